Source: an optimization exercise on an open RTL-to-GDS flow (aim: small area). Production flows keep margins and buffers that such runs may drop. Function was checked by simulation only, so behaviour that the tests miss may differ from the original. Runs are listed by start time; runs that overlapped did not see each other's results, and the first one shown may already differ from the original design. Some runs may be left out. An edit can pass the tests and still lose a function that they never use. No activity file was given, so power comes from the tool's default toggle rates.

==> flow/design.v <==
`timescale 1ns / 1ps
module Word(
	output reg	[679:0]	word	,
	input			[5:0]		choose
    );
always @(*) begin
	Word_Choose(choose);
	end
task Word_Choose;
	input	[5:0] d;
	begin
		word = 680'h0;
		case (d)
			0: word = 680'h00000000000000000000000000000000000000000000000000000000000000000000000000000000000000000000000000000000000000000000000000000000000000000000000000000000000000000000000000;
			1: word = 680'h00080000000000000000000000000000000000000000000000000000000000000000000000000000000000000000000000000000000000000000000000100000000000000000000060000000000040000000000000;
			2: word = 680'h001C1800000000600000003000000000070180000000400C00000001000000000000000000000000000000000000000000000000000000000000000000180000000020000000000030000000000060000000600000;
			3: word = 680'h001C0C000000003000000038000030000300E0000040600F00000000C000000000000000000000000000000000000000000000000000000000000000001E000030003800006000001C000000040070000000380000;
			4: word = 680'h00180E000000003800000031FFFFF8000300C0200060300E000C0C00E0000000000000000000000000000000000000000000000000000000000000000038000030001C0001F000001C0000000E00E00000001C0000;
			5: word = 680'h003806000000001C00000030C06000000300C0700030381C000FFE006000000000000000000003000000000000000000000000000000000000000000003F000030001C218FE000000E00001FFE00D00000001C0000;
			6: word = 680'h00300400C000001C000000300060003FFFFFFFF800383818000C1C406020000007F0FC003000FF000030000000000000000001F8801F807FF8000F880071C00030000871F00000000C0000000C01D0000200080020;
			7: word = 680'h007FFFFFE000001800000C300060001C0300C000001C1C18000C18404070000001C030007800070000780000000000000000060F8030C01C0E0038780070E000301FFFF9C00002000C0020000C0188000200000060;
			8: word = 680'h00E00C000002000000600F30006000000300C000001C1830000C18FFFFF0000001C0200078000700007800000000000000000C0380E0701C030060180060780030080080C0000200000070020C038C0003FFFFFFF0;
			9: word = 680'h00E00C000003FFFFFFF00E30006000000300C000001C1820000C10C00040000000E0600030000700003000000000000000001C0180C0301C0380C01800C03C20300101C0C00003FFFFFFF8078C03040006000000E0;
			10:word = 680'h01E00C000002000000780E30006000000300C00002080040100C31C00080000000E04000000007000000000000000000000038018180181C01C1C00C00C01C38300181C0C0000600000070060C0606000600000080;
			11:word = 680'h03600C030006000000C00E30806020000300800002000040300C21C00080000000704000000007000000000000000000000038008380181C01C1800401800C303000C180C00006080600C0060C0603000E00000500;
			12:word = 680'h067FFFFF8006000001800630FFFFF8018000000007FFFFFFF80C200000000000007080000000070000000000000000000000380083801C1C01C38004030000303000E300C0000E06078080060C0C03800E00000E00;
			13:word = 680'h0C600C00000E000001000630C0603000E000020006000000700C400006000000003080000000070000000000000000000000380003000C1C01C38000030000303000E200C0000E07870100061C1801C001FFFFFF00;
			14:word = 680'h08600C00000C000002000630C06030007030078006000000600C403FFF0000000039800030000700003000400000000000003C0003000C1C01C300000700403030004218C0300C0387000006181000F00000700000;
			15:word = 680'h10600C020000000000C00630C0603000313FFF800E000000800C4000000000000039000FF00007000FF007C7C03F9F8000001E0007000E1C01C7000005FFE0303000043CC0780001C70000061820037C0000E00000;
			16:word = 680'h207FFFFF0000000001E00630C0603000323003000E000019000C200000000000001F000070000700007001C8E00F060000001F0007000E1C0387000009807030301FFFFEFFFC000187000006185FFFB00001802000;
			17:word = 680'h00600C00000FFFFFFFF00630C0603010023003001CFFFFF8000C100000000000001E000070000700007001D06007040000000FC007000E1C030700001980603030000C00C18000808700000E188E00000003001800;
			18:word = 680'h00600C000000001800000630C060300C023003000040003C000C180000400000000E000070000700007001E070070C00000003F007000E1C0E0700002180E03030000C00C18000600700000C190000000006001C00;
			19:word = 680'h00600C008000001800000630C06030060430030000000070000C0C0000E00000000E000070000700007001C070039800000000FC07000E1FFC0700000180E03030000C00C18000780600000C1B0000000018000E00;
			20:word = 680'h00600C01C000001800000630C060300704300700000000C0000C0CFFFFF07FFFC00F000070000700007001C0700390000000003F07000E1C000700000180E03030000C00C180003C0600000FFF8100C000F0000700;
			21:word = 680'h007FFFFFE000001800000630C06030038830070000000300000C060630000000000F000070000700007001C07001F0000000000F87000E1C000700000180E03030000C31C180001C06000004032180E0007FFFFF00;
			22:word = 680'h006010000000001800000630C06030030830070000001600000C060630000000000B800070000700007001C07001E0000000000787000E1C000700000180C030300FFFF9C180001C06000000031080E0007E000300;
			23:word = 680'h00601C000000001800000E30C06030001830060000001C00200C0606300000000013800070000700007001C07000E00000000003C7000E1C000700000180C03030000C01818000080E0030000310C0C00000180300;
			24:word = 680'h000018001000001800000E30C06030001030060000001C00700C0606300000000013C00070000700007001C07000F00000000001C3000C1C000700000180C03030000C01818000000E0078000318E1C000001C0000;
			25:word = 680'h000018003800001800000E60C0603000303086003FFFFFFFF80D0E06300000000021C00070000700007001C07000F00000002001C3800C1C00038004018FC03030010D0181801FFFFFFFFC000F1861800000180000;
			26:word = 680'h3FFFFFFFFC00001800000860C060300020307E0018001C00000CFC0E300000000021E00070000700007001C07001380000002001C3801C1C00038004018784203003CC81818000000C000001F60C71800000180600;
			27:word = 680'h0000F9000000001800000060C060300060301C2000001C00000C380C301000000060E00070000700007001C07003380000003001C1801C1C000380080183040030038CE1818000001C00003F060C71000000180F00;
			28:word = 680'h0001D98000000018000000C0C063F007E030081000001C00000C200C301000000040E00070000700007001C070021C0000001001C180181C000180080180040030030C73018000001C000038060C730000FFFFFF80;
			29:word = 680'h000398C000000018000000C0C060E001C030001000001C00000C001C3010000000C0700070000700007001C070041E000000180380C0301C0001C0100180040030060C33018000003B800010060C62000000180000;
			30:word = 680'h0006186000000018000001808060C000C030003000001C00000C0018301000000080700070000700007001C0700C0E0000001C030060701C0000E0300180040030060C320180000070F00000060C02000000180000;
			31:word = 680'h001C1838000000180000018000600000C030003000001C00000C0038301000000180780070000700007001C0701C0F0000001E0E0030C01C0000704001800400300C0C2601800000E03E0000060C06000000180000;
			32:word = 680'h0038181C000000180000030000600000C030003800001C00000C00703010000007E0FE0FFF80FFF80FFF87F1FC7E3FC0000011FC001F807F00001F800180060030080C0C01800001C01F80000E0004000000180000;
			33:word = 680'h00E0180F80000E380000020000600000C038007800001C00000C00E0383800000000000000000000000000000000000000000000000000000000000001800F0070101C08018000038007C0039C0004100000180030;
			34:word = 680'h01801803FC0003F80000040000600000C01FFFF00003FC00000C01801FF800000000000000000000000000000000000000000000000000000000000001FFFE0FF020FC100180000E0003C000FC0008380000180078;
			35:word = 680'h06001800F80000F00000080000600000C00000000000F800000C03001FF0000000000000000000000000000000000000000000000000000000000000007FF803E0003820018000780001C00078FFFFFC1FFFFFFFFC;
			36:word = 680'h18001800300000700000100000600000C000000000007000000C1C00000000000000000000000000000000000000000000000000000000000000000000000000C0003040038003C00000C000200000000000000000;
			37:word = 680'h200010000000004000002000004000000000000000002000000800000000000000000000000000000000000000000000000000000000000000000000000000000000008002001C0000000000000000000000000000;
			38:word = 680'h00000000000000000000000000000000000000000000000000000000000000000000000000000000000000000000000000000000000000000000000000000000000000000000000000000000000000000000000000;
			39:word = 680'h00000000000000000000000000000000000000000000000000000000000000000000000000000000000000000000000000000000000000000000000000000000000000000000000000000000000000000000000000;
			endcase
		end
	endtask
endmodule
`timescale 1ns / 1ps
module Debouncer(
    input 	  		Raw		,
    input 	  		Clk		,
    input 	  		Rst		,
    output wire 	Enabled
    );
reg 			Debouncer		;
reg 			Debouncer_Prev	;
reg [7:0] 	Counter			;
always @ (posedge Clk) begin
	if (Rst) begin
		Counter <= 0;
		Debouncer <= 0;
		Debouncer_Prev <= 0;
		end
	else begin
		if (Counter == 130) begin
			Counter <= 0;
			Debouncer <= Raw;
			end
		else begin
			Counter <= Counter + 1;
			end
		Debouncer_Prev <= Debouncer;
		end
   end
assign Enabled = Debouncer && !Debouncer_Prev;
endmodule
`timescale 1ns / 1ps
module Game_Clock(
    input wire Clk		,
	 input wire	Rst		,
    input wire Pause		,
    output reg Game_Clk
    );
reg [14:0] Counter;
always @ (posedge Clk) begin
	if (Rst) begin
		Counter <= 0;
		Game_Clk <= 0;
		end
	else if (!Pause) begin
		if (Counter == 32500) begin
			Counter <= 0;
			Game_Clk <= 1;
			end
		else begin
			Counter <= Counter + 1;
			Game_Clk <= 0;
			end
		end
	else begin
		Game_Clk <= 0;
		end
  end
endmodule
`timescale 1ns / 1ps
module Cur_Type(
    input		[2:0] 		Type		,
    input 		[3:0] 		Pos_X		,
    input		[4:0] 		Pos_Y		,
    input 		[1:0] 		Cur_Rot	,
    output reg [7:0] 		Cur_1		,
    output reg [7:0] 		Cur_2		,
    output reg [7:0] 		Cur_3		,
    output reg [7:0] 		Cur_4		,
    output reg [2:0] 		Width		,
    output reg [2:0] 		Height
    );
parameter					BLOCKS_WIDE = 14			;
always @ (*) begin
	case (Type)
		3'b000: begin
			Cur_1 = 8'b11111111;
         Cur_2 = 8'b11111111;
         Cur_3 = 8'b11111111;
         Cur_4 = 8'b11111111;
         Width = 0;
         Height = 0;
         end
      3'b001: begin
         if (Cur_Rot == 0 || Cur_Rot == 2) begin
				Cur_1 = (Pos_Y * BLOCKS_WIDE) + Pos_X;
            Cur_2 = ((Pos_Y + 1) * BLOCKS_WIDE) + Pos_X;
            Cur_3 = ((Pos_Y + 2) * BLOCKS_WIDE) + Pos_X;
            Cur_4 = ((Pos_Y + 3) * BLOCKS_WIDE) + Pos_X;
            Width = 1;
            Height = 4;
            end
			else begin
            Cur_1 = (Pos_Y * BLOCKS_WIDE) + Pos_X;
            Cur_2 = (Pos_Y * BLOCKS_WIDE) + Pos_X + 1;
            Cur_3 = (Pos_Y * BLOCKS_WIDE) + Pos_X + 2;
            Cur_4 = (Pos_Y * BLOCKS_WIDE) + Pos_X + 3;
            Width = 4;
            Height = 1;
            end
         end
      3'b010: begin
         Cur_1 = (Pos_Y * BLOCKS_WIDE) + Pos_X;
         Cur_2 = (Pos_Y * BLOCKS_WIDE) + Pos_X + 1;
         Cur_3 = ((Pos_Y + 1) * BLOCKS_WIDE) + Pos_X;
         Cur_4 = ((Pos_Y + 1) * BLOCKS_WIDE) + Pos_X + 1;
         Width = 2;
         Height = 2;
         end
      3'b011: begin
         case (Cur_Rot)
				0: begin
					Cur_1 = (Pos_Y * BLOCKS_WIDE) + Pos_X + 1;
               Cur_2 = ((Pos_Y + 1) * BLOCKS_WIDE) + Pos_X;
               Cur_3 = ((Pos_Y + 1) * BLOCKS_WIDE) + Pos_X + 1;
               Cur_4 = ((Pos_Y + 1) * BLOCKS_WIDE) + Pos_X + 2;
               Width = 3;
               Height = 2;
               end
            1: begin
               Cur_1 = (Pos_Y * BLOCKS_WIDE) + Pos_X;
               Cur_2 = ((Pos_Y + 1) * BLOCKS_WIDE) + Pos_X;
               Cur_3 = ((Pos_Y + 2) * BLOCKS_WIDE) + Pos_X;
               Cur_4 = ((Pos_Y + 1) * BLOCKS_WIDE) + Pos_X + 1;
               Width = 2;
               Height = 3;
               end
            2: begin
               Cur_1 = (Pos_Y * BLOCKS_WIDE) + Pos_X;
               Cur_2 = (Pos_Y * BLOCKS_WIDE) + Pos_X + 1;
               Cur_3 = (Pos_Y * BLOCKS_WIDE) + Pos_X + 2;
               Cur_4 = ((Pos_Y + 1) * BLOCKS_WIDE) + Pos_X + 1;
               Width = 3;
               Height = 2;
               end
            3: begin
               Cur_1 = (Pos_Y * BLOCKS_WIDE) + Pos_X + 1;
               Cur_2 = ((Pos_Y + 1) * BLOCKS_WIDE) + Pos_X + 1;
               Cur_3 = ((Pos_Y + 2) * BLOCKS_WIDE) + Pos_X + 1;
               Cur_4 = ((Pos_Y + 1) * BLOCKS_WIDE) + Pos_X;
               Width = 2;
               Height = 3;
               end
            endcase
         end
		3'b100: begin
			if (Cur_Rot == 0 || Cur_Rot == 2) begin
				Cur_1 = (Pos_Y * BLOCKS_WIDE) + Pos_X + 1;
            Cur_2 = (Pos_Y * BLOCKS_WIDE) + Pos_X + 2;
            Cur_3 = ((Pos_Y + 1) * BLOCKS_WIDE) + Pos_X;
            Cur_4 = ((Pos_Y + 1) * BLOCKS_WIDE) + Pos_X + 1;
            Width = 3;
            Height = 2;
				end
			else begin
            Cur_1 = (Pos_Y * BLOCKS_WIDE) + Pos_X;
            Cur_2 = ((Pos_Y + 1) * BLOCKS_WIDE) + Pos_X;
            Cur_3 = ((Pos_Y + 1) * BLOCKS_WIDE) + Pos_X + 1;
            Cur_4 = ((Pos_Y + 2) * BLOCKS_WIDE) + Pos_X + 1;
            Width = 2;
            Height = 3;
            end
			end
      3'b101: begin
			if (Cur_Rot == 0 || Cur_Rot == 2) begin
				Cur_1 = (Pos_Y * BLOCKS_WIDE) + Pos_X;
            Cur_2 = (Pos_Y * BLOCKS_WIDE) + Pos_X + 1;
            Cur_3 = ((Pos_Y + 1) * BLOCKS_WIDE) + Pos_X + 1;
            Cur_4 = ((Pos_Y + 1) * BLOCKS_WIDE) + Pos_X + 2;
            Width = 3;
            Height = 2;
            end
			else begin
            Cur_1 = (Pos_Y * BLOCKS_WIDE) + Pos_X + 1;
            Cur_2 = ((Pos_Y + 1) * BLOCKS_WIDE) + Pos_X;
            Cur_3 = ((Pos_Y + 2) * BLOCKS_WIDE) + Pos_X;
            Cur_4 = ((Pos_Y + 1) * BLOCKS_WIDE) + Pos_X + 1;
            Width = 2;
            Height = 3;
            end
         end
      3'b110: begin
			case (Cur_Rot)
				0: begin
						Cur_1 = (Pos_Y * BLOCKS_WIDE) + Pos_X + 1;
						Cur_2 = ((Pos_Y + 1) * BLOCKS_WIDE) + Pos_X + 1;
						Cur_3 = ((Pos_Y + 2) * BLOCKS_WIDE) + Pos_X + 1;
						Cur_4 = ((Pos_Y + 2) * BLOCKS_WIDE) + Pos_X;
						Width = 2;
						Height = 3;
						end
            1: begin
						Cur_1 = (Pos_Y * BLOCKS_WIDE) + Pos_X;
						Cur_2 = ((Pos_Y + 1) * BLOCKS_WIDE) + Pos_X;
						Cur_3 = ((Pos_Y + 1) * BLOCKS_WIDE) + Pos_X + 1;
						Cur_4 = ((Pos_Y + 1) * BLOCKS_WIDE) + Pos_X + 2;
						Width = 3;
						Height = 2;
						end
            2: begin
                  Cur_1 = (Pos_Y * BLOCKS_WIDE) + Pos_X;
                  Cur_2 = ((Pos_Y + 1) * BLOCKS_WIDE) + Pos_X;
                  Cur_3 = ((Pos_Y + 2) * BLOCKS_WIDE) + Pos_X;
                  Cur_4 = (Pos_Y * BLOCKS_WIDE) + Pos_X + 1;
                  Width = 2;
                  Height = 3;
                  end
            3: begin
                  Cur_1 = (Pos_Y * BLOCKS_WIDE) + Pos_X;
                  Cur_2 = (Pos_Y * BLOCKS_WIDE) + Pos_X + 1;
                  Cur_3 = (Pos_Y * BLOCKS_WIDE) + Pos_X + 2;
                  Cur_4 = ((Pos_Y + 1) * BLOCKS_WIDE) + Pos_X + 2;
                  Width = 3;
                  Height = 2;
                  end
             endcase
          end
		3'b111: begin
			case (Cur_Rot)
				0: begin
						Cur_1 = (Pos_Y * BLOCKS_WIDE) + Pos_X;
                  Cur_2 = ((Pos_Y + 1) * BLOCKS_WIDE) + Pos_X;
                  Cur_3 = ((Pos_Y + 2) * BLOCKS_WIDE) + Pos_X;
                  Cur_4 = ((Pos_Y + 2) * BLOCKS_WIDE) + Pos_X + 1;
                  Width = 2;
                  Height = 3;
                  end
            1: begin
                  Cur_1 = ((Pos_Y + 1) * BLOCKS_WIDE) + Pos_X;
                  Cur_2 = (Pos_Y * BLOCKS_WIDE) + Pos_X;
                  Cur_3 = (Pos_Y * BLOCKS_WIDE) + Pos_X + 1;
                  Cur_4 = (Pos_Y * BLOCKS_WIDE) + Pos_X + 2;
                  Width = 3;
                  Height = 2;
                  end
            2: begin
                  Cur_1 = (Pos_Y * BLOCKS_WIDE) + Pos_X + 1;
                  Cur_2 = ((Pos_Y + 1) * BLOCKS_WIDE) + Pos_X + 1;
                  Cur_3 = ((Pos_Y + 2) * BLOCKS_WIDE) + Pos_X + 1;
                  Cur_4 = (Pos_Y * BLOCKS_WIDE) + Pos_X;
                  Width = 2;
                  Height = 3;
                  end
            3: begin
                  Cur_1 = ((Pos_Y + 1) * BLOCKS_WIDE) + Pos_X;
                  Cur_2 = ((Pos_Y + 1) * BLOCKS_WIDE) + Pos_X + 1;
                  Cur_3 = ((Pos_Y + 1) * BLOCKS_WIDE) + Pos_X + 2;
                  Cur_4 = (Pos_Y * BLOCKS_WIDE) + Pos_X + 2;
                  Width = 3;
                  Height = 2;
                  end
					endcase
				end
			endcase
		end
endmodule
`timescale 1ns / 1ps
module Cur_Control(
	 input					Clk			,
    input 	            Rst			,
    input	            Game_Clk		,
    input 	            Left_en		,
    input 	            Right_en		,
    input 	            Rotate_en	,
    input 	            Down_en		,
	 input 		[7:0] 	Cur_1			,
	 input 		[7:0] 	Cur_2			,
	 input 		[7:0] 	Cur_3			,
	 input 		[7:0] 	Cur_4			,
	 input 		[2:0] 	Cur_Width	,
	 input 		[2:0] 	Cur_Height	,
	 output reg	[251:0] 	Game			,
	 output reg  [3:0] 	Pos_X			,
    output reg  [4:0] 	Pos_Y			,
	 output reg 	[1:0]   	Cur_Rot		,
	 output reg	[2:0]		Type
    );
reg 		[2:0] 	Random				;
always @ (posedge Clk) begin
	if (Rst) begin
		Random <= 1;
		end
	else if (Random == 7) begin
		Random <= 1;
      end
	else begin
      Random <= Random + 1;
      end
   end
reg		[3:0]		Test_Pos_X			;
reg		[4:0]		Test_Pos_Y			;
reg		[1:0] 	Test_Cur_Rot		;
reg		[31:0]	New_Cur				;
reg 		[2:0] 	New_Width			;
reg		[2:0] 	New_Height			;
reg					Over					;
reg		[251:0]	g						;
reg		[255:0]	gx						;
reg		[3:0]		px						;
reg		[4:0]		py						;
reg		[1:0]		rot					;
reg		[2:0]		typ					;
always @ (posedge Clk) begin
	g = Game;
	px = Pos_X;
	py = Pos_Y;
	rot = Cur_Rot;
	typ = Type;
	if(Rst) begin
		px = 6;
		py = 0;
		rot = 0;
		g = 0;
		typ = 0;
		end
	else begin
		if(&g[251:238]) begin
			g = {g[237:0],14'b0};
			end
		if(&g[237:224]) begin
			g = {g[251:238],g[223:0],14'b0};
			end
		if(&g[223:210]) begin
			g = {g[251:224],g[209:0],14'b0};
			end
		if(&g[209:196]) begin
			g = {g[251:210],g[195:0],14'b0};
			end
		if(&g[195:182]) begin
			g = {g[251:196],g[181:0],14'b0};
			end
		if(&g[181:168]) begin
			g = {g[251:182],g[167:0],14'b0};
			end
		if(&g[167:154]) begin
			g = {g[251:168],g[153:0],14'b0};
			end
		if(&g[153:140]) begin
			g = {g[251:154],g[139:0],14'b0};
			end
		if(&g[139:126]) begin
			g = {g[251:140],g[125:0],14'b0};
			end
		if(&g[125: 112]) begin
			g = {g[251:126],g[111:0],14'b0};
			end
		if(&g[111: 98]) begin
			g = {g[251:112],g[97:0],14'b0};
			end
		if(&g[97 : 84]) begin
			g = {g[251:98],g[83:0],14'b0};
			end
		if(&g[83:70]) begin
			g = {g[251:84],g[69:0],14'b0};
			end
		if(&g[69:56]) begin
			g = {g[251:70],g[55:0],14'b0};
			end
		if(&g[55:42]) begin
			g = {g[251:56],g[41:0],14'b0};
			end
		if(&g[41:28]) begin
			g = {g[251:42],g[27:0],14'b0};
			end
		if(&g[27:14]) begin
			g = {g[251:28],g[13:0],14'b0};
			end
		if(&g[13:0]) begin
			g = {g[251:14],14'b0};
			end
		Over = |g[13:0];
		gx = {4'b0000, g};
		if(Over) begin
			g = { 14'b011111_11_111110,
						14'b000000_00_000000, 
						14'b000000_00_000000, 
						14'b011001_00_111110, 
						14'b000101_00_000010, 
						14'b001111_00_011110, 
						14'b010001_00_000010, 
						14'b001111_00_111110, 
						14'b000000_00_000000, 
						14'b000000_00_000000, 
						14'b000100_00_011100, 
						14'b001010_00_100010, 
						14'b001010_00_100010, 
						14'b010001_00_100010, 
						14'b010001_00_011100, 
						14'b000000_00_000000, 
						14'b000000_00_000000, 
						14'b011111_11_111110	 
						};
			typ = 0;
			end
		else begin
			if(Game_Clk || Down_en) begin
				Test_Pos_X = px;
				Test_Pos_Y = py + 1;
				Test_Cur_Rot = rot;
				Test_Cur(Test_Pos_X, Test_Pos_Y, Test_Cur_Rot, typ);
				if(py + New_Height < 18 &&
						!(gx[New_Cur[7:0]] || gx[New_Cur[15:8]] ||
							gx[New_Cur[23:16]]|| gx[New_Cur[31:24]])) begin
					py = Test_Pos_Y;
					end
				else begin
					g[Cur_1] = 1;
					g[Cur_2] = 1;
					g[Cur_3] = 1;
					g[Cur_4] = 1;
					typ = Random;
					px = 6;
					py = 0;
					rot = 0;
					end
				end
			else if (Left_en) begin
				Test_Pos_X = px - 1;
				Test_Pos_Y = py;
				Test_Cur_Rot = rot;
				Test_Cur(Test_Pos_X, Test_Pos_Y, Test_Cur_Rot, typ);
				if(px > 0 &&
						!(gx[New_Cur[7:0]] || gx[New_Cur[15:8]] ||
							gx[New_Cur[23:16]]|| gx[New_Cur[31:24]])) begin
					px = Test_Pos_X;
					end
				end
			else if (Right_en) begin
				Test_Pos_X = px + 1;
				Test_Pos_Y = py;
				Test_Cur_Rot = rot;
				Test_Cur(Test_Pos_X, Test_Pos_Y, Test_Cur_Rot, typ);
				if(px + New_Width < 14 &&
						!(gx[New_Cur[7:0]] || gx[New_Cur[15:8]] ||
							gx[New_Cur[23:16]]|| gx[New_Cur[31:24]])) begin
					px = Test_Pos_X;
					end
				end
			else if (Rotate_en) begin
				Test_Pos_X = px;
				Test_Pos_Y = py;
				Test_Cur_Rot = rot + 1;
				Test_Cur(Test_Pos_X, Test_Pos_Y, Test_Cur_Rot, typ);
				if (px + New_Width <= 14 &&
						py + New_Height <= 18 &&
							 !(gx[New_Cur[7:0]] || gx[New_Cur[15:8]] ||
									gx[New_Cur[23:16]]|| gx[New_Cur[31:24]])) begin
					rot = Test_Cur_Rot;
					end
				end
			end
		end
	Game <= g;
	Pos_X <= px;
	Pos_Y <= py;
	Cur_Rot <= rot;
	Type <= typ;
   end
task	Test_Cur;														 
	input 	[3:0] 	Test_Pos_X			;
   input	   [4:0] 	Test_Pos_Y			;
	input		[1:0]		Test_Cur_Rot		;
	input		[2:0]		Test_Type			;
   begin
		case (Test_Type)
		3'b000: begin
			New_Cur[7:0] = 8'b11111111;
         New_Cur[15:8] = 8'b11111111;
         New_Cur[23:16] = 8'b11111111;
         New_Cur[31:24] = 8'b11111111;
         New_Width = 0;
         New_Height = 0;
			end
      3'b001: begin
         if (Test_Cur_Rot == 0 || Test_Cur_Rot == 2) begin
				New_Cur[7:0] = (Test_Pos_Y * 14) + Test_Pos_X;
            New_Cur[15:8] = ((Test_Pos_Y + 1) * 14) + Test_Pos_X;
            New_Cur[23:16] = ((Test_Pos_Y + 2) * 14) + Test_Pos_X;
            New_Cur[31:24] = ((Test_Pos_Y + 3) * 14) + Test_Pos_X;
            New_Width = 1;
            New_Height = 4;
            end
			else begin
            New_Cur[7:0] = (Test_Pos_Y * 14) + Test_Pos_X;
            New_Cur[15:8] = (Test_Pos_Y * 14) + Test_Pos_X + 1;
            New_Cur[23:16] = (Test_Pos_Y * 14) + Test_Pos_X + 2;
            New_Cur[31:24] = (Test_Pos_Y * 14) + Test_Pos_X + 3;
            New_Width = 4;
            New_Height = 1;
            end
         end
      3'b010: begin
         New_Cur[7:0] = (Test_Pos_Y * 14) + Test_Pos_X;
         New_Cur[15:8] = (Test_Pos_Y * 14) + Test_Pos_X + 1;
         New_Cur[23:16] = ((Test_Pos_Y + 1) * 14) + Test_Pos_X;
         New_Cur[31:24] = ((Test_Pos_Y + 1) * 14) + Test_Pos_X + 1;
         New_Width = 2;
         New_Height = 2;
         end
      3'b011: begin
         case (Test_Cur_Rot)
				0: begin
					New_Cur[7:0] = (Test_Pos_Y * 14) + Test_Pos_X + 1;
               New_Cur[15:8] = ((Test_Pos_Y + 1) * 14) + Test_Pos_X;
               New_Cur[23:16] = ((Test_Pos_Y + 1) * 14) + Test_Pos_X + 1;
               New_Cur[31:24] = ((Test_Pos_Y + 1) * 14) + Test_Pos_X + 2;
               New_Width = 3;
               New_Height = 2;
               end
            1: begin
               New_Cur[7:0] = (Test_Pos_Y * 14) + Test_Pos_X;
               New_Cur[15:8] = ((Test_Pos_Y + 1) * 14) + Test_Pos_X;
               New_Cur[23:16] = ((Test_Pos_Y + 2) * 14) + Test_Pos_X;
               New_Cur[31:24] = ((Test_Pos_Y + 1) * 14) + Test_Pos_X + 1;
               New_Width = 2;
               New_Height = 3;
               end
            2: begin
               New_Cur[7:0] = (Test_Pos_Y * 14) + Test_Pos_X;
               New_Cur[15:8] = (Test_Pos_Y * 14) + Test_Pos_X + 1;
               New_Cur[23:16] = (Test_Pos_Y * 14) + Test_Pos_X + 2;
               New_Cur[31:24] = ((Test_Pos_Y + 1) * 14) + Test_Pos_X + 1;
               New_Width = 3;
               New_Height = 2;
               end
            3: begin
               New_Cur[7:0] = (Test_Pos_Y * 14) + Test_Pos_X + 1;
               New_Cur[15:8] = ((Test_Pos_Y + 1) * 14) + Test_Pos_X + 1;
               New_Cur[23:16] = ((Test_Pos_Y + 2) * 14) + Test_Pos_X + 1;
               New_Cur[31:24] = ((Test_Pos_Y + 1) * 14) + Test_Pos_X;
               New_Width = 2;
               New_Height = 3;
               end
            endcase
         end
		3'b100: begin
			if (Test_Cur_Rot == 0 || Test_Cur_Rot == 2) begin
				New_Cur[7:0] = (Test_Pos_Y * 14) + Test_Pos_X + 1;
            New_Cur[15:8] = (Test_Pos_Y * 14) + Test_Pos_X + 2;
            New_Cur[23:16] = ((Test_Pos_Y + 1) * 14) + Test_Pos_X;
            New_Cur[31:24] = ((Test_Pos_Y + 1) * 14) + Test_Pos_X + 1;
            New_Width = 3;
            New_Height = 2;
				end
			else begin
            New_Cur[7:0] = (Test_Pos_Y * 14) + Test_Pos_X;
            New_Cur[15:8] = ((Test_Pos_Y + 1) * 14) + Test_Pos_X;
            New_Cur[23:16] = ((Test_Pos_Y + 1) * 14) + Test_Pos_X + 1;
            New_Cur[31:24] = ((Test_Pos_Y + 2) * 14) + Test_Pos_X + 1;
            New_Width = 2;
            New_Height = 3;
            end
			end
      3'b101: begin
			if (Test_Cur_Rot == 0 || Test_Cur_Rot == 2) begin
				New_Cur[7:0] = (Test_Pos_Y * 14) + Test_Pos_X;
            New_Cur[15:8] = (Test_Pos_Y * 14) + Test_Pos_X + 1;
            New_Cur[23:16] = ((Test_Pos_Y + 1) * 14) + Test_Pos_X + 1;
            New_Cur[31:24] = ((Test_Pos_Y + 1) * 14) + Test_Pos_X + 2;
            New_Width = 3;
            New_Height = 2;
            end
			else begin
            New_Cur[7:0] = (Test_Pos_Y * 14) + Test_Pos_X + 1;
            New_Cur[15:8] = ((Test_Pos_Y + 1) * 14) + Test_Pos_X;
            New_Cur[23:16] = ((Test_Pos_Y + 2) * 14) + Test_Pos_X;
            New_Cur[31:24] = ((Test_Pos_Y + 1) * 14) + Test_Pos_X + 1;
            New_Width = 2;
            New_Height = 3;
            end
         end
      3'b110: begin			 
			case (Test_Cur_Rot)
				0: begin
						New_Cur[7:0] = (Test_Pos_Y * 14) + Test_Pos_X + 1;
						New_Cur[15:8] = ((Test_Pos_Y + 1) * 14) + Test_Pos_X + 1;
						New_Cur[23:16] = ((Test_Pos_Y + 2) * 14) + Test_Pos_X + 1;
						New_Cur[31:24] = ((Test_Pos_Y + 2) * 14) + Test_Pos_X;
						New_Width = 2;
						New_Height = 3;
						end
            1: begin
						New_Cur[7:0] = (Test_Pos_Y * 14) + Test_Pos_X;
						New_Cur[15:8] = ((Test_Pos_Y + 1) * 14) + Test_Pos_X;
						New_Cur[23:16] = ((Test_Pos_Y + 1) * 14) + Test_Pos_X + 1;
						New_Cur[31:24] = ((Test_Pos_Y + 1) * 14) + Test_Pos_X + 2;
						New_Width = 3;
						New_Height = 2;
						end
            2: begin
                  New_Cur[7:0] = (Test_Pos_Y * 14) + Test_Pos_X;
                  New_Cur[15:8] = ((Test_Pos_Y + 1) * 14) + Test_Pos_X;
                  New_Cur[23:16] = ((Test_Pos_Y + 2) * 14) + Test_Pos_X;
                  New_Cur[31:24] = (Test_Pos_Y * 14) + Test_Pos_X + 1;
                  New_Width = 2;
                  New_Height = 3;
                  end
            3: begin
                  New_Cur[7:0] = (Test_Pos_Y * 14) + Test_Pos_X;
                  New_Cur[15:8] = (Test_Pos_Y * 14) + Test_Pos_X + 1;
                  New_Cur[23:16] = (Test_Pos_Y * 14) + Test_Pos_X + 2;
                  New_Cur[31:24] = ((Test_Pos_Y + 1) * 14) + Test_Pos_X + 2;
                  New_Width = 3;
                  New_Height = 2;
                  end
             endcase
          end
		3'b111: begin
			case (Test_Cur_Rot)
				0: begin
						New_Cur[7:0] = (Test_Pos_Y * 14) + Test_Pos_X;
                  New_Cur[15:8] = ((Test_Pos_Y + 1) * 14) + Test_Pos_X;
                  New_Cur[23:16] = ((Test_Pos_Y + 2) * 14) + Test_Pos_X;
                  New_Cur[31:24] = ((Test_Pos_Y + 2) * 14) + Test_Pos_X + 1;
                  New_Width = 2;
                  New_Height = 3;
                  end
            1: begin
                  New_Cur[7:0] = ((Test_Pos_Y + 1) * 14) + Test_Pos_X;
                  New_Cur[15:8] = (Test_Pos_Y * 14) + Test_Pos_X;
                  New_Cur[23:16] = (Test_Pos_Y * 14) + Test_Pos_X + 1;
                  New_Cur[31:24] = (Test_Pos_Y * 14) + Test_Pos_X + 2;
                  New_Width = 3;
                  New_Height = 2;
                  end
            2: begin
                  New_Cur[7:0] = (Test_Pos_Y * 14) + Test_Pos_X + 1;
                  New_Cur[15:8] = ((Test_Pos_Y + 1) * 14) + Test_Pos_X + 1;
                  New_Cur[23:16] = ((Test_Pos_Y + 2) * 14) + Test_Pos_X + 1;
                  New_Cur[31:24] = (Test_Pos_Y * 14) + Test_Pos_X;
                  New_Width = 2;
                  New_Height = 3;
                  end
            3: begin
                  New_Cur[7:0] = ((Test_Pos_Y + 1) * 14) + Test_Pos_X;
                  New_Cur[15:8] = ((Test_Pos_Y + 1) * 14) + Test_Pos_X + 1;
                  New_Cur[23:16] = ((Test_Pos_Y + 1) * 14) + Test_Pos_X + 2;
                  New_Cur[31:24] = (Test_Pos_Y * 14) + Test_Pos_X + 2;
                  New_Width = 3;
                  New_Height = 2;
                  end
					endcase
				end
			endcase
      end
	endtask
endmodule
`timescale 1ns / 1ps
module Vga_Display(
    input 		                  Clk		,
    input 		                  Rst		,
    input [2:0]               	Type		,
    input [7:0]    					Cur_1		,
    input [7:0]               	Cur_2		,
    input [7:0]               	Cur_3		,
    input [7:0]               	Cur_4		,
    input [251:0]						Game		,
    output reg [7:0]             RGB		,
    output wire                  Hsync		,
    output wire                  Vsync
    );
reg [10:0] H_Cnt;
reg [9:0] V_Cnt;
parameter 		WINDOW_WIDTH = 1024;
parameter 		WINDOW_HEIGHT = 768;
parameter 		HSYNC_PULSE_WIDTH = 136;
parameter 		HSYNC_BACK_PORCH = 160;
parameter 		HSYNC_FRONT_PORCH = 24;
parameter 		VSYNC_PULSE_WIDTH = 6;
parameter 		VSYNC_BACK_PORCH = 29;
parameter 		VSYNC_FRONT_PORCH = 3;
parameter		GREEN  = 8'b00_111_000;
parameter		WHITE  = 8'b11_111_111;
parameter		BLACK  = 8'b00_000_000;
parameter		BROWN  = 8'b01_000_010;
parameter		YELLOW = 8'b10_111_111;
parameter		PINK   = 8'b10_001_111;
parameter		BULE   = 8'b11_110_000;
parameter		RED    = 8'b00_000_111;
parameter		GREY   = 8'b11_101_101;
parameter		ORANGE = 8'b00_101_111;
parameter		D_BLUE = 8'b11_000_000;
parameter		BLOCK  = 8'b00_101_111;
parameter		BLOCK_X_SIZE = 32;
parameter		BLOCK_Y_SIZE = 40;
parameter		BLOCKS_WIDE  = 14;
parameter		BLOCKS_HIGH  = 18;
parameter		BOARD_WIDTH  = (BLOCKS_WIDE * BLOCK_X_SIZE);
parameter		BOARD_HEIGHT = (BLOCKS_HIGH * BLOCK_Y_SIZE);
parameter		BOARD_X = (((WINDOW_WIDTH - BOARD_WIDTH) / 2) - 1);
parameter		BOARD_Y = (((WINDOW_HEIGHT - BOARD_HEIGHT) / 2) - 1);
parameter		H_BACK  = HSYNC_PULSE_WIDTH + HSYNC_BACK_PORCH;
parameter		V_BACK  = VSYNC_PULSE_WIDTH + VSYNC_BACK_PORCH;
parameter		H_TOTAL = H_BACK + WINDOW_WIDTH + HSYNC_FRONT_PORCH;
parameter		V_TOTAL = V_BACK + WINDOW_HEIGHT + VSYNC_FRONT_PORCH;
assign Hsync = ~(H_Cnt >= (WINDOW_WIDTH + HSYNC_FRONT_PORCH) &&
                     H_Cnt < (WINDOW_WIDTH + HSYNC_FRONT_PORCH + HSYNC_PULSE_WIDTH));
assign Vsync = ~(V_Cnt >= (WINDOW_HEIGHT + VSYNC_FRONT_PORCH) &&
                     V_Cnt < (WINDOW_HEIGHT + VSYNC_FRONT_PORCH + VSYNC_PULSE_WIDTH));
wire [9:0] Cur_Index = ((H_Cnt-BOARD_X)/BLOCK_X_SIZE) +
							(((V_Cnt-BOARD_Y)/BLOCK_Y_SIZE)*BLOCKS_WIDE);
wire		[679:0]	word_ji;
Word	ji		(	.word(word_ji)				,
					.choose(V_Cnt-25)
					);
reg [7:0] Pix;
always @ (posedge Clk) begin
	if (H_Cnt >= BOARD_X && V_Cnt >= BOARD_Y &&
			H_Cnt <= BOARD_X + BOARD_WIDTH && V_Cnt <= BOARD_Y + BOARD_HEIGHT) begin
		if (H_Cnt == BOARD_X || H_Cnt == BOARD_X + BOARD_WIDTH ||
				V_Cnt == BOARD_Y || V_Cnt == BOARD_Y + BOARD_HEIGHT) begin
			Pix = WHITE;
			end
		else begin
			if (Cur_Index == Cur_1 ||
					Cur_Index == Cur_2 ||
						Cur_Index == Cur_3 ||
							Cur_Index == Cur_4) begin
				case (Type)
					3'b000: Pix = BLOCK;
               3'b001: Pix = BROWN;
               3'b010: Pix = PINK;
               3'b011: Pix = BULE;
               3'b100: Pix = RED;
               3'b101: Pix = GREEN;
               3'b110: Pix = D_BLUE;
               3'b111: Pix = GREEN;
               endcase
				end
			else begin
				if(Game[Cur_Index] == 1) begin
					Pix = ORANGE;
					end
				else begin
					Pix = GREY;
					end
				end
			end
		if((H_Cnt-BOARD_X)%BLOCK_X_SIZE == 0 ||
				(V_Cnt-BOARD_Y)%BLOCK_Y_SIZE == 0) begin
			Pix = WHITE;
			end
		end
	else begin
      Pix = BLACK;
		end
	if(H_Cnt >= 172 && H_Cnt <= 679+172 &&
			V_Cnt >= 25 && V_Cnt <= 39+25 ) begin
		if(word_ji[679 - H_Cnt + 172] == 1) begin
			Pix = RED;
			end
		end
	RGB <= Pix;
   end
always@(posedge Clk)begin
   if (Rst) begin
      H_Cnt<=11'b0;
      end
   else if (H_Cnt==H_TOTAL-1) begin
      H_Cnt<=11'b0;
      end
   else begin
      H_Cnt<=H_Cnt+1'b1;
      end
   end
always@(posedge Clk)begin
   if (Rst) begin
      V_Cnt<=10'b0;
      end
   else if(H_Cnt==H_TOTAL-1) begin
      if(V_Cnt==V_TOTAL-1) begin
			V_Cnt<=10'b0;
         end
      else begin
         V_Cnt<=V_Cnt+1'b1;
         end
      end
	else begin
      V_Cnt<=V_Cnt;
      end
   end
endmodule
`timescale 1ns / 1ps
module Tetris(
    input wire        		Clk_In	,
    input wire        		Rotate	,
    input wire        		Left		,
    input wire        		Right		,
    input wire        		Down		,
    input wire        		Pause		,
    input wire        		Rst		,
    output wire [7:0] 		RGB		,
    output wire       		Hsync		,
    output wire       		Vsync
    );
wire		 	Clk	= Clk_In;
wire 		Rotate_En		;
wire 		Left_En			;
wire 		Right_En			;
wire 		Down_En			;
wire 		Count				;
Debouncer De_Rotate (.Raw(Rotate)			,
						   .Rst(Rst)				,
						   .Clk(Clk)				,
						   .Enabled(Rotate_En)
								);
Debouncer De_Left   (.Raw(Left)				,
						   .Rst(Rst)				,
					      .Clk(Clk)				,
					      .Enabled(Left_En)
								);
Debouncer De_Right  (.Raw(Right)				,
						   .Rst(Rst)				,
						   .Clk(Clk)				,
							.Enabled(Right_En)
								);
Debouncer De_Down  ( .Raw(Down)				,
						   .Rst(Rst)				,
						   .Clk(Clk)				,
						   .Enabled(Down_En)
								);
wire [7:0] 		Cur_1			;
wire [7:0] 		Cur_2			;
wire [7:0] 		Cur_3			;
wire [7:0] 		Cur_4			;
wire [2:0] 		Cur_Width	;
wire [2:0] 		Cur_Height	;
wire [3:0] 		Pos_X			;
wire [4:0] 		Pos_Y			;
wire [1:0] 		Cur_Rot		;
wire [2:0] 		Type			;
wire [251:0]	Game;
Cur_Type	   c1 ( .Type(Type)			,
					  .Pos_X(Pos_X)		,
					  .Pos_Y(Pos_Y)		,
					  .Cur_Rot(Cur_Rot)	,
					  .Cur_1(Cur_1)		,
					  .Cur_2(Cur_2)		,
					  .Cur_3(Cur_3)		,
					  .Cur_4(Cur_4)		,
					  .Width(Cur_Width)	,
					  .Height(Cur_Height)
						);
wire 		 Game_Clk	;
Game_Clock 	g1  (.Clk(Clk)				,
					  .Pause(Pause)		,
					  .Rst(Rst)				,
					  .Game_Clk(Game_Clk)
						);
Cur_Control c2 (.Game_Clk(Game_Clk)				,
					 .Clk(Clk)							,
					 .Rst(Rst)							,
					 .Left_en(Left_En)				,
					 .Right_en(Right_En)				,
					 .Rotate_en(Rotate_En)			,
					 .Down_en(Down_En)				,
					 .Cur_1(Cur_1)						,
					 .Cur_2(Cur_2)						,
					 .Cur_3(Cur_3)						,
					 .Cur_4(Cur_4)						,
					 .Cur_Rot(Cur_Rot)				,
					 .Pos_X(Pos_X)						,
					 .Game(Game)						,
					 .Pos_Y(Pos_Y)						,
					 .Type(Type)
						);
Vga_Display d1 ( .Clk(Clk)				,
					  .Rst(Rst)			,
					  .Type(Type)			,
					  .Cur_1(Cur_1)		,
					  .Cur_2(Cur_2)		,
					  .Cur_3(Cur_3)		,
					  .Cur_4(Cur_4)		,
					  .Game(Game)			,
					  .RGB(RGB)				,
					  .Hsync(Hsync)		,
					  .Vsync(Vsync)
						);
endmodule
==> flow/run.sh <==
#!/bin/bash
# synth_recipe.tcl (not shown) runs the flow's synth.tcl, then flattens the netlist and writes it again
# the make line also repeats each setting of config.mk as NAME=value (left out here)
make -C /OpenROAD-flow-scripts/flow DESIGN_CONFIG=/design/flow/config.mk WORK_HOME=/design/flow/orfs CLKGATE_MAP_FILE= SYNTH_SCRIPT=/design/flow/synth_recipe.tcl finish
==> flow/config.mk <==
export PLATFORM = sky130hd
export DESIGN_NAME = Tetris
export DESIGN_NICKNAME = Tetris
export VERILOG_FILES = /design/flow/design.v
export SDC_FILE = /design/flow/constraint.sdc
export NUM_CORES = 8
export LEC_CHECK = 0
export CAP_MARGIN = 20
export CELL_PAD_IN_SITES_DETAIL_PLACEMENT = 1
export CELL_PAD_IN_SITES_GLOBAL_PLACEMENT = 2
export CORE_MARGIN = 2
export CORE_UTILIZATION = 20
export PLACE_DENSITY = 0.3
export SLEW_MARGIN = 20
export SYNTH_MEMORY_MAX_BITS = 65536
==> flow/constraint.sdc <==
create_clock -name core_clock -period 20.0 [get_ports {Clk_In}]
set_input_delay 4.0000 -clock core_clock [delete_from_list [all_inputs] [get_ports {Clk_In}]]
set_output_delay 4.0000 -clock core_clock [all_outputs]
set_load 0.01 [all_outputs]
==> results of run 1 <==
-- layer usage --
| layer | vias to the layer above | part of all wire, % | wire, um | track usage (%) |
|---|---|---|---|---|
| met2 | 9271 | 43 | 577000 | 61.6 |
| li1 | 74627 | - | - | - |
| met1 | 95322 | 44 | 597000 | 55.1 |
| met4 | 74 | 5.7 | 77100 | 19.4 |
| met3 | 1991 | 7.3 | 98700 | 6.95 |
| met5 | - | 0.037 | 503 | 0 |
-- final timing paths --
| kind | endpoint | start | slack [ns] |
|---|---|---|---|
| max | c2.Cur_Rot[0] | c2.Game[240] | 0.49 |
| max reg2reg | c2.Cur_Rot[0] | c2.Game[240] | 0.49 |
| min reg2reg | d1.RGB[5] | flop | 0.46 |
| min | d1.RGB[5] | flop | 0.46 |
-- final cells by class --
cell class / instances / area (sq um)
repair buffers: 1425 / 11300
diodes: 60 / 150
flip-flops and latches: 360 / 7250
clock buffers: 68 / 1480
fillers: 77397 / 484000
clock inverters: 23 / 332
inverters: 257 / 980
well taps: 8350 / 10400
multi-input cells: 17495 / 112000
-- what timing repair did --
| action | CTS | global route |
|---|---|---|
| resized for setup | 1 | 6 |
| pin swaps | 0 | 3 |
| setup endpoints to repair | 93 | 273 |
| cloned | 0 | 1 |
| endpoints found under the hold margin | 0 | 0 |
| buffers inserted | 0 | 8 |
-- placed cells by master (no fill, tap or decap), types with 275 or more instances in the layout --
| master | Yosys | final |
|---|---|---|
| a211oi_1 | 644 | 630 |
| xnor2_1 | 353 | 337 |
| nor2_1 | 2540 | 2485 |
| a21oi_1 | 2328 | 2277 |
| nand3_1 | 492 | 481 |
| o211ai_1 | 635 | 635 |
| a221oi_1 | 294 | 281 |
| dfxtp_1 | 360 | 339 |
| nor3_1 | 416 | 398 |
| nand2_1 | 2637 | 2611 |
| a31oi_1 | 281 | 275 |
| mux2i_1 | 1048 | 1038 |
| o21ai_0 | 1887 | 1792 |
| buf_4 | 28 | 1363 |
-- power by group through the flow --
stage | registers [W] | clock network, W | logic (W)
after floorplan | 0.000755 | 0 | 0.000344
after global placement | 0.000779 | 0 | 0.000691
after detailed placement | 0.000779 | 0 | 0.000688
after CTS | 0.000763 | 0.00106 | 0.000690
after global routing | 0.000764 | 0.00108 | 0.000732
final | 0.000764 | 0.00103 | 0.000719
-- metrics by stage --
| stage | power [W] | TNS, ns | setup slack (ns) |
|---|---|---|---|
| floorplan | 0.00110 | 0 | 6.42 |
| global placement | 0.00147 | 0 | 0.107 |
| detailed placement | 0.00147 | -1.54 | -0.122 |
| CTS | 0.00252 | 0 | 0.0518 |
| global route | 0.00258 | 0 | 0.0119 |
| finish | 0.00252 | 0 | 0.492 |
-- kinds of logic (layout without fill, tap and decap cells) --
family                   Yosys count  count (layout)  share of synthesized area, %
AO/OA/AOI/OAI                   8129            8129                          41.6
AND/OR/NAND/NOR                 7133            7134                          24.6
buffers and inverters           2530            1773                          7.88
multiplexers                    1454            1454                          13.7
XOR/XNOR                         524             524                          3.65
flip-flops                       360             360                          5.74
adder cells (fa/ha/maj)          253             253                          2.82
other                              1              61                       0.00299
-- registers in the layout (all words and copies together) (netlist names), 2 cells and up, named ones only --
register / flops
De_Down.Counter: 8
De_Left.Counter: 8
De_Right.Counter: 8
De_Rotate.Counter: 8
c2.Cur_Rot: 2
c2.Game: 252
c2.Pos_X: 4
c2.Pos_Y: 5
c2.Random: 3
c2.Type: 3
d1.H_Cnt: 11
d1.RGB: 7
d1.V_Cnt: 10
g1.Counter: 15
==> summary.txt, run 1 <==
Clocking
  • H-tree depth: 2
  • Clock-pin transition on the worst setup and hold timing paths: 0.08 ns
  • Clock Path Buffers: 3
  • Hold buffers post-CTS: 0
  • CTS tree: yes
  • Clock insertion delay at the later pin of the skew report: 0.78 ns
  • TritonCTS Buffers: 50
  • CTS root buffer: clkbuf_16
  • Clk sink count: 360

Synth
  • Synth cell types: 129
  • Gate Count Post-Synth: 20384
  • Syn avg cell area: 6.16 sq um
  • Synth Flop Type: dfxtp_1
  • EDFF count, synth: 0
  • Synth Cell Area: 126000 sq um
  • Yosys top cell area share: 9.28%
  • Syn nets: 20642
  • Top cells by area, synth: a21oi_1 (9.3%), mux2i_1 (8.4%), nand2_1 (7.9%)
  • Post-synth ARST share: 0%
  • Most common cell in the synthesized netlist: nand2_1
  • Seq/Total Area, Yosys: 5.74%
  • Yosys reg bits: 360
  • Commonest cells in the netlist: nand2_1 (2637), nor2_1 (2540), a21oi_1 (2328), o21ai_0 (1887), clkbuf_1 (1758)
  • Yosys warns: 7
  • Synth area leader: a21oi_1

Detailed routing
  • DR vias/cell: 6.47
  • DRT iter0 DRCs: 22876
  • Number of iterations in the first detailed-routing pass: 7
  • WL/cell: 48.2 um
  • DRC Markers: 0
  • Via count: 181285
  • Remaining antenna violation count: 0
  • Final WL: 1350 mm

Floorplan
  • Die height: 797 um
  • Die Wd: 797 um
  • Core area: 627000 sq um
  • Number of I/O pins: 17
  • Initial core utilization: 20.0%
  • Num rows: 291
  • Die area: 634000 sq um

Timing
  • Crit share post-route: 97.5%
  • Clock Skews: 0.0833 ns
  • Final Critical Period: 19.51 ns
  • Final Max Slew Viols: 0
  • Least-Margin Pin Slew: 1.35 ns
  • Final setup viols: 0
  • Slew headroom: 9.93%
  • RSZ-0062 raised after global routing: false
  • Hold Worst Slack: 0.459 ns
  • Final Hold Viols: 0
  • Fmax achieved: 51.3 MHz

Placement
  • Placer's final routability congestion estimate: 0.995
  • Area after DPL: 141000 sq um
  • Number of port buffers: 16
  • HPWL Detailed: 1020 mm
  • Cells after DPL: 27873

Finish
  • Finished Cell Area: 143000 sq um
  • Layout Cells excl Fill: 28038
  • Synth-to-layout area growth: 14.2%
  • Final Util: 22.9%
  • Share of layout cells above drive strength 1: 13.0%
  • NumNets Final: 19847

Pwr
  • Sequential share of power: 30.4%
  • Leak: 48.0 nW
  • PD cells: 17.5 nW/um^2
  • Cell Int Power: 0.00149 W
  • Clock share of power: 41.1%
  • Gate power share: 28.6%
  • IR drop worst, VDD: 0.0511 mV
  • Psw: 0.00102 W
  • Net switching share of the total power: 40.6%

Critical path
  • Startpoint Class: flop
  • Req. time, crit path: 20.69 ns
  • Max FO, Critical Path: 41
  • Crit path largest cell delay: 0.97 ns
  • Cell mode on critical path: buf_4
  • CP Depth: 49
  • Worst r2r path cells: 49
  • Largest delay share family, worst path: simple AND/OR/NAND/NOR gates
  • Kind of critical path: flop to flop
  • Critical path arrival: 20.20 ns
  • CP max-delay cell: or4_2
  • Crit path buf inv count: 8
  • CP endpoint kind: flop

Flow run
  • Max-Cap Viols: 0

Global routing
  • GRT Overall Usage: 40.4%
  • Vias in the first global route: 173079
  • First-pass GRT wire length: 1760 mm
  • Pin count of the biggest net entering global routing: 152
  • GRT overflow: 0
  • Initial antenna violation count: 213

Min path
  • Worst Hold Class: flop to flop
  • WHS Path Cells: 1

Status
  • Status: finished clean
==> run 2: changes to the inputs <==
==> flow/design.v (replaced) <==
`timescale 1ns / 1ps
module Word(
	output reg	[679:0]	word	,
	input			[5:0]		choose
    );
always @(*) begin
	Word_Choose(choose);
	end
task Word_Choose;
	input	[5:0] d;
	begin
		word = 680'h0;
		case (d)
			0: word = 680'h00000000000000000000000000000000000000000000000000000000000000000000000000000000000000000000000000000000000000000000000000000000000000000000000000000000000000000000000000;
			1: word = 680'h00080000000000000000000000000000000000000000000000000000000000000000000000000000000000000000000000000000000000000000000000100000000000000000000060000000000040000000000000;
			2: word = 680'h001C1800000000600000003000000000070180000000400C00000001000000000000000000000000000000000000000000000000000000000000000000180000000020000000000030000000000060000000600000;
			3: word = 680'h001C0C000000003000000038000030000300E0000040600F00000000C000000000000000000000000000000000000000000000000000000000000000001E000030003800006000001C000000040070000000380000;
			4: word = 680'h00180E000000003800000031FFFFF8000300C0200060300E000C0C00E0000000000000000000000000000000000000000000000000000000000000000038000030001C0001F000001C0000000E00E00000001C0000;
			5: word = 680'h003806000000001C00000030C06000000300C0700030381C000FFE006000000000000000000003000000000000000000000000000000000000000000003F000030001C218FE000000E00001FFE00D00000001C0000;
			6: word = 680'h00300400C000001C000000300060003FFFFFFFF800383818000C1C406020000007F0FC003000FF000030000000000000000001F8801F807FF8000F880071C00030000871F00000000C0000000C01D0000200080020;
			7: word = 680'h007FFFFFE000001800000C300060001C0300C000001C1C18000C18404070000001C030007800070000780000000000000000060F8030C01C0E0038780070E000301FFFF9C00002000C0020000C0188000200000060;
			8: word = 680'h00E00C000002000000600F30006000000300C000001C1830000C18FFFFF0000001C0200078000700007800000000000000000C0380E0701C030060180060780030080080C0000200000070020C038C0003FFFFFFF0;
			9: word = 680'h00E00C000003FFFFFFF00E30006000000300C000001C1820000C10C00040000000E0600030000700003000000000000000001C0180C0301C0380C01800C03C20300101C0C00003FFFFFFF8078C03040006000000E0;
			10:word = 680'h01E00C000002000000780E30006000000300C00002080040100C31C00080000000E04000000007000000000000000000000038018180181C01C1C00C00C01C38300181C0C0000600000070060C0606000600000080;
			11:word = 680'h03600C030006000000C00E30806020000300800002000040300C21C00080000000704000000007000000000000000000000038008380181C01C1800401800C303000C180C00006080600C0060C0603000E00000500;
			12:word = 680'h067FFFFF8006000001800630FFFFF8018000000007FFFFFFF80C200000000000007080000000070000000000000000000000380083801C1C01C38004030000303000E300C0000E06078080060C0C03800E00000E00;
			13:word = 680'h0C600C00000E000001000630C0603000E000020006000000700C400006000000003080000000070000000000000000000000380003000C1C01C38000030000303000E200C0000E07870100061C1801C001FFFFFF00;
			14:word = 680'h08600C00000C000002000630C06030007030078006000000600C403FFF0000000039800030000700003000400000000000003C0003000C1C01C300000700403030004218C0300C0387000006181000F00000700000;
			15:word = 680'h10600C020000000000C00630C0603000313FFF800E000000800C4000000000000039000FF00007000FF007C7C03F9F8000001E0007000E1C01C7000005FFE0303000043CC0780001C70000061820037C0000E00000;
			16:word = 680'h207FFFFF0000000001E00630C0603000323003000E000019000C200000000000001F000070000700007001C8E00F060000001F0007000E1C0387000009807030301FFFFEFFFC000187000006185FFFB00001802000;
			17:word = 680'h00600C00000FFFFFFFF00630C0603010023003001CFFFFF8000C100000000000001E000070000700007001D06007040000000FC007000E1C030700001980603030000C00C18000808700000E188E00000003001800;
			18:word = 680'h00600C000000001800000630C060300C023003000040003C000C180000400000000E000070000700007001E070070C00000003F007000E1C0E0700002180E03030000C00C18000600700000C190000000006001C00;
			19:word = 680'h00600C008000001800000630C06030060430030000000070000C0C0000E00000000E000070000700007001C070039800000000FC07000E1FFC0700000180E03030000C00C18000780600000C1B0000000018000E00;
			20:word = 680'h00600C01C000001800000630C060300704300700000000C0000C0CFFFFF07FFFC00F000070000700007001C0700390000000003F07000E1C000700000180E03030000C00C180003C0600000FFF8100C000F0000700;
			21:word = 680'h007FFFFFE000001800000630C06030038830070000000300000C060630000000000F000070000700007001C07001F0000000000F87000E1C000700000180E03030000C31C180001C06000004032180E0007FFFFF00;
			22:word = 680'h006010000000001800000630C06030030830070000001600000C060630000000000B800070000700007001C07001E0000000000787000E1C000700000180C030300FFFF9C180001C06000000031080E0007E000300;
			23:word = 680'h00601C000000001800000E30C06030001830060000001C00200C0606300000000013800070000700007001C07000E00000000003C7000E1C000700000180C03030000C01818000080E0030000310C0C00000180300;
			24:word = 680'h000018001000001800000E30C06030001030060000001C00700C0606300000000013C00070000700007001C07000F00000000001C3000C1C000700000180C03030000C01818000000E0078000318E1C000001C0000;
			25:word = 680'h000018003800001800000E60C0603000303086003FFFFFFFF80D0E06300000000021C00070000700007001C07000F00000002001C3800C1C00038004018FC03030010D0181801FFFFFFFFC000F1861800000180000;
			26:word = 680'h3FFFFFFFFC00001800000860C060300020307E0018001C00000CFC0E300000000021E00070000700007001C07001380000002001C3801C1C00038004018784203003CC81818000000C000001F60C71800000180600;
			27:word = 680'h0000F9000000001800000060C060300060301C2000001C00000C380C301000000060E00070000700007001C07003380000003001C1801C1C000380080183040030038CE1818000001C00003F060C71000000180F00;
			28:word = 680'h0001D98000000018000000C0C063F007E030081000001C00000C200C301000000040E00070000700007001C070021C0000001001C180181C000180080180040030030C73018000001C000038060C730000FFFFFF80;
			29:word = 680'h000398C000000018000000C0C060E001C030001000001C00000C001C3010000000C0700070000700007001C070041E000000180380C0301C0001C0100180040030060C33018000003B800010060C62000000180000;
			30:word = 680'h0006186000000018000001808060C000C030003000001C00000C0018301000000080700070000700007001C0700C0E0000001C030060701C0000E0300180040030060C320180000070F00000060C02000000180000;
			31:word = 680'h001C1838000000180000018000600000C030003000001C00000C0038301000000180780070000700007001C0701C0F0000001E0E0030C01C0000704001800400300C0C2601800000E03E0000060C06000000180000;
			32:word = 680'h0038181C000000180000030000600000C030003800001C00000C00703010000007E0FE0FFF80FFF80FFF87F1FC7E3FC0000011FC001F807F00001F800180060030080C0C01800001C01F80000E0004000000180000;
			33:word = 680'h00E0180F80000E380000020000600000C038007800001C00000C00E0383800000000000000000000000000000000000000000000000000000000000001800F0070101C08018000038007C0039C0004100000180030;
			34:word = 680'h01801803FC0003F80000040000600000C01FFFF00003FC00000C01801FF800000000000000000000000000000000000000000000000000000000000001FFFE0FF020FC100180000E0003C000FC0008380000180078;
			35:word = 680'h06001800F80000F00000080000600000C00000000000F800000C03001FF0000000000000000000000000000000000000000000000000000000000000007FF803E0003820018000780001C00078FFFFFC1FFFFFFFFC;
			36:word = 680'h18001800300000700000100000600000C000000000007000000C1C00000000000000000000000000000000000000000000000000000000000000000000000000C0003040038003C00000C000200000000000000000;
			37:word = 680'h200010000000004000002000004000000000000000002000000800000000000000000000000000000000000000000000000000000000000000000000000000000000008002001C0000000000000000000000000000;
			38:word = 680'h00000000000000000000000000000000000000000000000000000000000000000000000000000000000000000000000000000000000000000000000000000000000000000000000000000000000000000000000000;
			39:word = 680'h00000000000000000000000000000000000000000000000000000000000000000000000000000000000000000000000000000000000000000000000000000000000000000000000000000000000000000000000000;
			endcase
		end
	endtask
endmodule
`timescale 1ns / 1ps
module Cur_Control(
    input  wire         Clk,
    input  wire         Rst,
    input  wire         Game_Clk,
    input  wire         Down_en,
    input  wire         Left_en,
    input  wire         Right_en,
    input  wire         Rotate_en,
    input  wire [2:0]   rnd,
    output reg  [251:0] G,
    output reg  [3:0]   px,
    output reg  [4:0]   py,
    output reg  [1:0]   rot,
    output reg  [2:0]   typ,
    output reg          over
    );
function [15:0] shape;
    input [2:0] t;
    input [1:0] r;
    begin
        case ({t, r})
            5'b00100, 5'b00110: shape = 16'h1111;
            5'b00101, 5'b00111: shape = 16'h000f;
            5'b01000, 5'b01001, 5'b01010, 5'b01011: shape = 16'h0033;
            5'b01100: shape = 16'h0072;
            5'b01101: shape = 16'h0131;
            5'b01110: shape = 16'h0027;
            5'b01111: shape = 16'h0232;
            5'b10000, 5'b10010: shape = 16'h0036;
            5'b10001, 5'b10011: shape = 16'h0231;
            5'b10100, 5'b10110: shape = 16'h0063;
            5'b10101, 5'b10111: shape = 16'h0132;
            5'b11000: shape = 16'h0322;
            5'b11001: shape = 16'h0071;
            5'b11010: shape = 16'h0113;
            5'b11011: shape = 16'h0047;
            5'b11100: shape = 16'h0311;
            5'b11101: shape = 16'h0017;
            5'b11110: shape = 16'h0223;
            5'b11111: shape = 16'h0074;
            default:  shape = 16'h0000;
        endcase
    end
endfunction
function [5:0] wh;
    input [2:0] t;
    input [1:0] r;
    begin
        case (t)
            3'd0: wh = {3'd0, 3'd0};
            3'd1: wh = r[0] ? {3'd4, 3'd1} : {3'd1, 3'd4};
            3'd2: wh = {3'd2, 3'd2};
            3'd3, 3'd4, 3'd5: wh = r[0] ? {3'd2, 3'd3} : {3'd3, 3'd2};
            default: wh = r[0] ? {3'd3, 3'd2} : {3'd2, 3'd3};
        endcase
    end
endfunction
wire [17:0] full;
wire [2:0]  sel [0:18];
wire [17:0] rem;
wire [13:0] g1 [0:17];
assign sel[18] = {2'b00, ~Rst};
genvar k;
generate
    for (k = 0; k < 18; k = k + 1) begin : rows
        assign full[k] = &G[14*k +: 14];
        wire [2:0] fr;
        assign fr[0] = full[k];
        if (k >= 1) assign fr[1] = full[k-1]; else assign fr[1] = 1'b0;
        if (k >= 2) assign fr[2] = full[k-2]; else assign fr[2] = 1'b0;
        assign rem[k] = |(sel[k+1] & fr);
        assign sel[k] = rem[k] ? {sel[k+1][1:0], 1'b0} : sel[k+1];
        wire [13:0] r0 = G[14*k +: 14];
        wire [13:0] r1, r2;
        if (k >= 1) assign r1 = G[14*(k-1) +: 14]; else assign r1 = 14'd0;
        if (k >= 2) assign r2 = G[14*(k-2) +: 14]; else assign r2 = 14'd0;
        assign g1[k] = ({14{sel[k][0]}} & r0) | ({14{sel[k][1]}} & r1) |
                       ({14{sel[k][2]}} & r2);
    end
endgenerate
wire over_now = ~over & (|g1[0]);
wire act      = ~Rst & ~over & ~over_now;
wire drop     = Game_Clk | Down_en;
wire a_drop   = act & drop;
wire a_left   = act & ~drop & Left_en;
wire a_right  = act & ~drop & ~Left_en & Right_en;
wire a_rot    = act & ~drop & ~Left_en & ~Right_en & Rotate_en;
wire [3:0] tx   = px + {{3{a_left}}, a_left | a_right};
wire [4:0] ty   = py + {4'd0, a_drop};
wire [1:0] trot = rot + {1'b0, a_rot};
wire [5:0] twh  = wh(typ, trot);
wire [4:0] txw  = {1'b0, tx} + {2'b00, twh[5:3]};
wire [4:0] tyh  = ty + {2'b00, twh[2:0]};
wire bound_ok   = (txw <= 5'd14) && (tyh <= 5'd18);
wire [15:0] tshape = shape(typ, trot);
wire [13:0] srow [0:3];
wire [13:0] slot [0:3];
genvar i;
generate
    for (i = 0; i < 4; i = i + 1) begin : srows
        wire [17:0] sh = {14'd0, tshape[4*i +: 4]} << tx;
        assign srow[i] = sh[13:0];
    end
    for (i = 0; i < 4; i = i + 1) begin : slots
        wire [1:0] idx = i - ty[1:0];
        assign slot[i] = srow[idx];
    end
endgenerate
wire [18:0] inr;
wire [17:0] hitrow;
generate
    for (k = 0; k < 19; k = k + 1) begin : inrows
        wire [4:0] d = k - ty;
        assign inr[k] = (d < 5'd4);
    end
    for (k = 0; k < 18; k = k + 1) begin : hits
        assign hitrow[k] = inr[k] & (|(g1[k] & slot[k % 4]));
    end
endgenerate
wire coll = |hitrow;
wire ok   = bound_ok & ~coll;
wire lock = a_drop & ~ok;
wire move = (a_drop | a_left | a_right | a_rot) & ok;
wire [251:0] gnext;
generate
    for (k = 0; k < 18; k = k + 1) begin : nxt
        assign gnext[14*k +: 14] = g1[k] | ({14{lock & inr[k+1]}} & slot[(k+1) % 4]);
    end
endgenerate
always @(posedge Clk) begin
    G <= gnext;
    if (Rst) begin
        px   <= 4'd6;
        py   <= 5'd0;
        rot  <= 2'd0;
        typ  <= 3'd0;
        over <= 1'b0;
    end
    else begin
        if (over_now) begin
            over <= 1'b1;
            typ  <= 3'd0;
        end
        if (move) begin
            px  <= tx;
            py  <= ty;
            rot <= trot;
        end
        if (lock) begin
            px  <= 4'd6;
            py  <= 5'd0;
            rot <= 2'd0;
            typ <= rnd;
        end
    end
end
endmodule
`timescale 1ns / 1ps
module Tetris(
    input wire        Clk_In,
    input wire        Rotate,
    input wire        Left,
    input wire        Right,
    input wire        Down,
    input wire        Pause,
    input wire        Rst,
    output wire [7:0] RGB,
    output wire       Hsync,
    output wire       Vsync
    );
wire Clk = Clk_In;
function [15:0] shape;
    input [2:0] t;
    input [1:0] r;
    begin
        case ({t, r})
            5'b00100, 5'b00110: shape = 16'h1111;
            5'b00101, 5'b00111: shape = 16'h000f;
            5'b01000, 5'b01001, 5'b01010, 5'b01011: shape = 16'h0033;
            5'b01100: shape = 16'h0072;
            5'b01101: shape = 16'h0131;
            5'b01110: shape = 16'h0027;
            5'b01111: shape = 16'h0232;
            5'b10000, 5'b10010: shape = 16'h0036;
            5'b10001, 5'b10011: shape = 16'h0231;
            5'b10100, 5'b10110: shape = 16'h0063;
            5'b10101, 5'b10111: shape = 16'h0132;
            5'b11000: shape = 16'h0322;
            5'b11001: shape = 16'h0071;
            5'b11010: shape = 16'h0113;
            5'b11011: shape = 16'h0047;
            5'b11100: shape = 16'h0311;
            5'b11101: shape = 16'h0017;
            5'b11110: shape = 16'h0223;
            5'b11111: shape = 16'h0074;
            default:  shape = 16'h0000;
        endcase
    end
endfunction
reg  [7:0] dcnt;
reg  [3:0] bd;
reg  [3:0] be;
wire       samp = (dcnt == 8'd130);
wire [3:0] raw  = {Rotate, Left, Right, Down};
always @(posedge Clk) begin
    if (Rst) begin
        dcnt <= 8'd0;
        bd   <= 4'd0;
        be   <= 4'd0;
    end
    else begin
        dcnt <= samp ? 8'd0 : dcnt + 8'd1;
        be   <= samp ? (raw & ~bd) : 4'd0;
        if (samp)
            bd <= raw;
    end
end
wire down_en   = be[0];
wire right_en  = be[1];
wire left_en   = be[2];
wire rotate_en = be[3];
reg [14:0] gcnt;
reg        gclk;
always @(posedge Clk) begin
    if (Rst) begin
        gcnt <= 15'd0;
        gclk <= 1'b0;
    end
    else if (!Pause) begin
        if (gcnt == 15'd32500) begin
            gcnt <= 15'd0;
            gclk <= 1'b1;
        end
        else begin
            gcnt <= gcnt + 15'd1;
            gclk <= 1'b0;
        end
    end
    else
        gclk <= 1'b0;
end
reg [2:0] rnd;
always @(posedge Clk) begin
    if (Rst || rnd == 3'd7)
        rnd <= 3'd1;
    else
        rnd <= rnd + 3'd1;
end
wire [251:0] G;
wire [3:0]   px;
wire [4:0]   py;
wire [1:0]   rot;
wire [2:0]   typ;
wire         over;
Cur_Control c2 (.Clk(Clk), .Rst(Rst), .Game_Clk(gclk), .Down_en(down_en),
                .Left_en(left_en), .Right_en(right_en), .Rotate_en(rotate_en),
                .rnd(rnd), .G(G), .px(px), .py(py), .rot(rot), .typ(typ),
                .over(over));
reg [10:0] hc;
reg [4:0]  vr;
reg [5:0]  vs;
wire hend = (hc == 11'd1343);
always @(posedge Clk) begin
    if (Rst) begin
        hc <= 11'd0;
        vr <= 5'd31;
        vs <= 6'd17;
    end
    else begin
        hc <= hend ? 11'd0 : hc + 11'd1;
        if (hend) begin
            if (vr == 5'd19 && vs == 6'd22) begin
                vr <= 5'd31;
                vs <= 6'd17;
            end
            else if (vs == 6'd39) begin
                vr <= vr + 5'd1;
                vs <= 6'd0;
            end
            else
                vs <= vs + 6'd1;
        end
    end
end
assign Hsync = ~(hc >= 11'd1048 && hc < 11'd1184);
assign Vsync = ~(vr == 5'd18 && vs >= 6'd28 && vs <= 6'd33);
wire in_v     = (vr <= 5'd17) || (vr == 5'd18 && vs == 6'd0);
wire in_h     = (hc >= 11'd287) && (hc <= 11'd735);
wire grid     = (hc[4:0] == 5'd31) || (vs == 6'd0);
wire [3:0] col = hc[8:5] - 4'd9;
wire [4:0] row = vr;
localparam [251:0] OVER_PAT = 252'h7ff8000000193e1408f1e4408f3e00000001070a22288912244700000001ffe;
reg [13:0] grow;
integer rr;
always @(*) begin
    grow = 14'd0;
    for (rr = 0; rr < 18; rr = rr + 1)
        if (row == rr)
            grow = over ? OVER_PAT[14*rr +: 14] : G[14*rr +: 14];
end
wire bcell = grow[col];
wire [4:0]  dy = row - py;
wire [4:0]  dx = {1'b0, col} - {1'b0, px};
wire [15:0] cshape = shape(typ, rot);
wire piece = (dy < 5'd4) && (dx < 5'd4) && cshape[{dy[1:0], dx[1:0]}];
reg [7:0] pcol;
always @(*) begin
    case (typ)
        3'd1: pcol = 8'b01_000_010;
        3'd2: pcol = 8'b10_001_111;
        3'd3: pcol = 8'b11_110_000;
        3'd4: pcol = 8'b00_000_111;
        3'd5: pcol = 8'b00_111_000;
        3'd6: pcol = 8'b11_000_000;
        3'd7: pcol = 8'b00_111_000;
        default: pcol = 8'b00_101_111;
    endcase
end
wire [679:0] word_row;
Word ji (.word(word_row), .choose(vs - 6'd2));
wire in_text = (vr == 5'd0) && (vs >= 6'd2) && (hc >= 11'd172) && (hc <= 11'd851);
wire [9:0] widx = 10'd851 - hc[9:0];
wire text = in_text && word_row[widx];
reg [7:0] pix;
always @(*) begin
    if (in_v && in_h) begin
        if (grid)
            pix = 8'hFF;
        else if (piece)
            pix = pcol;
        else if (bcell)
            pix = 8'b00_101_111;
        else
            pix = 8'b11_101_101;
    end
    else
        pix = 8'h00;
    if (text)
        pix = 8'b00_000_111;
end
reg [7:0] rgb_r;
always @(posedge Clk) rgb_r <= pix;
assign RGB = rgb_r;
endmodule
==> summary.txt, run 2 <==
Pwr
  • PD cells: 41.1 nW/um^2 (+130%)
  • IR drop worst, VDD: 0.0597 mV (+17%)
  • Leak: 14.8 nW (-69%)
  • Overall Power: 0.00184 W (-27%)

Detailed routing
  • Final WL: 387 mm (-71%)
  • DR vias/cell: 6.63 (+2.5%)
  • Via count: 53309 (-71%)
  • Met3 WL: 39.7 mm (-60%)
  • DRC Markers: 0 (unchanged)
  • Remaining antenna violation count: 0 (unchanged)
  • DRT iter0 DRCs: 7653 (-67%)
  • Met1 wire length: 178 mm (-70%)
  • Met2 WL: 154 mm (-73%)
  • Top sig layer: met5
  • WL/cell: 48.1 um (-0.15%)
  • Number of iterations in the first detailed-routing pass: 8 (+1)

Synth
  • EDFF count, synth: 0 (unchanged)
  • Seq/Total Area, Yosys: 17.1% (+11 points)
  • Synth Flop Type: dfxtp_1
  • Most common cell in the synthesized netlist: nand2_1
  • Yosys top cell area share: 17.1% (+7.9 points)
  • Yosys warns: 3 (-4)
  • Commonest cells in the netlist: nand2_1 (641), a21oi_1 (520), nor2_1 (464), clkbuf_1 (408), o21ai_0 (374)
  • Post-synth ARST share: 0% (unchanged)
  • Top cells by area, synth: dfxtp_1 (17%), a21oi_1 (6.7%), nand2_1 (6.2%)
  • Synth Cell Area: 38600 sq um (-69%)
  • Synth cell types: 125 (-3.1%)
  • Syn nets: 5682 (-72%)
  • Syn avg cell area: 6.94 sq um (+13%)
  • Synth area leader: dfxtp_1
  • Yosys reg bits: 331 (-8.1%)
  • Gate Count Post-Synth: 5569 (-73%)

Critical path
  • CP startpoint: Rst
  • Req. time, crit path: 20.52 ns (-0.17 ns)
  • CP endpoint kind: flop
  • Crit path largest cell delay: 1.00 ns (+0.03 ns)
  • Reg2reg start: c2.G[144]
  • CP max-delay cell: o41ai_1
  • Max FO, Critical Path: 45 (+9.8%)
  • Capture point of the worst reg-to-reg path: c2.G[46]
  • Kind of critical path: input pin to flop
  • Worst r2r path cells: 30 (-39%)
  • Startpoint Class: input pin
  • Cell mode on critical path: buf_4
  • Worst Setup EP: c2.G[46]
  • Critical path arrival: 15.31 ns (-4.89 ns)
  • R2r setup slk: 6.98 ns (+6.49 ns)

Timing
  • PnR worst setup slack: 5.21 ns (+4.72 ns)
  • Hold Worst Slack: 0.415 ns (-0.0442 ns)
  • Slew headroom: 12.4% (+2.4 points)
  • Setup TNS: 0 ns (unchanged)
  • Final Hold Viols: 0 (unchanged)
  • Crit share post-route: 74.0% (-24 points)
  • RSZ-0062 raised after global routing: false
  • Clock Skews: 0.0792 ns (-0.00414 ns)
  • Fmax achieved: 67.6 MHz (+32%)
  • Final Critical Period: 14.79 ns (-4.72 ns)
  • Final setup viols: 0 (unchanged)
  • Final Max Slew Viols: 0 (unchanged)
  • Least-Margin Pin Slew: 1.31 ns (-0.0367 ns)

Floorplan
  • Die height: 444 um (-44%)
  • Initial core utilization: 20.1% (+0.072 points)
  • Die area: 197000 sq um (-69%)
  • Number of I/O pins: 17 (unchanged)
  • Num rows: 161 (-45%)
  • Die Wd: 444 um (-44%)
  • Core area: 192000 sq um (-69%)

Clocking
  • CTS tree: yes
  • Clk sink count: 331 (-8.1%)
  • H-tree depth: 2 (unchanged)
  • Hold buffers post-CTS: 0 (unchanged)
  • Clock-pin transition on the worst setup and hold timing paths: 0.06 ns (-0.02 ns)
  • TritonCTS Buffers: 47 (-6.0%)
  • Clock Path Buffers: 3 (unchanged)
  • CTS root buffer: clkbuf_16
  • Post-CTS Resized: 0 (-1)
  • Clock insertion delay at the later pin of the skew report: 0.72 ns (-0.06 ns)
  • Post-CTS Setup Inserts: 0 (unchanged)

Status
  • Status: finished clean

Finish
  • Area of the multi-input gates: 29900 sq um (-73%)
  • NumNets Final: 5588 (-72%)
  • Most frequent cells in the layout: nand2_1 (639), a21oi_1 (517), nor2_1 (449)
  • Filler Cell Count: 23287 (-70%)
  • Synth-to-layout area growth: 15.9%
  • Layout Cells excl Fill: 8043 (-71%)
  • Max reg flops: 252 (unchanged)
  • Share of layout cells above drive strength 1: 13.9% (+0.92 points)
  • Sequential cell area: 6640 sq um (-8.4%)
  • Most common cell after layout, fill and taps aside: nand2_1
  • Biggest regs: c2.G x252, gcnt x15, hc x11
  • Top reg by flops: c2.G

Global routing
  • Vias in the first global route: 50784 (-71%)
  • Pin count of the biggest net entering global routing: 122 (-20%)
  • Initial antenna violation count: 30 (-86%)
  • First-pass GRT wire length: 507 mm (-71%)
  • GRT Overall Usage: 37.6% (-2.8 points)
  • GRT overflow: 0 (unchanged)

Placement
  • Placer's final routability congestion estimate: 0.992 (-0.32%)
  • Post-Place Worst Slack: 4.78 ns (+4.91 ns)
  • HPWL Detailed: 290 mm (-72%)
  • Number of port buffers: 16 (unchanged)
  • Cells after DPL: 7952 (-71%)

Flow run
  • Max-Cap Viols: 0 (unchanged)

Min path
  • Worst Hold Class: flop to flop
  • WHS Path Cells: 1 (unchanged)
==> run 2: changes by cell type in the layout (fill, tap and decap cells not counted), sizes merged, moves of 304 or more <==
cell / delta
nor2: -2075
nand2: -1997
a21oi: -1812
o21ai: -1550
buf: -1033
mux2i: -1012
a211oi: -564
o211ai: -548
nand3: -319
xnor2: -304
==> run 2: worst max-delay path, delay by kind of cell <==
kind            cells  cell delay [ns]
buf+inv             7             2.37
simple gates        7             3.57
compound gates     11             4.55
fa+ha+maj           2             0.72
==> run 2: logic make-up after synthesis <==
group | synth area share, %
compound gates | 45.0
xor+xnor | 1.69
fa+ha+maj | 3.56
buf+inv | 6.67
flops | 17.1
mux | 2.13
simple gates | 23.8
==> run 2: area by class of cell <==
class / count / area share [%]
Antenna cell: 5 / 0.0279
Clock buffer: 64 / 3.04
Clock inverter: 22 / 0.673
Inverter: 96 / 0.805
Multi-Input combinational cell: 4609 / 66.9
Sequential cell: 331 / 14.8
Tap cell: 2526 / 7.06
Timing Repair Buffer: 390 / 6.71
==> run 2: layer usage <==
| metal | GRT usage [%] | vias up |
|---|---|---|
| met5 | 0 | - |
| met4 | 12.9 | 10 |
| met3 | 10.0 | 581 |
| met2 | 52.6 | 3206 |
| met1 | 54.6 | 27981 |
| li1 | - | 21531 |
==> run 2: metrics by stage <==
stage	utilization, %	cell area [sq um]
floorplan	-	38600
global placement	22.4	43000
detailed placement	22.4	43100
CTS	23.3	44800
global route	23.3	44800
finish	23.3	44800
==> run 2: worst min path at each step <==
stage	start	end	slack, ns
floorplan	rnd[0]	rnd[0]	0.38
global placement	rnd[0]	rnd[0]	0.40
detailed placement	rnd[0]	rnd[0]	0.41
CTS	rnd[0]	rnd[0]	0.42
global route	rnd[0]	rnd[0]	0.44
finish	rnd[0]	rnd[0]	0.42
==> run 2: power by group <==
part	switching, W	leakage [nW]	total (W)	internal, W
Combinational	0.000172	11.3	0.000224	0.0000517
Sequential	0.00000513	2.67	0.000667	0.000662
Clock	0.000416	0.814	0.000950	0.000534
Total	0.000594	14.8	0.00184	0.00125
## Run 3: large edit since run 2, in outline
flow/design.v: 402 -> 2514 lines; modules unchanged: 0
  Word: edited, 56 -> 2157 lines, shown in part
  Cur_Control: edited, 157 -> 166 lines
  Tetris: edited, 186 -> 188 lines
==> module Word as of run 3, first 27 of 2157 lines <==
module Word(
    input  wire [5:0]  vs,
    input  wire [10:0] hx,
    output wire        text
    );
  wire new_n19, new_n20, new_n21, new_n22, new_n23, new_n24, new_n25,
    new_n26, new_n27, new_n28, new_n29, new_n30, new_n31, new_n32, new_n33,
    new_n34, new_n35, new_n36, new_n37, new_n38, new_n39, new_n40, new_n41,
    new_n42, new_n43, new_n44, new_n45, new_n46, new_n47, new_n48, new_n49,
    new_n50, new_n51, new_n52, new_n53, new_n54, new_n55, new_n56, new_n57,
    new_n58, new_n59, new_n60, new_n61, new_n62, new_n63, new_n64, new_n65,
    new_n66, new_n67, new_n68, new_n69, new_n70, new_n71, new_n72, new_n73,
    new_n74, new_n75, new_n76, new_n77, new_n78, new_n79, new_n80, new_n81,
    new_n82, new_n83, new_n84, new_n85, new_n86, new_n87, new_n88, new_n89,
    new_n90, new_n91, new_n92, new_n93, new_n94, new_n95, new_n96, new_n97,
    new_n98, new_n99, new_n100, new_n101, new_n102, new_n103, new_n104,
    new_n105, new_n106, new_n107, new_n108, new_n109, new_n110, new_n111,
    new_n112, new_n113, new_n114, new_n115, new_n116, new_n117, new_n118,
    new_n119, new_n120, new_n121, new_n122, new_n123, new_n124, new_n125,
    new_n126, new_n127, new_n128, new_n129, new_n130, new_n131, new_n132,
    new_n133, new_n134, new_n135, new_n136, new_n137, new_n138, new_n139,
    new_n140, new_n141, new_n142, new_n143, new_n144, new_n145, new_n146,
    new_n147, new_n148, new_n149, new_n150, new_n151, new_n152, new_n153,
    new_n154, new_n155, new_n156, new_n157, new_n158, new_n159, new_n160,
    new_n161, new_n162, new_n163, new_n164, new_n165, new_n166, new_n167,
    new_n168, new_n169, new_n170, new_n171, new_n172, new_n173, new_n174,
    new_n175, new_n176, new_n177, new_n178, new_n179, new_n180, new_n181,
==> module Cur_Control, changes in run 3 <==
@@ -92,26 +92,35 @@
 wire [4:0] txw  = {1'b0, tx} + {2'b00, twh[5:3]};
 wire [4:0] tyh  = ty + {2'b00, twh[2:0]};
 wire bound_ok   = (txw <= 5'd14) && (tyh <= 5'd18);
+wire [15:0] txo = 16'd1 << tx;
+wire [19:0] tyo = 20'd1 << ty;
 wire [15:0] tshape = shape(typ, trot);
-wire [13:0] srow [0:3];
 wire [13:0] slot [0:3];
-genvar i;
+genvar i, c;
 generate
-    for (i = 0; i < 4; i = i + 1) begin : srows
-        wire [17:0] sh = {14'd0, tshape[4*i +: 4]} << tx;
-        assign srow[i] = sh[13:0];
-    end
     for (i = 0; i < 4; i = i + 1) begin : slots
         wire [1:0] idx = i - ty[1:0];
-        assign slot[i] = srow[idx];
+        wire [3:0] srow = tshape[4*idx +: 4];
+        for (c = 0; c < 14; c = c + 1) begin : cols
+            wire [3:0] t;
+            assign t[0] = txo[c] & srow[0];
+            if (c >= 1) assign t[1] = txo[c-1] & srow[1]; else assign t[1] = 1'b0;
+            if (c >= 2) assign t[2] = txo[c-2] & srow[2]; else assign t[2] = 1'b0;
+            if (c >= 3) assign t[3] = txo[c-3] & srow[3]; else assign t[3] = 1'b0;
+            assign slot[i][c] = |t;
+        end
     end
 endgenerate
 wire [18:0] inr;
 wire [17:0] hitrow;
 generate
     for (k = 0; k < 19; k = k + 1) begin : inrows
-        wire [4:0] d = k - ty;
-        assign inr[k] = (d < 5'd4);
+        wire [3:0] t;
+        assign t[0] = tyo[k];
+        if (k >= 1) assign t[1] = tyo[k-1]; else assign t[1] = 1'b0;
+        if (k >= 2) assign t[2] = tyo[k-2]; else assign t[2] = 1'b0;
+        if (k >= 3) assign t[3] = tyo[k-3]; else assign t[3] = 1'b0;
+        assign inr[k] = |t;
     end
     for (k = 0; k < 18; k = k + 1) begin : hits
         assign hitrow[k] = inr[k] & (|(g1[k] & slot[k % 4]));
==> module Tetris, changes in run 3 <==
@@ -133,14 +133,18 @@
 wire [4:0] row = vr;
 localparam [251:0] OVER_PAT = 252'h7ff8000000193e1408f1e4408f3e00000001070a22288912244700000001ffe;
 reg [13:0] grow;
+reg [13:0] prow;
 integer rr;
 always @(*) begin
     grow = 14'd0;
+    prow = 14'd0;
     for (rr = 0; rr < 18; rr = rr + 1)
-        if (row == rr)
-            grow = over ? OVER_PAT[14*rr +: 14] : G[14*rr +: 14];
+        if (row == rr) begin
+            grow = G[14*rr +: 14];
+            prow = OVER_PAT[14*rr +: 14];
+        end
 end
-wire bcell = grow[col];
+wire bcell = over ? prow[col] : grow[col];
 wire [4:0]  dy = row - py;
 wire [4:0]  dx = {1'b0, col} - {1'b0, px};
 wire [15:0] cshape = shape(typ, rot);
@@ -158,11 +162,9 @@
         default: pcol = 8'b00_101_111;
     endcase
 end
-wire [679:0] word_row;
-Word ji (.word(word_row), .choose(vs - 6'd2));
-wire in_text = (vr == 5'd0) && (vs >= 6'd2) && (hc >= 11'd172) && (hc <= 11'd851);
-wire [9:0] widx = 10'd851 - hc[9:0];
-wire text = in_text && word_row[widx];
+wire wbit;
+Word ji (.vs(vs), .hx(hc), .text(wbit));
+wire text = (vr == 5'd0) && wbit;
 reg [7:0] pix;
 always @(*) begin
     if (in_v && in_h) begin
==> flow/config.mk (replaced) <==
export PLATFORM = sky130hd
export DESIGN_NAME = Tetris
export DESIGN_NICKNAME = Tetris
export VERILOG_FILES = /design/flow/design.v
export SDC_FILE = /design/flow/constraint.sdc
export NUM_CORES = 8
export LEC_CHECK = 0
export ABC_AREA = 1
export CAP_MARGIN = 20
export CELL_PAD_IN_SITES_DETAIL_PLACEMENT = 0
export CELL_PAD_IN_SITES_GLOBAL_PLACEMENT = 0
export CORE_MARGIN = 2
export CORE_UTILIZATION = 65
export PLACE_DENSITY = 0.75
export SLEW_MARGIN = 20
export SYNTH_MEMORY_MAX_BITS = 65536
==> summary.txt, run 3 <==
Status
  • Status: did not finish
  • Failing step: global routing
  • Error: [ERROR GRT-0116] Global routing finished with congestion. Check the congestion regions in the DRC Viewer.

Clocking
  • Clk sink count: 331 (unchanged)
  • H-tree depth: 2 (unchanged)
  • TritonCTS Buffers: 40 (-15%)
  • Post-CTS Setup Inserts: 0 (unchanged)
  • CTS root buffer: clkbuf_16
  • Clock Path Buffers: 3 (unchanged)
  • Hold buffers post-CTS: 0 (unchanged)
  • Post-CTS Resized: 0 (unchanged)

Synth
  • Synth Cell Area: 33400 sq um (-13%)
  • Most common cell in the synthesized netlist: nand2_1
  • Commonest cells in the netlist: nand2_1 (1031), inv_1 (846), nor2_1 (697), nand3_1 (442), o21ai_0 (368)
  • Syn nets: 5800 (+2.1%)
  • Yosys top cell area share: 19.8% (+2.7 points)
  • EDFF count, synth: 0 (unchanged)
  • Yosys reg bits: 331 (unchanged)
  • Syn avg cell area: 5.85 sq um (-16%)
  • Synth Flop Type: dfxtp_1
  • Synth area leader: dfxtp_1
  • Yosys warns: 2 (-1)
  • Top cells by area, synth: dfxtp_1 (20%), nand2_1 (12%), inv_1 (9.5%)
  • Seq/Total Area, Yosys: 19.8% (+2.7 points)
  • Synth cell types: 75 (-40%)
  • Post-synth ARST share: 0% (unchanged)
  • Gate Count Post-Synth: 5712 (+2.6%)

Floorplan
  • Num rows: 83 (-48%)
  • Number of I/O pins: 17 (unchanged)
  • Die Wd: 231 um (-48%)
  • Initial core utilization: 65.5% (+45 points)
  • Die height: 231 um (-48%)

Placement
  • HPWL Detailed: 155 mm (-47%)
  • Cells after DPL: 6288 (-21%)
  • Number of port buffers: 16 (unchanged)
  • Placer's final routability congestion estimate: 1.71 (+72%)

Global routing
  • GRT Overall Usage: 82.0%
  • Vias in the first global route: 49340
  • First-pass GRT wire length: 327 mm
  • Pin count of the biggest net entering global routing: 118
  • GRT overflow: 128
## run 3: changes by cell type after synthesis, sizes merged, moves of 173 or more
cell and change:
nand2 +410, nand3 +294, nor2 +257, a21oi -196, inv +831, o31ai -173, o21ai +215, clkbuf -265
## run 3: power groups by stage
stage	combinational (W)	clock (W)	sequential (W)
CTS	0.0000357	0.000781	0.000664
detailed placement	0.0000346	0	0.000679
global placement	0.0000340	0	0.000679
floorplan	0.0000237	0	0.000678
## run 3: metal layers
| layer | GRT overflow | track usage (%) |
|---|---|---|
| met5 | 5 | 55.5 |
| met4 | 34 | 69.6 |
| met3 | 39 | 74.0 |
| met2 | 36 | 91.8 |
| met1 | 14 | 85.8 |
## run 3: worst max path at each step
stage               from        end
floorplan            Rst   c2.G[21]
global placement     Rst  c2.G[142]
detailed placement   Rst   c2.G[30]
CTS                  Rst   c2.G[31]
## run 3: stage by stage
stage / power, W / hold slack [ns] / instance area [sq um] / util, % / worst slack, ns
after floorplan: 0.000701 / 0.383 / 33400 / - / 6.56
after global placement: 0.000713 / 0.400 / 34100 / 66.7 / 1.64
after detailed placement: 0.000713 / 0.410 / 34100 / 66.7 / 1.22
after CTS: 0.00148 / 0.430 / 35500 / 69.5 / 1.52
## run 3: logic make-up after synthesis
family / after synthesis / synth area share (%)
AND/OR/NAND/NOR: 2581 / 34.3
AO/OA/AOI/OAI: 1552 / 28.5
buffers and inverters: 1144 / 13.6
flip-flops: 331 / 19.8
adder cells (fa/ha/maj): 81 / 3.14
XOR/XNOR: 23 / 0.602
==> run 4: changes to the inputs <==
==> flow/config.mk (replaced) <==
export PLATFORM = sky130hd
export DESIGN_NAME = Tetris
export DESIGN_NICKNAME = Tetris
export VERILOG_FILES = /design/flow/design.v
export SDC_FILE = /design/flow/constraint.sdc
export NUM_CORES = 8
export LEC_CHECK = 0
export ABC_AREA = 1
export CAP_MARGIN = 20
export CELL_PAD_IN_SITES_DETAIL_PLACEMENT = 1
export CELL_PAD_IN_SITES_GLOBAL_PLACEMENT = 2
export CORE_MARGIN = 2
export CORE_UTILIZATION = 30
export PLACE_DENSITY = 0.45
export SLEW_MARGIN = 20
export SYNTH_MEMORY_MAX_BITS = 65536
==> summary.txt, run 4 <==
Timing
  • Final Critical Period: 19.19 ns
  • Final setup viols: 0
  • Final Max Slew Viols: 0
  • Final Hold Viols: 0
  • Setup TNS: 0 ns
  • Crit share post-route: 96.0%
  • RSZ-0062 raised after global routing: false
  • Slew headroom: 9.78%
  • Clock Skews: 0.0520 ns
  • Fmax achieved: 52.1 MHz
  • Least-Margin Pin Slew: 1.35 ns

Clocking
  • Clock-pin transition on the worst setup and hold timing paths: 0.06 ns
  • CTS root buffer: clkbuf_16
  • Clock insertion delay at the later pin of the skew report: 0.65 ns
  • H-tree depth: 2 (unchanged)
  • Clock Path Buffers: 3 (unchanged)
  • CTS tree: yes
  • Hold buffers post-CTS: 0 (unchanged)
  • TritonCTS Buffers: 42 (+5.0%)
  • Clk sink count: 331 (unchanged)

Global routing
  • GRT overflow: 0
  • Initial antenna violation count: 43
  • Pin count of the biggest net entering global routing: 51
  • First-pass GRT wire length: 391 mm
  • GRT Overall Usage: 49.9%
  • Vias in the first global route: 45533

Detailed routing
  • Remaining antenna violation count: 0
  • DRT iter0 DRCs: 9144
  • DRC Markers: 0
  • WL/cell: 40.4 um
  • DR vias/cell: 6.76
  • Via count: 49433
  • Number of iterations in the first detailed-routing pass: 6
  • Final WL: 296 mm

Finish
  • Filler Cell Count: 14680
  • Top reg by flops: c2.G
  • NumNets Final: 5851
  • Share of layout cells above drive strength 1: 8.19%
  • Max reg flops: 252
  • Most frequent cells in the layout: nand2_1 (1031), inv_1 (846), nor2_1 (683)
  • Biggest regs: c2.G x252, gcnt x15, hc x11
  • Sequential cell area: 6630 sq um
  • Most common cell after layout, fill and taps aside: nand2_1
  • Synth-to-layout area growth: 12.5%
  • Area of the multi-input gates: 22400 sq um

Min path
  • Worst Hold Class: flop to flop
  • Hold wc startpoint: bd[1]

Floorplan
  • Die area: 114000 sq um
  • Num rows: 122 (+47%)
  • Die Wd: 338 um (+46%)
  • Core area: 111000 sq um
  • Die height: 338 um (+46%)
  • Number of I/O pins: 17 (unchanged)
  • Initial core utilization: 30.2% (-35 points)

Synth
  • Synth Flop Type: dfxtp_1
  • Most common cell in the synthesized netlist: nand2_1
  • Yosys warns: 2 (unchanged)
  • Top cells by area, synth: dfxtp_1 (20%), nand2_1 (12%), inv_1 (9.5%)
  • Seq/Total Area, Yosys: 19.8% (unchanged)
  • Gate Count Post-Synth: 5712 (unchanged)
  • Synth Cell Area: 33400 sq um (unchanged)
  • Yosys reg bits: 331 (unchanged)
  • EDFF count, synth: 0 (unchanged)
  • Syn nets: 5800 (unchanged)
  • Yosys top cell area share: 19.8% (unchanged)
  • Synth area leader: dfxtp_1
  • Syn avg cell area: 5.85 sq um (unchanged)
  • Commonest cells in the netlist: nand2_1 (1031), inv_1 (846), nor2_1 (697), nand3_1 (442), o21ai_0 (368)
  • Post-synth ARST share: 0% (unchanged)
  • Synth cell types: 75 (unchanged)

Critical path
  • CP endpoint kind: flop
  • Startpoint Class: input pin
  • CP startpoint: Rst
  • Critical path arrival: 19.71 ns
  • Kind of critical path: input pin to flop
  • Req. time, crit path: 20.52 ns
  • Crit path largest cell delay: 0.64 ns
  • Cell mode on critical path: nand2_1
  • CP max-delay cell: o21ai_0
  • Max FO, Critical Path: 18
  • Crit path buf inv count: 15
  • Largest delay share family, worst path: simple AND/OR/NAND/NOR gates
  • R2r setup slk: 3.86 ns
  • Reg2reg start: c2.G[250]

Placement
  • HPWL Detailed: 236 mm (+52%)
  • Placer's final routability congestion estimate: 1.17 (-31%)
  • Number of port buffers: 16 (unchanged)

Status
  • Status: finished clean

Flow run
  • Max-Cap Viols: 0
run 4: stage by stage:
stage / area, sq um / util, % / std cells / setup WS, ns / hold WS, ns
2_1_floorplan: 33400 / - / 5712 / 6.56 / 0.383
3_3_place_gp: 35900 / 32.5 / 7203 / 0.762 / 0.408
3_5_place_dp: 36000 / 32.5 / 7204 / 0.459 / 0.415
4_1_cts: 37500 / 33.9 / 7282 / 1.04 / 0.423
5_1_grt: 37600 / 33.9 / 7289 / 0.0501 / 0.431
6_report: 37600 / 34.0 / 7311 / 0.807 / 0.418
run 4: cell families (layout without fill, tap and decap cells):
logic type	count (synthesis)	after routing	share of synthesized area (%)
simple gates	2581	2581	34.3
buf+inv	1144	1229	13.6
compound gates	1552	1552	28.5
fa+ha+maj	81	81	3.14
flops	331	331	19.8
xor+xnor	23	23	0.602
other cells	0	26	0
run 4: final timing paths:
path         cells past startpoint   endpoint
max                             74  c2.G[166]
min                              1      be[1]
max reg2reg                     75  c2.G[166]
min reg2reg                      1      be[1]
run 4: cell type report:
cell class	count	area share (%)
Multi-Input combinational cell	4237	59.6
Antenna cell	26	0.173
Clock buffer	49	2.89
Timing Repair Buffer	205	4.18
Tap cell	1488	4.95
Inverter	946	9.45
Clock inverter	29	1.12
Sequential cell	331	17.6
run 4: repair_timing:
action,in CTS,in global routing
gates resized for setup,0,6
buffers inserted,0,0
setup endpoints to repair,0,258
run 4: layer usage:
layer | routed length [um] | track usage, %
met2 | 106000 | 62.4
met1 | 122000 | 66.9
met5 | 802 | 2.64
met3 | 50500 | 27.7
met4 | 16800 | 23.7
Power of run 4 is not shown: the default activity estimate is doubtful for this run.
==> run 5: changes to the inputs <==
--- a/flow/design.v
+++ b/flow/design.v
@@ -2215,20 +2215,24 @@
     end
 endfunction
 wire [17:0] full;
-wire [2:0]  sel [0:18];
-wire [17:0] rem;
+wire [19:0] below;       
+wire [17:0] second;      
+wire [18:0] two;         
+wire [2:0]  sel [0:17];  
 wire [13:0] g1 [0:17];
-assign sel[18] = {2'b00, ~Rst};
+assign below[19] = 1'b0;
+assign below[18] = 1'b0;
+assign two[18]   = 1'b0;
 genvar k;
 generate
-    for (k = 0; k < 18; k = k + 1) begin : rows
-        assign full[k] = &G[14*k +: 14];
-        wire [2:0] fr;
-        assign fr[0] = full[k];
-        if (k >= 1) assign fr[1] = full[k-1]; else assign fr[1] = 1'b0;
-        if (k >= 2) assign fr[2] = full[k-2]; else assign fr[2] = 1'b0;
-        assign rem[k] = |(sel[k+1] & fr);
-        assign sel[k] = rem[k] ? {sel[k+1][1:0], 1'b0} : sel[k+1];
+    for (k = 17; k >= 0; k = k - 1) begin : rows
+        if (k == 0) assign full[k] = 1'b0;
+        else        assign full[k] = &G[14*k +: 14];
+        assign below[k]  = below[k+1] | full[k];
+        assign second[k] = full[k] & below[k+2];
+        if (k >= 1) assign two[k] = two[k+1] | second[k-1];
+        else        assign two[k] = two[k+1];
+        assign sel[k] = {3{~Rst}} & {two[k], below[k] & ~two[k], ~below[k]};
         wire [13:0] r0 = G[14*k +: 14];
         wire [13:0] r1, r2;
         if (k >= 1) assign r1 = G[14*(k-1) +: 14]; else assign r1 = 14'd0;
@@ -2240,13 +2244,12 @@
 wire over_now = ~over & (|g1[0]);
 wire act      = ~Rst & ~over & ~over_now;
 wire drop     = Game_Clk | Down_en;
-wire a_drop   = act & drop;
-wire a_left   = act & ~drop & Left_en;
-wire a_right  = act & ~drop & ~Left_en & Right_en;
-wire a_rot    = act & ~drop & ~Left_en & ~Right_en & Rotate_en;
-wire [3:0] tx   = px + {{3{a_left}}, a_left | a_right};
-wire [4:0] ty   = py + {4'd0, a_drop};
-wire [1:0] trot = rot + {1'b0, a_rot};
+wire d_left   = ~drop & Left_en;
+wire d_right  = ~drop & ~Left_en & Right_en;
+wire d_rot    = ~drop & ~Left_en & ~Right_en & Rotate_en;
+wire [3:0] tx   = px + {{3{d_left}}, d_left | d_right};
+wire [4:0] ty   = py + {4'd0, drop};
+wire [1:0] trot = rot + {1'b0, d_rot};
 wire [5:0] twh  = wh(typ, trot);
 wire [4:0] txw  = {1'b0, tx} + {2'b00, twh[5:3]};
 wire [4:0] tyh  = ty + {2'b00, twh[2:0]};
@@ -2282,17 +2285,19 @@
         assign inr[k] = |t;
     end
     for (k = 0; k < 18; k = k + 1) begin : hits
-        assign hitrow[k] = inr[k] & (|(g1[k] & slot[k % 4]));
+        if (k == 0) assign hitrow[k] = 1'b0;
+        else        assign hitrow[k] = inr[k] & (|(g1[k] & slot[k % 4]));
     end
 endgenerate
 wire coll = |hitrow;
 wire ok   = bound_ok & ~coll;
-wire lock = a_drop & ~ok;
-wire move = (a_drop | a_left | a_right | a_rot) & ok;
+wire lock = act & drop & ~ok;
+wire move = act & (drop | d_left | d_right | d_rot) & ok;
 wire [251:0] gnext;
 generate
     for (k = 0; k < 18; k = k + 1) begin : nxt
-        assign gnext[14*k +: 14] = g1[k] | ({14{lock & inr[k+1]}} & slot[(k+1) % 4]);
+        if (k == 0) assign gnext[14*k +: 14] = {14{lock & inr[k+1]}} & slot[(k+1) % 4];
+        else        assign gnext[14*k +: 14] = g1[k] | ({14{lock & inr[k+1]}} & slot[(k+1) % 4]);
     end
 endgenerate
 always @(posedge Clk) begin
--- a/flow/config.mk
+++ b/flow/config.mk
@@ -11,6 +11,10 @@
 export CELL_PAD_IN_SITES_GLOBAL_PLACEMENT = 2
 export CORE_MARGIN = 2
 export CORE_UTILIZATION = 30
+export CTS_BUF_LIST = sky130_fd_sc_hd__clkbuf_8
+export CTS_CLUSTER_DIAMETER = 60
+export CTS_CLUSTER_SIZE = 20
+export GPL_TIMING_DRIVEN = 0
 export PLACE_DENSITY = 0.45
 export SLEW_MARGIN = 20
 export SYNTH_MEMORY_MAX_BITS = 65536
==> summary.txt, run 5 <==
Flow run
  • Max-Cap Viols: 1 (+1)

Floorplan
  • Number of I/O pins: 17 (unchanged)
  • Core area: 109000 sq um (-1.8%)
  • Die height: 335 um (-0.85%)
  • Die area: 112000 sq um (-1.7%)
  • Initial core utilization: 30.2% (about the same)
  • Die Wd: 335 um (-0.85%)
  • Num rows: 121 (-0.82%)

Critical path
  • Critical path arrival: 6.69 ns (-13.02 ns)
  • CP endpoint kind: primary output
  • Reg2reg start: vs[0]
  • Max FO, Critical Path: 11 (-7)
  • Capture point of the worst reg-to-reg path: rgb_r[5]
  • R2r setup slk: 9.34 ns (+5.48 ns)
  • CP startpoint: vs[0]
  • Worst r2r path cells: 23 (-69%)
  • Kind of critical path: flop to primary output
  • Startpoint Class: flop
  • Req. time, crit path: 16.00 ns (-4.52 ns)
  • Worst Setup EP: Vsync

Min path
  • Hold wc startpoint: bd[1]
  • Worst Hold Class: flop to flop

Timing
  • PnR worst setup slack: 9.31 ns (+8.50 ns)
  • Fmax achieved: 93.5 MHz (+79%)
  • Least-Margin Pin Slew: 1.51 ns (+0.154 ns)
  • Hold Worst Slack: 0.433 ns (+0.0154 ns)
  • Clock Skews: 0.145 ns (+0.0932 ns)
  • Final Max Slew Viols: 2 (+2)
  • Slew headroom: -1.58% (-11 points)
  • Final setup viols: 0 (unchanged)
  • Final Critical Period: 10.69 ns (-8.50 ns)
  • RSZ-0062 raised after global routing: false
  • Setup TNS: 0 ns (unchanged)
  • Crit share post-route: 53.5% (-42 points)
  • Final Hold Viols: 0 (unchanged)

Status
  • Violated checks: capacitance limit, slew limit
  • Status: failed layout checks

Finish
  • Most frequent cells in the layout: nand2_1 (1769), inv_1 (706), nor2_1 (669)
  • Synth-to-layout area growth: 12.2%
  • Final Util: 33.9% (-0.077 points)
  • Max reg flops: 252 (unchanged)
  • Top reg by flops: c2.G
  • Share of layout cells above drive strength 1: 6.88% (-1.3 points)
  • Biggest regs: c2.G x252, gcnt x15, hc x11
  • Most common cell after layout, fill and taps aside: nand2_1
  • NumNets Final: 6047 (+3.3%)

Detailed routing
  • WL/cell: 38.6 um (-4.6%)
  • Remaining antenna violation count: 0 (unchanged)
  • DR vias/cell: 6.51 (-3.7%)
  • Final WL: 287 mm (-2.9%)
  • Number of iterations in the first detailed-routing pass: 6 (unchanged)
  • Via count: 48507 (-1.9%)
  • DRT iter0 DRCs: 7089 (-22%)
  • DRC Markers: 0 (unchanged)

Placement
  • Placer's final routability congestion estimate: 1.14 (-2.6%)
  • Post-Place Worst Slack: 10.25 ns (+9.79 ns)
  • Number of port buffers: 15 (-1)
  • HPWL Detailed: 223 mm (-5.4%)

Global routing
  • First-pass GRT wire length: 380 mm (-2.7%)
  • GRT Overall Usage: 49.2% (-0.69 points)
  • GRT overflow: 0 (unchanged)
  • Initial antenna violation count: 38 (-12%)
  • Pin count of the biggest net entering global routing: 17 (-67%)
  • Vias in the first global route: 44913 (-1.4%)

Clocking
  • Clock-pin transition on the worst setup and hold timing paths: 0.10 ns (+0.04 ns)
  • Post-CTS Resized: 0 (unchanged)
  • TritonCTS Buffers: 49 (+17%)
  • Clock Path Buffers: 3 (unchanged)
  • H-tree depth: 2 (unchanged)
  • CTS tree: yes
  • Clk sink count: 331 (unchanged)
  • Clock insertion delay at the later pin of the skew report: 0.85 ns (+0.20 ns)
  • CTS root buffer: clkbuf_8
  • Post-CTS Setup Inserts: 0 (unchanged)
  • Hold buffers post-CTS: 0 (unchanged)

Synth
  • Yosys reg bits: 331 (unchanged)
  • Most common cell in the synthesized netlist: nand2_1
  • Yosys warns: 2 (unchanged)
  • Synth area leader: nand2_1
  • Synth Flop Type: dfxtp_1
  • Top cells by area, synth: nand2_1 (20%), dfxtp_1 (20%), nand3_1 (10%)
  • Seq/Total Area, Yosys: 20.2% (+0.34 points)
  • Synth Cell Area: 32900 sq um (-1.7%)
  • Syn avg cell area: 5.60 sq um (-4.3%)
  • Gate Count Post-Synth: 5866 (+2.7%)
  • Syn nets: 5952 (+2.6%)
  • Post-synth ARST share: 0% (unchanged)
  • EDFF count, synth: 0 (unchanged)
  • Commonest cells in the netlist: nand2_1 (1769), nor2_1 (704), inv_1 (703), nand3_1 (659), dfxtp_1 (331)
  • Yosys top cell area share: 20.2% (+0.39 points)
  • Synth cell types: 73 (-2.7%)
-- run 5: worst min path at each step --
stage / cells after the start / slack, ns / to
2_1_floorplan: 1 / 0.38 / rnd[0]
3_3_place_gp: 1 / 0.40 / rnd[0]
3_5_place_dp: 1 / 0.41 / be[1]
4_1_cts: 1 / 0.43 / be[1]
5_1_grt: 1 / 0.45 / be[1]
6_report: 1 / 0.43 / be[1]
-- run 5: final cells by class --
class                      instances  area (sq um)
tap                             1414          1770
inverter                         767          2880
buffer                           201           950
sequential                       331          6630
clock buffer                      52           716
clock inverter                    40           524
fill                           14835         71800
multi-input combinational       4567         22700
timing repair buffer              44           602
antenna                           31          77.6
-- run 5: metal layers --
metal | vias up | part of all wire [%] | global-route usage [%]
met1 | 23991 | 41 | 65.6
met3 | 896 | 15 | 21.9
met5 | - | 0.17 | 0.521
met2 | 3819 | 37 | 65.1
met4 | 48 | 6.5 | 26.1
li1 | 19753 | - | -
-- run 5: logic make-up (layout without fill, tap and decap cells) --
logic type / after synthesis / after routing / share of synthesized area [%]
other: 0 / 31 / 0
AO/OA/AOI/OAI: 933 / 933 / 17.9
XOR/XNOR: 20 / 20 / 0.556
flip-flops: 331 / 331 / 20.2
adder cells (fa/ha/maj): 79 / 79 / 3.12
buffers and inverters: 968 / 1104 / 11.6
AND/OR/NAND/NOR: 3534 / 3534 / 46.7
multiplexers: 1 / 1 / 0.0305
-- run 5: worst max-delay path, stage by stage, from the launching register on --
cell and delay (ns):
dfxtp_1 0.36, clkbuf_1 0.30, inv_1 0.28, clkbuf_1 1.03, clkbuf_1 0.72, buf_1 0.99, clkbuf_2 0.66, ha_1 0.46
o211ai_1 0.15, nor3_1 0.14, o21ai_0 0.22, clkdlybuf4s50_1 0.63
-- run 5: metrics by stage --
stage	cell area (sq um)	instances
6_report	36900	7447
5_1_grt	36800	7417
4_1_cts	36800	7414
2_1_floorplan	32900	5866
3_3_place_gp	34800	7295
3_5_place_dp	35500	7322
Power of run 5 is not shown: the default activity estimate is doubtful for this run.
==> run 6: changes to the inputs <==
==> flow/flow/run.sh (new file) <==
#!/bin/bash
# Own layout flow: the standard flow (standard.sh) with one change.  The
# ABC script that maps the synthesised logic to standard cells is replaced by
# an area-oriented one (flow/abc_area.script).  Everything else (synthesis
# passes, register names and cells, floorplan, power grid, placement, CTS,
# routing) is the standard flow's.  The make output goes to flow_make.log;
# ORFS keeps each step's log under orfs/logs/.
set -euo pipefail
W=$(pwd)
cat > "$W/own_synth.tcl" <<TCL
# The standard flow's synthesis script (synth_recipe.tcl), with ABC's -script replaced
proc abc {args} {
  set i [lsearch -exact \$args -script]
  if {\$i >= 0} { lset args [expr {\$i + 1}] {$W/flow/abc_area.script} }
  yosys abc {*}\$args
}
source {$W/synth_recipe.tcl}
TCL
sed "s#SYNTH_SCRIPT=[^ ]*#SYNTH_SCRIPT=$W/own_synth.tcl#" "$W/standard.sh" > "$W/own_standard.sh"
grep -q "SYNTH_SCRIPT=$W/own_synth.tcl" "$W/own_standard.sh"
bash "$W/own_standard.sh" > "$W/flow_make.log" 2>&1
==> flow/flow/abc_area.script (new file) <==
strash
dc2
balance
rewrite
refactor
balance
rewrite
rewrite -z
balance
refactor -z
rewrite -z
balance
dc2
amap
topo
==> flow/standard.sh (new file) <==
#!/bin/bash
# synth_recipe.tcl (not shown) runs the flow's synth.tcl, then flattens the netlist and writes it again
# the make line also repeats each setting of config.mk as NAME=value (left out here)
make -C /OpenROAD-flow-scripts/flow DESIGN_CONFIG=/design/flow/config.mk WORK_HOME=/design/flow/orfs CLKGATE_MAP_FILE= SYNTH_SCRIPT=/design/flow/synth_recipe.tcl "${@:-finish}"
==> flow/config.mk (replaced) <==
export PLATFORM = sky130hd
export DESIGN_NAME = Tetris
export DESIGN_NICKNAME = Tetris
export VERILOG_FILES = /design/flow/design.v
export SDC_FILE = /design/flow/constraint.sdc
export NUM_CORES = 8
export LEC_CHECK = 0
export ABC_AREA = 1
export CAP_MARGIN = 20
export CELL_PAD_IN_SITES_DETAIL_PLACEMENT = 1
export CELL_PAD_IN_SITES_GLOBAL_PLACEMENT = 2
export CORE_MARGIN = 2
export CORE_UTILIZATION = 28
export PLACE_DENSITY = 0.55
export SLEW_MARGIN = 20
export SYNTH_MEMORY_MAX_BITS = 65536
removed: flow/run.sh
==> summary.txt, run 6 <==
Synth
  • Syn nets: 3790 (-36%)
  • Top cells by area, synth: dfxtp_1 (25%), a222oi_1 (11%), nor2_1 (11%)
  • Synth Flop Type: dfxtp_1
  • Post-synth ARST share: 0% (unchanged)
  • Yosys top cell area share: 25.4% (+5.2 points)
  • Commonest cells in the netlist: nor2_1 (738), o21ai_0 (438), clkinv_1 (409), dfxtp_1 (331), a222oi_1 (279)
  • Synth Cell Area: 26000 sq um (-21%)
  • Yosys reg bits: 331 (unchanged)
  • Yosys warns: 2 (unchanged)
  • Syn avg cell area: 7.03 sq um (+25%)
  • Synth cell types: 58 (-21%)
  • Gate Count Post-Synth: 3704 (-37%)
  • Synth area leader: dfxtp_1
  • Most common cell in the synthesized netlist: nor2_1
  • EDFF count, synth: 0 (unchanged)
  • Seq/Total Area, Yosys: 25.4% (+5.3 points)

Critical path
  • Startpoint Class: flop
  • CP endpoint kind: flop
  • Kind of critical path: flop to flop
  • Cell mode on critical path: o21ai_0
  • R2r setup slk: 9.66 ns (+0.32 ns)
  • Largest delay share family, worst path: compound AO/OA/AOI/OAI gates
  • Req. time, crit path: 20.40 ns (+4.40 ns)
  • Crit path largest cell delay: 1.01 ns (-0.02 ns)
  • Critical path arrival: 10.74 ns (+4.05 ns)
  • Worst r2r path cells: 29 (+26%)
  • Reg2reg start: c2.typ[0]
  • CP Depth: 29 (+18)
  • Max FO, Critical Path: 14 (+3)
  • CP max-delay cell: o21a_1
  • Crit path buf inv count: 4 (-3)
  • Capture point of the worst reg-to-reg path: c2.G[220]

Global routing
  • First-pass GRT wire length: 342 mm (-10%)
  • GRT overflow: 0 (unchanged)
  • GRT Overall Usage: 51.4% (+2.2 points)
  • Pin count of the biggest net entering global routing: 60 (+43)
  • Initial antenna violation count: 55 (+45%)
  • Vias in the first global route: 39439 (-12%)

Placement
  • HPWL Detailed: 180 mm (-19%)
  • Cells after DPL: 5154 (-30%)
  • Placer's final routability congestion estimate: 1.21 (+5.6%)
  • Area after DPL: 29200 sq um (-18%)
  • Number of port buffers: 16 (+1)

Finish
  • Filler Cell Count: 11509 (-22%)
  • Layout Cells excl Fill: 5288 (-29%)
  • Top reg by flops: c2.G
  • NumNets Final: 4054 (-33%)
  • Most common cell after layout, fill and taps aside: nor2_1
  • Synth-to-layout area growth: 19.3%
  • Finished Cell Area: 31100 sq um (-16%)
  • Biggest regs: c2.G x252, gcnt x15, hc x11
  • Area of the multi-input gates: 18000 sq um (-21%)
  • Most frequent cells in the layout: nor2_1 (709), o21ai_0 (432), clkinv_1 (409)
  • Max reg flops: 252 (unchanged)
  • Share of layout cells above drive strength 1: 7.95% (+1.1 points)
  • Sequential cell area: 6630 sq um (about the same)

Clocking
  • Hold buffers post-CTS: 0 (unchanged)
  • TritonCTS Buffers: 43 (-12%)
  • Post-CTS Setup Inserts: 0 (unchanged)
  • Clk sink count: 331 (unchanged)
  • Clock-pin transition on the worst setup and hold timing paths: 0.06 ns (-0.04 ns)
  • Clock Path Buffers: 3 (unchanged)
  • Post-CTS Resized: 0 (unchanged)
  • CTS root buffer: clkbuf_16
  • H-tree depth: 2 (unchanged)
  • CTS tree: yes
  • Clock insertion delay at the later pin of the skew report: 0.64 ns (-0.21 ns)

Floorplan
  • Die height: 309 um (-7.8%)
  • Initial core utilization: 28.3% (-1.9 points)
  • Number of I/O pins: 17 (unchanged)
  • Core area: 91900 sq um (-15%)
  • Num rows: 111 (-8.3%)
  • Die area: 95500 sq um (-15%)
  • Die Wd: 309 um (-7.8%)

Timing
  • Crit share post-route: 51.7% (-1.8 points)
  • Clock Skews: 0.0667 ns (-0.0784 ns)
  • Setup TNS: 0 ns (unchanged)
  • Slew headroom: 10.9% (+12 points)
  • RSZ-0062 raised after global routing: false
  • Final Max Slew Viols: 0 (-2)
  • Final Hold Viols: 0 (unchanged)
  • Hold Worst Slack: 0.434 ns (+0.000549 ns)
  • Final setup viols: 0 (unchanged)
  • Fmax achieved: 96.7 MHz (+3.4%)
  • Final Critical Period: 10.34 ns (-0.353 ns)
  • Least-Margin Pin Slew: 1.33 ns (-0.176 ns)

Detailed routing
  • DRT iter0 DRCs: 7377 (+4.1%)
  • Final WL: 247 mm (-14%)
  • DRC Markers: 0 (unchanged)
  • DR vias/cell: 7.69 (+18%)
  • WL/cell: 46.7 um (+21%)
  • Remaining antenna violation count: 0 (unchanged)
  • Number of iterations in the first detailed-routing pass: 14 (+8)
  • Via count: 40655 (-16%)

Min path
  • Worst Hold Class: flop to flop
  • Hold wc startpoint: rnd[0]
  • Worst Hold End: rnd[0]
  • WHS Path Cells: 1 (unchanged)

Status
  • Status: finished clean

Flow run
  • Max-Cap Viols: 0 (-1)
## run 6: cell count changes after synthesis, sizes merged, moves of 50 or more
cell / change
a21oi: -103
a222oi: +279
buf: -80
clkbuf: -120
clkinv: +388
inv: -746
nand2: -1604
nand3: -625
nand4: -147
nor3: +62
o211ai: -64
o21a: +50
o21ai: +142
o22ai: +108
## run 6: cells by family (layout without fill, tap and decap cells)
family,Yosys count,in the layout,synth area share [%]
flip-flops,331,331,25.4
adder cells (fa/ha/maj),79,79,3.94
other,0,45,0
buffers and inverters,410,706,5.92
AND/OR/NAND/NOR,1366,1366,23.3
AO/OA/AOI/OAI,1518,1518,41.4
## run 6: routing by layer
metal  track usage, %  up-vias  wire length, um
met5            0.809        -              359
li1                 -    15213                -
met3             25.9     1683            33300
met4             49.3       36            30300
met1             53.6    19663            80400
met2             74.3     4060           102000
## run 6: area by class of cell
cell class	instances	area share, %
well taps	1243	5.01
clock buffers	57	3.86
multi-input cells	2963	58.0
clock inverters	20	0.902
repair buffers	220	5.55
flip-flops and latches	331	21.3
diodes	45	0.363
inverters	409	4.94
## run 6: worst max-delay path by stage
stage / slack [ns] / start / to
after floorplan: 11.42 / Rst / c2.G[20]
after global placement: 9.51 / Rst / c2.G[212]
after detailed placement: 9.51 / Rst / c2.G[163]
after CTS: 10.06 / Rst / c2.G[163]
after global routing: 9.29 / c2.G[242] / c2.G[215]
final: 9.66 / c2.typ[0] / c2.G[220]
## run 6: stage by stage
step	utilization (%)	setup WS, ns
finish	33.8	9.66
global route	33.7	9.29
CTS	33.4	10.06
detailed placement	31.8	9.51
global placement	31.8	9.51
floorplan	-	11.42
Power of run 6 is not shown: the default activity estimate is doubtful for this run.
==> run 7: changes to the inputs <==
--- a/flow/config.mk
+++ b/flow/config.mk
@@ -11,6 +11,10 @@
 export CELL_PAD_IN_SITES_GLOBAL_PLACEMENT = 2
 export CORE_MARGIN = 2
 export CORE_UTILIZATION = 28
+export CTS_BUF_LIST = sky130_fd_sc_hd__clkbuf_8
+export CTS_CLUSTER_DIAMETER = 50
+export CTS_CLUSTER_SIZE = 16
+export GPL_TIMING_DRIVEN = 0
 export PLACE_DENSITY = 0.55
 export SLEW_MARGIN = 20
 export SYNTH_MEMORY_MAX_BITS = 65536
==> summary.txt, run 7 <==
Placement
  • HPWL Detailed: 178 mm (-1.1%)
  • Placer's final routability congestion estimate: 1.11 (-8.3%)
  • Number of port buffers: 16 (unchanged)

Clocking
  • Clock-pin transition on the worst setup and hold timing paths: 0.09 ns (+0.03 ns)
  • Clk sink count: 331 (unchanged)
  • TritonCTS Buffers: 54 (+26%)
  • CTS tree: yes
  • Post-CTS Setup Inserts: 0 (unchanged)
  • CTS root buffer: clkbuf_8
  • Hold buffers post-CTS: 0 (unchanged)
  • Post-CTS Resized: 0 (unchanged)
  • H-tree depth: 2 (unchanged)
  • Clock Path Buffers: 3 (unchanged)
  • Clock insertion delay at the later pin of the skew report: 0.80 ns (+0.16 ns)

Detailed routing
  • Number of iterations in the first detailed-routing pass: 15 (+1)
  • DRT iter0 DRCs: 7003 (-5.1%)
  • WL/cell: 45.5 um (-2.5%)
  • Final WL: 233 mm (-5.4%)
  • Remaining antenna violation count: 0 (unchanged)
  • DR vias/cell: 7.46 (-2.9%)
  • Via count: 38274 (-5.9%)
  • DRC Markers: 0 (unchanged)

Finish
  • Biggest regs: c2.G x252, gcnt x15, hc x11
  • Share of layout cells above drive strength 1: 6.01% (-1.9 points)
  • Synth-to-layout area growth: 14.9%
  • Top reg by flops: c2.G
  • Most common cell after layout, fill and taps aside: nor2_1
  • NumNets Final: 3915 (-3.4%)
  • Max reg flops: 252 (unchanged)
  • Filler Cell Count: 11472 (-0.32%)
  • Most frequent cells in the layout: nor2_1 (691), o21ai_0 (426), clkinv_1 (406)

Timing
  • Hold Worst Slack: 0.433 ns (-0.000656 ns)
  • RSZ-0062 raised after global routing: false
  • Final Critical Period: 11.29 ns (+0.951 ns)
  • Slew headroom: 10.6% (-0.27 points)
  • Clock Skews: 0.0785 ns (+0.0118 ns)
  • Final Hold Viols: 0 (unchanged)
  • Final setup viols: 0 (unchanged)
  • Setup TNS: 0 ns (unchanged)
  • Final Max Slew Viols: 0 (unchanged)
  • Least-Margin Pin Slew: 1.34 ns (+0.00902 ns)
  • Fmax achieved: 88.6 MHz (-8.4%)
  • Crit share post-route: 56.5% (+4.8 points)

Synth
  • Seq/Total Area, Yosys: 25.4% (unchanged)
  • EDFF count, synth: 0 (unchanged)
  • Synth Flop Type: dfxtp_1
  • Synth cell types: 58 (unchanged)
  • Syn nets: 3790 (unchanged)
  • Syn avg cell area: 7.03 sq um (unchanged)
  • Most common cell in the synthesized netlist: nor2_1
  • Yosys top cell area share: 25.4% (unchanged)
  • Post-synth ARST share: 0% (unchanged)
  • Top cells by area, synth: dfxtp_1 (25%), a222oi_1 (11%), nor2_1 (11%)
  • Yosys reg bits: 331 (unchanged)
  • Yosys warns: 2 (unchanged)
  • Synth area leader: dfxtp_1
  • Synth Cell Area: 26000 sq um (unchanged)
  • Commonest cells in the netlist: nor2_1 (738), o21ai_0 (438), clkinv_1 (409), dfxtp_1 (331), a222oi_1 (279)
  • Gate Count Post-Synth: 3704 (unchanged)

Min path
  • Worst Hold End: be[3]
  • Hold wc startpoint: bd[3]
  • Worst Hold Class: flop to flop
  • WHS Path Cells: 1 (unchanged)

Critical path
  • CP endpoint kind: flop
  • Max FO, Critical Path: 15 (+1)
  • Reg2reg start: vs[4]
  • Worst r2r path cells: 26 (-10%)
  • R2r setup slk: 8.71 ns (-0.95 ns)
  • Startpoint Class: flop
  • Kind of critical path: flop to flop
  • Req. time, crit path: 20.59 ns (+0.19 ns)
  • Capture point of the worst reg-to-reg path: rgb_r[3]
  • Critical path arrival: 11.88 ns (+1.14 ns)

Floorplan
  • Die area: 95500 sq um (unchanged)
  • Die Wd: 309 um (unchanged)
  • Core area: 91900 sq um (unchanged)
  • Die height: 309 um (unchanged)
  • Initial core utilization: 28.3% (unchanged)
  • Number of I/O pins: 17 (unchanged)
  • Num rows: 111 (unchanged)

Global routing
  • Vias in the first global route: 37014 (-6.1%)
  • GRT overflow: 0 (unchanged)
  • First-pass GRT wire length: 315 mm (-8.0%)
  • Pin count of the biggest net entering global routing: 49 (-18%)
  • GRT Overall Usage: 47.4% (-4.0 points)
  • Initial antenna violation count: 24 (-56%)

Status
  • Status: finished clean

Flow run
  • Max-Cap Viols: 0 (unchanged)
==> run 7: cell count changes in the layout (fill, tap and decap cells not counted), sizes merged <==
cell	previous run	this run
clkdlybuf4s18	0	1
diode	45	11
clkinvlp	2	6
buf	203	51
clkinv	419	425
inv	4	18
bufinv	4	5
==> run 7: metal layers <==
metal | wire length [um] | up-vias | part of all wire, % | global-route usage [%]
li1 | - | 14904 | - | -
met1 | 82900 | 18727 | 36 | 54.5
met2 | 96300 | 3479 | 41 | 70.5
met3 | 27400 | 1144 | 12 | 14.4
met4 | 26500 | 20 | 11 | 43.0
met5 | 141 | - | 0.060 | 0
==> run 7: layout make-up <==
cell class	instances	area [sq um]	area share, %
plain buffers	1	7.51	0.0251
flip-flops and latches	331	6630	22.2
clock buffers	56	771	2.58
multi-input cells	2963	18100	60.6
diodes	11	27.5	0.0920
clock inverters	45	561	1.87
well taps	1243	1560	5.20
inverters	409	1540	5.16
repair buffers	69	681	2.27
==> run 7: metrics by stage <==
stage          cells  setup WS (ns)  util [%]  area (sq um)
4_1_cts         5113           9.26      32.4         29800
3_3_place_gp    4963           3.80      30.2         27800
6_report        5128           8.71      32.5         29900
2_1_floorplan   3704          11.42         -         26000
5_1_grt         5119           8.32      32.5         29900
3_5_place_dp    5012           9.31      31.0         28500
==> run 7: worst max-delay path: stages (launching register included) <==
cell	delay (ns)
dfxtp_1	0.38
clkinv_1	0.45
nor2_1	0.46
clkinv_1	0.40
nor2_1	0.76
clkinv_1	0.64
nor2_1	0.39
clkinv_1	0.65
nor2_4	0.93
clkinv_2	0.75
nor2_1	0.98
clkinv_1	0.89
nor3_1	0.63
a21oi_1	0.19
o211ai_1	0.26
a311oi_1	0.24
a31oi_1	0.22
or4_1	0.12
nor4_1	0.10
nand2b_1	0.26
o2111ai_1	0.07
or4_1	0.25
nand2_1	0.09
nand2_1	0.12
nand4_1	0.43
nand2_1	0.34
a31oi_1	0.10
==> run 7: how the worst max path moves through the flow <==
stage,to,slack (ns),startpoint
2_1_floorplan,c2.G[20],11.42,Rst
3_3_place_gp,c2.G[195],3.80,Rst
3_5_place_dp,c2.G[220],9.31,Rst
4_1_cts,c2.G[210],9.26,c2.G[243]
5_1_grt,c2.G[154],8.32,c2.G[243]
6_report,rgb_r[3],8.71,vs[4]
==> run 7: cell families (layout without fill, tap and decap cells) <==
logic type / after synthesis / count (layout) / share of synthesized area [%]
other cells: 0 / 11 / 0
flops: 331 / 331 / 25.4
buf+inv: 410 / 580 / 5.92
fa+ha+maj: 79 / 79 / 3.94
compound gates: 1518 / 1518 / 41.4
simple gates: 1366 / 1366 / 23.3
Power of run 7 is not shown: the default activity estimate is doubtful for this run.
==> run 8: changes to the inputs <==
--- a/flow/config.mk
+++ b/flow/config.mk
@@ -11,9 +11,9 @@
 export CELL_PAD_IN_SITES_GLOBAL_PLACEMENT = 2
 export CORE_MARGIN = 2
 export CORE_UTILIZATION = 28
-export CTS_BUF_LIST = sky130_fd_sc_hd__clkbuf_8
-export CTS_CLUSTER_DIAMETER = 50
-export CTS_CLUSTER_SIZE = 16
+export CTS_BUF_LIST = sky130_fd_sc_hd__clkbuf_16
+export CTS_CLUSTER_DIAMETER = 80
+export CTS_CLUSTER_SIZE = 30
 export GPL_TIMING_DRIVEN = 0
 export PLACE_DENSITY = 0.55
 export SLEW_MARGIN = 20
==> summary.txt, run 8 <==
Status
  • Status: finished clean

Floorplan
  • Die height: 309 um (unchanged)
  • Die area: 95500 sq um (unchanged)
  • Initial core utilization: 28.3% (unchanged)
  • Num rows: 111 (unchanged)
  • Die Wd: 309 um (unchanged)
  • Core area: 91900 sq um (unchanged)
  • Number of I/O pins: 17 (unchanged)

Critical path
  • Cell mode on critical path: clkinv_1
  • Startpoint Class: flop
  • Critical path arrival: 12.17 ns (+0.29 ns)
  • Crit path largest cell delay: 0.97 ns (about the same)
  • Kind of critical path: flop to flop
  • CP max-delay cell: nor2_1
  • Largest delay share family, worst path: simple AND/OR/NAND/NOR gates
  • Crit path buf inv count: 6 (unchanged)
  • Req. time, crit path: 20.48 ns (-0.11 ns)
  • Max FO, Critical Path: 15 (unchanged)
  • CP endpoint kind: flop

Detailed routing
  • DRC Markers: 0 (unchanged)
  • WL/cell: 45.7 um (+0.52%)
  • Via count: 38172 (-0.27%)
  • Remaining antenna violation count: 0 (unchanged)
  • Final WL: 233 mm (-0.36%)
  • DRT iter0 DRCs: 7454 (+6.4%)
  • Number of iterations in the first detailed-routing pass: 13 (-2)
  • DR vias/cell: 7.51 (+0.62%)

Synth
  • Top cells by area, synth: dfxtp_1 (25%), a222oi_1 (11%), nor2_1 (11%)
  • EDFF count, synth: 0 (unchanged)
  • Seq/Total Area, Yosys: 25.4% (unchanged)
  • Synth cell types: 58 (unchanged)
  • Yosys reg bits: 331 (unchanged)
  • Synth area leader: dfxtp_1
  • Commonest cells in the netlist: nor2_1 (738), o21ai_0 (438), clkinv_1 (409), dfxtp_1 (331), a222oi_1 (279)
  • Syn avg cell area: 7.03 sq um (unchanged)
  • Gate Count Post-Synth: 3704 (unchanged)
  • Yosys top cell area share: 25.4% (unchanged)
  • Post-synth ARST share: 0% (unchanged)
  • Most common cell in the synthesized netlist: nor2_1
  • Synth Cell Area: 26000 sq um (unchanged)
  • Syn nets: 3790 (unchanged)
  • Yosys warns: 2 (unchanged)
  • Synth Flop Type: dfxtp_1

Clocking
  • Clock insertion delay at the later pin of the skew report: 0.66 ns (-0.14 ns)
  • CTS tree: yes
  • Post-CTS Resized: 0 (unchanged)
  • Clock-pin transition on the worst setup and hold timing paths: 0.09 ns (about the same)
  • Post-CTS Setup Inserts: 0 (unchanged)
  • TritonCTS Buffers: 27 (-50%)
  • Hold buffers post-CTS: 0 (unchanged)
  • Clock Path Buffers: 3 (unchanged)
  • H-tree depth: 1 (-1)
  • Clk sink count: 331 (unchanged)
  • CTS root buffer: clkbuf_16

Global routing
  • Vias in the first global route: 36846 (-0.45%)
  • Initial antenna violation count: 23 (-4.2%)
  • First-pass GRT wire length: 314 mm (-0.20%)
  • Pin count of the biggest net entering global routing: 49 (unchanged)
  • GRT Overall Usage: 47.2% (-0.18 points)
  • GRT overflow: 0 (unchanged)

Flow run
  • Max-Cap Viols: 0 (unchanged)

Placement
  • HPWL Detailed: 178 mm (unchanged)
  • Number of port buffers: 16 (unchanged)
  • Placer's final routability congestion estimate: 1.11 (unchanged)

Timing
  • Least-Margin Pin Slew: 1.29 ns (-0.0458 ns)
  • Slew headroom: 13.7% (+3.1 points)
  • Setup TNS: 0 ns (unchanged)
  • Final setup viols: 0 (unchanged)
  • Clock Skews: 0.0666 ns (-0.0119 ns)
  • Final Max Slew Viols: 0 (unchanged)
  • Final Critical Period: 11.69 ns (+0.396 ns)
  • Crit share post-route: 58.4% (+2.0 points)
  • Fmax achieved: 85.6 MHz (-3.4%)
  • Hold Worst Slack: 0.437 ns (+0.00419 ns)
  • RSZ-0062 raised after global routing: false
  • Final Hold Viols: 0 (unchanged)

Finish
  • Share of layout cells above drive strength 1: 4.84% (-1.2 points)
  • Biggest regs: c2.G x252, gcnt x15, hc x11
  • Most frequent cells in the layout: nor2_1 (689), o21ai_0 (426), clkinv_1 (407)
  • Max reg flops: 252 (unchanged)
  • Synth-to-layout area growth: 13.6%
  • NumNets Final: 3889 (-0.66%)
  • Most common cell after layout, fill and taps aside: nor2_1
  • Top reg by flops: c2.G

Min path
  • Worst Hold Class: flop to flop
run 8: cell count changes in the layout (fill, tap and decap cells not counted), moves of 5 or more:
cell | before | now
diode_2 | 11 | 16
clkbuf_8 | 56 | 0
clkinvlp_4 | 6 | 0
clkinv_4 | 7 | 2
clkbuf_16 | 0 | 27
bufinv_16 | 5 | 0
run 8: final timing paths:
check	start	endpoint	slack, ns	depth (start not counted)
min reg2reg	bd[2]	be[2]	0.44	1
max	vs[4]	rgb_r[3]	8.31	26
min	bd[2]	be[2]	0.44	1
max reg2reg	vs[4]	rgb_r[3]	8.31	26
run 8: metrics by stage:
stage / util (%) / cell area, sq um / std cells / worst slack (ns)
2_1_floorplan: - / 26000 / 3704 / 11.42
3_3_place_gp: 30.2 / 27800 / 4963 / 3.80
3_5_place_dp: 31.0 / 28500 / 5012 / 9.31
4_1_cts: 32.0 / 29500 / 5062 / 9.21
5_1_grt: 32.1 / 29500 / 5067 / 8.43
6_report: 32.2 / 29600 / 5083 / 8.31
run 8: per-layer routing:
| metal | global-route usage [%] | wire [um] | vias up |
|---|---|---|---|
| met5 | 0 | 100 | - |
| met4 | 43.2 | 26800 | 12 |
| met3 | 14.6 | 27400 | 1118 |
| met2 | 70.1 | 95600 | 3433 |
| met1 | 54.1 | 82600 | 18762 |
| li1 | - | - | 14847 |
run 8: worst register-to-register path: cells and delay by family, from the launching register on:
family                 cells  cell delay (ns)
AO/OA/AOI/OAI              6             1.10
buffers and inverters      6             3.95
flip-flops                 1             0.37
AND/OR/NAND/NOR           14             6.14
run 8: cell families after synthesis:
kind of cell	after synthesis	synth area share, %
buffers and inverters	410	5.92
AND/OR/NAND/NOR	1366	23.3
adder cells (fa/ha/maj)	79	3.94
AO/OA/AOI/OAI	1518	41.4
flip-flops	331	25.4
run 8: area by class of cell:
type	instances	area, sq um
clock inverter	23	304
sequential	331	6630
buffer	1	7.51
antenna	16	40.0
tap	1243	1560
timing repair buffer	70	682
fill	11485	62400
clock buffer	27	676
multi-input combinational	2963	18100
inverter	409	1540
Power of run 8 is not shown: the default activity estimate is doubtful for this run.
--- run 9: outline of the changes from run 8 ---
flow/design.v: 2519 -> 2447 lines; modules unchanged: 1
  Word: edited, 2157 -> 2070 lines, shown in part
  Tetris: edited, 188 -> 203 lines
==> module Word as of run 9, first 27 of 2070 lines <==
module Word(
    input  wire [5:0]  vs,
    input  wire [10:0] hx,
    output wire        text
    );
  wire new_n19, new_n20, new_n21, new_n22, new_n23, new_n24, new_n25,
    new_n26, new_n27, new_n28, new_n29, new_n30, new_n31, new_n32, new_n33,
    new_n34, new_n35, new_n36, new_n37, new_n38, new_n39, new_n40, new_n41,
    new_n42, new_n43, new_n44, new_n45, new_n46, new_n47, new_n48, new_n49,
    new_n50, new_n51, new_n52, new_n53, new_n54, new_n55, new_n56, new_n57,
    new_n58, new_n59, new_n60, new_n61, new_n62, new_n63, new_n64, new_n65,
    new_n66, new_n67, new_n68, new_n69, new_n70, new_n71, new_n72, new_n73,
    new_n74, new_n75, new_n76, new_n77, new_n78, new_n79, new_n80, new_n81,
    new_n82, new_n83, new_n84, new_n85, new_n86, new_n87, new_n88, new_n89,
    new_n90, new_n91, new_n92, new_n93, new_n94, new_n95, new_n96, new_n97,
    new_n98, new_n99, new_n100, new_n101, new_n102, new_n103, new_n104,
    new_n105, new_n106, new_n107, new_n108, new_n109, new_n110, new_n111,
    new_n112, new_n113, new_n114, new_n115, new_n116, new_n117, new_n118,
    new_n119, new_n120, new_n121, new_n122, new_n123, new_n124, new_n125,
    new_n126, new_n127, new_n128, new_n129, new_n130, new_n131, new_n132,
    new_n133, new_n134, new_n135, new_n136, new_n137, new_n138, new_n139,
    new_n140, new_n141, new_n142, new_n143, new_n144, new_n145, new_n146,
    new_n147, new_n148, new_n149, new_n150, new_n151, new_n152, new_n153,
    new_n154, new_n155, new_n156, new_n157, new_n158, new_n159, new_n160,
    new_n161, new_n162, new_n163, new_n164, new_n165, new_n166, new_n167,
    new_n168, new_n169, new_n170, new_n171, new_n172, new_n173, new_n174,
    new_n175, new_n176, new_n177, new_n178, new_n179, new_n180, new_n181,
==> module Tetris, changes in run 9 <==
@@ -42,8 +42,9 @@
 reg  [7:0] dcnt;
 reg  [3:0] bd;
 reg  [3:0] be;
-wire       samp = (dcnt == 8'd130);
+wire       samp = (dcnt == 8'he4);
 wire [3:0] raw  = {Rotate, Left, Right, Down};
+wire       dfb  = ~(dcnt[7] ^ dcnt[5] ^ dcnt[4] ^ dcnt[3]);
 always @(posedge Clk) begin
     if (Rst) begin
         dcnt <= 8'd0;
@@ -51,7 +52,7 @@
         be   <= 4'd0;
     end
     else begin
-        dcnt <= samp ? 8'd0 : dcnt + 8'd1;
+        dcnt <= samp ? 8'd0 : {dcnt[6:0], dfb};
         be   <= samp ? (raw & ~bd) : 4'd0;
         if (samp)
             bd <= raw;
@@ -132,19 +133,33 @@
 wire [3:0] col = hc[8:5] - 4'd9;
 wire [4:0] row = vr;
 localparam [251:0] OVER_PAT = 252'h7ff8000000193e1408f1e4408f3e00000001070a22288912244700000001ffe;
-reg [13:0] grow;
+wire [17:0] rowoh;
+wire [13:0] coloh;
+wire [13:0] colbit;
+genvar gr, gc;
+generate
+    for (gr = 0; gr < 18; gr = gr + 1) begin : rsel
+        assign rowoh[gr] = (row == gr);
+    end
+    for (gc = 0; gc < 14; gc = gc + 1) begin : csel
+        assign coloh[gc] = (col == gc);
+        wire [17:0] colv;
+        for (gr = 0; gr < 18; gr = gr + 1) begin : cv
+            assign colv[gr] = G[14*gr + gc];
+        end
+        assign colbit[gc] = |(rowoh & colv);
+    end
+endgenerate
+wire gbit = |(coloh & colbit);
 reg [13:0] prow;
 integer rr;
 always @(*) begin
-    grow = 14'd0;
     prow = 14'd0;
     for (rr = 0; rr < 18; rr = rr + 1)
-        if (row == rr) begin
-            grow = G[14*rr +: 14];
+        if (row == rr)
             prow = OVER_PAT[14*rr +: 14];
-        end
-end
-wire bcell = over ? prow[col] : grow[col];
+end
+wire bcell = over ? prow[col] : gbit;
 wire [4:0]  dy = row - py;
 wire [4:0]  dx = {1'b0, col} - {1'b0, px};
 wire [15:0] cshape = shape(typ, rot);
==> flow/flow/run.sh (replaced) <==
#!/bin/bash
# Own layout flow: the standard flow (standard.sh) with three changes.
#  1. The ABC script that maps the synthesised logic to standard cells is an
#     area-oriented one (flow/abc_area.script) instead of ORFS's.
#  2. Clock tree synthesis builds fewer, larger sink clusters and inserts no
#     dummy loads (CTS_ARGS below).
#  3. The port buffers are buf_2 cells (BUFFER_PORTS_ARGS below).
# Everything else (synthesis passes, register names and cells, floorplan,
# power grid, placement, routing) is the standard flow's.  The make output
# goes to flow_make.log; ORFS keeps each step's log under orfs/logs/.
set -euo pipefail
W=$(pwd)
cat > "$W/own_synth.tcl" <<TCL
# The standard flow's synthesis script (synth_recipe.tcl), with ABC's -script replaced
proc abc {args} {
  set i [lsearch -exact \$args -script]
  if {\$i >= 0} { lset args [expr {\$i + 1}] {$W/flow/abc_area.script} }
  yosys abc {*}\$args
}
source {$W/synth_recipe.tcl}
TCL
sed "s#SYNTH_SCRIPT=[^ ]*#SYNTH_SCRIPT=$W/own_synth.tcl#" "$W/standard.sh" > "$W/own_standard.sh"
grep -q "SYNTH_SCRIPT=$W/own_synth.tcl" "$W/own_standard.sh"
CTS="-sink_clustering_enable -repair_clock_nets -sink_clustering_size 24"
CTS="$CTS -sink_clustering_max_diameter 70 -buf_list sky130_fd_sc_hd__clkbuf_16"
CTS="$CTS -dont_use_dummy_load"
PORTS="-inputs -outputs -buffer_cell sky130_fd_sc_hd__buf_2"
bash "$W/own_standard.sh" "CTS_ARGS=$CTS" "BUFFER_PORTS_ARGS=$PORTS" finish \
  > "$W/flow_make.log" 2>&1
==> flow/config.mk (replaced) <==
export PLATFORM = sky130hd
export DESIGN_NAME = Tetris
export DESIGN_NICKNAME = Tetris
export VERILOG_FILES = /design/flow/design.v
export SDC_FILE = /design/flow/constraint.sdc
export NUM_CORES = 8
export LEC_CHECK = 0
export ABC_AREA = 1
export CAP_MARGIN = 30
export CELL_PAD_IN_SITES_DETAIL_PLACEMENT = 1
export CELL_PAD_IN_SITES_GLOBAL_PLACEMENT = 2
export CORE_MARGIN = 2
export CORE_UTILIZATION = 28
export GPL_TIMING_DRIVEN = 0
export PLACE_DENSITY = 0.55
export SLEW_MARGIN = 30
export SYNTH_MEMORY_MAX_BITS = 65536
==> summary.txt, run 9 <==
Finish
  • Area of the multi-input gates: 17700 sq um (-2.2%)
  • Most frequent cells in the layout: nor2_1 (531), o21ai_0 (402), clkinv_1 (387)
  • Sequential cell area: 6630 sq um (about the same)
  • Top reg by flops: c2.G
  • Most common cell after layout, fill and taps aside: nor2_1
  • Filler Cell Count: 10857 (-5.5%)
  • Synth-to-layout area growth: 15.9%
  • Biggest regs: c2.G x252, gcnt x15, hc x11
  • Share of layout cells above drive strength 1: 7.93% (+3.1 points)
  • NumNets Final: 3644 (-6.3%)
  • Max reg flops: 252 (unchanged)

Synth
  • Post-Synth XOR/XNOR Area: 0% (unchanged)
  • Yosys warns: 2 (unchanged)
  • Top cells by area, synth: dfxtp_1 (27%), a222oi_1 (12%), nor2_1 (9.3%)
  • Yosys top cell area share: 26.6% (+1.1 points)
  • Synth Area in Compound Gates: 41.7% (+0.34 points)
  • Seq/Total Area, Yosys: 26.6% (+1.1 points)
  • Most common cell in the synthesized netlist: nor2_1
  • Post-synth ARST share: 0% (unchanged)
  • Largest family of logic cells by synthesized area: compound AO/OA/AOI/OAI gates
  • Synth area leader: dfxtp_1
  • Mux cell area share after synthesis: 0% (unchanged)
  • Gate Count Post-Synth: 3428 (-7.5%)
  • EDFF count, synth: 0 (unchanged)
  • Commonest cells in the netlist: nor2_1 (619), o21ai_0 (415), clkinv_1 (390), dfxtp_1 (331), a222oi_1 (304)
  • Synth cell types: 60 (+3.4%)
  • Synth Cell Area: 24900 sq um (-4.3%)
  • Synth Flop Type: dfxtp_1
  • Yosys reg bits: 331 (unchanged)
  • Synth Area in Simple Gates: 21.1% (-2.2 points)
  • Syn avg cell area: 7.27 sq um (+3.4%)
  • Syn nets: 3525 (-7.0%)
  • Adder-Cell Fraction of Synth Area: 4.67% (+0.73 points)

Floorplan
  • Num rows: 109 (-1.8%)
  • Die Wd: 302 um (-2.1%)
  • Die area: 91400 sq um (-4.2%)
  • Die height: 302 um (-2.1%)
  • Initial core utilization: 28.2% (-0.11 points)
  • Core area: 88400 sq um (-3.9%)
  • Number of I/O pins: 17 (unchanged)

Clocking
  • Post-CTS Resized: 0 (unchanged)
  • Hold buffers post-CTS: 0 (unchanged)
  • Clock insertion delay at the later pin of the skew report: 0.67 ns (about the same)
  • Post-CTS Setup Inserts: 0 (unchanged)
  • Clock-pin transition on the worst setup and hold timing paths: 0.07 ns (-0.02 ns)
  • CTS tree: yes
  • H-tree depth: 1 (unchanged)
  • TritonCTS Buffers: 29 (+7.4%)
  • Clk sink count: 331 (unchanged)
  • Clock Path Buffers: 3 (unchanged)
  • CTS root buffer: clkbuf_16

Critical path
  • Crit path buf inv count: 7 (+1)
  • Crit path largest cell delay: 1.02 ns (+0.05 ns)
  • Critical path arrival: 12.26 ns (+0.09 ns)
  • Largest delay share family, worst path: simple AND/OR/NAND/NOR gates
  • Startpoint Class: flop
  • CP endpoint kind: flop
  • Req. time, crit path: 20.49 ns (about the same)
  • Kind of critical path: flop to flop
  • Cell mode on critical path: clkinv_1
  • CP max-delay cell: clkinv_1
  • Max FO, Critical Path: 14 (-1)

Global routing
  • GRT overflow: 0 (unchanged)
  • Initial antenna violation count: 36 (+57%)
  • Pin count of the biggest net entering global routing: 61 (+24%)
  • First-pass GRT wire length: 325 mm (+3.4%)
  • GRT Overall Usage: 51.8% (+4.7 points)
  • Vias in the first global route: 36323 (-1.4%)

Timing
  • Least-Margin Pin Slew: 1.23 ns (-0.0599 ns)
  • Crit share post-route: 58.9% (+0.42 points)
  • Final setup viols: 0 (unchanged)
  • Final Max Slew Viols: 0 (unchanged)
  • Final Hold Viols: 0 (unchanged)
  • Slew headroom: 17.7% (+4.0 points)
  • Final Critical Period: 11.77 ns (+0.0835 ns)
  • Fmax achieved: 84.9 MHz (-0.71%)
  • Clock Skews: 0.133 ns (+0.0663 ns)
  • PnR worst setup slack: 8.23 ns (-0.0835 ns)
  • RSZ-0062 raised after global routing: false
  • Setup TNS: 0 ns (unchanged)

Detailed routing
  • Remaining antenna violation count: 0 (unchanged)
  • DRT iter0 DRCs: 7649 (+2.6%)
  • WL/cell: 51.4 um (+12%)
  • Final WL: 244 mm (+4.8%)
  • Number of iterations in the first detailed-routing pass: 17 (+4)
  • Via count: 37779 (-1.0%)
  • DRC Markers: 0 (unchanged)
  • DR vias/cell: 7.97 (+6.1%)

Min path
  • Worst Hold Class: flop to flop

Placement
  • Number of port buffers: 16 (unchanged)
  • Post-Place Worst Slack: 8.77 ns (-0.543 ns)
  • HPWL Detailed: 184 mm (+3.3%)
  • Placer's final routability congestion estimate: 1.16 (+5.2%)

Flow run
  • Max-Cap Viols: 0 (unchanged)

Status
  • Status: finished clean
run 9: changes by cell type in the layout (fill, tap and decap cells not counted), sizes merged, moves of 17 or more:
cell / before / now
diode: 16 / 33
clkinv: 417 / 390
o21ai: 438 / 415
a21oi: 143 / 119
nor2: 738 / 619
a221oi: 28 / 55
a222oi: 279 / 304
nor3: 150 / 90
buf: 54 / 83
o21a: 50 / 32
a211oi: 51 / 22
run 9: logic make-up (layout without fill, tap and decap cells):
logic type	Yosys count	in the layout
DFF	331	331
AOI/OAI and AO/OA	1445	1445
adders and majority gates	90	90
buffers and inverters	391	508
and+or+nand+nor	1171	1171
other	0	33
run 9: worst paths after layout:
kind              endpoint  cells after the start  startpoint  slack, ns
setup / recovery  rgb_r[3]                     28       vs[4]       8.23
hold / removal      rnd[0]                      1      rnd[0]       0.42
setup reg to reg  rgb_r[3]                     28       vs[4]       8.23
hold reg to reg     rnd[0]                      1      rnd[0]       0.42
run 9: through the flow:
| step | instances | hold slack [ns] | utilization, % | area (sq um) |
|---|---|---|---|---|
| global placement | 4609 | 0.405 | 30.0 | 26500 |
| floorplan | 3428 | 0.387 | - | 24900 |
| global route | 4715 | 0.431 | 32.6 | 28800 |
| detailed placement | 4676 | 0.412 | 31.6 | 27900 |
| CTS | 4705 | 0.426 | 32.4 | 28700 |
| finish | 4743 | 0.424 | 32.7 | 28900 |
run 9: area by class of cell:
type	instances	area share, %
inverter	390	5.08
tap	1165	5.04
clock buffer	29	2.51
timing repair buffer	88	2.73
buffer	1	0.0260
antenna	33	0.286
sequential	331	22.9
multi-input combinational	2706	61.4
run 9: worst reg2reg max path: cells and delay by family (launching register included):
| family | cells | cell delay, ns |
|---|---|---|
| buffers and inverters | 7 | 3.65 |
| AO/OA/AOI/OAI | 4 | 0.95 |
| flip-flops | 1 | 0.70 |
| AND/OR/NAND/NOR | 17 | 6.33 |
run 9: routing by layer:
metal  vias up  global-route usage, %  part of all wire (%)
li1      14016                      -                     -
met1     18344                   54.2                    32
met2      3852                   76.9                    42
met3      1549                   21.0                    13
met4        18                   53.9                    13
met5         -                  0.104                 0.050
Power of run 9 is not shown: the default activity estimate is doubtful for this run.
==> run 10: changes to the inputs <==
--- a/flow/config.mk
+++ b/flow/config.mk
@@ -10,8 +10,8 @@
 export CELL_PAD_IN_SITES_DETAIL_PLACEMENT = 1
 export CELL_PAD_IN_SITES_GLOBAL_PLACEMENT = 2
 export CORE_MARGIN = 2
-export CORE_UTILIZATION = 28
+export CORE_UTILIZATION = 32
 export GPL_TIMING_DRIVEN = 0
-export PLACE_DENSITY = 0.55
+export PLACE_DENSITY = 0.6
 export SLEW_MARGIN = 30
 export SYNTH_MEMORY_MAX_BITS = 65536
==> summary.txt, run 10 <==
Timing
  • Fmax achieved: 84.5 MHz (-0.50%)
  • Final Critical Period: 11.83 ns (+0.0586 ns)
  • Final Hold Viols: 0 (unchanged)
  • Slew headroom: 15.9% (-1.8 points)
  • Least-Margin Pin Slew: 1.26 ns (+0.0221 ns)
  • Final Max Slew Viols: 0 (unchanged)
  • Crit share post-route: 59.2% (+0.29 points)
  • Clock Skews: 0.0887 ns (-0.0442 ns)
  • RSZ-0062 raised after global routing: false
  • Hold Worst Slack: 0.423 ns (-0.000939 ns)
  • Setup TNS: 0 ns (unchanged)
  • Final setup viols: 0 (unchanged)

Finish
  • Most frequent cells in the layout: nor2_1 (545), o21ai_0 (403), clkinv_1 (388)
  • Synth-to-layout area growth: 15.5%
  • Top reg by flops: c2.G
  • Biggest regs: c2.G x252, gcnt x15, hc x11
  • Share of layout cells above drive strength 1: 7.80% (-0.13 points)
  • NumNets Final: 3650 (+0.16%)
  • Max reg flops: 252 (unchanged)
  • Most common cell after layout, fill and taps aside: nor2_1
  • Final Util: 37.2% (+4.5 points)
  • Filler Cell Count: 9597 (-12%)

Critical path
  • CP endpoint kind: flop
  • Worst r2r path cells: 30 (+7.1%)
  • Capture point of the worst reg-to-reg path: c2.G[135]
  • Critical path arrival: 12.26 ns (about the same)
  • Max FO, Critical Path: 16 (+2)
  • Startpoint Class: flop
  • Crit path largest cell delay: 1.12 ns (+0.10 ns)
  • R2r setup slk: 8.17 ns (-0.06 ns)
  • CP max-delay cell: a222oi_1
  • Reg2reg start: c2.typ[0]
  • Req. time, crit path: 20.43 ns (-0.06 ns)
  • Kind of critical path: flop to flop

Detailed routing
  • DR vias/cell: 8.27 (+3.8%)
  • WL/cell: 49.5 um (-3.7%)
  • Final WL: 229 mm (-6.0%)
  • Via count: 38274 (+1.3%)
  • DRC Markers: 0 (unchanged)
  • Remaining antenna violation count: 0 (unchanged)
  • Number of iterations in the first detailed-routing pass: 15 (-2)
  • DRT iter0 DRCs: 8928 (+17%)

Clocking
  • Clock-pin transition on the worst setup and hold timing paths: 0.07 ns (about the same)
  • Clock insertion delay at the later pin of the skew report: 0.66 ns (about the same)
  • Post-CTS Resized: 0 (unchanged)
  • CTS tree: yes
  • CTS root buffer: clkbuf_16
  • TritonCTS Buffers: 29 (unchanged)
  • Hold buffers post-CTS: 0 (unchanged)
  • Post-CTS Setup Inserts: 0 (unchanged)
  • H-tree depth: 1 (unchanged)
  • Clock Path Buffers: 3 (unchanged)
  • Clk sink count: 331 (unchanged)

Global routing
  • GRT Overall Usage: 54.8% (+2.9 points)
  • GRT overflow: 0 (unchanged)
  • Initial antenna violation count: 32 (-11%)
  • Pin count of the biggest net entering global routing: 61 (unchanged)
  • First-pass GRT wire length: 311 mm (-4.4%)
  • Vias in the first global route: 36265 (-0.16%)

Synth
  • Yosys warns: 2 (unchanged)
  • Commonest cells in the netlist: nor2_1 (619), o21ai_0 (415), clkinv_1 (390), dfxtp_1 (331), a222oi_1 (304)
  • Top cells by area, synth: dfxtp_1 (27%), a222oi_1 (12%), nor2_1 (9.3%)
  • EDFF count, synth: 0 (unchanged)
  • Gate Count Post-Synth: 3428 (unchanged)
  • Syn nets: 3525 (unchanged)
  • Synth Cell Area: 24900 sq um (unchanged)
  • Synth Flop Type: dfxtp_1
  • Yosys reg bits: 331 (unchanged)
  • Syn avg cell area: 7.27 sq um (unchanged)
  • Yosys top cell area share: 26.6% (unchanged)
  • Synth area leader: dfxtp_1
  • Most common cell in the synthesized netlist: nor2_1
  • Synth cell types: 60 (unchanged)
  • Seq/Total Area, Yosys: 26.6% (unchanged)
  • Post-synth ARST share: 0% (unchanged)

Floorplan
  • Core area: 77300 sq um (-12%)
  • Number of I/O pins: 17 (unchanged)
  • Initial core utilization: 32.2% (+4.0 points)
  • Die Wd: 283 um (-6.4%)
  • Die area: 80200 sq um (-12%)
  • Die height: 283 um (-6.4%)
  • Num rows: 102 (-6.4%)

Placement
  • Number of port buffers: 16 (unchanged)
  • HPWL Detailed: 171 mm (-7.3%)
  • Placer's final routability congestion estimate: 1.24 (+6.1%)

Min path
  • Worst Hold End: dcnt[3]
  • WHS Path Cells: 2 (+1)
  • Hold wc startpoint: dcnt[2]
  • Worst Hold Class: flop to flop

Flow run
  • Max-Cap Viols: 0 (unchanged)

Status
  • Status: finished clean
-- run 10: cell counts after synthesis --
No cell type changed its count.
-- run 10: logic make-up after synthesis --
kind of cell	after synthesis	share of synthesized area, %
and+or+nand+nor	1171	21.1
adders and majority gates	90	4.67
AOI/OAI and AO/OA	1445	41.7
buffers and inverters	391	5.90
DFF	331	26.6
-- run 10: worst max-delay path: cells and delay by family (launching register included) --
| kind | cells | cell delay, ns |
|---|---|---|
| DFF | 1 | 0.77 |
| buffers and inverters | 10 | 3.62 |
| AOI/OAI and AO/OA | 10 | 3.59 |
| and+or+nand+nor | 10 | 3.61 |
-- run 10: metrics by stage --
stage | instances | instance area, sq um | setup slack [ns]
floorplan | 3428 | 24900 | 11.62
global placement | 4484 | 26300 | 5.90
detailed placement | 4556 | 27800 | 9.04
CTS | 4585 | 28600 | 8.93
global route | 4595 | 28700 | 8.21
finish | 4628 | 28800 | 8.17
-- run 10: worst max path at each step --
stage | start | to | slack, ns | depth (start not counted)
after floorplan | Rst | c2.G[238] | 11.62 | 15
after global placement | c2.G[244] | c2.typ[1] | 5.90 | 49
after detailed placement | c2.typ[0] | c2.G[135] | 9.04 | 30
after CTS | be[0] | c2.G[135] | 8.93 | 33
after global routing | be[0] | c2.G[135] | 8.21 | 33
final | c2.typ[0] | c2.G[135] | 8.17 | 30
-- run 10: metal layers --
layer,vias to the layer above,GRT usage [%],part of all wire [%]
met2,4206,76.6,40
met5,-,2.14,0.069
met4,20,55.4,13
met1,18266,57.6,32
li1,14041,-,-
met3,1741,28.2,15
-- run 10: area by class of cell --
type                            count  area [sq um]  area share (%)
Buffer                              1          7.51          0.0261
Timing Repair Buffer               94           876            3.04
Inverter                          390          1470            5.09
Sequential cell                   331          6630            23.0
Tap cell                         1040          1300            4.52
Clock buffer                       29           726            2.52
Multi-Input combinational cell   2706         17700            61.5
Antenna cell                       37          92.6           0.321
Power of run 10 is not shown: the default activity estimate is doubtful for this run.
==> run 11: changes to the inputs <==
--- a/flow/design.v
+++ b/flow/design.v
@@ -2308,18 +2308,19 @@
 wire rotate_en = be[3];
 reg [14:0] gcnt;
 reg        gclk;
+wire       gfb = ~(gcnt[14] ^ gcnt[13]);
 always @(posedge Clk) begin
     if (Rst) begin
         gcnt <= 15'd0;
         gclk <= 1'b0;
     end
     else if (!Pause) begin
-        if (gcnt == 15'd32500) begin
+        if (gcnt == 15'h42f4) begin
             gcnt <= 15'd0;
             gclk <= 1'b1;
         end
         else begin
-            gcnt <= gcnt + 15'd1;
+            gcnt <= {gcnt[13:0], gfb};
             gclk <= 1'b0;
         end
     end
--- a/flow/flow/run.sh
+++ b/flow/flow/run.sh
@@ -1,10 +1,12 @@
 #!/bin/bash
-# Own layout flow: the standard flow (standard.sh) with three changes.
+# Own layout flow: the standard flow (standard.sh) with four changes.
 #  1. The ABC script that maps the synthesised logic to standard cells is an
 #     area-oriented one (flow/abc_area.script) instead of ORFS's.
 #  2. Clock tree synthesis builds fewer, larger sink clusters and inserts no
 #     dummy loads (CTS_ARGS below).
 #  3. The port buffers are buf_2 cells (BUFFER_PORTS_ARGS below).
+#  4. Synthesis does not map adders to half/full-adder cells
+#     (ADDER_MAP_FILE empty), so ABC optimises that logic with the rest.
 # Everything else (synthesis passes, register names and cells, floorplan,
 # power grid, placement, routing) is the standard flow's.  The make output
 # goes to flow_make.log; ORFS keeps each step's log under orfs/logs/.
@@ -25,5 +27,5 @@
 CTS="$CTS -sink_clustering_max_diameter 70 -buf_list sky130_fd_sc_hd__clkbuf_16"
 CTS="$CTS -dont_use_dummy_load"
 PORTS="-inputs -outputs -buffer_cell sky130_fd_sc_hd__buf_2"
-bash "$W/own_standard.sh" "CTS_ARGS=$CTS" "BUFFER_PORTS_ARGS=$PORTS" finish \
+bash "$W/own_standard.sh" "CTS_ARGS=$CTS" "BUFFER_PORTS_ARGS=$PORTS" ADDER_MAP_FILE= finish \
   > "$W/flow_make.log" 2>&1
--- a/flow/config.mk
+++ b/flow/config.mk
@@ -10,8 +10,8 @@
 export CELL_PAD_IN_SITES_DETAIL_PLACEMENT = 1
 export CELL_PAD_IN_SITES_GLOBAL_PLACEMENT = 2
 export CORE_MARGIN = 2
-export CORE_UTILIZATION = 32
+export CORE_UTILIZATION = 28
 export GPL_TIMING_DRIVEN = 0
-export PLACE_DENSITY = 0.6
+export PLACE_DENSITY = 0.55
 export SLEW_MARGIN = 30
 export SYNTH_MEMORY_MAX_BITS = 65536
==> summary.txt, run 11 <==
Status
  • Status: finished clean

Timing
  • Final setup viols: 0 (unchanged)
  • Final Critical Period: 12.02 ns (+0.192 ns)
  • Least-Margin Pin Slew: 1.21 ns (-0.0493 ns)
  • RSZ-0062 raised after global routing: false
  • Fmax achieved: 83.2 MHz (-1.6%)
  • Final Max Slew Viols: 0 (unchanged)
  • Hold Worst Slack: 0.421 ns (-0.00204 ns)
  • Final Hold Viols: 0 (unchanged)
  • Setup TNS: 0 ns (unchanged)
  • Clock Skews: 0.0631 ns (-0.0256 ns)
  • Crit share post-route: 60.1% (+0.96 points)
  • Slew headroom: 18.9% (+3.0 points)

Synth
  • Syn avg cell area: 7.02 sq um (-3.5%)
  • Synth cell types: 56 (-6.7%)
  • Yosys warns: 2 (unchanged)
  • Synth area leader: dfxtp_1
  • EDFF count, synth: 0 (unchanged)
  • Post-synth ARST share: 0% (unchanged)
  • Synth Flop Type: dfxtp_1
  • Seq/Total Area, Yosys: 27.9% (+1.3 points)
  • Synth Cell Area: 23800 sq um (-4.7%)
  • Yosys reg bits: 331 (unchanged)
  • Syn nets: 3393 (-3.7%)
  • Commonest cells in the netlist: nor2_1 (716), o21ai_0 (413), clkinv_1 (343), dfxtp_1 (331), a222oi_1 (277)
  • Most common cell in the synthesized netlist: nor2_1
  • Gate Count Post-Synth: 3386 (-1.2%)
  • Top cells by area, synth: dfxtp_1 (28%), a222oi_1 (12%), nor2_1 (11%)
  • Yosys top cell area share: 27.9% (+1.3 points)

Finish
  • Share of layout cells above drive strength 1: 10.5% (+2.7 points)
  • Final Util: 33.8% (-3.4 points)
  • Max reg flops: 252 (unchanged)
  • Synth-to-layout area growth: 19.3%
  • Biggest regs: c2.G x252, gcnt x15, hc x11
  • Top reg by flops: c2.G
  • Most frequent cells in the layout: nor2_1 (630), o21ai_0 (402), clkinv_1 (338)
  • NumNets Final: 3564 (-2.4%)
  • Most common cell after layout, fill and taps aside: nor2_1
  • Filler Cell Count: 10481 (+9.2%)
  • Finished Cell Area: 28400 sq um (-1.6%)

Detailed routing
  • DR vias/cell: 7.96 (-3.8%)
  • WL/cell: 50.0 um (+1.0%)
  • DRT iter0 DRCs: 7547 (-15%)
  • Via count: 37567 (-1.8%)
  • DRC Markers: 0 (unchanged)
  • Remaining antenna violation count: 0 (unchanged)
  • Final WL: 236 mm (+3.0%)
  • Number of iterations in the first detailed-routing pass: 14 (-1)

Critical path
  • Crit path largest cell delay: 0.81 ns (-0.31 ns)
  • Req. time, crit path: 20.52 ns (+0.09 ns)
  • Startpoint Class: flop
  • Max FO, Critical Path: 15 (-1)
  • Critical path arrival: 12.54 ns (+0.28 ns)
  • CP endpoint kind: flop
  • Kind of critical path: flop to flop
  • Cell mode on critical path: clkinv_1
  • CP max-delay cell: nor4_2

Global routing
  • GRT Overall Usage: 52.5% (-2.3 points)
  • Pin count of the biggest net entering global routing: 59 (-3.3%)
  • GRT overflow: 0 (unchanged)
  • Initial antenna violation count: 35 (+9.4%)
  • First-pass GRT wire length: 315 mm (+1.4%)
  • Vias in the first global route: 35543 (-2.0%)

Clocking
  • Post-CTS Setup Inserts: 0 (unchanged)
  • H-tree depth: 1 (unchanged)
  • Clk sink count: 331 (unchanged)
  • CTS tree: yes
  • Clock insertion delay at the later pin of the skew report: 0.64 ns (-0.02 ns)
  • TritonCTS Buffers: 30 (+3.4%)
  • CTS root buffer: clkbuf_16
  • Hold buffers post-CTS: 0 (unchanged)
  • Post-CTS Resized: 0 (unchanged)
  • Clock-pin transition on the worst setup and hold timing paths: 0.08 ns (about the same)
  • Clock Path Buffers: 3 (unchanged)

Placement
  • Number of port buffers: 16 (unchanged)
  • Placer's final routability congestion estimate: 1.14 (-7.8%)
  • HPWL Detailed: 180 mm (+5.5%)
  • Area after DPL: 27400 sq um (-1.5%)

Floorplan
  • Core area: 83800 sq um (+8.4%)
  • Number of I/O pins: 17 (unchanged)
  • Die area: 87200 sq um (+8.8%)
  • Die height: 295 um (+4.3%)
  • Die Wd: 295 um (+4.3%)
  • Num rows: 106 (+3.9%)
  • Initial core utilization: 28.4% (-3.9 points)

Flow run
  • Max-Cap Viols: 0 (unchanged)

Min path
  • Worst Hold Class: flop to flop
run 11: path summary, 6_finish.rpt:
check,from,end,slack (ns),cells past startpoint
worst max-delay path,c2.G[244],c2.G[166],7.98,38
worst min-delay path,rnd[0],rnd[0],0.42,1
worst max register to register,c2.G[244],c2.G[166],7.98,38
worst min register to register,rnd[0],rnd[0],0.42,1
run 11: layout make-up:
| class | instances | area (sq um) | area share [%] |
|---|---|---|---|
| antenna | 31 | 77.6 | 0.274 |
| inverter | 343 | 1290 | 4.56 |
| tap | 1134 | 1420 | 5.00 |
| timing repair buffer | 139 | 1260 | 4.45 |
| clock buffer | 30 | 751 | 2.65 |
| multi-input combinational | 2711 | 16900 | 59.7 |
| sequential | 331 | 6630 | 23.4 |
| buffer | 1 | 7.51 | 0.0265 |
run 11: kinds of logic (layout without fill, tap and decap cells):
kind of cell / after synthesis / after routing / share of synthesized area (%)
AOI/OAI and AO/OA: 1420 / 1420 / 42.4
buffers and inverters: 344 / 513 / 5.45
DFF: 331 / 331 / 27.9
other: 0 / 31 / 0
and+or+nand+nor: 1291 / 1291 / 24.2
run 11: metal layers:
layer	part of all wire, %	wire length (um)	track usage, %
met2	41	95700	76.0
met5	0.035	83	1.44
met4	14	32600	56.7
met3	13	30700	21.3
met1	33	76800	55.3
run 11: stage by stage:
step	cells	setup slack (ns)
5_1_grt	4696	7.74
6_report	4720	7.98
2_1_floorplan	3386	8.92
3_5_place_dp	4655	7.85
3_3_place_gp	4536	2.18
4_1_cts	4685	8.17
run 11: critical path: cells and delay by family, from the launching register on:
family	cells	cell delay, ns
DFF	1	0.38
AOI/OAI and AO/OA	10	2.78
buffers and inverters	11	2.45
and+or+nand+nor	17	6.27
Power of run 11 is not shown: the default activity estimate is doubtful for this run.
==> run 12: changes to the inputs <==
--- a/flow/config.mk
+++ b/flow/config.mk
@@ -6,12 +6,12 @@
 export NUM_CORES = 8
 export LEC_CHECK = 0
 export ABC_AREA = 1
-export CAP_MARGIN = 30
+export CAP_MARGIN = 15
 export CELL_PAD_IN_SITES_DETAIL_PLACEMENT = 1
 export CELL_PAD_IN_SITES_GLOBAL_PLACEMENT = 2
 export CORE_MARGIN = 2
 export CORE_UTILIZATION = 28
 export GPL_TIMING_DRIVEN = 0
 export PLACE_DENSITY = 0.55
-export SLEW_MARGIN = 30
+export SLEW_MARGIN = 15
 export SYNTH_MEMORY_MAX_BITS = 65536
==> summary.txt, run 12 <==
Status
  • Status: finished clean

Synth
  • Synth Flop Type: dfxtp_1
  • Most common cell in the synthesized netlist: nor2_1
  • Seq/Total Area, Yosys: 27.9% (unchanged)
  • Syn avg cell area: 7.02 sq um (unchanged)
  • Post-synth ARST share: 0% (unchanged)
  • Synth Cell Area: 23800 sq um (unchanged)
  • Yosys reg bits: 331 (unchanged)
  • Yosys top cell area share: 27.9% (unchanged)
  • Syn nets: 3393 (unchanged)
  • Yosys warns: 2 (unchanged)
  • EDFF count, synth: 0 (unchanged)
  • Gate Count Post-Synth: 3386 (unchanged)
  • Synth cell types: 56 (unchanged)
  • Synth area leader: dfxtp_1
  • Commonest cells in the netlist: nor2_1 (716), o21ai_0 (413), clkinv_1 (343), dfxtp_1 (331), a222oi_1 (277)
  • Top cells by area, synth: dfxtp_1 (28%), a222oi_1 (12%), nor2_1 (11%)

Critical path
  • Req. time, crit path: 20.53 ns (about the same)
  • CP startpoint: c2.G[244]
  • Reg2reg start: c2.G[244]
  • CP max-delay cell: nor2b_1
  • CP endpoint kind: flop
  • Startpoint Class: flop
  • Worst r2r path cells: 37 (-2.6%)
  • Cell mode on critical path: clkinv_1
  • Critical path arrival: 13.17 ns (+0.63 ns)
  • Kind of critical path: flop to flop
  • Crit path largest cell delay: 0.97 ns (+0.16 ns)
  • Max FO, Critical Path: 15 (unchanged)

Clocking
  • TritonCTS Buffers: 30 (unchanged)
  • CTS tree: yes
  • Post-CTS Setup Inserts: 0 (unchanged)
  • Clock insertion delay at the later pin of the skew report: 0.67 ns (+0.03 ns)
  • Post-CTS Resized: 0 (unchanged)
  • Clock Path Buffers: 3 (unchanged)
  • H-tree depth: 1 (unchanged)
  • Clk sink count: 331 (unchanged)
  • Hold buffers post-CTS: 0 (unchanged)
  • CTS root buffer: clkbuf_16
  • Clock-pin transition on the worst setup and hold timing paths: 0.07 ns (about the same)

Min path
  • WHS Path Cells: 1 (unchanged)
  • Worst Hold Class: flop to flop
  • Hold wc startpoint: rnd[0]

Timing
  • Hold Worst Slack: 0.416 ns (-0.00505 ns)
  • Clock Skews: 0.0764 ns (+0.0132 ns)
  • Final Critical Period: 12.65 ns (+0.623 ns)
  • Setup TNS: 0 ns (unchanged)
  • Fmax achieved: 79.1 MHz (-4.9%)
  • Final Hold Viols: 0 (unchanged)
  • Crit share post-route: 63.2% (+3.1 points)
  • Slew headroom: 3.98% (-15 points)
  • Least-Margin Pin Slew: 1.43 ns (+0.227 ns)
  • RSZ-0062 raised after global routing: false
  • Final setup viols: 0 (unchanged)
  • Final Max Slew Viols: 0 (unchanged)

Global routing
  • Vias in the first global route: 35369 (-0.49%)
  • Initial antenna violation count: 40 (+14%)
  • Pin count of the biggest net entering global routing: 59 (unchanged)
  • GRT Overall Usage: 52.5% (about the same)
  • First-pass GRT wire length: 315 mm (about the same)
  • GRT overflow: 0 (unchanged)

Detailed routing
  • Final WL: 237 mm (+0.28%)
  • Via count: 37373 (-0.52%)
  • DRT iter0 DRCs: 7685 (+1.8%)
  • Number of iterations in the first detailed-routing pass: 14 (unchanged)
  • DR vias/cell: 7.94 (-0.20%)
  • Remaining antenna violation count: 0 (unchanged)
  • WL/cell: 50.3 um (+0.60%)
  • DRC Markers: 0 (unchanged)

Floorplan
  • Die Wd: 295 um (unchanged)
  • Core area: 83800 sq um (unchanged)
  • Die height: 295 um (unchanged)
  • Initial core utilization: 28.4% (unchanged)
  • Number of I/O pins: 17 (unchanged)
  • Die area: 87200 sq um (unchanged)
  • Num rows: 106 (unchanged)

Finish
  • Synth-to-layout area growth: 18.6%
  • Max reg flops: 252 (unchanged)
  • Filler Cell Count: 10380 (-0.96%)
  • Share of layout cells above drive strength 1: 8.78% (-1.7 points)
  • Layout Cells excl Fill: 4705 (-0.32%)
  • Sequential cell area: 6630 sq um (about the same)
  • Area of the multi-input gates: 16700 sq um (-1.3%)
  • NumNets Final: 3553 (-0.31%)
  • Biggest regs: c2.G x252, gcnt x15, hc x11
  • Final Util: 33.6% (-0.21 points)
  • Top reg by flops: c2.G
  • Most common cell after layout, fill and taps aside: nor2_1
  • Most frequent cells in the layout: nor2_1 (659), o21ai_0 (403), clkinv_1 (341)

Placement
  • Number of port buffers: 16 (unchanged)
  • Placer's final routability congestion estimate: 1.14 (unchanged)
  • HPWL Detailed: 181 mm (+0.17%)
  • Cells after DPL: 4645 (-0.21%)

Flow run
  • Max-Cap Viols: 0 (unchanged)
## run 12: cell counts after synthesis
No cell type changed its count.
## run 12: cell type report
class	instances	share of cell area (%)
diodes	27	0.240
plain buffers	1	0.0266
clock buffers	30	2.66
inverters	343	4.58
multi-input cells	2711	59.2
flip-flops and latches	331	23.5
well taps	1134	5.04
repair buffers	128	4.69
## run 12: worst paths after layout
kind                            slack (ns)   endpoint
worst max-delay path                  7.35  c2.G[131]
worst min-delay path                  0.42     rnd[0]
worst max register to register        7.35  c2.G[131]
worst min register to register        0.42     rnd[0]
## run 12: logic make-up after synthesis
kind of cell,share of synthesized area (%)
AOI/OAI and AO/OA,42.4
and+or+nand+nor,24.2
buffers and inverters,5.45
DFF,27.9
## run 12: through the flow
| step | setup WS (ns) | area [sq um] |
|---|---|---|
| floorplan | 8.92 | 23800 |
| global placement | 2.18 | 25300 |
| detailed placement | 7.41 | 27200 |
| CTS | 7.81 | 28000 |
| global route | 7.15 | 28100 |
| finish | 7.35 | 28200 |
## run 12: layer usage
metal | vias to the layer above | track usage, % | part of all wire, %
met3 | 1453 | 21.0 | 13
li1 | 13887 | - | -
met4 | 14 | 57.0 | 13
met1 | 18172 | 55.4 | 32
met2 | 3847 | 76.2 | 41
met5 | - | 1.50 | 0.079
## run 12: worst max-delay path, delay by kind of cell (launching register included)
family	cells	cell delay (ns)
and+or+nand+nor	20	8.11
buffers and inverters	10	2.32
AOI/OAI and AO/OA	7	1.69
DFF	1	0.38
Power of run 12 is not shown: the default activity estimate is doubtful for this run.
==> run 13: changes to the inputs <==
--- a/flow/flow/run.sh
+++ b/flow/flow/run.sh
@@ -1,7 +1,8 @@
 #!/bin/bash
 # Own layout flow: the standard flow (standard.sh) with four changes.
 #  1. The ABC script that maps the synthesised logic to standard cells is an
-#     area-oriented one (flow/abc_area.script) instead of ORFS's.
+#     area-oriented one (flow/abc_area.script) instead of ORFS's, and does not
+#     use the weakest (_0) cells.
 #  2. Clock tree synthesis builds fewer, larger sink clusters and inserts no
 #     dummy loads (CTS_ARGS below).
 #  3. The port buffers are buf_2 cells (BUFFER_PORTS_ARGS below).
@@ -17,6 +18,9 @@
 proc abc {args} {
   set i [lsearch -exact \$args -script]
   if {\$i >= 0} { lset args [expr {\$i + 1}] {$W/flow/abc_area.script} }
+  foreach c {a2111oi_0 a21boi_0 and2_0 o21ai_0 o311ai_0 or2_0} {
+    lappend args -dont_use sky130_fd_sc_hd__\$c
+  }
   yosys abc {*}\$args
 }
 source {$W/synth_recipe.tcl}
--- a/flow/config.mk
+++ b/flow/config.mk
@@ -6,12 +6,12 @@
 export NUM_CORES = 8
 export LEC_CHECK = 0
 export ABC_AREA = 1
-export CAP_MARGIN = 15
+export CAP_MARGIN = 30
 export CELL_PAD_IN_SITES_DETAIL_PLACEMENT = 1
 export CELL_PAD_IN_SITES_GLOBAL_PLACEMENT = 2
 export CORE_MARGIN = 2
 export CORE_UTILIZATION = 28
 export GPL_TIMING_DRIVEN = 0
 export PLACE_DENSITY = 0.55
-export SLEW_MARGIN = 15
+export SLEW_MARGIN = 30
 export SYNTH_MEMORY_MAX_BITS = 65536
==> summary.txt, run 13 <==
Timing
  • Final Hold Viols: 0 (unchanged)
  • Least-Margin Pin Slew: 1.18 ns (-0.259 ns)
  • Crit share post-route: 59.9% (-3.3 points)
  • Final Critical Period: 11.98 ns (-0.667 ns)
  • RSZ-0062 raised after global routing: false
  • Setup TNS: 0 ns (unchanged)
  • Final setup viols: 0 (unchanged)
  • Slew headroom: 21.2% (+17 points)
  • Final Max Slew Viols: 0 (unchanged)
  • Clock Skews: 0.0707 ns (-0.00561 ns)
  • Fmax achieved: 83.5 MHz (+5.6%)

Detailed routing
  • DR vias/cell: 7.94 (about the same)
  • DRT iter0 DRCs: 7883 (+2.6%)
  • Number of iterations in the first detailed-routing pass: 11 (-3)
  • Final WL: 236 mm (-0.13%)
  • DRC Markers: 0 (unchanged)
  • WL/cell: 50.2 um (-0.22%)
  • Remaining antenna violation count: 0 (unchanged)
  • Via count: 37375 (+0.0054%)

Finish
  • Most common cell after layout, fill and taps aside: nor2_1
  • Share of layout cells above drive strength 1: 10.9% (+2.1 points)
  • Filler Cell Count: 10300 (-0.77%)
  • Max reg flops: 252 (unchanged)
  • Top reg by flops: c2.G
  • Biggest regs: c2.G x252, gcnt x15, hc x11
  • Synth-to-layout area growth: 19.0%
  • NumNets Final: 3568 (+0.42%)
  • Most frequent cells in the layout: nor2_1 (622), o21ai_1 (402), clkinv_1 (344)

Clocking
  • Clock-pin transition on the worst setup and hold timing paths: 0.09 ns (+0.02 ns)
  • Clk sink count: 331 (unchanged)
  • H-tree depth: 1 (unchanged)
  • TritonCTS Buffers: 29 (-3.3%)
  • CTS tree: yes
  • CTS root buffer: clkbuf_16
  • Post-CTS Resized: 0 (unchanged)
  • Clock insertion delay at the later pin of the skew report: 0.65 ns (-0.02 ns)
  • Clock Path Buffers: 3 (unchanged)
  • Hold buffers post-CTS: 0 (unchanged)
  • Post-CTS Setup Inserts: 0 (unchanged)

Placement
  • Placer's final routability congestion estimate: 1.14 (+0.45%)
  • HPWL Detailed: 181 mm (+0.55%)
  • Number of port buffers: 16 (unchanged)

Synth
  • Gate Count Post-Synth: 3390 (+0.12%)
  • Top cells by area, synth: dfxtp_1 (28%), a222oi_1 (12%), nor2_1 (11%)
  • Syn avg cell area: 7.02 sq um (about the same)
  • Synth cell types: 56 (unchanged)
  • Post-synth ARST share: 0% (unchanged)
  • Synth Cell Area: 23800 sq um (+0.11%)
  • Seq/Total Area, Yosys: 27.9% (-0.029 points)
  • Synth area leader: dfxtp_1
  • Syn nets: 3397 (+0.12%)
  • Commonest cells in the netlist: nor2_1 (714), o21ai_1 (411), clkinv_1 (348), dfxtp_1 (331), a222oi_1 (277)
  • EDFF count, synth: 0 (unchanged)
  • Most common cell in the synthesized netlist: nor2_1
  • Synth Flop Type: dfxtp_1
  • Yosys warns: 2 (unchanged)
  • Yosys top cell area share: 27.9% (-0.029 points)
  • Yosys reg bits: 331 (unchanged)

Floorplan
  • Die height: 296 um (about the same)
  • Number of I/O pins: 17 (unchanged)
  • Num rows: 106 (unchanged)
  • Initial core utilization: 28.3% (about the same)
  • Core area: 84000 sq um (+0.16%)
  • Die Wd: 296 um (about the same)
  • Die area: 87300 sq um (+0.11%)

Global routing
  • GRT Overall Usage: 52.4% (-0.11 points)
  • Initial antenna violation count: 22 (-45%)
  • First-pass GRT wire length: 316 mm (about the same)
  • Pin count of the biggest net entering global routing: 59 (unchanged)
  • GRT overflow: 0 (unchanged)
  • Vias in the first global route: 35942 (+1.6%)

Critical path
  • CP endpoint kind: flop
  • Max FO, Critical Path: 15 (unchanged)
  • Crit path largest cell delay: 0.79 ns (-0.18 ns)
  • Largest delay share family, worst path: simple AND/OR/NAND/NOR gates
  • Req. time, crit path: 20.52 ns (about the same)
  • Critical path arrival: 12.50 ns (-0.67 ns)
  • Kind of critical path: flop to flop
  • Crit path buf inv count: 11 (+1)
  • Startpoint Class: flop
  • CP max-delay cell: nor2_1

Min path
  • Worst Hold Class: flop to flop

Flow run
  • Max-Cap Viols: 0 (unchanged)

Status
  • Status: finished clean
## run 13: cell types whose count changed after synthesis, moves of 3 or more
| cell | change |
|---|---|
| o21ai_0 | -413 |
| o21ai_1 | +411 |
| or2_1 | +11 |
| or2_0 | -10 |
| a2111oi_0 | -9 |
| a2111oi_1 | +6 |
| clkinv_1 | +5 |
| and2_0 | -3 |
| and2_1 | +3 |
## run 13: logic make-up (layout without fill, tap and decap cells)
| kind of cell | Yosys count | count (layout) | synth area share, % |
|---|---|---|---|
| DFF | 331 | 331 | 27.9 |
| and+or+nand+nor | 1292 | 1292 | 24.2 |
| buffers and inverters | 349 | 518 | 5.52 |
| other | 0 | 16 | 0 |
| AOI/OAI and AO/OA | 1418 | 1418 | 42.4 |
## run 13: layout make-up
type                    instances  area [sq um]  share of cell area, %
repair buffers                140          1220                   4.31
inverters                     348          1320                   4.65
flip-flops and latches        331          6630                   23.4
well taps                    1134          1420                   5.01
multi-input cells            2710         16900                   59.9
diodes                         16          40.0                  0.141
plain buffers                   1          7.51                 0.0265
clock buffers                  29           726                   2.56
## run 13: metrics by stage
step / setup WS, ns / instances / hold slack (ns) / instance area [sq um] / utilization, %
4_1_cts: 8.16 / 4692 / 0.397 / 28100 / 33.5
2_1_floorplan: 8.97 / 3390 / 0.375 / 23800 / -
3_3_place_gp: 1.46 / 4540 / 0.393 / 25300 / 30.1
3_5_place_dp: 7.92 / 4663 / 0.419 / 27400 / 32.6
5_1_grt: 8.10 / 4693 / 0.423 / 28300 / 33.7
6_report: 8.02 / 4709 / 0.398 / 28300 / 33.7
## run 13: layer usage
| metal | vias to the layer above | GRT usage [%] | share of wire, % |
|---|---|---|---|
| met5 | - | 0.831 | 0.044 |
| met4 | 8 | 55.5 | 14 |
| met3 | 1596 | 21.1 | 13 |
| met2 | 3871 | 76.8 | 40 |
| met1 | 17931 | 55.1 | 32 |
| li1 | 13969 | - | - |
## run 13: path summary, 6_finish.rpt
| check | cells after the start | slack, ns | startpoint | end |
|---|---|---|---|---|
| worst max-delay path | 38 | 8.02 | c2.G[246] | c2.G[221] |
| worst min-delay path | 1 | 0.40 | bd[2] | be[2] |
| worst max register to register | 38 | 8.02 | c2.G[246] | c2.G[221] |
| worst min register to register | 1 | 0.40 | bd[2] | be[2] |
Power of run 13 is not shown: the default activity estimate is doubtful for this run.
==> run 14: changes to the inputs <==
--- a/flow/config.mk
+++ b/flow/config.mk
@@ -6,12 +6,12 @@
 export NUM_CORES = 8
 export LEC_CHECK = 0
 export ABC_AREA = 1
-export CAP_MARGIN = 30
+export CAP_MARGIN = 10
 export CELL_PAD_IN_SITES_DETAIL_PLACEMENT = 1
 export CELL_PAD_IN_SITES_GLOBAL_PLACEMENT = 2
 export CORE_MARGIN = 2
 export CORE_UTILIZATION = 28
 export GPL_TIMING_DRIVEN = 0
 export PLACE_DENSITY = 0.55
-export SLEW_MARGIN = 30
+export SLEW_MARGIN = 10
 export SYNTH_MEMORY_MAX_BITS = 65536
==> summary.txt, run 14 <==
Timing
  • Final Critical Period: 12.94 ns (+0.959 ns)
  • Final Hold Viols: 0 (unchanged)
  • Clock Skews: 0.0955 ns (+0.0248 ns)
  • Slew headroom: -4.50% (-26 points)
  • RSZ-0062 raised after global routing: false
  • PnR worst setup slack: 7.06 ns (-0.959 ns)
  • Final Max Slew Viols: 2 (+2)
  • Fmax achieved: 77.3 MHz (-7.4%)
  • Least-Margin Pin Slew: 1.56 ns (+0.387 ns)
  • Setup TNS: 0 ns (unchanged)
  • Crit share post-route: 64.7% (+4.8 points)
  • Final setup viols: 0 (unchanged)

Synth
  • Synth cell types: 56 (unchanged)
  • Seq/Total Area, Yosys: 27.9% (unchanged)
  • Gate Count Post-Synth: 3390 (unchanged)
  • Synth Cell Area: 23800 sq um (unchanged)
  • Top cells by area, synth: dfxtp_1 (28%), a222oi_1 (12%), nor2_1 (11%)
  • Commonest cells in the netlist: nor2_1 (714), o21ai_1 (411), clkinv_1 (348), dfxtp_1 (331), a222oi_1 (277)
  • EDFF count, synth: 0 (unchanged)
  • Most common cell in the synthesized netlist: nor2_1
  • Syn nets: 3397 (unchanged)
  • Syn avg cell area: 7.02 sq um (unchanged)
  • Yosys top cell area share: 27.9% (unchanged)
  • Synth Flop Type: dfxtp_1
  • Synth area leader: dfxtp_1
  • Yosys warns: 2 (unchanged)
  • Post-synth ARST share: 0% (unchanged)
  • Yosys reg bits: 331 (unchanged)

Floorplan
  • Initial core utilization: 28.3% (unchanged)
  • Die Wd: 296 um (unchanged)
  • Die height: 296 um (unchanged)
  • Number of I/O pins: 17 (unchanged)
  • Core area: 84000 sq um (unchanged)
  • Num rows: 106 (unchanged)
  • Die area: 87300 sq um (unchanged)

Global routing
  • Vias in the first global route: 35678 (-0.73%)
  • GRT overflow: 0 (unchanged)
  • First-pass GRT wire length: 314 mm (-0.44%)
  • Pin count of the biggest net entering global routing: 59 (unchanged)
  • GRT Overall Usage: 52.2% (-0.20 points)
  • Initial antenna violation count: 22 (unchanged)

Critical path
  • CP endpoint kind: flop
  • CP max-delay cell: nor2b_1
  • Max FO, Critical Path: 15 (unchanged)
  • Critical path arrival: 13.44 ns (+0.94 ns)
  • Worst r2r path cells: 37 (-2.6%)
  • Startpoint Class: flop
  • R2r setup slk: 7.06 ns (-0.96 ns)
  • Reg2reg start: c2.G[246]
  • Cell mode on critical path: clkinv_1
  • Crit path largest cell delay: 1.02 ns (+0.23 ns)
  • Capture point of the worst reg-to-reg path: c2.G[154]
  • Kind of critical path: flop to flop
  • Req. time, crit path: 20.50 ns (-0.02 ns)

Clocking
  • Clock Path Buffers: 3 (unchanged)
  • Post-CTS Resized: 0 (unchanged)
  • Clock-pin transition on the worst setup and hold timing paths: 0.09 ns (about the same)
  • Post-CTS Setup Inserts: 0 (unchanged)
  • H-tree depth: 1 (unchanged)
  • CTS root buffer: clkbuf_16
  • CTS tree: yes
  • Clk sink count: 331 (unchanged)
  • Hold buffers post-CTS: 0 (unchanged)
  • Clock insertion delay at the later pin of the skew report: 0.64 ns (about the same)
  • TritonCTS Buffers: 29 (unchanged)

Placement
  • Number of port buffers: 16 (unchanged)
  • Post-Place Worst Slack: 7.50 ns (-0.421 ns)
  • Placer's final routability congestion estimate: 1.14 (unchanged)
  • HPWL Detailed: 180 mm (-0.66%)

Min path
  • Worst Hold End: be[2]
  • WHS Path Cells: 1 (unchanged)
  • Worst Hold Class: flop to flop
  • Hold wc startpoint: bd[2]

Detailed routing
  • Number of iterations in the first detailed-routing pass: 13 (+2)
  • DRC Markers: 0 (unchanged)
  • WL/cell: 50.2 um (about the same)
  • Final WL: 235 mm (-0.65%)
  • Remaining antenna violation count: 0 (unchanged)
  • Via count: 37076 (-0.80%)
  • DR vias/cell: 7.92 (-0.16%)
  • DRT iter0 DRCs: 7726 (-2.0%)

Finish
  • NumNets Final: 3542 (-0.73%)
  • Sequential cell area: 6630 sq um (about the same)
  • Biggest regs: c2.G x252, gcnt x15, hc x11
  • Filler Cell Count: 10355 (+0.53%)
  • Most frequent cells in the layout: nor2_1 (664), o21ai_1 (411), clkinv_1 (345)
  • Synth-to-layout area growth: 17.4%
  • Area of the multi-input gates: 16600 sq um (-2.0%)
  • Most common cell after layout, fill and taps aside: nor2_1
  • Max reg flops: 252 (unchanged)
  • Top reg by flops: c2.G
  • Share of layout cells above drive strength 1: 7.93% (-2.9 points)

Status
  • Status: failed layout checks
  • Violated checks: capacitance limit, slew limit

Flow run
  • Max-Cap Viols: 3 (+3)
run 14: cell counts after synthesis:
No cell type changed its count.
run 14: layer usage:
layer | GRT usage [%] | share of wire, %
met1 | 55.2 | 33
met2 | 76.1 | 41
met3 | 20.6 | 13
met4 | 56.1 | 14
met5 | 0.277 | 0.11
run 14: per-stage QoR:
step | cell area, sq um | util (%) | cells | hold WS (ns)
6_report | 27900 | 33.3 | 4679 | 0.400
4_1_cts | 27800 | 33.1 | 4664 | 0.400
3_5_place_dp | 27100 | 32.2 | 4635 | 0.418
5_1_grt | 27900 | 33.3 | 4668 | 0.424
3_3_place_gp | 25300 | 30.1 | 4540 | 0.393
2_1_floorplan | 23800 | - | 3390 | 0.375
run 14: cell type report:
class / count / area share [%]
antenna: 12 / 0.107
buffer: 1 / 0.0269
tap: 1134 / 5.08
timing repair buffer: 114 / 4.32
inverter: 348 / 4.69
sequential: 331 / 23.7
clock buffer: 29 / 2.60
multi-input combinational: 2710 / 59.5
run 14: worst max-delay path: cells and delay by family (launching register included):
kind	cells	cell delay [ns]
compound gates	10	3.18
buf+inv	10	2.10
flops	1	0.34
simple gates	17	7.20
run 14: kinds of logic after synthesis:
kind of cell / share of synthesized area, %
buf+inv: 5.52
flops: 27.9
compound gates: 42.4
simple gates: 24.2
run 14: how the worst max path moves through the flow:
stage,to,slack (ns),start,depth (start not counted)
3_3_place_gp,c2.typ[0],1.46,Rst,20
6_report,c2.G[154],7.06,c2.G[246],37
4_1_cts,c2.typ[2],7.94,c2.G[246],38
2_1_floorplan,c2.G[154],8.97,Rst,16
3_5_place_dp,c2.typ[2],7.50,Rst,22
5_1_grt,c2.typ[2],6.75,c2.G[245],38
Power of run 14 is not shown: the default activity estimate is doubtful for this run.
==> run 15: changes to the inputs <==
--- a/flow/config.mk
+++ b/flow/config.mk
@@ -6,12 +6,12 @@
 export NUM_CORES = 8
 export LEC_CHECK = 0
 export ABC_AREA = 1
-export CAP_MARGIN = 10
+export CAP_MARGIN = 5
 export CELL_PAD_IN_SITES_DETAIL_PLACEMENT = 1
 export CELL_PAD_IN_SITES_GLOBAL_PLACEMENT = 2
 export CORE_MARGIN = 2
 export CORE_UTILIZATION = 28
 export GPL_TIMING_DRIVEN = 0
 export PLACE_DENSITY = 0.55
-export SLEW_MARGIN = 10
+export SLEW_MARGIN = 5
 export SYNTH_MEMORY_MAX_BITS = 65536
==> summary.txt, run 15 <==
Synth
  • Synth Flop Type: dfxtp_1
  • Syn avg cell area: 7.02 sq um (unchanged)
  • Synth Area in Simple Gates: 24.2% (unchanged)
  • Top cells by area, synth: dfxtp_1 (28%), a222oi_1 (12%), nor2_1 (11%)
  • Synth Cell Area: 23800 sq um (unchanged)
  • Gate Count Post-Synth: 3390 (unchanged)
  • Post-synth ARST share: 0% (unchanged)
  • Adder-Cell Fraction of Synth Area: 0% (unchanged)
  • Synth area leader: dfxtp_1
  • Yosys top cell area share: 27.9% (unchanged)
  • Seq/Total Area, Yosys: 27.9% (unchanged)
  • Yosys warns: 2 (unchanged)
  • Largest family of logic cells by synthesized area: compound AO/OA/AOI/OAI gates
  • Syn nets: 3397 (unchanged)
  • Commonest cells in the netlist: nor2_1 (714), o21ai_1 (411), clkinv_1 (348), dfxtp_1 (331), a222oi_1 (277)
  • Post-Synth XOR/XNOR Area: 0% (unchanged)
  • Synth Area in Compound Gates: 42.4% (unchanged)
  • Mux cell area share after synthesis: 0% (unchanged)
  • Most common cell in the synthesized netlist: nor2_1
  • EDFF count, synth: 0 (unchanged)
  • Yosys reg bits: 331 (unchanged)
  • Synth cell types: 56 (unchanged)

Timing
  • Final Hold Viols: 0 (unchanged)
  • RSZ-0062 raised after global routing: false
  • Fmax achieved: 76.7 MHz (-0.82%)
  • Setup TNS: 0 ns (unchanged)
  • Least-Margin Pin Slew: 1.59 ns (+0.0231 ns)
  • Clock Skews: 0.0747 ns (-0.0209 ns)
  • Crit share post-route: 65.2% (+0.54 points)
  • Final Critical Period: 13.05 ns (+0.108 ns)
  • Final Max Slew Viols: 30 (+28)
  • Final setup viols: 0 (unchanged)
  • Slew headroom: -6.05% (-1.5 points)

Finish
  • Top reg by flops: c2.G
  • Max reg flops: 252 (unchanged)
  • Synth-to-layout area growth: 17.2%
  • Share of layout cells above drive strength 1: 7.44% (-0.48 points)
  • Most frequent cells in the layout: nor2_1 (678), o21ai_1 (411), clkinv_1 (346)
  • NumNets Final: 3542 (unchanged)
  • Biggest regs: c2.G x252, gcnt x15, hc x11
  • Most common cell after layout, fill and taps aside: nor2_1

Flow run
  • Max-Cap Viols: 6 (+3)

Clocking
  • Clock Path Buffers: 3 (unchanged)
  • Clock insertion delay at the later pin of the skew report: 0.65 ns (about the same)
  • H-tree depth: 1 (unchanged)
  • Hold buffers post-CTS: 0 (unchanged)
  • Post-CTS Setup Inserts: 0 (unchanged)
  • CTS root buffer: clkbuf_16
  • Clock-pin transition on the worst setup and hold timing paths: 0.09 ns (about the same)
  • CTS tree: yes
  • Post-CTS Resized: 0 (unchanged)
  • Clk sink count: 331 (unchanged)
  • TritonCTS Buffers: 30 (+3.4%)

Placement
  • HPWL Detailed: 180 mm (about the same)
  • Placer's final routability congestion estimate: 1.14 (unchanged)
  • Number of port buffers: 16 (unchanged)

Detailed routing
  • DRT iter0 DRCs: 7644 (-1.1%)
  • Via count: 37313 (+0.64%)
  • Number of iterations in the first detailed-routing pass: 12 (-1)
  • DR vias/cell: 7.97 (+0.53%)
  • Final WL: 234 mm (-0.13%)
  • DRC Markers: 0 (unchanged)
  • WL/cell: 50.1 um (-0.24%)
  • Remaining antenna violation count: 0 (unchanged)

Critical path
  • Kind of critical path: flop to flop
  • Crit path largest cell delay: 1.04 ns (+0.02 ns)
  • Cell mode on critical path: clkinv_1
  • Req. time, crit path: 20.53 ns (+0.03 ns)
  • CP max-delay cell: nor2b_1
  • CP endpoint kind: flop
  • Max FO, Critical Path: 15 (unchanged)
  • Startpoint Class: flop
  • Critical path arrival: 13.57 ns (+0.13 ns)

Status
  • Status: failed layout checks
  • Violated checks: capacitance limit, slew limit

Floorplan
  • Initial core utilization: 28.3% (unchanged)
  • Num rows: 106 (unchanged)
  • Core area: 84000 sq um (unchanged)
  • Die height: 296 um (unchanged)
  • Number of I/O pins: 17 (unchanged)
  • Die Wd: 296 um (unchanged)
  • Die area: 87300 sq um (unchanged)

Global routing
  • GRT Overall Usage: 52.2% (about the same)
  • First-pass GRT wire length: 314 mm (about the same)
  • Vias in the first global route: 35772 (+0.26%)
  • GRT overflow: 0 (unchanged)
  • Initial antenna violation count: 30 (+36%)
  • Pin count of the biggest net entering global routing: 59 (unchanged)

Min path
  • Worst Hold Class: flop to flop
[run 15: cell counts after synthesis]
Identical to the previous run, type by type.
[run 15: through the flow]
step	setup WS (ns)	area, sq um	utilization [%]	hold slack [ns]	instances
after floorplan	8.97	23800	-	0.375	3390
after global placement	1.46	25300	30.1	0.393	4540
after detailed placement	7.54	27000	32.1	0.416	4633
after CTS	7.93	27700	33.0	0.405	4663
after global routing	6.89	27800	33.2	0.426	4667
final	6.95	27900	33.2	0.403	4684
[run 15: cell families after synthesis]
kind of cell	count (synthesis)
AOI/OAI and AO/OA	1418
and+or+nand+nor	1292
buffers and inverters	349
DFF	331
[run 15: routing by layer]
| metal | vias up | global-route usage (%) | wire [um] |
|---|---|---|---|
| met5 | - | 0.333 | 121 |
| met4 | 16 | 56.3 | 32600 |
| met3 | 1587 | 20.7 | 30500 |
| met2 | 3733 | 76.2 | 94900 |
| met1 | 18064 | 55.0 | 76300 |
| li1 | 13913 | - | - |
[run 15: worst max-delay path: cells and delay by family (launching register included)]
family          cells  cell delay, ns
simple gates       17            7.25
buf+inv            10            2.10
compound gates     10            3.21
flops               1            0.34
[run 15: worst paths after layout]
kind | startpoint | to | slack [ns] | cells after the start
min reg2reg | bd[2] | be[2] | 0.40 | 1
min | bd[2] | be[2] | 0.40 | 1
max reg2reg | c2.G[246] | c2.G[154] | 6.95 | 37
max | c2.G[246] | c2.G[154] | 6.95 | 37
[run 15: layout make-up]
cell class | instances | area [sq um]
buffer | 1 | 7.51
timing repair buffer | 113 | 1200
clock buffer | 30 | 751
sequential | 331 | 6630
antenna | 17 | 42.5
inverter | 348 | 1310
multi-input combinational | 2710 | 16500
tap | 1134 | 1420
fill | 10320 | 56100
Power of run 15 is not shown: the default activity estimate is doubtful for this run.
==> run 16: changes to the inputs <==
--- a/flow/flow/run.sh
+++ b/flow/flow/run.sh
@@ -27,8 +27,8 @@
 TCL
 sed "s#SYNTH_SCRIPT=[^ ]*#SYNTH_SCRIPT=$W/own_synth.tcl#" "$W/standard.sh" > "$W/own_standard.sh"
 grep -q "SYNTH_SCRIPT=$W/own_synth.tcl" "$W/own_standard.sh"
-CTS="-sink_clustering_enable -repair_clock_nets -sink_clustering_size 24"
-CTS="$CTS -sink_clustering_max_diameter 70 -buf_list sky130_fd_sc_hd__clkbuf_16"
+CTS="-sink_clustering_enable -repair_clock_nets -sink_clustering_size 20"
+CTS="$CTS -sink_clustering_max_diameter 60 -buf_list sky130_fd_sc_hd__clkbuf_8"
 CTS="$CTS -dont_use_dummy_load"
 PORTS="-inputs -outputs -buffer_cell sky130_fd_sc_hd__buf_2"
 bash "$W/own_standard.sh" "CTS_ARGS=$CTS" "BUFFER_PORTS_ARGS=$PORTS" ADDER_MAP_FILE= finish \
--- a/flow/config.mk
+++ b/flow/config.mk
@@ -6,12 +6,12 @@
 export NUM_CORES = 8
 export LEC_CHECK = 0
 export ABC_AREA = 1
-export CAP_MARGIN = 5
+export CAP_MARGIN = 15
 export CELL_PAD_IN_SITES_DETAIL_PLACEMENT = 1
 export CELL_PAD_IN_SITES_GLOBAL_PLACEMENT = 2
 export CORE_MARGIN = 2
 export CORE_UTILIZATION = 28
 export GPL_TIMING_DRIVEN = 0
 export PLACE_DENSITY = 0.55
-export SLEW_MARGIN = 5
+export SLEW_MARGIN = 15
 export SYNTH_MEMORY_MAX_BITS = 65536
==> summary.txt, run 16 <==
Clocking
  • Clock insertion delay at the later pin of the skew report: 0.70 ns (+0.05 ns)
  • Post-CTS Resized: 0 (unchanged)
  • Clock Path Buffers: 3 (unchanged)
  • Post-CTS Setup Inserts: 0 (unchanged)
  • Clk sink count: 331 (unchanged)
  • TritonCTS Buffers: 38 (+27%)
  • CTS root buffer: clkbuf_8
  • CTS tree: yes
  • Hold buffers post-CTS: 0 (unchanged)
  • Clock-pin transition on the worst setup and hold timing paths: 0.11 ns (+0.02 ns)
  • H-tree depth: 2 (+1)

Global routing
  • First-pass GRT wire length: 316 mm (+0.44%)
  • Initial antenna violation count: 26 (-13%)
  • Vias in the first global route: 35856 (+0.23%)
  • GRT overflow: 0 (unchanged)
  • GRT Overall Usage: 52.5% (+0.25 points)
  • Pin count of the biggest net entering global routing: 59 (unchanged)

Critical path
  • R2r setup slk: 6.94 ns (about the same)
  • Max FO, Critical Path: 15 (unchanged)
  • Capture point of the worst reg-to-reg path: c2.typ[2]
  • Critical path arrival: 13.54 ns (-0.03 ns)
  • CP max-delay cell: nor2b_1
  • CP endpoint kind: flop
  • Reg2reg start: c2.G[246]
  • Req. time, crit path: 20.48 ns (-0.05 ns)
  • Kind of critical path: flop to flop
  • Crit path largest cell delay: 1.05 ns (about the same)
  • Startpoint Class: flop
  • Worst r2r path cells: 39 (+5.4%)

Detailed routing
  • Remaining antenna violation count: 0 (unchanged)
  • DRT iter0 DRCs: 7752 (+1.4%)
  • Final WL: 235 mm (+0.35%)
  • WL/cell: 49.9 um (-0.23%)
  • DR vias/cell: 7.97 (about the same)
  • Number of iterations in the first detailed-routing pass: 11 (-1)
  • DRC Markers: 0 (unchanged)
  • Via count: 37564 (+0.67%)

Synth
  • Synth cell types: 56 (unchanged)
  • Mux cell area share after synthesis: 0% (unchanged)
  • Commonest cells in the netlist: nor2_1 (714), o21ai_1 (411), clkinv_1 (348), dfxtp_1 (331), a222oi_1 (277)
  • Synth Area in Simple Gates: 24.2% (unchanged)
  • Syn nets: 3397 (unchanged)
  • Yosys reg bits: 331 (unchanged)
  • Synth Cell Area: 23800 sq um (unchanged)
  • Adder-Cell Fraction of Synth Area: 0% (unchanged)
  • Yosys top cell area share: 27.9% (unchanged)
  • EDFF count, synth: 0 (unchanged)
  • Syn avg cell area: 7.02 sq um (unchanged)
  • Yosys warns: 2 (unchanged)
  • Gate Count Post-Synth: 3390 (unchanged)
  • Largest family of logic cells by synthesized area: compound AO/OA/AOI/OAI gates
  • Post-Synth XOR/XNOR Area: 0% (unchanged)
  • Synth area leader: dfxtp_1
  • Most common cell in the synthesized netlist: nor2_1
  • Seq/Total Area, Yosys: 27.9% (unchanged)
  • Top cells by area, synth: dfxtp_1 (28%), a222oi_1 (12%), nor2_1 (11%)
  • Post-synth ARST share: 0% (unchanged)
  • Synth Area in Compound Gates: 42.4% (unchanged)
  • Synth Flop Type: dfxtp_1

Placement
  • Number of port buffers: 16 (unchanged)
  • Post-Place Worst Slack: 7.65 ns (+0.111 ns)
  • HPWL Detailed: 181 mm (+0.36%)
  • Placer's final routability congestion estimate: 1.14 (unchanged)

Finish
  • Synth-to-layout area growth: 16.9%
  • Filler Cell Count: 10374 (+0.52%)
  • Top reg by flops: c2.G
  • NumNets Final: 3566 (+0.68%)
  • Final Util: 33.1% (-0.082 points)
  • Share of layout cells above drive strength 1: 8.77% (+1.3 points)
  • Most common cell after layout, fill and taps aside: nor2_1
  • Most frequent cells in the layout: nor2_1 (661), o21ai_1 (408), clkinv_1 (345)
  • Max reg flops: 252 (unchanged)
  • Biggest regs: c2.G x252, gcnt x15, hc x11

Timing
  • PnR worst setup slack: 6.94 ns (-0.0149 ns)
  • Least-Margin Pin Slew: 1.47 ns (-0.116 ns)
  • RSZ-0062 raised after global routing: false
  • Fmax achieved: 76.6 MHz (-0.11%)
  • Final setup viols: 0 (unchanged)
  • Clock Skews: 0.110 ns (+0.0351 ns)
  • Crit share post-route: 65.3% (+0.075 points)
  • Final Hold Viols: 0 (unchanged)
  • Final Max Slew Viols: 0 (-100%)
  • Setup TNS: 0 ns (unchanged)
  • Slew headroom: 1.74% (+7.8 points)
  • Final Critical Period: 13.06 ns (+0.0149 ns)

Min path
  • Worst Hold End: be[2]
  • Worst Hold Class: flop to flop
  • WHS Path Cells: 1 (unchanged)
  • Hold wc startpoint: bd[2]

Floorplan
  • Die area: 87300 sq um (unchanged)
  • Core area: 84000 sq um (unchanged)
  • Number of I/O pins: 17 (unchanged)
  • Die height: 296 um (unchanged)
  • Initial core utilization: 28.3% (unchanged)
  • Die Wd: 296 um (unchanged)
  • Num rows: 106 (unchanged)

Status
  • Violated checks: capacitance limit
  • Status: failed layout checks

Flow run
  • Max-Cap Viols: 1 (-5)
## run 16: changes by cell type in the layout (fill, tap and decap cells not counted), moves of 3 or more
cell | previous run | this run
clkbuf_8 | 0 | 38
clkbuf_16 | 30 | 0
nor2_1 | 678 | 661
nor2_2 | 36 | 52
buf_4 | 39 | 52
buf_2 | 16 | 26
buf_8 | 30 | 20
buf_6 | 24 | 27
diode_2 | 17 | 20
o21ai_1 | 411 | 408
o21ai_2 | 0 | 3
## run 16: through the flow
stage	instance area [sq um]	std cells	hold WS (ns)
finish	27800	4711	0.390
global route	27800	4693	0.416
CTS	27700	4689	0.389
detailed placement	27200	4651	0.416
global placement	25300	4540	0.393
floorplan	23800	3390	0.375
## run 16: metal layers
layer | global-route usage (%) | up-vias | wire (um) | share of wire, %
li1 | - | 13937 | - | -
met1 | 56.0 | 18091 | 77100 | 33
met2 | 75.9 | 3945 | 96000 | 41
met3 | 20.4 | 1573 | 30600 | 13
met4 | 56.5 | 18 | 31300 | 13
met5 | 1.61 | - | 193 | 0.082
## run 16: logic make-up after synthesis
group | count (synthesis)
AO/OA/AOI/OAI | 1418
buffers and inverters | 349
flip-flops | 331
AND/OR/NAND/NOR | 1292
## run 16: how the worst max path moves through the flow
stage	from	cells after the start	endpoint
finish	c2.G[246]	39	c2.typ[2]
global route	c2.G[246]	39	c2.typ[2]
CTS	c2.G[246]	39	c2.typ[2]
detailed placement	Rst	22	c2.typ[2]
global placement	Rst	20	c2.typ[0]
floorplan	Rst	16	c2.G[154]
## run 16: worst max-delay path, delay by kind of cell (launching register included)
kind | cells | cell delay, ns
compound gates | 10 | 2.95
simple gates | 19 | 7.25
buf+inv | 10 | 2.31
flops | 1 | 0.35
## run 16: final cells by class
| type | count | area [sq um] | share of cell area (%) |
|---|---|---|---|
| Sequential cell | 331 | 6630 | 23.8 |
| Timing Repair Buffer | 129 | 1220 | 4.40 |
| Tap cell | 1134 | 1420 | 5.10 |
| Buffer | 1 | 7.51 | 0.0270 |
| Clock buffer | 38 | 523 | 1.88 |
| Multi-Input combinational cell | 2710 | 16700 | 59.9 |
| Inverter | 348 | 1310 | 4.71 |
| Antenna cell | 20 | 50.0 | 0.180 |
Power of run 16 is not shown: the default activity estimate is doubtful for this run.
==> run 17: changes to the inputs <==
--- a/flow/config.mk
+++ b/flow/config.mk
@@ -6,12 +6,12 @@
 export NUM_CORES = 8
 export LEC_CHECK = 0
 export ABC_AREA = 1
-export CAP_MARGIN = 15
+export CAP_MARGIN = 20
 export CELL_PAD_IN_SITES_DETAIL_PLACEMENT = 1
 export CELL_PAD_IN_SITES_GLOBAL_PLACEMENT = 2
 export CORE_MARGIN = 2
 export CORE_UTILIZATION = 28
 export GPL_TIMING_DRIVEN = 0
 export PLACE_DENSITY = 0.55
-export SLEW_MARGIN = 15
+export SLEW_MARGIN = 20
 export SYNTH_MEMORY_MAX_BITS = 65536
==> summary.txt, run 17 <==
Min path
  • Hold wc startpoint: dcnt[1]
  • Worst Hold Class: flop to flop
  • WHS Path Cells: 2 (+1)
  • Worst Hold End: dcnt[2]

Placement
  • Number of port buffers: 16 (unchanged)
  • HPWL Detailed: 182 mm (+0.41%)
  • Placer's final routability congestion estimate: 1.14 (unchanged)
  • Post-Place Worst Slack: 7.34 ns (-0.313 ns)

Finish
  • Most common cell after layout, fill and taps aside: nor2_1
  • Most frequent cells in the layout: nor2_1 (652), o21ai_1 (405), clkinv_1 (345)
  • Synth-to-layout area growth: 17.4%
  • Final Util: 33.3% (+0.13 points)
  • Top reg by flops: c2.G
  • Max reg flops: 252 (unchanged)
  • Sequential cell area: 6630 sq um (unchanged)
  • Share of layout cells above drive strength 1: 9.44% (+0.67 points)
  • Biggest regs: c2.G x252, gcnt x15, hc x11
  • Filler Cell Count: 10355 (-0.18%)
  • Area of the multi-input gates: 16800 sq um (+0.61%)
  • NumNets Final: 3568 (+0.056%)

Timing
  • Clock Skews: 0.145 ns (+0.0352 ns)
  • PnR worst setup slack: 6.51 ns (-0.431 ns)
  • Slew headroom: 10.2% (+8.4 points)
  • Crit share post-route: 67.5% (+2.2 points)
  • RSZ-0062 raised after global routing: false
  • Least-Margin Pin Slew: 1.34 ns (-0.133 ns)
  • Setup TNS: 0 ns (unchanged)
  • Final Critical Period: 13.49 ns (+0.431 ns)
  • Final Hold Viols: 0 (unchanged)
  • Final Max Slew Viols: 0 (unchanged)
  • Fmax achieved: 74.1 MHz (-3.2%)
  • Final setup viols: 0 (unchanged)

Synth
  • Yosys top cell area share: 27.9% (unchanged)
  • Seq/Total Area, Yosys: 27.9% (unchanged)
  • Most common cell in the synthesized netlist: nor2_1
  • Synth Cell Area: 23800 sq um (unchanged)
  • Syn avg cell area: 7.02 sq um (unchanged)
  • Top cells by area, synth: dfxtp_1 (28%), a222oi_1 (12%), nor2_1 (11%)
  • Synth area leader: dfxtp_1
  • Commonest cells in the netlist: nor2_1 (714), o21ai_1 (411), clkinv_1 (348), dfxtp_1 (331), a222oi_1 (277)
  • Post-synth ARST share: 0% (unchanged)
  • Yosys warns: 2 (unchanged)
  • EDFF count, synth: 0 (unchanged)
  • Synth cell types: 56 (unchanged)
  • Synth Flop Type: dfxtp_1
  • Yosys reg bits: 331 (unchanged)
  • Syn nets: 3397 (unchanged)
  • Gate Count Post-Synth: 3390 (unchanged)

Floorplan
  • Core area: 84000 sq um (unchanged)
  • Num rows: 106 (unchanged)
  • Initial core utilization: 28.3% (unchanged)
  • Die height: 296 um (unchanged)
  • Number of I/O pins: 17 (unchanged)
  • Die Wd: 296 um (unchanged)
  • Die area: 87300 sq um (unchanged)

Clocking
  • Clock-pin transition on the worst setup and hold timing paths: 0.10 ns (about the same)
  • CTS root buffer: clkbuf_8
  • TritonCTS Buffers: 41 (+7.9%)
  • Clk sink count: 331 (unchanged)
  • Clock Path Buffers: 3 (unchanged)
  • Post-CTS Setup Inserts: 0 (unchanged)
  • Hold buffers post-CTS: 0 (unchanged)
  • Clock insertion delay at the later pin of the skew report: 0.73 ns (+0.03 ns)
  • H-tree depth: 2 (unchanged)
  • CTS tree: yes
  • Post-CTS Resized: 0 (unchanged)

Critical path
  • Crit path largest cell delay: 1.03 ns (-0.02 ns)
  • Critical path arrival: 14.05 ns (+0.51 ns)
  • Kind of critical path: flop to flop
  • Req. time, crit path: 20.56 ns (+0.08 ns)
  • Startpoint Class: flop
  • CP max-delay cell: nor2b_1
  • Reg2reg start: c2.G[246]
  • Max FO, Critical Path: 15 (unchanged)
  • Worst r2r path cells: 38 (-2.6%)
  • Capture point of the worst reg-to-reg path: c2.G[217]
  • CP endpoint kind: flop
  • R2r setup slk: 6.51 ns (-0.43 ns)

Detailed routing
  • DRT iter0 DRCs: 7681 (-0.92%)
  • Remaining antenna violation count: 0 (unchanged)
  • DR vias/cell: 7.91 (-0.84%)
  • Via count: 37224 (-0.91%)
  • Final WL: 235 mm (about the same)
  • Number of iterations in the first detailed-routing pass: 12 (+1)
  • WL/cell: 50.0 um (about the same)
  • DRC Markers: 0 (unchanged)

Global routing
  • First-pass GRT wire length: 315 mm (-0.24%)
  • Initial antenna violation count: 28 (+7.7%)
  • Vias in the first global route: 35792 (-0.18%)
  • GRT overflow: 0 (unchanged)
  • GRT Overall Usage: 52.4% (-0.099 points)
  • Pin count of the biggest net entering global routing: 59 (unchanged)

Flow run
  • Max-Cap Viols: 0 (-1)

Status
  • Status: finished clean
-- run 17: worst max-delay path by stage --
stage | startpoint | end | depth (start not counted)
after floorplan | Rst | c2.G[154] | 16
after global placement | Rst | c2.typ[0] | 20
after detailed placement | Rst | c2.G[197] | 22
after CTS | c2.G[246] | c2.G[199] | 38
after global routing | c2.G[246] | c2.G[142] | 38
final | c2.G[246] | c2.G[217] | 38
-- run 17: final cells by class --
cell class | instances | area share (%)
Multi-Input combinational cell | 2710 | 60.0
Sequential cell | 331 | 23.7
Tap cell | 1134 | 5.08
Inverter | 348 | 4.69
Timing Repair Buffer | 128 | 4.31
Clock buffer | 41 | 2.02
Antenna cell | 15 | 0.134
Buffer | 1 | 0.0269
-- run 17: metrics by stage --
step	std cells	hold slack (ns)	area, sq um
after global placement	4540	0.393	25300
after CTS	4692	0.414	27800
after detailed placement	4651	0.419	27200
after floorplan	3390	0.375	23800
after global routing	4696	0.446	27900
final	4708	0.408	27900
-- run 17: routing by layer --
layer / vias to the layer above / part of all wire (%) / GRT usage, %
li1: 13936 / - / -
met2: 3722 / 41 / 76.7
met4: 20 / 14 / 56.2
met3: 1531 / 13 / 19.8
met5: - / 0.074 / 0
met1: 18015 / 33 / 55.6
-- run 17: cell families (layout without fill, tap and decap cells) --
group           after synthesis  after routing  share of synthesized area, %
compound gates             1418           1418                          42.4
buf+inv                     349            518                          5.52
flops                       331            331                          27.9
other cells                   0             15                             0
simple gates               1292           1292                          24.2
-- run 17: worst max-delay path: cells and delay by family (launching register included) --
kind / cells / cell delay [ns]
AND/OR/NAND/NOR: 20 / 8.78
buffers and inverters: 11 / 2.50
AO/OA/AOI/OAI: 7 / 1.69
flip-flops: 1 / 0.35
Power of run 17 is not shown: the default activity estimate is doubtful for this run.
==> run 18: changes to the inputs <==
--- a/flow/config.mk
+++ b/flow/config.mk
@@ -8,7 +8,7 @@
 export ABC_AREA = 1
 export CAP_MARGIN = 20
 export CELL_PAD_IN_SITES_DETAIL_PLACEMENT = 1
-export CELL_PAD_IN_SITES_GLOBAL_PLACEMENT = 2
+export CELL_PAD_IN_SITES_GLOBAL_PLACEMENT = 1
 export CORE_MARGIN = 2
 export CORE_UTILIZATION = 28
 export GPL_TIMING_DRIVEN = 0
==> summary.txt, run 18 <==
Detailed routing
  • DRT iter0 DRCs: 7663 (-0.23%)
  • DR vias/cell: 7.79 (-1.5%)
  • WL/cell: 49.7 um (-0.56%)
  • DRC Markers: 0 (unchanged)
  • Number of iterations in the first detailed-routing pass: 13 (+1)
  • Via count: 36897 (-0.88%)
  • Final WL: 235 mm (about the same)
  • Remaining antenna violation count: 0 (unchanged)

Clocking
  • H-tree depth: 2 (unchanged)
  • Post-CTS Resized: 0 (unchanged)
  • CTS root buffer: clkbuf_8
  • Hold buffers post-CTS: 0 (unchanged)
  • CTS tree: yes
  • Clock Path Buffers: 3 (unchanged)
  • Clk sink count: 331 (unchanged)
  • Post-CTS Setup Inserts: 0 (unchanged)
  • Clock-pin transition on the worst setup and hold timing paths: 0.09 ns (about the same)
  • Clock insertion delay at the later pin of the skew report: 0.72 ns (about the same)
  • TritonCTS Buffers: 41 (unchanged)

Synth
  • Post-Synth XOR/XNOR Area: 0% (unchanged)
  • Top cells by area, synth: dfxtp_1 (28%), a222oi_1 (12%), nor2_1 (11%)
  • Synth Area in Simple Gates: 24.2% (unchanged)
  • Syn avg cell area: 7.02 sq um (unchanged)
  • Yosys reg bits: 331 (unchanged)
  • Most common cell in the synthesized netlist: nor2_1
  • Mux cell area share after synthesis: 0% (unchanged)
  • EDFF count, synth: 0 (unchanged)
  • Yosys top cell area share: 27.9% (unchanged)
  • Syn nets: 3397 (unchanged)
  • Adder-Cell Fraction of Synth Area: 0% (unchanged)
  • Synth Flop Type: dfxtp_1
  • Post-synth ARST share: 0% (unchanged)
  • Largest family of logic cells by synthesized area: compound AO/OA/AOI/OAI gates
  • Synth cell types: 56 (unchanged)
  • Synth Cell Area: 23800 sq um (unchanged)
  • Commonest cells in the netlist: nor2_1 (714), o21ai_1 (411), clkinv_1 (348), dfxtp_1 (331), a222oi_1 (277)
  • Yosys warns: 2 (unchanged)
  • Gate Count Post-Synth: 3390 (unchanged)
  • Seq/Total Area, Yosys: 27.9% (unchanged)
  • Synth area leader: dfxtp_1
  • Synth Area in Compound Gates: 42.4% (unchanged)

Global routing
  • GRT Overall Usage: 53.1% (+0.69 points)
  • Vias in the first global route: 35041 (-2.1%)
  • Initial antenna violation count: 35 (+25%)
  • GRT overflow: 0 (unchanged)
  • Pin count of the biggest net entering global routing: 32 (-46%)
  • First-pass GRT wire length: 318 mm (+0.81%)

Critical path
  • CP endpoint kind: flop
  • Largest delay share family, worst path: simple AND/OR/NAND/NOR gates
  • R2r setup slk: 7.46 ns (+0.95 ns)
  • CP max-delay cell: nor2b_1
  • Worst r2r path cells: 37 (-2.6%)
  • Req. time, crit path: 20.49 ns (-0.07 ns)
  • Crit path largest cell delay: 1.05 ns (+0.02 ns)
  • Reg2reg start: c2.G[246]
  • Startpoint Class: flop
  • Capture point of the worst reg-to-reg path: c2.typ[2]
  • Crit path buf inv count: 8 (-3)
  • Kind of critical path: flop to flop
  • Critical path arrival: 13.03 ns (-1.02 ns)
  • Max FO, Critical Path: 15 (unchanged)
  • Cell mode on critical path: nor2_1

Timing
  • Least-Margin Pin Slew: 1.35 ns (+0.0183 ns)
  • Clock Skews: 0.134 ns (-0.0106 ns)
  • Final setup viols: 0 (unchanged)
  • Final Critical Period: 12.54 ns (-0.947 ns)
  • Crit share post-route: 62.7% (-4.7 points)
  • Final Max Slew Viols: 0 (unchanged)
  • Slew headroom: 9.38% (-0.79 points)
  • Final Hold Viols: 0 (unchanged)
  • Fmax achieved: 79.7 MHz (+7.5%)
  • RSZ-0062 raised after global routing: false

Floorplan
  • Die area: 87300 sq um (unchanged)
  • Number of I/O pins: 17 (unchanged)
  • Core area: 84000 sq um (unchanged)
  • Die Wd: 296 um (unchanged)
  • Num rows: 106 (unchanged)
  • Die height: 296 um (unchanged)
  • Initial core utilization: 28.3% (unchanged)

Flow run
  • Max-Cap Viols: 0 (unchanged)

Min path
  • WHS Path Cells: 1 (-1)
  • Worst Hold Class: flop to flop
  • Worst Hold End: rnd[0]
  • Hold wc startpoint: rnd[0]

Finish
  • Most common cell after layout, fill and taps aside: nor2_1
  • Finished Cell Area: 28200 sq um (+1.1%)
  • Top reg by flops: c2.G
  • Filler Cell Count: 10360 (+0.048%)
  • Max reg flops: 252 (unchanged)
  • Share of layout cells above drive strength 1: 10.3% (+0.84 points)
  • Biggest regs: c2.G x252, gcnt x15, hc x11
  • Most frequent cells in the layout: nor2_1 (648), o21ai_1 (404), clkinv_1 (346)
  • NumNets Final: 3588 (+0.56%)
  • Synth-to-layout area growth: 18.7%

Placement
  • Placer's final routability congestion estimate: 1.18 (+3.3%)
  • Number of port buffers: 16 (unchanged)
  • Area after DPL: 27400 sq um (+0.55%)
  • HPWL Detailed: 179 mm (-1.5%)

Status
  • Status: finished clean
==> run 18: changes by cell type in the layout (fill, tap and decap cells not counted), moves of 2 or more <==
cell,delta
buf_4,+5
nor4b_1,-2
buf_2,+2
nor4_1,-3
nor2_1,-4
buf_8,+2
nor4_2,+3
buf_6,+11
buf_12,+2
diode_2,+8
nor2_2,+4
==> run 18: worst max path at each step <==
stage | cells past startpoint | start | endpoint | slack, ns
after floorplan | 16 | Rst | c2.G[154] | 8.97
after global placement | 20 | Rst | c2.typ[1] | -0.06
after detailed placement | 21 | Rst | c2.typ[2] | 8.02
after CTS | 37 | c2.G[246] | c2.typ[2] | 7.99
after global routing | 37 | c2.G[246] | c2.typ[2] | 6.97
final | 37 | c2.G[246] | c2.typ[2] | 7.46
==> run 18: cells by family (layout without fill, tap and decap cells) <==
kind of cell           Yosys count  after routing
AOI/OAI and AO/OA             1418           1418
DFF                            331            331
and+or+nand+nor               1292           1292
buffers and inverters          349            538
other                            0             23
==> run 18: layout make-up <==
cell class	count	area, sq um	area share [%]
Antenna cell	23	57.6	0.204
Multi-Input combinational cell	2710	16800	59.6
Clock buffer	41	564	2.00
Inverter	348	1310	4.64
Buffer	1	7.51	0.0266
Tap cell	1134	1420	5.03
Timing Repair Buffer	148	1430	5.05
Sequential cell	331	6630	23.5
==> run 18: routing by layer <==
layer  track usage, %  wire [um]  vias to the layer above  share of wire, %
met4             55.5      30700                       14                13
li1                 -          -                    13971                 -
met1             56.4      78700                    17892                33
met5             1.33         89                        -             0.038
met2             74.3      94400                     3561                40
met3             25.1      31400                     1459                13
==> run 18: through the flow <==
| stage | setup WS, ns | util, % | setup TNS [ns] | hold slack, ns | std cells |
|---|---|---|---|---|---|
| after global placement | -0.0554 | 30.1 | -0.153 | 0.395 | 4540 |
| after global routing | 6.97 | 33.6 | 0 | 0.450 | 4716 |
| final | 7.46 | 33.6 | 0 | 0.416 | 4736 |
| after floorplan | 8.97 | - | 0 | 0.375 | 3390 |
| after CTS | 7.99 | 33.3 | 0 | 0.429 | 4703 |
| after detailed placement | 8.02 | 32.6 | 0 | 0.411 | 4662 |
Power of run 18 is not shown: the default activity estimate is doubtful for this run.
==> run 19: changes to the inputs <==
--- a/flow/flow/run.sh
+++ b/flow/flow/run.sh
@@ -27,8 +27,8 @@
 TCL
 sed "s#SYNTH_SCRIPT=[^ ]*#SYNTH_SCRIPT=$W/own_synth.tcl#" "$W/standard.sh" > "$W/own_standard.sh"
 grep -q "SYNTH_SCRIPT=$W/own_synth.tcl" "$W/own_standard.sh"
-CTS="-sink_clustering_enable -repair_clock_nets -sink_clustering_size 20"
-CTS="$CTS -sink_clustering_max_diameter 60 -buf_list sky130_fd_sc_hd__clkbuf_8"
+CTS="-sink_clustering_enable -repair_clock_nets -sink_clustering_size 16"
+CTS="$CTS -sink_clustering_max_diameter 50 -buf_list sky130_fd_sc_hd__clkbuf_8"
 CTS="$CTS -dont_use_dummy_load"
 PORTS="-inputs -outputs -buffer_cell sky130_fd_sc_hd__buf_2"
 bash "$W/own_standard.sh" "CTS_ARGS=$CTS" "BUFFER_PORTS_ARGS=$PORTS" ADDER_MAP_FILE= finish \
--- a/flow/config.mk
+++ b/flow/config.mk
@@ -8,7 +8,7 @@
 export ABC_AREA = 1
 export CAP_MARGIN = 20
 export CELL_PAD_IN_SITES_DETAIL_PLACEMENT = 1
-export CELL_PAD_IN_SITES_GLOBAL_PLACEMENT = 1
+export CELL_PAD_IN_SITES_GLOBAL_PLACEMENT = 2
 export CORE_MARGIN = 2
 export CORE_UTILIZATION = 28
 export GPL_TIMING_DRIVEN = 0
==> summary.txt, run 19 <==
Status
  • Status: finished clean

Critical path
  • CP startpoint: c2.G[246]
  • CP endpoint kind: flop
  • Startpoint Class: flop
  • CP max-delay cell: nor2b_1
  • Reg2reg start: c2.G[246]
  • R2r setup slk: 6.77 ns (-0.68 ns)
  • Worst Setup EP: c2.G[213]
  • Crit path largest cell delay: 1.06 ns (about the same)
  • Max FO, Critical Path: 15 (unchanged)
  • Req. time, crit path: 20.68 ns (+0.19 ns)
  • Capture point of the worst reg-to-reg path: c2.G[213]
  • Worst r2r path cells: 38 (+2.7%)
  • Critical path arrival: 13.91 ns (+0.88 ns)
  • Cell mode on critical path: clkinv_1
  • Kind of critical path: flop to flop

Timing
  • RSZ-0062 raised after global routing: false
  • Final Max Slew Viols: 0 (unchanged)
  • Setup TNS: 0 ns (unchanged)
  • Crit share post-route: 66.1% (+3.4 points)
  • Final Critical Period: 13.23 ns (+0.685 ns)
  • Fmax achieved: 75.6 MHz (-5.2%)
  • Slew headroom: 12.8% (+3.4 points)
  • Least-Margin Pin Slew: 1.31 ns (-0.0465 ns)
  • Clock Skews: 0.109 ns (-0.0257 ns)
  • Final setup viols: 0 (unchanged)
  • Final Hold Viols: 0 (unchanged)

Synth
  • Commonest cells in the netlist: nor2_1 (714), o21ai_1 (411), clkinv_1 (348), dfxtp_1 (331), a222oi_1 (277)
  • Post-synth ARST share: 0% (unchanged)
  • Synth cell types: 56 (unchanged)
  • Synth Cell Area: 23800 sq um (unchanged)
  • EDFF count, synth: 0 (unchanged)
  • Synth Flop Type: dfxtp_1
  • Syn nets: 3397 (unchanged)
  • Yosys reg bits: 331 (unchanged)
  • Top cells by area, synth: dfxtp_1 (28%), a222oi_1 (12%), nor2_1 (11%)
  • Synth area leader: dfxtp_1
  • Seq/Total Area, Yosys: 27.9% (unchanged)
  • Most common cell in the synthesized netlist: nor2_1
  • Yosys warns: 2 (unchanged)
  • Yosys top cell area share: 27.9% (unchanged)
  • Syn avg cell area: 7.02 sq um (unchanged)
  • Gate Count Post-Synth: 3390 (unchanged)

Detailed routing
  • DRT iter0 DRCs: 7891 (+3.0%)
  • Final WL: 235 mm (about the same)
  • WL/cell: 49.9 um (+0.44%)
  • DRC Markers: 0 (unchanged)
  • DR vias/cell: 7.93 (+1.8%)
  • Number of iterations in the first detailed-routing pass: 13 (unchanged)
  • Remaining antenna violation count: 0 (unchanged)
  • Via count: 37400 (+1.4%)

Global routing
  • Pin count of the biggest net entering global routing: 59 (+84%)
  • Vias in the first global route: 35947 (+2.6%)
  • Initial antenna violation count: 25 (-29%)
  • First-pass GRT wire length: 314 mm (-1.0%)
  • GRT overflow: 0 (unchanged)
  • GRT Overall Usage: 52.4% (-0.64 points)

Min path
  • Worst Hold Class: flop to flop

Clocking
  • Clk sink count: 331 (unchanged)
  • Clock-pin transition on the worst setup and hold timing paths: 0.09 ns (about the same)
  • Post-CTS Resized: 0 (unchanged)
  • Hold buffers post-CTS: 0 (unchanged)
  • Clock Path Buffers: 3 (unchanged)
  • CTS tree: yes
  • H-tree depth: 2 (unchanged)
  • Clock insertion delay at the later pin of the skew report: 0.79 ns (+0.07 ns)
  • TritonCTS Buffers: 47 (+15%)
  • CTS root buffer: clkbuf_8
  • Post-CTS Setup Inserts: 0 (unchanged)

Finish
  • Final Util: 33.3% (-0.29 points)
  • Most frequent cells in the layout: nor2_1 (653), o21ai_1 (405), clkinv_1 (345)
  • Share of layout cells above drive strength 1: 9.51% (-0.77 points)
  • Most common cell after layout, fill and taps aside: nor2_1
  • Max reg flops: 252 (unchanged)
  • Filler Cell Count: 10363 (+0.029%)
  • NumNets Final: 3573 (-0.42%)
  • Biggest regs: c2.G x252, gcnt x15, hc x11
  • Top reg by flops: c2.G
  • Synth-to-layout area growth: 17.7%

Floorplan
  • Die area: 87300 sq um (unchanged)
  • Num rows: 106 (unchanged)
  • Core area: 84000 sq um (unchanged)
  • Initial core utilization: 28.3% (unchanged)
  • Die Wd: 296 um (unchanged)
  • Die height: 296 um (unchanged)
  • Number of I/O pins: 17 (unchanged)

Placement
  • Placer's final routability congestion estimate: 1.14 (-3.2%)
  • Number of port buffers: 16 (unchanged)
  • HPWL Detailed: 182 mm (+1.5%)

Flow run
  • Max-Cap Viols: 0 (unchanged)
==> run 19: cell count changes in the layout (fill, tap and decap cells not counted), sizes merged <==
cell	delta
diode	-6
buf	-22
clkdlybuf4s18	+1
clkbuf	+6
==> run 19: routing by layer <==
layer  GRT usage [%]  vias up  part of all wire [%]
met2            76.1     3779                    40
met4            57.5       14                    14
met5           0.443        -                 0.038
met3            20.6     1642                    13
li1                -    13929                     -
met1            55.3    18036                    33
==> run 19: how the worst min path moves through the flow <==
stage           start      to  slack, ns  depth (start not counted)
3_3_place_gp   rnd[0]  rnd[0]       0.39                          1
3_5_place_dp   rnd[0]  rnd[0]       0.42                          1
4_1_cts         bd[3]   be[3]       0.41                          1
6_report        bd[3]   be[3]       0.41                          1
5_1_grt         bd[3]   be[3]       0.44                          1
2_1_floorplan  rnd[0]  rnd[0]       0.38                          1
==> run 19: per-stage QoR <==
stage	cell area, sq um	instances	worst slack (ns)	hold WS [ns]
floorplan	23800	3390	8.97	0.375
detailed placement	27200	4651	7.34	0.419
global route	28000	4701	6.64	0.435
global placement	25300	4540	1.46	0.393
finish	28000	4715	6.77	0.405
CTS	27900	4698	7.67	0.409
==> run 19: worst max-delay path, delay by kind of cell (launching register included) <==
| kind | cells | cell delay, ns |
|---|---|---|
| buffers and inverters | 11 | 2.54 |
| and+or+nand+nor | 18 | 7.65 |
| AOI/OAI and AO/OA | 9 | 2.63 |
| DFF | 1 | 0.34 |
==> run 19: area by class of cell <==
type	instances	area (sq um)	area share (%)
repair buffers	127	1190	4.27
multi-input cells	2710	16700	59.8
inverters	348	1310	4.68
well taps	1134	1420	5.07
flip-flops and latches	331	6630	23.7
plain buffers	1	7.51	0.0268
diodes	17	42.5	0.152
clock buffers	47	647	2.31
==> run 19: cells by family (layout without fill, tap and decap cells) <==
| group | count (synthesis) | after routing | share of synthesized area [%] |
|---|---|---|---|
| other | 0 | 17 | 0 |
| DFF | 331 | 331 | 27.9 |
| buffers and inverters | 349 | 523 | 5.52 |
| AOI/OAI and AO/OA | 1418 | 1418 | 42.4 |
| and+or+nand+nor | 1292 | 1292 | 24.2 |
Power of run 19 is not shown: the default activity estimate is doubtful for this run.

==> what the ideal ports hide <==
In the flow no input, the clock included, has a driving cell. The finished layouts below were timed again as built, in two steps. Step 1, drivers: a clkbuf_16 drives Clk_In and a buf_2 each remaining input, both assumed. Step 2 times the ports against the registers' clock, not the clock port: input delays grow and output delays shrink by t, the midpoint of the rising clock arrivals with the driver on. Three values: no drivers, after step 1, after step 2; two values: the first two.
| run | shift t [ns] | setup WS [ns] | worst register clock-pin slew, ns |
|---|---|---|---|
| run 1 | 0.863 | 0.492 / 0.492 / 0.492 | 0.08 / 0.08 |
| run 2 | 0.750 | 5.208 / 5.260 / 4.509 | 0.09 / 0.09 |
| run 4 | 0.695 | 0.807 / 0.849 / 0.154 | 0.07 / 0.07 |
| run 5 | 0.853 | 9.307 / 9.228 / 9.339 | 0.12 / 0.12 |
| run 6 | 0.676 | 9.659 / 9.659 / 9.204 | 0.07 / 0.07 |
| run 7 | 0.822 | 8.708 / 8.708 / 8.708 | 0.10 / 0.10 |
| run 8 | 0.694 | 8.312 / 8.312 / 8.312 | 0.11 / 0.11 |
| run 9 | 0.681 | 8.228 / 8.228 / 8.083 | 0.09 / 0.09 |
| run 10 | 0.689 | 8.170 / 8.169 / 8.169 | 0.10 / 0.10 |
| run 11 | 0.688 | 7.977 / 7.977 / 7.828 | 0.09 / 0.09 |
| run 12 | 0.701 | 7.355 / 7.355 / 7.160 | 0.10 / 0.10 |
| run 13 | 0.683 | 8.021 / 8.021 / 8.021 | 0.10 / 0.10 |
| run 14 | 0.664 | 7.062 / 7.062 / 6.844 | 0.10 / 0.10 |
| run 15 | 0.688 | 6.955 / 6.955 / 6.876 | 0.10 / 0.10 |
| run 16 | 0.710 | 6.940 / 6.940 / 6.895 | 0.11 / 0.11 |
| run 17 | 0.723 | 6.509 / 6.509 / 6.396 | 0.11 / 0.11 |
| run 18 | 0.717 | 7.456 / 7.456 / 7.456 | 0.12 / 0.12 |
| run 19 | 0.796 | 6.771 / 6.771 / 6.524 | 0.09 / 0.09 |
For run 2, which loses most, drivers alone change the setup slack by +0.052 ns; drivers and shift together by -0.699 ns.
